What follows belongs to an exercise in optimizing a design on an open flow for small area; a production flow would make more cautious choices. At most, simulation tests tie the RTL to the original design; equivalence was not proved. Runs are listed by start time; runs that overlapped did not see each other's results, and the first one shown may already differ from the original design. Not every run is shown, and edits may drop behaviour that the tests do not exercise. No functional check of the RTL was part of runs 2 to 6. The flow treats the clock pin as an ideal source, which a real chip does not have.

## flow/design.v

```verilog
`timescale 1ns / 1ps
module fbsbdecoder(
    input pclk, 
    input resetn, 
    input rx, 
    output [7:0] data_o, 
    output dataValid,
    output reg sample,
    output parity_out
    );
    reg [1:0] RxD_sync;
    always @(posedge pclk or negedge resetn) begin 
        if(~resetn)
            RxD_sync <= 2'b0;
        else
            RxD_sync <= {RxD_sync[0], rx}; 
    end
    reg [2:0] tieoff;
    parameter IDLE = 8'h0; 
    parameter SYNCHIGH0 = 8'h1; 
    parameter SYNCHIGH1 = 8'h2; 
    parameter SYNCHIGH2 = 8'h3; 
    parameter SYNCHIGH3 = 8'h17; 
    parameter SYNCHIGH4 = 8'h18; 
    parameter PENDING = 8'h31; 
    parameter SYNCLOW0 = 8'h4; 
    parameter SYNCLOW1 = 8'h5; 
    parameter SYNCLOW2 = 8'h6; 
    parameter SYNCLOW3 = 8'h19; 
    parameter SYNCLOW4 = 8'h1a; 
    parameter DECODE0 = 8'h7; 
    parameter DECODE1 = 8'h8; 
    parameter DECODE2 = 8'h9; 
    parameter DECODE3 = 8'ha; 
    parameter DECODE4 = 8'hb; 
    parameter DECODE5 = 8'hc; 
    parameter DECODE6 = 8'hd; 
    parameter DECODE7 = 8'he; 
    parameter DECODE8 = 8'hf; 
    parameter DECODE9 = 8'h10; 
    parameter DECODEa = 8'h11; 
    parameter DECODEb = 8'h12; 
    parameter VERIFY0 = 8'h22;
    parameter VERIFY1 = 8'h23;
    parameter VERIFY2 = 8'h24;
    parameter VERIFY3 = 8'h25;
    reg [7:0] nxtState, curState, curStateBuf; 
    reg [5:0] bitcounter;
    reg [30:0] sampleCounter; 
    reg [15:0] nextSamplePoint; 
    reg curParity;
    reg [5:0] curSampledValue, nxtSampledValue;
    reg [3:0] curSampledValueIndex, nxtSampledValueIndex; 
    always @(posedge pclk or negedge resetn) begin 
        if(~resetn) begin 
            sample <= 1'b0; 
            sampleCounter <= 31'h0; 
            nextSamplePoint <= 31'd24;  
        end else begin 
            if((curState == IDLE) || (curState == PENDING)) begin 
                sample <= 1'b0; 
                sampleCounter <= 31'h0; 
                nextSamplePoint <= 31'd8;  
            end else begin 
                sampleCounter <= sampleCounter + 1'b1; 
                if(sampleCounter == nextSamplePoint) begin 
                    sample <= 1'b1;
                end else begin
                    if(curState == VERIFY0) begin
                        sample <= 1'b0;
                        nextSamplePoint <= nextSamplePoint + 31'h50;
                    end
                    if((curState > SYNCLOW2) && ((curState < DECODE9) || (curState[7:4] == 4'h2))) begin
                        if(sampleCounter >= (nextSamplePoint + 31'd3))begin
                            sample <= 1'b0;
                            nextSamplePoint <= nextSamplePoint + 31'd25; 
                        end
                    end else begin
                            if(sampleCounter > nextSamplePoint)begin
                            sample <= 1'b0;
                            if((curState == 8'h1a) && (curSampledValueIndex == 3'h3))
                                nextSamplePoint <= nextSamplePoint + 31'd17;
                            else
                                nextSamplePoint <= nextSamplePoint + 31'd10; 
                        end    
                    end
                end
            end 
        end 
    end 
    function [0:0] decodedValueSync;
        input [4:0] sampledValue;
        integer i; 
        reg [3:0] zeroCounter; 
        reg [3:0] oneCounter; 
        begin 
            zeroCounter = 4'h0; 
            oneCounter = 4'h0; 
            for(i=0;i<5;i=i+1) begin 
                if(sampledValue[i] == 1'b1) begin 
                    oneCounter = oneCounter + 1'b1; 
                end else if(sampledValue[i] == 1'b0) begin 
                    zeroCounter = zeroCounter + 1'b1; 
                end
            end 
            if(oneCounter > zeroCounter) begin 
                decodedValueSync = 1'b1; 
            end else if(oneCounter < zeroCounter) begin 
                decodedValueSync = 1'b0; 
            end else begin 
                decodedValueSync = 1'b0; 
            end 
        end 
    endfunction
    function [2:0] decodedValue;
        input [5:0] sampledValue;
        integer i; 
        reg [3:0] zeroCounter;
        reg [3:0] oneCounter; 
        reg [3:0] one;
        begin 
            zeroCounter = 4'h0; 
            oneCounter = 4'h0; 
            one = 4'h1;
            for(i=0;i<6;i=i+1) begin 
                    if(sampledValue[i] == 1'b1) begin 
                        oneCounter = oneCounter + 1'b1; 
                    end if(sampledValue[i] == 1'b0) begin 
                        zeroCounter = zeroCounter + 1'b1; 
                    end
            end 
            if(oneCounter > zeroCounter) begin
                if(zeroCounter > one) begin 
                    decodedValue = 3'b011; 
                end else begin 
                    decodedValue = 3'b001;
                end
            end
            if(zeroCounter == oneCounter) begin
                decodedValue = 3'b101;
            end
            if(zeroCounter > oneCounter) begin  
                if(oneCounter > one) begin
                    decodedValue = 3'b010;
                end else begin 
                    decodedValue = 3'b000; 
                end
            end
        end
endfunction
    reg [11:0] curRawData;
    reg [11:0] nxtRawData;
    reg curDataValid, nxtDataValid; 
    reg nxtParity;
    reg parity_parity;
    always @(posedge pclk or negedge resetn) begin 
        if(~resetn) begin 
            curState <= IDLE; 
            curRawData <= 12'h0; 
            curDataValid <= 1'b0; 
            curSampledValue <= 5'h0; 
            curSampledValueIndex <= 4'h0; 
            curParity <= 1'b0;
            curStateBuf <= IDLE;
            parity_parity <= 1'b0;
        end else begin 
            curStateBuf <= curState;
            curState <= nxtState; 
            curRawData <= nxtRawData; 
            curDataValid <= nxtDataValid; 
            curSampledValue <= nxtSampledValue; 
            curSampledValueIndex <= nxtSampledValueIndex; 
            curParity <= nxtParity;
            parity_parity <= tieoff[0];           
        end 
    end  
    always @(*) begin 
        nxtState = curState; 
        nxtRawData = curRawData; 
        nxtDataValid = 1'b0; 
        nxtSampledValue = curSampledValue; 
        nxtSampledValueIndex = curSampledValueIndex; 
        nxtParity = curParity;
        tieoff = {2'b00, parity_parity};
        case(curState)
            IDLE: begin 
                nxtParity = 1'b0;
                if(&RxD_sync) begin 
                    nxtState = SYNCHIGH0; 
                    nxtRawData = 12'h0; 
                end 
            end 
            SYNCHIGH0: begin 
                if(sample) begin 
                    nxtSampledValue[nxtSampledValueIndex] = RxD_sync[1]; 
                    nxtSampledValueIndex = curSampledValueIndex + 1'b1; 
                end 
                if(curSampledValueIndex == 4'h5) begin 
                    nxtSampledValueIndex = 4'h0; 
                    if(decodedValueSync(curSampledValue)) begin 
                        nxtState = SYNCHIGH1; 
                    end else begin 
                        nxtState = IDLE; 
                    end 
                end 
            end 
            SYNCHIGH1: begin 
                if(sample) begin 
                    nxtSampledValue[nxtSampledValueIndex] = RxD_sync[1]; 
                    nxtSampledValueIndex = curSampledValueIndex + 1'b1; 
                end 
                if(curSampledValueIndex == 4'h5) begin 
                    nxtSampledValueIndex = 4'h0; 
                    if(decodedValueSync(curSampledValue)) begin 
                        nxtState = SYNCHIGH2; 
                    end else begin 
                        nxtState = IDLE; 
                    end 
                end 
            end 
            SYNCHIGH2: begin 
                if(sample) begin 
                    nxtSampledValue[nxtSampledValueIndex] = RxD_sync[1]; 
                    nxtSampledValueIndex = curSampledValueIndex + 1'b1; 
                end 
                if(curSampledValueIndex == 4'h5) begin 
                    nxtSampledValueIndex = 4'h0; 
                    if(decodedValueSync(curSampledValue)) begin 
                        nxtState = SYNCHIGH3; 
                    end else begin 
                        nxtState = IDLE; 
                    end 
                end 
            end 
            SYNCHIGH3: begin 
                if(sample) begin 
                    nxtSampledValue[nxtSampledValueIndex] = RxD_sync[1]; 
                    nxtSampledValueIndex = curSampledValueIndex + 1'b1; 
                end 
                if(curSampledValueIndex == 4'h5) begin 
                    nxtSampledValueIndex = 4'h0; 
                    if(decodedValueSync(curSampledValue)) begin 
                        nxtState = SYNCHIGH4; 
                    end else begin 
                        nxtState = IDLE; 
                    end 
                end 
            end 
            SYNCHIGH4: begin 
                if(sample) begin 
                    nxtSampledValue[nxtSampledValueIndex] = RxD_sync[1]; 
                    nxtSampledValueIndex = curSampledValueIndex + 1'b1; 
                end 
                if(curSampledValueIndex == 4'h4) begin 
                    nxtSampledValueIndex = 4'h0; 
                    if(decodedValueSync({curSampledValue, 1'b1})) begin 
                        nxtState = PENDING; 
                    end else begin 
                        nxtState = IDLE; 
                    end 
                end 
            end 
            PENDING: begin 
                if(~|RxD_sync) begin 
                    nxtState = SYNCLOW0; 
                end 
            end 
            SYNCLOW0: begin 
                if(sample) begin 
                    nxtSampledValue[nxtSampledValueIndex] = RxD_sync[1]; 
                    nxtSampledValueIndex = curSampledValueIndex + 1'b1; 
                end 
                if(curSampledValueIndex == 4'h5) begin 
                    nxtSampledValueIndex = 4'h0; 
                    if(~decodedValueSync(curSampledValue)) begin 
                        nxtState = SYNCLOW1; 
                    end else begin 
                        nxtState = SYNCLOW0; 
                    end 
                end 
            end 
            SYNCLOW1: begin 
                if(sample) begin 
                    nxtSampledValue[nxtSampledValueIndex] = RxD_sync[1]; 
                    nxtSampledValueIndex = curSampledValueIndex + 1'b1; 
                end 
                if(curSampledValueIndex == 4'h5) begin 
                    nxtSampledValueIndex = 4'h0; 
                    if(~decodedValueSync(curSampledValue)) begin 
                        nxtState = SYNCLOW2; 
                    end else begin 
                        nxtState = IDLE; 
                    end 
                end 
            end 
            SYNCLOW2: begin 
                if(sample) begin 
                    nxtSampledValue[nxtSampledValueIndex] = RxD_sync[1]; 
                    nxtSampledValueIndex = curSampledValueIndex + 1'b1; 
                end 
                if(curSampledValueIndex == 4'h5) begin 
                    nxtSampledValueIndex = 4'h0; 
                    if(~decodedValueSync(curSampledValue)) begin 
                        nxtState = SYNCLOW3; 
                    end else begin 
                        nxtState = IDLE; 
                    end 
                end 
            end 
            SYNCLOW3: begin 
                if(sample) begin 
                    nxtSampledValue[nxtSampledValueIndex] = RxD_sync[1]; 
                    nxtSampledValueIndex = curSampledValueIndex + 1'b1; 
                end 
                if(curSampledValueIndex == 4'h5) begin 
                    nxtSampledValueIndex = 4'h0; 
                    if(~decodedValueSync(curSampledValue)) begin 
                        nxtState = SYNCLOW4; 
                    end else begin 
                        nxtState = IDLE; 
                    end 
                end 
            end 
            SYNCLOW4: begin 
                if(sample) begin 
                    nxtSampledValue[nxtSampledValueIndex] = RxD_sync[1]; 
                    nxtSampledValueIndex = curSampledValueIndex + 1'b1; 
                end 
                if(curSampledValueIndex == 4'h4) begin 
                    nxtSampledValueIndex = 4'h0; 
                    if(~decodedValueSync({curSampledValue, 1'b0})) begin 
                        nxtState = DECODE0; 
                    end else begin 
                        nxtState = IDLE; 
                    end 
                end 
            end 
            DECODE0: begin 
                if(sample) begin 
                    nxtSampledValue[nxtSampledValueIndex] = RxD_sync[1]; 
                    nxtSampledValueIndex = curSampledValueIndex + 1'b1; 
                end
                if(curSampledValueIndex == 4'h6) begin 
                    nxtSampledValueIndex = 4'h0; 
                    nxtRawData[7] = decodedValue(curSampledValue ^ 6'b000111) & 3'b001; 
                    nxtParity = nxtRawData[7];
                    nxtState = DECODE1; 
                end 
            end 
            DECODE1: begin 
                if(sample) begin 
                    nxtSampledValue[nxtSampledValueIndex] = RxD_sync[1]; 
                    nxtSampledValueIndex = curSampledValueIndex + 1'b1; 
                end 
                if(curSampledValueIndex == 4'h6) begin 
                    nxtSampledValueIndex = 4'h0; 
                    nxtRawData[6] = decodedValue(curSampledValue ^ 6'b000111) & 3'b001; 
                    nxtParity = curParity ^ nxtRawData[6];
                    nxtState = DECODE2; 
                end 
            end 
            DECODE2: begin 
                if(sample) begin 
                    nxtSampledValue[nxtSampledValueIndex] = RxD_sync[1]; 
                    nxtSampledValueIndex = curSampledValueIndex + 1'b1; 
                end 
                if(curSampledValueIndex == 4'h6) begin 
                    nxtSampledValueIndex = 4'h0; 
                    nxtRawData[5] = decodedValue(curSampledValue ^ 6'b000111) & 3'b001; 
                    nxtParity = curParity ^ nxtRawData[5];
                    nxtState = DECODE3; 
                end 
            end 
            DECODE3: begin 
                if(sample) begin 
                    nxtSampledValue[nxtSampledValueIndex] = RxD_sync[1]; 
                    nxtSampledValueIndex = curSampledValueIndex + 1'b1; 
                end 
                if(curSampledValueIndex == 4'h6) begin 
                    nxtSampledValueIndex = 4'h0; 
                    nxtRawData[4] = decodedValue(curSampledValue ^ 6'b000111) & 3'b001; 
                    nxtParity = curParity ^ nxtRawData[4];
                    nxtState = DECODE4; 
                end 
            end 
            DECODE4: begin 
                if(sample) begin 
                    nxtSampledValue[nxtSampledValueIndex] = RxD_sync[1]; 
                    nxtSampledValueIndex = curSampledValueIndex + 1'b1; 
                end 
                if(curSampledValueIndex == 4'h6) begin 
                    nxtSampledValueIndex = 4'h0; 
                    nxtRawData[3] = decodedValue(curSampledValue ^ 6'b000111) & 3'b001; 
                    nxtParity = curParity ^ nxtRawData[3];
                    nxtState = DECODE5; 
                end 
            end 
            DECODE5: begin 
                if(sample) begin 
                    nxtSampledValue[nxtSampledValueIndex] = RxD_sync[1]; 
                    nxtSampledValueIndex = curSampledValueIndex + 1'b1; 
                end 
                if(curSampledValueIndex == 4'h6) begin 
                    nxtSampledValueIndex = 4'h0; 
                    nxtRawData[2] = decodedValue(curSampledValue ^ 6'b000111) & 3'b001; 
                    nxtParity = curParity ^ nxtRawData[2];
                    nxtState = DECODE6; 
                end 
            end 
            DECODE6: begin 
                if(sample) begin 
                    nxtSampledValue[nxtSampledValueIndex] = RxD_sync[1]; 
                    nxtSampledValueIndex = curSampledValueIndex + 1'b1; 
                end 
                if(curSampledValueIndex == 4'h6) begin 
                    nxtSampledValueIndex = 4'h0; 
                    nxtRawData[1] = decodedValue(curSampledValue ^ 6'b000111) & 3'b001; 
                    nxtParity = curParity ^ nxtRawData[1];
                    nxtState = DECODE7; 
                end 
            end 
            DECODE7: begin 
                if(sample) begin 
                    nxtSampledValue[nxtSampledValueIndex] = RxD_sync[1]; 
                    nxtSampledValueIndex = curSampledValueIndex + 1'b1; 
                end 
                if(curSampledValueIndex == 4'h6) begin 
                    nxtSampledValueIndex = 4'h0; 
                    nxtRawData[0] = decodedValue(curSampledValue ^ 6'b000111) & 3'b001; 
                    nxtParity = curParity ^ nxtRawData[0];
                    nxtState = DECODE8; 
                end 
            end 
            DECODE8: begin 
                if(sample) begin 
                    nxtSampledValue[nxtSampledValueIndex] = RxD_sync[1]; 
                    nxtSampledValueIndex = curSampledValueIndex + 1'b1; 
                end 
                if(curSampledValueIndex == 4'h5) begin 
                    nxtSampledValueIndex = 4'h0; 
                    {tieoff[2], tieoff[1], tieoff[0]} = decodedValue(curSampledValue ^ 6'b000111); 
                    if(bitcounter == 6'd35)
                        nxtState = VERIFY0;
                    else
                        nxtState = DECODE0; 
                end 
            end 
            DECODE9: begin 
                if(sample) begin 
                    nxtSampledValue[nxtSampledValueIndex] = RxD_sync[1]; 
                    nxtSampledValueIndex = curSampledValueIndex + 1'b1; 
                end 
                if(curSampledValueIndex == 4'h5) begin 
                    nxtSampledValueIndex = 4'h0; 
                    nxtRawData[9] = decodedValue(curSampledValue); 
                    nxtState = DECODEa; 
                end 
            end 
            DECODEa: begin 
                if(sample) begin 
                    nxtSampledValue[nxtSampledValueIndex] = RxD_sync[1]; 
                    nxtSampledValueIndex = curSampledValueIndex + 1'b1; 
                end 
                if(curSampledValueIndex == 4'h5) begin 
                    nxtSampledValueIndex = 4'h0; 
                    nxtRawData[10] = decodedValue(curSampledValue); 
                    nxtState = DECODEb; 
                end 
            end 
            DECODEb: begin 
                if(sample) begin 
                    nxtSampledValue[nxtSampledValueIndex] = RxD_sync[1]; 
                    nxtSampledValueIndex = curSampledValueIndex + 1'b1; 
                end 
                if(curSampledValueIndex == 4'h5) begin 
                    nxtSampledValueIndex = 4'h0; 
                    nxtRawData[11] = decodedValue(curSampledValue); 
                    nxtState = VERIFY0; 
                end 
            end 
            VERIFY0: begin 
                nxtState = VERIFY1; 
            end 
            VERIFY1: begin 
                    nxtState = VERIFY2; 
            end 
            VERIFY2: begin 
                    nxtState = VERIFY3; 
            end 
            VERIFY3: begin 
                    nxtState = IDLE; 
            end 
            default: begin 
                nxtState = IDLE; 
            end 
        endcase 
    end 
    always@(posedge pclk or negedge resetn) begin
        if(~resetn)
            bitcounter <= 6'b0;
        else begin
        if(curStateBuf == DECODE8) begin
            if(curState != curStateBuf) begin
                if(bitcounter < 6'd35)
                    bitcounter <= bitcounter + 1;
            end
        end
        if(curState == IDLE)
            bitcounter <= 6'b0;
        end
    end
    reg validFlag;
    reg validReq;
    reg [4:0] dataValid_reg;
    always@(posedge pclk or negedge resetn) begin
        if(~resetn) begin
            dataValid_reg <= 5'b0;
            validFlag <= 1'b0;
        end else begin
        dataValid_reg[4:1] <= dataValid_reg[3:0];
        if(validReq == 1'b1) begin
            if(validFlag == 1'b0) begin
                dataValid_reg[0] <= 1'b1;
                validFlag <= 1'b1;
            end else begin
                dataValid_reg[0] <= 1'b0;
            end
        end else begin
            dataValid_reg[0] <= 1'b0;
            validFlag <= 1'b0;
        end
        end
    end
    always@(posedge pclk or negedge resetn) begin
        if(~resetn)
            validReq <= 1'b0;
        else if((curStateBuf == DECODE8) && (curState != DECODE8))
            validReq <= 1'b1;
        else
            validReq <= 1'b0;
    end
    assign data_o = curRawData[7:0];
    assign dataValid = dataValid_reg[4];
    assign parity_out = curParity ^ parity_parity;
endmodule
```

## flow/run.sh

```bash
#!/bin/bash
# synth_recipe.tcl (not shown) runs the flow's synth.tcl, then flattens the netlist and writes it again
# the make line also repeats each setting of config.mk as NAME=value (left out here)
make -C /OpenROAD-flow-scripts/flow DESIGN_CONFIG=/design/flow/config.mk WORK_HOME=/design/flow/orfs CLKGATE_MAP_FILE= SYNTH_SCRIPT=/design/flow/synth_recipe.tcl finish
```

## flow/config.mk

```make
export PLATFORM = sky130hd
export DESIGN_NAME = fbsbdecoder
export DESIGN_NICKNAME = fbsbdecoder
export VERILOG_FILES = /design/flow/design.v
export SDC_FILE = /design/flow/constraint.sdc
export NUM_CORES = 4
export LEC_CHECK = 0
export CAP_MARGIN = 20
export CORE_MARGIN = 2
export CORE_UTILIZATION = 40
export SLEW_MARGIN = 20
```

## flow/constraint.sdc

```tcl
create_clock -name core_clock -period 10.0 [get_ports {pclk}]
set_input_delay 2.0000 -clock core_clock [delete_from_list [all_inputs] [get_ports {pclk}]]
set_output_delay 2.0000 -clock core_clock [all_outputs]
set_load 0.01 [all_outputs]
```

==> run summary, run 1 <==
| Result | This run | Unit |
| --- | --- | --- |
| Required arrival time at the worst endpoint | 10270 | ps |
| First-pass GRT wire length | 31400 | µm |
| Hold-fix buffers at CTS | 0 | - |
| Post-synthesis instance total | 932 | - |
| Sequential area share after synthesis | 30.8 | % |
| Routability congestion estimate | 0.861 | - |
| Min-Delay Startpoint | dataValid_reg[1] | - |
| Final hold slack | 347 | ps |
| Diodes inserted | 0 | - |
| Relative slew slack | 45.6 | % |
| Min Tclk post-route | 4800 | ps |
| Resized cells post-CTS | 0 | - |
| Root buffer selected by CTS | sky130_fd_sc_hd__clkbuf_16 | - |
| Area of the core region | 18800 | µm² |
| Synthesized flop and latch total | 95 | - |
| Maximum number of pins on one net before global-route repair | 53 | - |
| Number of rows created at floorplan | 50 | - |
| Transition at the pin with the smallest max-transition slack | 810 | ps |
| Total setup violations reported at the end of the flow | 0 | - |
| Clock latency of the later-clocked register in the worst-skew pair | 350 | ps |
| Number of buffers created by CTS | 9 | - |
| TritonCTS clock tree | done | - |
| Die outline area | 20500 | µm² |
| Crit path launch | curSampledValue[2] | - |
| Antenna viol nets, final | 0 | - |
| Detailed Route WL | 18400 | µm |
| Part of the cycle the worst path needs | 48.0 | % |
| Final instance area | 8350 | µm² |
| H-tree level count | 3 | - |
| Violation count after the first detailed-routing iteration | 585 | - |
| Residual overflow from global routing | 0 | - |
| Post-detailed-placement cell area | 8020 | µm² |
| I/O Buffers | 13 | - |
| Final count of pins violating max slew | 0 | - |
| Final Hold Fails | 0 | - |
| Number of maximum-capacitance violations | 0 | - |
| Buffers from clock root to sink, at most | 2 | - |
| Max Freq | 208 | MHz |
| Layout cells sized above 1 | 5.78 | % |
| EDFF count, synth | 0 | - |
| Mapped Avg Cell Area | 8.30 | µm² |
| Die span in x | 143 | µm |
| Vert. Die Dim | 143 | µm |
| Class of the worst hold path | flop to flop | - |
| Worst EP arrival | 5080 | ps |
| Number of global-route vias before repair | 6280 | - |
| Post-CTS setup repair buffer count | 0 | - |
| Crit path launch type | flop | - |
| Kind of critical path | flop to flop | - |
| Number of warnings printed during yosys synthesis | 1 | - |
| Top FF cell, synth | sky130_fd_sc_hd__dfrtp_1 | - |
| Largest reg by FF count | sampleCounter | - |
| Largest driver fanout on the critical path | 15 | - |
| Number of antenna violations at the first check in global routing | 0 | - |
| Distinct cells, synth | 79 | - |
| Register clock-pin slew on the reported worst setup and hold paths | 70 | ps |
| Half-perimeter wire length after detailed placement | 13400 | µm |
| Number of iterations in the first detailed-routing pass | 5 | - |
| Drt via density | 5.57 | - |
| Post-Syn Area | 7740 | µm² |
| Largest registers ranked by flip-flop count | sampleCounter (31), nextSamplePoint (16), curRawData (8) | - |
| Kind of end point of the critical path | flop | - |
| Aggregate global-route resource usage | 18.9 | % |
| Boundary pin count | 14 | - |
| Total number of clock tree sinks | 95 | - |
| Final nets | 986 | - |
| Mapped Nets | 1006 | - |
| Ys async rst share | 100 | % |
| Outcome | timing/DRC/antenna clean | - |
| DR WL/cell | 15.6 | µm |
| Accumulated negative setup slack | 0 | ps |
| Initial core utilization | 41.1 | % |
| Unrepaired setup endpoints after global routing | no | - |
| Clock skew | 5.36 | ps |
| Start of the worst register-to-register path | curSampledValue[2] | - |
| DRC errors left | 0 | - |
| Area Overhead vs Synth | 7.92 | % |
| Routed vias | 6551 | - |
| Largest register FFs | 31 | - |
-- worst max-delay path, stage by stage, from the launching register on --
cell                      delay, ps
sky130_fd_sc_hd__dfrtp_1        460
sky130_fd_sc_hd__inv_1          120
sky130_fd_sc_hd__fa_1           860
sky130_fd_sc_hd__xor2_1         380
sky130_fd_sc_hd__nor2_1         130
sky130_fd_sc_hd__nor2_1         330
sky130_fd_sc_hd__inv_1           90
sky130_fd_sc_hd__ha_1           270
sky130_fd_sc_hd__mux2_2         260
sky130_fd_sc_hd__ha_1           300
sky130_fd_sc_hd__nor2b_1        130
sky130_fd_sc_hd__o21a_1         160
sky130_fd_sc_hd__o21a_1         160
sky130_fd_sc_hd__o21ai_1        530
sky130_fd_sc_hd__nand2_1        180
sky130_fd_sc_hd__nor2_1         180
sky130_fd_sc_hd__a32oi_1        110
sky130_fd_sc_hd__o21ai_0         90
-- routing by layer --
layer / wire, µm / track usage [%]
met1: 8810 / 25.5
met2: 8590 / 31.2
met3: 691 / 3.15
met4: 303 / 5.37
met5: 0 / 0
-- synthesized netlist by cell type (30+ instances only) --
master / count / area [µm²]
sky130_fd_sc_hd__a21oi_1: 61 / 305
sky130_fd_sc_hd__clkbuf_1: 35 / 131
sky130_fd_sc_hd__dfrtp_1: 93 / 2330
sky130_fd_sc_hd__ha_1: 70 / 876
sky130_fd_sc_hd__inv_1: 41 / 154
sky130_fd_sc_hd__nand2_1: 82 / 308
sky130_fd_sc_hd__nand3_1: 36 / 180
sky130_fd_sc_hd__nor2_1: 113 / 424
sky130_fd_sc_hd__nor3_1: 30 / 150
sky130_fd_sc_hd__o21ai_0: 39 / 195
sky130_fd_sc_hd__xnor2_1: 48 / 420
sky130_fd_sc_hd__xor2_1: 33 / 289
-- metrics by stage --
stage	instances	util, %	setup WS (ps)
4_1_cts	1176	44.3	5180
2_1_floorplan	932	-	5420
6_report	1177	44.3	5200
3_5_place_dp	1160	42.6	5190
5_1_grt	1177	44.3	4710
3_3_place_gp	1160	42.6	5310
-- path summary, 6_finish.rpt --
check,slack (ps),cells after the start,end
worst max-delay path,5200,17,curRawData[0]
worst min-delay path,350,0,dataValid_reg[2]
worst max register to register,5200,17,curRawData[0]
worst min register to register,350,0,dataValid_reg[2]
max in group asynchronous,7260,2,curSampledValue[3]
min in group asynchronous,1650,1,sampleCounter[24]
-- logic make-up after synthesis --
group	share of synthesized area (%)
AND/OR/NAND/NOR	23.5
AO/OA/AOI/OAI	17.1
flip-flops	30.8
buffers and inverters	4.48
XOR/XNOR	9.17
adder cells (fa/ha/maj)	11.6
multiplexers	3.36
-- layout make-up --
class / count / area, µm²
timing repair buffer: 17 / 155
inverter: 41 / 154
sequential: 95 / 2380
clock buffer: 13 / 260
multi-input combinational: 748 / 5010
tap: 260 / 325
fill: 1860 / 10500
clock inverter: 3 / 65.1
-- layout by cell type, fill, tap and decap left out, types with 12 or more instances in the layout --
master                            Yosys  final
sky130_fd_sc_hd__or3_1               12     12
sky130_fd_sc_hd__nor2b_1             21     21
sky130_fd_sc_hd__a21oi_1             61     61
sky130_fd_sc_hd__o21ai_0             39     39
sky130_fd_sc_hd__ha_1                70     70
sky130_fd_sc_hd__inv_1               41     41
sky130_fd_sc_hd__mux2_2              12     12
sky130_fd_sc_hd__nand4_1             25     25
sky130_fd_sc_hd__xnor2_1             48     48
sky130_fd_sc_hd__nor3_1              30     30
sky130_fd_sc_hd__nor2_1             113    113
sky130_fd_sc_hd__clkdlybuf4s50_1      0     12
sky130_fd_sc_hd__dfrtp_1             93     93
sky130_fd_sc_hd__nand2_1             82     82
sky130_fd_sc_hd__a31oi_1             12     12
sky130_fd_sc_hd__xor2_1              33     33
sky130_fd_sc_hd__nand3_1             36     36
Power of run 1 is not shown: the default activity estimate is doubtful for this run.
==> run 2, diff against run 1 <==
==> flow/design.v (replaced) <==
`timescale 1ns / 1ps
module fbsbdecoder(
    input pclk,
    input resetn,
    input rx,
    output [7:0] data_o,
    output dataValid,
    output sample,
    output parity_out
    );
    localparam [4:0] SH0 = 5'd0,  SH4 = 5'd4,  IDLE = 5'd7;
    localparam [4:0] SL0 = 5'd8,  SL4 = 5'd12, PEND = 5'd15;
    localparam [4:0] D0  = 5'd16, D7  = 5'd23, D8 = 5'd24, VER = 5'd25;
    reg [1:0] sync;
    reg       s2;
    reg [4:0] st;
    reg [5:0] cnt;
    reg       half;
    reg [1:0] vote;
    reg [4:0] dd;
    reg [13:0] r;
    reg [7:0] data;
    reg       par, pp;
    reg [2:0] tmr;
    wire idle  = (st == IDLE);
    wire pend  = (st == PEND);
    wire scls  = ~st[4] & ~(st[2] & (st[1] | st[0]));    
    wire dcls  = st[4] & ~(st[3] & st[0]);                
    wire ver   = (st == VER);
    wire lastg = st[2];                                   
    wire low   = st[3];                                   
    wire stuck = ~|r[13:3];
    assign sample = (scls & (dd == 5'd0)) | (dcls & (dd[4:2] == 3'd0) & ~(dd[1] & dd[0]));
    wire ev    = sample & (dd == 5'd0);                   
    wire cap   = sample;
    wire rxs   = sync[1];
    wire v3    = (vote == 2'd3);
    wire sdec  = scls & (cnt[2:0] == (lastg ? 3'd4 : 3'd5));
    wire spass = low ? ~v3 : (lastg ? vote[1] : v3);
    wire ddec  = dcls & ~half & (dd == 5'd24);
    wire ppdec = (st == D8) & half & (dd == 5'd0);
    wire last  = (cnt == 6'd35);
    wire vb    = rxs ^ (dcls & ~half);
    wire [1:0] vinc = (vote == 2'd3) ? 2'd3 : vote + {1'b0, vb};
    always @(posedge pclk or negedge resetn) begin
        if (~resetn) begin
            sync <= 2'b0;
            st   <= IDLE;
            data <= 8'h0;
            par  <= 1'b0;
            pp   <= 1'b0;
            tmr  <= 3'd0;
        end else begin
            sync <= {sync[0], rx};
            tmr  <= tmr + {2'b0, |tmr};
            if (idle) begin
                par <= 1'b0;
                if (&sync) begin
                    st   <= SH0;
                    data <= 8'h0;
                end
            end else if (pend) begin
                if (~|sync) st <= SL0;
            end else if (sdec) begin
                if (spass) st <= lastg ? (low ? D0 : PEND) : st + 5'd1;
                else       st <= (st == SL0) ? SL0 : IDLE;
            end else if (ddec) begin
                if (st == D8) begin
                    st  <= last ? VER : D0;
                    tmr <= 3'd2;
                end else begin
                    st <= st + 5'd1;
                    data[~st[2:0]] <= v3;
                    par <= (st == D0) ? v3 : par ^ v3;
                end
            end else if (ver) begin
                if (dd == 5'd21) st <= IDLE;
            end
            if (ppdec) pp <= v3;
        end
    end
    always @(posedge pclk) begin
        s2 <= rxs;
        if (idle | pend)
            dd <= 5'd9;
        else if (ev)
            dd <= dcls ? 5'd24 : ((st == SL4) & (cnt[2:0] == 3'd3)) ? 5'd18 : 5'd9;
        else if (~(stuck & (dd == 5'd3)))
            dd <= dd - 5'd1;
        if (idle | pend)
            r <= 14'd3278;
        else if (ev)
            r <= r + (dcls ? 14'd5 : ((st == SL4) & (cnt[2:0] == 3'd3)) ? 14'd3 : 14'd2);
        if (idle | (scls & sdec))
            cnt <= 6'd0;
        else if ((scls & cap) | ((st == D8) & ddec))
            cnt <= cnt + 6'd1;
        if (~dcls)
            half <= 1'b0;
        else if (ev)
            half <= ~half;
        if (idle | sdec)
            vote <= 2'd0;
        else if (ddec)
            vote <= (st == D7) ? {1'b0, s2} : 2'd0;
        else if (cap)
            vote <= vinc;
    end
    assign data_o     = data;
    assign dataValid  = &tmr;
    assign parity_out = par ^ pp;
endmodule
==> run summary, run 2 <==
| Result | This run | Unit | Delta |
| --- | --- | --- | --- |
| Outcome | timing/DRC/antenna clean | - |  |
| Diodes inserted | 0 | - | unchanged |
| Min-Delay Startpoint | sync[0] | - |  |
| DR WL/cell | 14.9 | µm | -4.9% |
| Clock latency of the later-clocked register in the worst-skew pair | 310 | ps | -40 ps |
| R2R setup slack | 6980 | ps | +1780 ps |
| Routability congestion estimate | 0.861 | - | about the same |
| Synthesized flop and latch total | 49 | - | -48% |
| Detailed Route WL | 6780 | µm | -63% |
| Root buffer selected by CTS | sky130_fd_sc_hd__clkbuf_8 | - |  |
| Sequential area share after synthesis | 35.0 | % | +4.3 points |
| Largest register FFs | 14 | - | -55% |
| Post-Syn Area | 3100 | µm² | -60% |
| Boundary pin count | 14 | - | unchanged |
| Transition at the pin with the smallest max-transition slack | 872 | ps | +61.8 ps |
| Number of buffers created by CTS | 5 | - | -4 |
| Initial core utilization | 40.7 | % | -0.36 points |
| Residual overflow from global routing | 0 | - | unchanged |
| Accumulated negative setup slack | 0 | ps | unchanged |
| Required arrival time at the worst endpoint | 8000 | ps | -2270 ps |
| Largest registers ranked by flip-flop count | r (14), data (8), cnt (6) | - |  |
| Start of the worst register-to-register path | st[0] | - |  |
| Final count of pins violating max slew | 0 | - | unchanged |
| Total number of clock tree sinks | 49 | - | -48% |
| H-tree level count | 2 | - | -1 |
| Worst EP arrival | 2700 | ps | -2380 ps |
| Register clock-pin slew on the reported worst setup and hold paths | 90 | ps | +20 ps |
| Path depth of the worst reg2reg path | 11 | - | -6 |
| Half-perimeter wire length after detailed placement | 5000 | µm | -63% |
| Number of rows created at floorplan | 32 | - | -36% |
| Kind of critical path | flop to output port | - |  |
| Xor/xnor share of the synthesized area | 5.65 | % | -3.5 points |
| Antenna viol nets, final | 0 | - | unchanged |
| Number of warnings printed during yosys synthesis | 1 | - | unchanged |
| Mapped Avg Cell Area | 8.83 | µm² | +6.3% |
| Hold-fix buffers at CTS | 0 | - | unchanged |
| Storage element area | 1080 | µm² | -54% |
| Min Tclk post-route | 4700 | ps | -103 ps |
| Reg2reg end | r[8] | - |  |
| Layout cells sized above 1 | 6.50 | % | +0.72 points |
| Kind of end point of the critical path | output port | - |  |
| Aggregate global-route resource usage | 17.0 | % | -1.9 points |
| Crit path launch | st[0] | - |  |
| Top library cells by usage in the layout, fill and taps aside | sky130_fd_sc_hd__nand2_1, sky130_fd_sc_hd__dfxtp_1, sky130_fd_sc_hd__o21ai_0 | - |  |
| Hold Path Sink | sync[1] | - |  |
| Complex-gate fraction of the synthesized area | 21.3 | % | +4.2 points |
| Class of the worst hold path | flop to flop | - |  |
| Biggest area contributors in the synthesized netlist | sky130_fd_sc_hd__dfxtp_1, sky130_fd_sc_hd__dfrtp_1, sky130_fd_sc_hd__ha_1, sky130_fd_sc_hd__o21ai_0, sky130_fd_sc_hd__nand2_1 | - |  |
| DRC errors left | 0 | - | unchanged |
| Fraction of the mapped netlist area in simple logic gates | 22.4 | % | -1.1 points |
| Total setup violations reported at the end of the flow | 0 | - | unchanged |
| Die outline area | 8460 | µm² | -59% |
| Max Freq | 213 | MHz | +2.2% |
| Buffers from clock root to sink, at most | 2 | - | unchanged |
| Dominant combinational cell family by area after synthesis | simple AND/OR/NAND/NOR gates | - |  |
| Largest reg by FF count | r | - |  |
| Relative slew slack | 41.7 | % | -3.9 points |
| Number of global-route vias before repair | 2391 | - | -62% |
| Area of the core region | 7610 | µm² | -60% |
| Post-CTS setup repair buffer count | 0 | - | unchanged |
| Number of antenna violations at the first check in global routing | 0 | - | unchanged |
| Final core utilization | 44.4 | % | +0.10 points |
| EDFF count, synth | 0 | - | unchanged |
| Routed vias | 2547 | - | -61% |
| I/O Buffers | 13 | - | unchanged |
| Library cell with the largest summed area after synthesis | sky130_fd_sc_hd__dfxtp_1 | - |  |
| Largest driver fanout on the critical path | 12 | - | -3 |
| Post-synthesis adder-cell area fraction | 9.53 | % | -2.0 points |
| Vert. Die Dim | 92.0 | µm | -36% |
| Number of iterations in the first detailed-routing pass | 5 | - | unchanged |
| Smallest setup slack after layout | 5300 | ps | +103 ps |
| Post-synthesis instance total | 351 | - | -62% |
| Number of maximum-capacitance violations | 0 | - | unchanged |
| Mapped Nets | 377 | - | -63% |
| Final standard cell count with taps included and fillers excluded | 456 | - | -61% |
| Final Hold Fails | 0 | - | unchanged |
| Multiplexer share of the synthesized area | 1.29 | % | -2.1 points |
| Violation count after the first detailed-routing iteration | 226 | - | -61% |
| Dpl cells | 448 | - | -61% |
| Part of the cycle the worst path needs | 47.0 | % | -1.0 points |
| Resized cells post-CTS | 0 | - | unchanged |
| Area Overhead vs Synth | 9.13 | % |  |
| Ys async rst share | 40.8 | % | -59 points |
| Clock skew | 6.91 | ps | +1.55 ps |
| Drt via density | 5.59 | - | +0.35% |
| Distinct cells, synth | 65 | - | -18% |
| First-pass GRT wire length | 11800 | µm | -62% |
| Most common library cells after synthesis | sky130_fd_sc_hd__nand2_1, sky130_fd_sc_hd__dfxtp_1, sky130_fd_sc_hd__o21ai_0, sky130_fd_sc_hd__ha_1, sky130_fd_sc_hd__nor2_1 | - |  |
| Top-count cell post-synth | sky130_fd_sc_hd__nand2_1 | - |  |
| Fillers | 744 | - | -60% |
| Most frequent standard cell in the layout excluding fill and tap cells | sky130_fd_sc_hd__nand2_1 | - |  |
| Unrepaired setup endpoints after global routing | no | - |  |
| Maximum number of pins on one net before global-route repair | 21 | - | -60% |
| Area taken by multi-input logic gates | 1860 | µm² | -63% |
| Worst hold path depth | 0 | - | unchanged |
| Post-Place Setup Slack | 5630 | ps | +441 ps |
| Crit path launch type | flop | - |  |
| TritonCTS clock tree | done | - |  |
| Final nets | 379 | - | -62% |
| Top-area cell type share of the netlist area | 18.7 | % | -11 points |
| Top FF cell, synth | sky130_fd_sc_hd__dfxtp_1 | - |  |
| Die span in x | 92.0 | µm | -36% |
[run 2: worst max-delay path by stage]
stage             end  slack [ps]
2_1_floorplan  sample        6200
3_3_place_gp   sample        5670
3_5_place_dp   sample        5630
4_1_cts        sample        5290
5_1_grt        sample        5120
6_report       sample        5300
[run 2: kinds of logic after synthesis]
family          after synthesis
compound gates               96
xor+xnor                     20
fa+ha+maj                    23
buf+inv                      35
flops                        49
mux                           4
simple gates                124
[run 2: layout make-up]
| type | count | area share, % |
|---|---|---|
| Clock inverter | 2 | 0.518 |
| Sequential cell | 49 | 32.1 |
| Multi-Input combinational cell | 267 | 55.1 |
| Timing Repair Buffer | 13 | 3.85 |
| Clock buffer | 6 | 2.78 |
| Inverter | 17 | 1.89 |
| Tap cell | 102 | 3.77 |
[run 2: worst max-delay path: stages, from the launching register on]
cell                              delay (ps)
sky130_fd_sc_hd__dfstp_2                 650
sky130_fd_sc_hd__inv_1                   140
sky130_fd_sc_hd__ha_1                    330
sky130_fd_sc_hd__nor2b_1                 360
sky130_fd_sc_hd__nor3b_1                 110
sky130_fd_sc_hd__o21ai_0                 220
sky130_fd_sc_hd__inv_1                   100
sky130_fd_sc_hd__clkdlybuf4s50_1         480
[run 2: through the flow]
stage                     hold slack (ps)  instance area (µm²)
after global placement                397                 3270
after CTS                             409                 3380
after floorplan                       367                 3100
final                                 403                 3380
after detailed placement              387                 3270
after global routing                  417                 3380
[run 2: layer usage]
layer	share of wire [%]	track usage [%]
met1	50	24.4
met2	44	26.3
met3	3.7	3.04
met4	1.5	4.73
met5	0	0
Power of run 2 is not shown: the default activity estimate is doubtful for this run.
==> run 3, diff against run 2 <==
--- a/flow/config.mk
+++ b/flow/config.mk
@@ -7,5 +7,6 @@
 export LEC_CHECK = 0
 export CAP_MARGIN = 20
 export CORE_MARGIN = 2
-export CORE_UTILIZATION = 40
+export CORE_UTILIZATION = 88
+export PLACE_DENSITY = 0.93
 export SLEW_MARGIN = 20
==> run summary, run 3 <==
| Result | This run | Unit | Delta |
| --- | --- | --- | --- |
| Dominant combinational cell family by area after synthesis | simple AND/OR/NAND/NOR gates | - |  |
| Post-synthesis instance total | 351 | - | unchanged |
| Top-area cell type share of the netlist area | 18.7 | % | unchanged |
| Top FF cell, synth | sky130_fd_sc_hd__dfxtp_1 | - |  |
| Post-Syn Area | 3100 | µm² | unchanged |
| Vert. Die Dim | 63.3 | µm | -31% |
| Biggest area contributors in the synthesized netlist | sky130_fd_sc_hd__dfxtp_1, sky130_fd_sc_hd__dfrtp_1, sky130_fd_sc_hd__ha_1, sky130_fd_sc_hd__o21ai_0, sky130_fd_sc_hd__nand2_1 | - |  |
| Number of rows created at floorplan | 21 | - | -34% |
| Initial core utilization | 92.1 | % | +51 points |
| Xor/xnor share of the synthesized area | 5.65 | % | unchanged |
| Fraction of the mapped netlist area in simple logic gates | 22.4 | % | unchanged |
| Stage at which the flow ended | 3_1_place_gp_skip_io | - |  |
| Most common library cells after synthesis | sky130_fd_sc_hd__nand2_1, sky130_fd_sc_hd__dfxtp_1, sky130_fd_sc_hd__o21ai_0, sky130_fd_sc_hd__ha_1, sky130_fd_sc_hd__nor2_1 | - |  |
| Complex-gate fraction of the synthesized area | 21.3 | % | unchanged |
| Multiplexer share of the synthesized area | 1.29 | % | unchanged |
| Post-synthesis adder-cell area fraction | 9.53 | % | unchanged |
| Number of warnings printed during yosys synthesis | 1 | - | unchanged |
| Outcome | did not finish | - |  |
| Synthesized flop and latch total | 49 | - | unchanged |
| Distinct cells, synth | 65 | - | unchanged |
| Ys async rst share | 40.8 | % | unchanged |
| Mapped Nets | 377 | - | unchanged |
| Library cell with the largest summed area after synthesis | sky130_fd_sc_hd__dfxtp_1 | - |  |
| Top-count cell post-synth | sky130_fd_sc_hd__nand2_1 | - |  |
| Stop err | [ERROR GPL-0301] Utilization 103.085 % exceeds 100%. | - |  |
| Die span in x | 63.3 | µm | -31% |
| Sequential area share after synthesis | 35.0 | % | unchanged |
| Mapped Avg Cell Area | 8.83 | µm² | unchanged |
| EDFF count, synth | 0 | - | unchanged |
==> run 3: cell counts after synthesis <==
No cell type changed its count.
==> run 3: cell families after synthesis <==
logic type	Yosys count
xor+xnor	20
flops	49
mux	4
buf+inv	35
compound gates	96
simple gates	124
fa+ha+maj	23
==> run 4, diff against run 3 <==
--- a/flow/config.mk
+++ b/flow/config.mk
@@ -7,6 +7,6 @@
 export LEC_CHECK = 0
 export CAP_MARGIN = 20
 export CORE_MARGIN = 2
-export CORE_UTILIZATION = 88
-export PLACE_DENSITY = 0.93
+export CORE_UTILIZATION = 70
+export PLACE_DENSITY = 0.75
 export SLEW_MARGIN = 20
==> run summary, run 4 <==
| Result | This run | Unit | Delta |
| --- | --- | --- | --- |
| Outcome | timing/DRC/antenna clean | - |  |
| Detailed Route WL | 7010 | µm |  |
| Buffers from clock root to sink, at most | 2 | - |  |
| Number of rows created at floorplan | 24 | - | +14% |
| Fillers | 317 | - |  |
| Most common library cells after synthesis | sky130_fd_sc_hd__nand2_1, sky130_fd_sc_hd__dfxtp_1, sky130_fd_sc_hd__o21ai_0, sky130_fd_sc_hd__ha_1, sky130_fd_sc_hd__nor2_1 | - |  |
| Resized cells post-CTS | 0 | - |  |
| Required arrival time at the worst endpoint | 8000 | ps |  |
| Post-CTS setup repair buffer count | 0 | - |  |
| Kind of end point of the critical path | output port | - |  |
| Aggregate global-route resource usage | 30.5 | % |  |
| Drt via density | 6.53 | - |  |
| Worst hold path depth | 0 | - |  |
| Violation count after the first detailed-routing iteration | 225 | - |  |
| Biggest area contributors in the synthesized netlist | sky130_fd_sc_hd__dfxtp_1, sky130_fd_sc_hd__dfrtp_1, sky130_fd_sc_hd__ha_1, sky130_fd_sc_hd__o21ai_0, sky130_fd_sc_hd__nand2_1 | - |  |
| Number of maximum-capacitance violations | 0 | - |  |
| Residual overflow from global routing | 0 | - |  |
| Total number of clock tree sinks | 49 | - |  |
| First-pass GRT wire length | 12000 | µm |  |
| Xor/xnor share of the synthesized area | 5.65 | % | unchanged |
| Largest reg by FF count | r | - |  |
| Area Overhead vs Synth | 7.07 | % |  |
| Half-perimeter wire length after detailed placement | 5070 | µm |  |
| Post-synthesis instance total | 351 | - | unchanged |
| Most frequent standard cell in the layout excluding fill and tap cells | sky130_fd_sc_hd__nand2_1 | - |  |
| Final hold slack | 395 | ps |  |
| Mapped Avg Cell Area | 8.83 | µm² | unchanged |
| Storage element area | 1080 | µm² |  |
| Class of the worst hold path | flop to flop | - |  |
| Maximum number of pins on one net before global-route repair | 21 | - |  |
| Routability congestion estimate | 0.923 | - |  |
| Multiplexer share of the synthesized area | 1.29 | % | unchanged |
| Number of global-route vias before repair | 2575 | - |  |
| Initial core utilization | 72.1 | % | -20 points |
| Die outline area | 4970 | µm² |  |
| Register clock-pin slew on the reported worst setup and hold paths | 90 | ps |  |
| Fraction of the mapped netlist area in simple logic gates | 22.4 | % | unchanged |
| Complex-gate fraction of the synthesized area | 21.3 | % | unchanged |
| Final nets | 379 | - |  |
| Final count of pins violating max slew | 0 | - |  |
| Library cell with the largest summed area after synthesis | sky130_fd_sc_hd__dfxtp_1 | - |  |
| Kind of critical path | flop to output port | - |  |
| Max Freq | 211 | MHz |  |
| Diodes inserted | 0 | - |  |
| Path depth of the worst reg2reg path | 11 | - |  |
| Distinct cells, synth | 65 | - | unchanged |
| Relative slew slack | 38.9 | % |  |
| Top-count cell post-synth | sky130_fd_sc_hd__nand2_1 | - |  |
| Number of warnings printed during yosys synthesis | 1 | - | unchanged |
| Number of antenna violations at the first check in global routing | 0 | - |  |
| Post-Syn Area | 3100 | µm² | unchanged |
| Hold-fix buffers at CTS | 0 | - |  |
| Worst EP arrival | 2740 | ps |  |
| DRC errors left | 0 | - |  |
| Boundary pin count | 14 | - |  |
| EDFF count, synth | 0 | - | unchanged |
| Root buffer selected by CTS | sky130_fd_sc_hd__clkbuf_8 | - |  |
| Sequential area share after synthesis | 35.0 | % | unchanged |
| Total setup violations reported at the end of the flow | 0 | - |  |
| Top library cells by usage in the layout, fill and taps aside | sky130_fd_sc_hd__nand2_1, sky130_fd_sc_hd__dfxtp_1, sky130_fd_sc_hd__o21ai_0 | - |  |
| Reg2reg end | r[12] | - |  |
| Largest register FFs | 14 | - |  |
| Vert. Die Dim | 70.5 | µm | +11% |
| Mapped Nets | 377 | - | unchanged |
| Number of buffers created by CTS | 5 | - |  |
| Final Hold Fails | 0 | - |  |
| Crit path launch type | flop | - |  |
| Clock skew | 14.8 | ps |  |
| Die span in x | 70.5 | µm | +11% |
| Largest registers ranked by flip-flop count | r (14), data (8), cnt (6) | - |  |
| Clock latency of the later-clocked register in the worst-skew pair | 320 | ps |  |
| Synthesized flop and latch total | 49 | - | unchanged |
| Min Tclk post-route | 4740 | ps |  |
| DR WL/cell | 17.3 | µm |  |
| Min-Delay Startpoint | sync[0] | - |  |
| H-tree level count | 2 | - |  |
| Antenna viol nets, final | 0 | - |  |
| Routed vias | 2653 | - |  |
| R2R setup slack | 6840 | ps |  |
| Ys async rst share | 40.8 | % | unchanged |
| Hold Path Sink | sync[1] | - |  |
| Top-area cell type share of the netlist area | 18.7 | % | unchanged |
| Number of iterations in the first detailed-routing pass | 4 | - |  |
| Largest driver fanout on the critical path | 12 | - |  |
| TritonCTS clock tree | done | - |  |
| Area taken by multi-input logic gates | 1860 | µm² |  |
| Part of the cycle the worst path needs | 47.4 | % |  |
| Layout cells sized above 1 | 6.50 | % |  |
| Transition at the pin with the smallest max-transition slack | 914 | ps |  |
| Accumulated negative setup slack | 0 | ps |  |
| Top FF cell, synth | sky130_fd_sc_hd__dfxtp_1 | - |  |
| Start of the worst register-to-register path | st[0] | - |  |
| Area of the core region | 4290 | µm² |  |
| I/O Buffers | 13 | - |  |
| Unrepaired setup endpoints after global routing | no | - |  |
| Dominant combinational cell family by area after synthesis | simple AND/OR/NAND/NOR gates | - |  |
| Post-synthesis adder-cell area fraction | 9.53 | % | unchanged |
==> run 4: area by class of cell <==
class	instances	share of cell area, %
clock inverters	2	0.490
well taps	52	1.96
repair buffers	13	3.92
clock buffers	6	2.83
flip-flops and latches	49	32.7
inverters	17	1.92
multi-input cells	267	56.2
==> run 4: cells by family (layout without fill, tap and decap cells) <==
logic type / Yosys count / after routing
xor gates and xnor gates: 20 / 20
and+or+nand+nor: 124 / 124
adders and majority gates: 23 / 23
buffers and inverters: 35 / 38
AOI/OAI and AO/OA: 96 / 96
muxes: 4 / 4
DFF: 49 / 49
==> run 4: critical path: stages (launching register included) <==
cell and delay, ps:
sky130_fd_sc_hd__dfstp_2 660, sky130_fd_sc_hd__inv_1 150, sky130_fd_sc_hd__ha_1 350, sky130_fd_sc_hd__nor2b_1 380, sky130_fd_sc_hd__nor3b_1 110, sky130_fd_sc_hd__o21ai_0 210, sky130_fd_sc_hd__inv_1 90, sky130_fd_sc_hd__clkdlybuf4s50_1 480
==> run 4: per-layer routing <==
| layer | global-route usage [%] | wire [µm] |
|---|---|---|
| met1 | 36.6 | 2910 |
| met2 | 51.4 | 3460 |
| met3 | 6.35 | 398 |
| met4 | 16.0 | 250 |
| met5 | 0 | 0 |
==> run 4: how the worst max path moves through the flow <==
stage,start,end,depth (start not counted)
2_1_floorplan,st[0],sample,8
6_report,st[0],sample,7
3_3_place_gp,st[0],sample,7
3_5_place_dp,st[0],sample,7
4_1_cts,st[0],sample,7
5_1_grt,st[0],sample,7
==> run 4: stage by stage <==
| stage | cells | setup WS, ps | instance area, µm² | util (%) |
|---|---|---|---|---|
| floorplan | 351 | 6200 | 3100 | - |
| global placement | 398 | 5690 | 3210 | 74.7 |
| detailed placement | 398 | 5640 | 3210 | 74.7 |
| CTS | 406 | 5300 | 3320 | 77.2 |
| global route | 406 | 5020 | 3320 | 77.2 |
| finish | 406 | 5260 | 3320 | 77.2 |
Power of run 4 is not shown: the default activity estimate is doubtful for this run.
==> run 5, diff against run 4 <==
--- a/flow/design.v
+++ b/flow/design.v
@@ -12,7 +12,6 @@
     localparam [4:0] SL0 = 5'd8,  SL4 = 5'd12, PEND = 5'd15;
     localparam [4:0] D0  = 5'd16, D7  = 5'd23, D8 = 5'd24, VER = 5'd25;
     reg [1:0] sync;
-    reg       s2;
     reg [4:0] st;
     reg [5:0] cnt;
     reg       half;
@@ -21,7 +20,6 @@
     reg [13:0] r;
     reg [7:0] data;
     reg       par, pp;
-    reg [2:0] tmr;
     wire idle  = (st == IDLE);
     wire pend  = (st == PEND);
     wire scls  = ~st[4] & ~(st[2] & (st[1] | st[0]));    
@@ -40,6 +38,8 @@
     wire ddec  = dcls & ~half & (dd == 5'd24);
     wire ppdec = (st == D8) & half & (dd == 5'd0);
     wire last  = (cnt == 6'd35);
+    wire sixth = dcls & half & (dd == 5'd0) & (st != D8);
+    wire tmode = idle | ((st == SH0) & (cnt[2:0] == 3'd0));
     wire vb    = rxs ^ (dcls & ~half);
     wire [1:0] vinc = (vote == 2'd3) ? 2'd3 : vote + {1'b0, vb};
     always @(posedge pclk or negedge resetn) begin
@@ -49,10 +49,9 @@
             data <= 8'h0;
             par  <= 1'b0;
             pp   <= 1'b0;
-            tmr  <= 3'd0;
+            vote <= 2'd0;
         end else begin
             sync <= {sync[0], rx};
-            tmr  <= tmr + {2'b0, |tmr};
             if (idle) begin
                 par <= 1'b0;
                 if (&sync) begin
@@ -67,20 +66,28 @@
             end else if (ddec) begin
                 if (st == D8) begin
                     st  <= last ? VER : D0;
-                    tmr <= 3'd2;
                 end else begin
                     st <= st + 5'd1;
-                    data[~st[2:0]] <= v3;
-                    par <= (st == D0) ? v3 : par ^ v3;
+                    data[~st[2:0]] <= vote[1];
+                    par <= (st == D0) ? vote[1] : par ^ vote[1];
                 end
             end else if (ver) begin
                 if (dd == 5'd21) st <= IDLE;
             end
             if (ppdec) pp <= v3;
+            if (sdec)
+                vote <= 2'd0;
+            else if (ddec)
+                vote <= (st == D7) ? {1'b0, vote[0]} : 2'd0;
+            else if (ver)
+                vote <= {1'b0, dd == 5'd21};
+            else if (cap)
+                vote <= sixth ? {vinc == 2'd3, rxs} : vinc;
+            else if (tmode)
+                vote <= vote + {1'b0, |vote};
         end
     end
     always @(posedge pclk) begin
-        s2 <= rxs;
         if (idle | pend)
             dd <= 5'd9;
         else if (ev)
@@ -99,14 +106,8 @@
             half <= 1'b0;
         else if (ev)
             half <= ~half;
-        if (idle | sdec)
-            vote <= 2'd0;
-        else if (ddec)
-            vote <= (st == D7) ? {1'b0, s2} : 2'd0;
-        else if (cap)
-            vote <= vinc;
     end
     assign data_o     = data;
-    assign dataValid  = &tmr;
+    assign dataValid  = ((st == D0) & ~half & (dd == 5'd18)) | (tmode & (vote == 2'd3));
     assign parity_out = par ^ pp;
 endmodule
==> flow/flow/run.sh (new file) <==
#!/bin/bash
# Own layout flow: the standard ORFS flow (standard.sh) with two changes to synthesis
# and two to placement/CTS:
#  - the combinational logic is mapped with an area-oriented ABC script (flow/area.abc)
#    instead of ORFS's speed script, and adders are left to ABC (no ha/fa cell mapping);
#    everything else in synthesis, including register mapping and naming, is the standard
#    synthesis (synth_recipe.tcl sourcing ORFS's synth.tcl, patched only at the abc call);
#  - ports are buffered with buf_1 instead of the default clkdlybuf4s50_1;
#  - CTS uses small clock buffers and no dummy loads.
# Each tool's output goes to the ORFS logs under orfs/logs; make's output to flow_make.log.
set -euo pipefail
W=$(pwd)
F=$W/flow
# ORFS synth.tcl with the abc call's script swapped for flow/area.abc
sed 's#^  log_cmd abc {\*}\$abc_args#  set abc_args [lreplace $abc_args 1 1 $::env(OWN_ABC_SCRIPT)]\n  log_cmd abc {*}$abc_args#' \
  "$FLOW_HOME/scripts/synth.tcl" > "$W/own_synth_body.tcl"
grep -q OWN_ABC_SCRIPT "$W/own_synth_body.tcl"
sed "s#\$::env(SCRIPTS_DIR)/synth.tcl#$W/own_synth_body.tcl#" "$W/synth_recipe.tcl" > "$W/own_synth.tcl"
grep -q own_synth_body "$W/own_synth.tcl"
export OWN_ABC_SCRIPT=$F/area.abc
export BUFFER_PORTS_ARGS="-buffer_cell sky130_fd_sc_hd__buf_1"
export CTS_ARGS="-sink_clustering_enable -repair_clock_nets -dont_use_dummy_load -buf_list {sky130_fd_sc_hd__clkbuf_8}"
bash "$W/standard.sh" SYNTH_SCRIPT="$W/own_synth.tcl" ADDER_MAP_FILE= finish > "$W/flow_make.log" 2>&1
==> flow/flow/area.abc (new file) <==
strash
ifraig
scorr
dc2
strash
&get -n
&dch -f
&nf -R 1000
&put
topo
stime -c
==> flow/standard.sh (new file) <==
#!/bin/bash
# synth_recipe.tcl (not shown) runs the flow's synth.tcl, then flattens the netlist and writes it again
# the make line also repeats each setting of config.mk as NAME=value (left out here)
make -C /OpenROAD-flow-scripts/flow DESIGN_CONFIG=/design/flow/config.mk WORK_HOME=/design/flow/orfs CLKGATE_MAP_FILE= SYNTH_SCRIPT=/design/flow/synth_recipe.tcl "${@:-finish}"
removed: flow/run.sh
==> run summary, run 5 <==
| Result | This run | Unit | Delta |
| --- | --- | --- | --- |
| Most frequent standard cell in the layout excluding fill and tap cells | sky130_fd_sc_hd__nand2_1 | - |  |
| Violation count after the first detailed-routing iteration | 145 | - | -36% |
| Met3 GRT Util | 6.51 | % | +0.16 points |
| Maximum number of pins on one net before global-route repair | 23 | - | +9.5% |
| Number of buffers created by CTS | 5 | - | unchanged |
| Mapped Nets | 292 | - | -23% |
| Final count of pins violating max slew | 0 | - | unchanged |
| Clock skew | 18.8 | ps | +4.04 ps |
| Initial core utilization | 74.6 | % | +2.5 points |
| Final nets | 313 | - | -17% |
| Top FF cell, synth | sky130_fd_sc_hd__dfxtp_1 | - |  |
| Relative slew slack | 42.9 | % | +4.0 points |
| Half-perimeter wire length after detailed placement | 3680 | µm | -27% |
| Final hold slack | 456 | ps | +60.6 ps |
| Post-synthesis instance total | 289 | - | -18% |
| Number of iterations in the first detailed-routing pass | 5 | - | +1 |
| Drt via density | 6.29 | - | -3.7% |
| Number of antenna violations at the first check in global routing | 0 | - | unchanged |
| Synthesized flop and latch total | 45 | - | -8.2% |
| Part of the cycle the worst path needs | 43.0 | % | -4.4 points |
| Hold-fix buffers at CTS | 0 | - | unchanged |
| Vert. Die Dim | 61.5 | µm | -13% |
| Start of the worst register-to-register path | st[3] | - |  |
| Kind of end point of the critical path | output port | - |  |
| Min Tclk post-route | 4300 | ps | -442 ps |
| Critical path buffers and inverters | 1 | - | -2 |
| Cell mode on critical path | sky130_fd_sc_hd__nand3_1 | - |  |
| Global routing usage on met1 | 36.2 | % | -0.42 points |
| Aggregate global-route resource usage | 29.5 | % | -1.1 points |
| Routed vias | 2215 | - | -17% |
| Worst hold path depth | 0 | - | unchanged |
| Resized cells post-CTS | 0 | - | unchanged |
| Largest registers ranked by flip-flop count | r (14), data (8), cnt (6) | - |  |
| TritonCTS clock tree | done | - |  |
| Area Overhead vs Synth | 7.95 | % |  |
| DRC errors left | 0 | - | unchanged |
| Most heavily used metal layer in global routing | met2 | - |  |
| R2R setup slack | 5900 | ps | -940 ps |
| Accumulated negative setup slack | 0 | ps | unchanged |
| Total number of clock tree sinks | 45 | - | -8.2% |
| Max Freq | 232 | MHz | +10% |
| Distinct cells, synth | 42 | - | -35% |
| Biggest area contributors in the synthesized netlist | sky130_fd_sc_hd__dfxtp_1, sky130_fd_sc_hd__dfrtp_1, sky130_fd_sc_hd__nand2_1, sky130_fd_sc_hd__nor2_1, sky130_fd_sc_hd__a21oi_1 | - |  |
| Sequential area share after synthesis | 43.2 | % | +8.2 points |
| Buffers from clock root to sink, at most | 2 | - | unchanged |
| Path depth of the worst reg2reg path | 13 | - | +2 |
| Longest individual stage delay on the worst path | 760 | ps | +100 ps |
| Antenna viol nets, final | 0 | - | unchanged |
| I/O Buffers | 13 | - | unchanged |
| Register clock-pin slew on the reported worst setup and hold paths | 80 | ps | about the same |
| Largest reg by FF count | r | - |  |
| Number of rows created at floorplan | 20 | - | -17% |
| Top-count cell post-synth | sky130_fd_sc_hd__nand2_1 | - |  |
| Kind of critical path | flop to output port | - |  |
| Library cell with the largest summed area after synthesis | sky130_fd_sc_hd__dfxtp_1 | - |  |
| H-tree level count | 2 | - | unchanged |
| Post-CTS setup repair buffer count | 0 | - | unchanged |
| Slowest cell on the critical path | sky130_fd_sc_hd__dfstp_2 | - |  |
| Post-Syn Area | 2310 | µm² | -25% |
| First-pass GRT wire length | 8340 | µm | -31% |
| Diodes inserted | 0 | - | unchanged |
| Mapped Avg Cell Area | 8.01 | µm² | -9.3% |
| Min-Delay Startpoint | sync[0] | - |  |
| Number of warnings printed during yosys synthesis | 1 | - | unchanged |
| Class of the worst hold path | flop to flop | - |  |
| Top-area cell type share of the netlist area | 22.5 | % | +3.7 points |
| Largest driver fanout on the critical path | 22 | - | +10 |
| Final Hold Fails | 0 | - | unchanged |
| Reg2reg end | r[13] | - |  |
| Number of maximum-capacitance violations | 0 | - | unchanged |
| Largest register FFs | 14 | - | unchanged |
| Crit path launch type | flop | - |  |
| Top library cells by usage in the layout, fill and taps aside | sky130_fd_sc_hd__nand2_1, sky130_fd_sc_hd__nor2_1, sky130_fd_sc_hd__a21oi_1, sky130_fd_sc_hd__o21ai_0, sky130_fd_sc_hd__dfxtp_1 | - |  |
| Worst EP arrival | 2300 | ps | -440 ps |
| Number of global-route vias before repair | 1918 | - | -26% |
| Layout cells sized above 1 | 2.92 | % | -3.6 points |
| Boundary pin count | 14 | - | unchanged |
| Ys async rst share | 42.2 | % | +1.4 points |
| Die span in x | 61.5 | µm | -13% |
| Die outline area | 3780 | µm² | -24% |
| DR WL/cell | 14.6 | µm | -16% |
| Area of the core region | 3100 | µm² | -28% |
| Root buffer selected by CTS | sky130_fd_sc_hd__clkbuf_8 | - |  |
| Outcome | timing/DRC/antenna clean | - |  |
| Met2 track utilization from global routing | 48.9 | % | -2.5 points |
| Residual overflow from global routing | 0 | - | unchanged |
| Kind of cell adding the most delay to the critical path | simple AND/OR/NAND/NOR gates | - |  |
| Total setup violations reported at the end of the flow | 0 | - | unchanged |
| Hold Path Sink | sync[1] | - |  |
| Clock latency of the later-clocked register in the worst-skew pair | 300 | ps | -20 ps |
| Required arrival time at the worst endpoint | 8000 | ps | about the same |
| Ordered list of cells on the worst path | nand3_1, or3_1, nand2_1, nand3_1, o41ai_1, buf_1 | - |  |
| EDFF count, synth | 0 | - | unchanged |
| Unrepaired setup endpoints after global routing | no | - |  |
| Detailed Route WL | 5130 | µm | -27% |
| Routability congestion estimate | 0.921 | - | -0.28% |
| Most common library cells after synthesis | sky130_fd_sc_hd__nand2_1, sky130_fd_sc_hd__nor2_1, sky130_fd_sc_hd__a21oi_1, sky130_fd_sc_hd__dfxtp_1, sky130_fd_sc_hd__o21ai_0 | - |  |
| Transition at the pin with the smallest max-transition slack | 847 | ps | -66.3 ps |
==> run 5: changes by cell type in the layout (fill, tap and decap cells not counted), sizes merged, moves of 5 or more <==
cell,change
a21oi,+9
nand2,+9
ha,-22
xor2,-6
nor2,+15
clkinv,+7
or3,-6
nor3,+13
clkdlybuf4s50,-13
nand4,-5
a2111oi,-6
buf,+14
inv,-17
==> run 5: logic make-up after synthesis <==
group / share of synthesized area, %
buffers and inverters: 1.30
and+or+nand+nor: 28.0
AOI/OAI and AO/OA: 20.9
muxes: 0.919
xor gates and xnor gates: 5.68
DFF: 43.2
==> run 5: how the worst max path moves through the flow <==
stage	from	end	slack, ps	cells after the start
5_1_grt	st[3]	r[13]	5540	13
4_1_cts	st[2]	dataValid	5730	6
3_3_place_gp	st[2]	dataValid	6160	6
2_1_floorplan	st[2]	dataValid	6440	5
6_report	st[2]	dataValid	5700	6
3_5_place_dp	st[2]	dataValid	6070	6
==> run 5: routing by layer <==
metal  vias up  wire length, µm
li1       1096                -
met1      1014             2250
met2        87             2420
met3        18              288
met4         0              165
met5         -                0
==> run 5: layout make-up <==
class                           count  area (µm²)
Fill cell                         232         604
Sequential cell                    45        1000
Inverter                            8        30.0
Clock buffer                        5        68.8
Tap cell                           44        55.1
Timing Repair Buffer               14        60.1
Multi-Input combinational cell    236        1280
==> run 5: per-stage QoR <==
stage	util [%]	instance area (µm²)	setup WS [ps]	cells
floorplan	-	2310	6440	289
global placement	77.9	2420	6160	346
detailed placement	77.9	2420	6070	346
CTS	80.2	2490	5730	351
global route	80.5	2500	5540	352
finish	80.5	2500	5700	352
==> run 5: worst reg2reg max path, stage by stage, from the launching register on <==
cell,delay (ps)
sky130_fd_sc_hd__dfrtp_1,540
sky130_fd_sc_hd__nand2_1,140
sky130_fd_sc_hd__nand2_1,210
sky130_fd_sc_hd__o21ai_0,760
sky130_fd_sc_hd__and2_0,500
sky130_fd_sc_hd__o211ai_1,230
sky130_fd_sc_hd__nor2_1,180
sky130_fd_sc_hd__and2_0,280
sky130_fd_sc_hd__and3_1,220
sky130_fd_sc_hd__and2_0,240
sky130_fd_sc_hd__and3_1,260
sky130_fd_sc_hd__and3_1,220
sky130_fd_sc_hd__o21ai_0,100
sky130_fd_sc_hd__a21oi_1,140
Power of run 5 is not shown: the default activity estimate is doubtful for this run.
==> run 6, diff against run 5 <==
--- a/flow/flow/run.sh
+++ b/flow/flow/run.sh
@@ -19,5 +19,5 @@
 grep -q own_synth_body "$W/own_synth.tcl"
 export OWN_ABC_SCRIPT=$F/area.abc
 export BUFFER_PORTS_ARGS="-buffer_cell sky130_fd_sc_hd__buf_1"
-export CTS_ARGS="-sink_clustering_enable -repair_clock_nets -dont_use_dummy_load -buf_list {sky130_fd_sc_hd__clkbuf_8}"
+export CTS_ARGS="-sink_clustering_enable -repair_clock_nets -dont_use_dummy_load -sink_clustering_size 50 -sink_clustering_max_diameter 200 -buf_list {sky130_fd_sc_hd__clkbuf_16}"
 bash "$W/standard.sh" SYNTH_SCRIPT="$W/own_synth.tcl" ADDER_MAP_FILE= finish > "$W/flow_make.log" 2>&1
==> run summary, run 6 <==
| Result | This run | Unit | Delta |
| --- | --- | --- | --- |
| Top library cells by usage in the layout, fill and taps aside | sky130_fd_sc_hd__nand2_1, sky130_fd_sc_hd__nor2_1, sky130_fd_sc_hd__a21oi_1, sky130_fd_sc_hd__o21ai_0, sky130_fd_sc_hd__dfxtp_1 | - |  |
| Resized cells post-CTS | 0 | - | unchanged |
| Number of maximum-capacitance violations | 0 | - | unchanged |
| Final count of pins violating max slew | 0 | - | unchanged |
| Vert. Die Dim | 61.5 | µm | unchanged |
| Final hold slack | 462 | ps | +6.18 ps |
| TritonCTS clock tree | done | - |  |
| Accumulated negative setup slack | 0 | ps | unchanged |
| Number of global-route vias before repair | 1967 | - | +2.6% |
| Register clock-pin slew on the reported worst setup and hold paths | 60 | ps | -20 ps |
| Routability congestion estimate | 0.921 | - | unchanged |
| Area of the core region | 3100 | µm² | unchanged |
| Area Overhead vs Synth | 9.95 | % |  |
| Fillers | 211 | - | -9.1% |
| Start of the worst register-to-register path | st[3] | - |  |
| Sequential area share after synthesis | 43.2 | % | unchanged |
| Ys async rst share | 42.2 | % | unchanged |
| Top-area cell type share of the netlist area | 22.5 | % | unchanged |
| Maximum number of pins on one net before global-route repair | 23 | - | unchanged |
| I/O Buffers | 13 | - | unchanged |
| Initial core utilization | 74.6 | % | unchanged |
| Antenna viol nets, final | 0 | - | unchanged |
| Buffers from clock root to sink, at most | 2 | - | unchanged |
| Most common library cells after synthesis | sky130_fd_sc_hd__nand2_1, sky130_fd_sc_hd__nor2_1, sky130_fd_sc_hd__a21oi_1, sky130_fd_sc_hd__dfxtp_1, sky130_fd_sc_hd__o21ai_0 | - |  |
| Largest driver fanout on the critical path | 22 | - | unchanged |
| Largest reg by FF count | r | - |  |
| Biggest area contributors in the synthesized netlist | sky130_fd_sc_hd__dfxtp_1, sky130_fd_sc_hd__dfrtp_1, sky130_fd_sc_hd__nand2_1, sky130_fd_sc_hd__nor2_1, sky130_fd_sc_hd__a21oi_1 | - |  |
| Distinct cells, synth | 42 | - | unchanged |
| Largest register FFs | 14 | - | unchanged |
| Kind of critical path | flop to output port | - |  |
| Die span in x | 61.5 | µm | unchanged |
| Total setup violations reported at the end of the flow | 0 | - | unchanged |
| Path depth of the worst reg2reg path | 13 | - | unchanged |
| Kind of end point of the critical path | output port | - |  |
| Top-count cell post-synth | sky130_fd_sc_hd__nand2_1 | - |  |
| Min Tclk post-route | 4290 | ps | -7.27 ps |
| Outcome | timing/DRC/antenna clean | - |  |
| Post-Syn Area | 2310 | µm² | unchanged |
| Transition at the pin with the smallest max-transition slack | 823 | ps | -24.0 ps |
| R2R setup slack | 5910 | ps | about the same |
| Die outline area | 3780 | µm² | unchanged |
| EDFF count, synth | 0 | - | unchanged |
| Mapped Nets | 292 | - | unchanged |
| Most frequent standard cell in the layout excluding fill and tap cells | sky130_fd_sc_hd__nand2_1 | - |  |
| DR WL/cell | 15.0 | µm | +2.7% |
| Number of buffers created by CTS | 5 | - | unchanged |
| Detailed Route WL | 5250 | µm | +2.4% |
| Post-synthesis instance total | 289 | - | unchanged |
| First-pass GRT wire length | 8570 | µm | +2.8% |
| Boundary pin count | 14 | - | unchanged |
| DRC errors left | 0 | - | unchanged |
| Clock latency of the later-clocked register in the worst-skew pair | 280 | ps | -20 ps |
| Clock skew | 12.6 | ps | -6.24 ps |
| Root buffer selected by CTS | sky130_fd_sc_hd__clkbuf_16 | - |  |
| Mapped Avg Cell Area | 8.01 | µm² | unchanged |
| Relative slew slack | 44.5 | % | +1.6 points |
| Number of antenna violations at the first check in global routing | 0 | - | unchanged |
| Top FF cell, synth | sky130_fd_sc_hd__dfxtp_1 | - |  |
| Aggregate global-route resource usage | 30.4 | % | +0.91 points |
| Synthesized flop and latch total | 45 | - | unchanged |
| Worst EP arrival | 2290 | ps | about the same |
| Part of the cycle the worst path needs | 42.9 | % | -0.073 points |
| Class of the worst hold path | flop to flop | - |  |
| Diodes inserted | 0 | - | unchanged |
| Final nets | 312 | - | -0.32% |
| Crit path launch type | flop | - |  |
| Hold-fix buffers at CTS | 0 | - | unchanged |
| Post-CTS setup repair buffer count | 0 | - | unchanged |
| Largest registers ranked by flip-flop count | r (14), data (8), cnt (6) | - |  |
| Library cell with the largest summed area after synthesis | sky130_fd_sc_hd__dfxtp_1 | - |  |
| Layout cells sized above 1 | 2.93 | % | +0.0095 points |
| Drt via density | 6.25 | - | -0.71% |
| Routed vias | 2193 | - | -0.99% |
| Number of rows created at floorplan | 20 | - | unchanged |
| Hold Path Sink | sync[1] | - |  |
| Max Freq | 233 | MHz | +0.17% |
| Violation count after the first detailed-routing iteration | 155 | - | +6.9% |
| H-tree level count | 2 | - | unchanged |
| Number of warnings printed during yosys synthesis | 1 | - | unchanged |
| Worst hold path depth | 0 | - | unchanged |
| Residual overflow from global routing | 0 | - | unchanged |
| Number of iterations in the first detailed-routing pass | 4 | - | -1 |
| Unrepaired setup endpoints after global routing | no | - |  |
| Min-Delay Startpoint | sync[0] | - |  |
| Reg2reg end | r[13] | - |  |
| Half-perimeter wire length after detailed placement | 3680 | µm | unchanged |
| Required arrival time at the worst endpoint | 8000 | ps | about the same |
| Total number of clock tree sinks | 45 | - | unchanged |
| Final Hold Fails | 0 | - | unchanged |
[run 6: per-stage QoR]
step	cells	worst slack (ps)	utilization, %	area [µm²]
2_1_floorplan	289	6440	-	2310
5_1_grt	351	5570	82.0	2540
6_report	351	5710	82.0	2540
4_1_cts	351	5740	82.0	2540
3_5_place_dp	346	6070	77.9	2420
3_3_place_gp	346	6160	77.9	2420
[run 6: kinds of logic (layout without fill, tap and decap cells)]
group | count (synthesis) | after routing | synth area share (%)
compound gates | 81 | 81 | 20.9
xor+xnor | 15 | 15 | 5.68
buf+inv | 8 | 26 | 1.30
flops | 45 | 45 | 43.2
mux | 2 | 2 | 0.919
simple gates | 138 | 138 | 28.0
[run 6: critical path: stages, from the launching register on]
cell	delay [ps]
sky130_fd_sc_hd__dfstp_2	760
sky130_fd_sc_hd__nand3_1	270
sky130_fd_sc_hd__or3_1	480
sky130_fd_sc_hd__nand2_1	130
sky130_fd_sc_hd__nand3_1	90
sky130_fd_sc_hd__o41ai_1	90
sky130_fd_sc_hd__buf_1	190
[run 6: final cells by class]
| type | instances | area (µm²) | share of cell area, % |
|---|---|---|---|
| timing repair buffer | 13 | 50.0 | 1.97 |
| inverter | 8 | 30.0 | 1.18 |
| sequential | 45 | 1000 | 39.3 |
| tap | 44 | 55.1 | 2.16 |
| clock buffer | 5 | 125 | 4.92 |
| multi-input combinational | 236 | 1280 | 50.5 |
[run 6: how the worst max path moves through the flow]
| stage | cells past startpoint | endpoint | slack (ps) | startpoint |
|---|---|---|---|---|
| floorplan | 5 | dataValid | 6440 | st[2] |
| global placement | 6 | dataValid | 6160 | st[2] |
| detailed placement | 6 | dataValid | 6070 | st[2] |
| CTS | 6 | dataValid | 5740 | st[2] |
| global route | 13 | r[13] | 5570 | st[3] |
| finish | 6 | dataValid | 5710 | st[2] |
[run 6: layer usage]
metal,up-vias,wire length (µm),global-route usage [%],share of wire [%]
met4,0,171,14.3,3.3
met1,997,2320,37.1,44
li1,1087,-,-,-
met3,20,289,7.14,5.5
met2,89,2480,50.4,47
met5,-,0,0,0
Power of run 6 is not shown: the default activity estimate is doubtful for this run.
==> run 7, diff against run 6 <==
--- a/flow/design.v
+++ b/flow/design.v
@@ -8,8 +8,8 @@
     output sample,
     output parity_out
     );
-    localparam [4:0] SH0 = 5'd0,  SH4 = 5'd4,  IDLE = 5'd7;
-    localparam [4:0] SL0 = 5'd8,  SL4 = 5'd12, PEND = 5'd15;
+    localparam [4:0] SH0 = 5'd1,  SH4 = 5'd5,  IDLE = 5'd0;
+    localparam [4:0] SL0 = 5'd9,  SL4 = 5'd13, PEND = 5'd8;
     localparam [4:0] D0  = 5'd16, D7  = 5'd23, D8 = 5'd24, VER = 5'd25;
     reg [1:0] sync;
     reg [4:0] st;
@@ -17,17 +17,17 @@
     reg       half;
     reg [1:0] vote;
     reg [4:0] dd;
-    reg [13:0] r;
+    reg [10:0] h;
     reg [7:0] data;
     reg       par, pp;
     wire idle  = (st == IDLE);
     wire pend  = (st == PEND);
-    wire scls  = ~st[4] & ~(st[2] & (st[1] | st[0]));    
+    wire scls  = ~st[4] & (st[2:0] != 3'd0) & ~(st[2] & st[1]);    
     wire dcls  = st[4] & ~(st[3] & st[0]);                
     wire ver   = (st == VER);
-    wire lastg = st[2];                                   
+    wire lastg = st[2] & st[0];                           
     wire low   = st[3];                                   
-    wire stuck = ~|r[13:3];
+    wire stuck = ~|h[10:9];
     assign sample = (scls & (dd == 5'd0)) | (dcls & (dd[4:2] == 3'd0) & ~(dd[1] & dd[0]));
     wire ev    = sample & (dd == 5'd0);                   
     wire cap   = sample;
@@ -95,9 +95,9 @@
         else if (~(stuck & (dd == 5'd3)))
             dd <= dd - 5'd1;
         if (idle | pend)
-            r <= 14'd3278;
-        else if (ev)
-            r <= r + (dcls ? 14'd5 : ((st == SL4) & (cnt[2:0] == 3'd3)) ? 14'd3 : 14'd2);
+            h <= 11'd737;
+        else if (ev & (dcls ? half : (cnt[2:0] == 3'd2)))
+            h <= h + 11'd1;
         if (idle | (scls & sdec))
             cnt <= 6'd0;
         else if ((scls & cap) | ((st == D8) & ddec))
--- a/flow/flow/run.sh
+++ b/flow/flow/run.sh
@@ -19,5 +19,5 @@
 grep -q own_synth_body "$W/own_synth.tcl"
 export OWN_ABC_SCRIPT=$F/area.abc
 export BUFFER_PORTS_ARGS="-buffer_cell sky130_fd_sc_hd__buf_1"
-export CTS_ARGS="-sink_clustering_enable -repair_clock_nets -dont_use_dummy_load -sink_clustering_size 50 -sink_clustering_max_diameter 200 -buf_list {sky130_fd_sc_hd__clkbuf_16}"
+export CTS_ARGS="-sink_clustering_enable -repair_clock_nets -dont_use_dummy_load -buf_list {sky130_fd_sc_hd__clkbuf_8}"
 bash "$W/standard.sh" SYNTH_SCRIPT="$W/own_synth.tcl" ADDER_MAP_FILE= finish > "$W/flow_make.log" 2>&1
==> flow/flow/area.abc (replaced) <==
strash
ifraig
scorr
dc2
strash
dc2
strash
&get -n
&dch -f
&nf -R 1000
&put
&get -n
&dch -f
&nf -R 1000
&put
topo
stime -c
--- a/flow/config.mk
+++ b/flow/config.mk
@@ -6,7 +6,7 @@
 export NUM_CORES = 4
 export LEC_CHECK = 0
 export CAP_MARGIN = 20
-export CORE_MARGIN = 2
-export CORE_UTILIZATION = 70
-export PLACE_DENSITY = 0.75
+export CORE_AREA = 4 4 68 68
+export DIE_AREA = 0 0 72 72
+export PLACE_DENSITY = 0.6
 export SLEW_MARGIN = 20
==> run summary, run 7 <==
| Result | This run | Unit | Delta |
| --- | --- | --- | --- |
| Outcome | timing/DRC/antenna clean | - |  |
| Clock latency of the later-clocked register in the worst-skew pair | 290 | ps | about the same |
| Buffers from clock root to sink, at most | 2 | - | unchanged |
| Dominant combinational cell family by area after synthesis | simple AND/OR/NAND/NOR gates | - |  |
| Synthesized flop and latch total | 42 | - | -6.7% |
| Ordered list of cells on the worst path | nor3_1, o21bai_1, nor3_1, a31oi_1, clkinv_1, buf_1 | - |  |
| Mapped Avg Cell Area | 8.14 | µm² | +1.6% |
| Most frequent standard cell in the layout excluding fill and tap cells | sky130_fd_sc_hd__nor2_1 | - |  |
| Accumulated negative setup slack | 0 | ps | unchanged |
| Aggregate global-route resource usage | 20.9 | % | -9.5 points |
| First-pass GRT wire length | 8440 | µm | -1.5% |
| Most common library cells after synthesis | sky130_fd_sc_hd__nor2_1, sky130_fd_sc_hd__nand2_1, sky130_fd_sc_hd__o21ai_0, sky130_fd_sc_hd__dfxtp_1, sky130_fd_sc_hd__a21oi_1 | - |  |
| Final nets | 279 | - | -11% |
| Multiplexer share of the synthesized area | 0.484 | % | -0.43 points |
| Number of iterations in the first detailed-routing pass | 4 | - | unchanged |
| Crit path launch type | flop | - |  |
| Top-area cell type share of the netlist area | 23.0 | % | +0.52 points |
| Transition at the pin with the smallest max-transition slack | 919 | ps | +95.9 ps |
| Number of antenna violations at the first check in global routing | 0 | - | unchanged |
| H-tree level count | 2 | - | unchanged |
| Top sig layer | met4 | - |  |
| Top FF cell, synth | sky130_fd_sc_hd__dfxtp_1 | - |  |
| Root buffer selected by CTS | sky130_fd_sc_hd__clkbuf_8 | - |  |
| Maximum number of pins on one net before global-route repair | 20 | - | -13% |
| Kind of critical path | flop to output port | - |  |
| Die outline area | 5180 | µm² | +37% |
| Area Overhead vs Synth | 9.50 | % |  |
| Largest driver fanout on the critical path | 17 | - | -23% |
| Diodes inserted | 0 | - | unchanged |
| Mapped Nets | 257 | - | -12% |
| Number of maximum-capacitance violations | 0 | - | unchanged |
| Number of warnings printed during yosys synthesis | 1 | - | unchanged |
| Min-Delay Startpoint | sync[0] | - |  |
| DRC errors left | 0 | - | unchanged |
| Final count of pins violating max slew | 0 | - | unchanged |
| Worst EP arrival | 2540 | ps | +250 ps |
| Hold-fix buffers at CTS | 0 | - | unchanged |
| Violation count after the first detailed-routing iteration | 196 | - | +26% |
| Complex-gate fraction of the synthesized area | 18.5 | % | -2.5 points |
| Unrepaired setup endpoints after global routing | no | - |  |
| Max Freq | 220 | MHz | -5.3% |
| Fillers | 390 | - | +85% |
| Longest individual stage delay on the worst path | 640 | ps | -120 ps |
| Register clock-pin slew on the reported worst setup and hold paths | 70 | ps | about the same |
| Total setup violations reported at the end of the flow | 0 | - | unchanged |
| Largest registers ranked by flip-flop count | h (11), data (8), cnt (6) | - |  |
| Required arrival time at the worst endpoint | 8000 | ps | about the same |
| Post-CTS setup repair buffer count | 0 | - | unchanged |
| Post-synthesis adder-cell area fraction | 0 | % | unchanged |
| Final Hold Fails | 0 | - | unchanged |
| Part of the cycle the worst path needs | 45.4 | % | +2.4 points |
| TritonCTS clock tree | done | - |  |
| Biggest area contributors in the synthesized netlist | sky130_fd_sc_hd__dfrtp_1, sky130_fd_sc_hd__dfxtp_1, sky130_fd_sc_hd__nor2_1, sky130_fd_sc_hd__o21ai_0, sky130_fd_sc_hd__a21oi_1 | - |  |
| Dpl cells | 319 | - | -7.8% |
| Number of buffers created by CTS | 5 | - | unchanged |
| Met2 wire length | 2110 | µm | -15% |
| Fraction of the mapped netlist area in simple logic gates | 31.2 | % | +3.2 points |
| EDFF count, synth | 0 | - | unchanged |
| Routability congestion estimate | 0.905 | - | -1.7% |
| Layout cells sized above 1 | 2.92 | % | -0.012 points |
| Class of the worst hold path | flop to flop | - |  |
| Min Tclk post-route | 4540 | ps | +242 ps |
| Vert. Die Dim | 72 | µm | +17% |
| Initial core utilization | 52.0 | % | -23 points |
| Half-perimeter wire length after detailed placement | 3530 | µm | -4.0% |
| Clock skew | 13.2 | ps | +0.625 ps |
| Area of the core region | 3970 | µm² | +28% |
| Boundary pin count | 14 | - | unchanged |
| Crit path launch | st[0] | - |  |
| Total number of clock tree sinks | 42 | - | -6.7% |
| Slowest cell on the critical path | sky130_fd_sc_hd__nor3_1 | - |  |
| Final standard cell count with taps included and fillers excluded | 324 | - | -7.7% |
| Detailed Route WL | 4840 | µm | -8.0% |
| Kind of end point of the critical path | output port | - |  |
| Xor/xnor share of the synthesized area | 3.81 | % | -1.9 points |
| Start of the worst register-to-register path | st[0] | - |  |
| Library cell with the largest summed area after synthesis | sky130_fd_sc_hd__dfrtp_1 | - |  |
| Largest register FFs | 11 | - | -3 |
| Routed met1 length | 2330 | µm | +0.35% |
| Drt via density | 5.85 | - | -6.4% |
| Residual overflow from global routing | 0 | - | unchanged |
| Number of global-route vias before repair | 1735 | - | -12% |
| Cell mode on critical path | sky130_fd_sc_hd__nor3_1 | - |  |
| DR WL/cell | 14.9 | µm | -0.29% |
| Resized cells post-CTS | 0 | - | unchanged |
| Distinct cells, synth | 35 | - | -17% |
| Relative slew slack | 38.3 | % | -6.3 points |
| Sequential area share after synthesis | 45.3 | % | +2.1 points |
| Number of rows created at floorplan | 23 | - | +15% |
| Post-synthesis instance total | 254 | - | -12% |
| Largest reg by FF count | h | - |  |
| Antenna viol nets, final | 0 | - | unchanged |
| Total length of routed met3 wires | 325 | µm | +12% |
| Post-Syn Area | 2070 | µm² | -11% |
| Ys async rst share | 45.2 | % | +3.0 points |
| I/O Buffers | 13 | - | unchanged |
| Top library cells by usage in the layout, fill and taps aside | sky130_fd_sc_hd__nor2_1, sky130_fd_sc_hd__nand2_1, sky130_fd_sc_hd__o21ai_0 | - |  |
| Top-count cell post-synth | sky130_fd_sc_hd__nor2_1 | - |  |
| Die span in x | 72 | µm | +17% |
| Routed vias | 1895 | - | -14% |
run 7: cell types whose count changed in the layout (fill, tap and decap cells not counted), sizes merged, moves of 3 or more:
cell,change
nand2,-10
a21oi,-4
a31oi,+4
clkinv,-4
nor2,-4
xnor2,-4
and3,+3
dfrtp,+3
dfstp,-3
dfxtp,-3
nand3,-3
nor4,+3
o211ai,-3
run 7: final cells by class:
cell class / count / area [µm²] / area share (%)
multi-input cells: 208 / 1120 / 49.3
flip-flops and latches: 42 / 936 / 41.3
clock buffers: 5 / 68.8 / 3.04
repair buffers: 15 / 65.1 / 2.87
well taps: 50 / 62.6 / 2.76
inverters: 4 / 15.0 / 0.663
run 7: path summary, 6_finish.rpt:
path	to	slack (ps)	cells after the start
min in group asynchronous	vote[0]	1650	1
hold / removal	sync[1]	400	0
setup / recovery	sample	5460	6
max in group asynchronous	data[1]	8000	1
hold reg to reg	sync[1]	400	0
setup reg to reg	h[10]	5910	15
run 7: layer usage:
metal  track usage [%]  up-vias
met1              30.5      860
li1                  -      977
met2              30.4       50
met4              8.14        0
met5                 0        -
met3              4.16        8
run 7: cells by family (layout without fill, tap and decap cells):
group           after synthesis  after routing
xor+xnor                      9              9
mux                           1              1
simple gates                132            132
flops                        42             42
compound gates               66             66
buf+inv                       4             24
run 7: critical path: cells and delay by family (launching register included):
family                 cells  cell delay (ps)
and+or+nand+nor            2              740
DFF                        1              550
AOI/OAI and AO/OA          2              600
buffers and inverters      2              360
run 7: stage by stage:
| step | instance area (µm²) | worst slack, ps | hold WS (ps) | utilization [%] |
|---|---|---|---|---|
| after floorplan | 2070 | 6290 | 376 | - |
| after global placement | 2190 | 5940 | 391 | 55.2 |
| after detailed placement | 2190 | 5850 | 394 | 55.2 |
| after global routing | 2260 | 5190 | 444 | 57.0 |
| final | 2260 | 5460 | 405 | 57.0 |
| after CTS | 2260 | 5510 | 412 | 57.0 |
Power of run 7 is not shown: the default activity estimate is doubtful for this run.
==> run 8, diff against run 7 <==
--- a/flow/flow/area.abc
+++ b/flow/flow/area.abc
@@ -3,6 +3,9 @@
 scorr
 dc2
 strash
+&get -n
+&deepsyn -T 30
+&put
 dc2
 strash
 &get -n
--- a/flow/config.mk
+++ b/flow/config.mk
@@ -5,8 +5,8 @@
 export SDC_FILE = /design/flow/constraint.sdc
 export NUM_CORES = 4
 export LEC_CHECK = 0
-export CAP_MARGIN = 20
+export CAP_MARGIN = 0
 export CORE_AREA = 4 4 68 68
 export DIE_AREA = 0 0 72 72
 export PLACE_DENSITY = 0.6
-export SLEW_MARGIN = 20
+export SLEW_MARGIN = 0
==> run summary, run 8 <==
| Result | This run | Unit | Delta |
| --- | --- | --- | --- |
| Outcome | timing/DRC/antenna clean | - |  |
| Sequential area share after synthesis | 47.7 | % | +2.5 points |
| Maximum number of pins on one net before global-route repair | 20 | - | unchanged |
| Top-area cell type share of the netlist area | 24.3 | % | +1.2 points |
| Distinct cells, synth | 39 | - | +11% |
| Most common library cells after synthesis | sky130_fd_sc_hd__a21oi_1, sky130_fd_sc_hd__dfxtp_1, sky130_fd_sc_hd__nor2_1, sky130_fd_sc_hd__nand2_1, sky130_fd_sc_hd__dfrtp_1 | - |  |
| Max Freq | 222 | MHz | +0.80% |
| Largest register FFs | 11 | - | unchanged |
| Mapped Nets | 229 | - | -11% |
| Class of the worst hold path | flop to flop | - |  |
| Layout cells sized above 1 | 2.05 | % | -0.87 points |
| Mapped Avg Cell Area | 8.68 | µm² | +6.6% |
| Ordered list of cells on the worst path | or2_0, or3_1, nor2_1, a21o_1, nand3_1, o31ai_1, buf_1 | - |  |
| Aggregate global-route resource usage | 20.4 | % | -0.52 points |
| Biggest area contributors in the synthesized netlist | sky130_fd_sc_hd__dfrtp_1, sky130_fd_sc_hd__dfxtp_1, sky130_fd_sc_hd__a21oi_1, sky130_fd_sc_hd__nor2_1, sky130_fd_sc_hd__nor3_1 | - |  |
| Top FF cell, synth | sky130_fd_sc_hd__dfxtp_1 | - |  |
| H-tree level count | 2 | - | unchanged |
| EDFF count, synth | 0 | - | unchanged |
| Crit path launch type | flop | - |  |
| Relative slew slack | 33.3 | % | -4.9 points |
| Boundary pin count | 14 | - | unchanged |
| Vert. Die Dim | 72 | µm | unchanged |
| Number of warnings printed during yosys synthesis | 1 | - | unchanged |
| Drt via density | 6.22 | - | +6.4% |
| Initial core utilization | 49.4 | % | -2.7 points |
| Accumulated negative setup slack | 0 | ps | unchanged |
| Diodes inserted | 0 | - | unchanged |
| Number of rows created at floorplan | 23 | - | unchanged |
| Number of global-route vias before repair | 1684 | - | -2.9% |
| Resized cells post-CTS | 0 | - | unchanged |
| Number of antenna violations at the first check in global routing | 0 | - | unchanged |
| Largest reg by FF count | h | - |  |
| Residual overflow from global routing | 0 | - | unchanged |
| Hold-fix buffers at CTS | 0 | - | unchanged |
| Synthesized flop and latch total | 42 | - | unchanged |
| Min Tclk post-route | 4500 | ps | -35.9 ps |
| Number of iterations in the first detailed-routing pass | 4 | - | unchanged |
| Part of the cycle the worst path needs | 45.0 | % | -0.36 points |
| Required arrival time at the worst endpoint | 8000 | ps | about the same |
| Top library cells by usage in the layout, fill and taps aside | sky130_fd_sc_hd__a21oi_1, sky130_fd_sc_hd__nor2_1, sky130_fd_sc_hd__dfxtp_1 | - |  |
| Final Hold Fails | 0 | - | unchanged |
| Area of the core region | 3970 | µm² | unchanged |
| Kind of critical path | flop to output port | - |  |
| Post-synthesis instance total | 226 | - | -11% |
| Die outline area | 5180 | µm² | unchanged |
| TritonCTS clock tree | done | - |  |
| Final count of pins violating max slew | 0 | - | unchanged |
| Worst EP arrival | 2500 | ps | -40 ps |
| Transition at the pin with the smallest max-transition slack | 1000 | ps | +80.6 ps |
| First-pass GRT wire length | 8280 | µm | -1.9% |
| Top-count cell post-synth | sky130_fd_sc_hd__a21oi_1 | - |  |
| Final nets | 249 | - | -11% |
| Half-perimeter wire length after detailed placement | 3600 | µm | +1.9% |
| Largest driver fanout on the critical path | 12 | - | -5 |
| DR WL/cell | 16.6 | µm | +11% |
| I/O Buffers | 13 | - | unchanged |
| Violation count after the first detailed-routing iteration | 169 | - | -14% |
| Detailed Route WL | 4870 | µm | +0.66% |
| Die span in x | 72 | µm | unchanged |
| Library cell with the largest summed area after synthesis | sky130_fd_sc_hd__dfrtp_1 | - |  |
| Unrepaired setup endpoints after global routing | no | - |  |
| Register clock-pin slew on the reported worst setup and hold paths | 60 | ps | about the same |
| Number of buffers created by CTS | 5 | - | unchanged |
| Fillers | 384 | - | -1.5% |
| Number of maximum-capacitance violations | 0 | - | unchanged |
| Most frequent standard cell in the layout excluding fill and tap cells | sky130_fd_sc_hd__a21oi_1 | - |  |
| Routed vias | 1830 | - | -3.4% |
| Largest registers ranked by flip-flop count | h (11), data (8), cnt (6) | - |  |
| Clock latency of the later-clocked register in the worst-skew pair | 290 | ps | about the same |
| Total setup violations reported at the end of the flow | 0 | - | unchanged |
| Area Overhead vs Synth | 9.19 | % |  |
| Kind of end point of the critical path | output port | - |  |
| Clock skew | 20.2 | ps | +7.00 ps |
| Post-CTS setup repair buffer count | 0 | - | unchanged |
| Post-Syn Area | 1960 | µm² | -5.1% |
| Routability congestion estimate | 0.915 | - | +1.0% |
| Slowest cell on the critical path | sky130_fd_sc_hd__or3_1 | - |  |
| DRC errors left | 0 | - | unchanged |
| Antenna viol nets, final | 0 | - | unchanged |
| Buffers from clock root to sink, at most | 2 | - | unchanged |
| Ys async rst share | 45.2 | % | unchanged |
| Longest individual stage delay on the worst path | 560 | ps | -80 ps |
| Root buffer selected by CTS | sky130_fd_sc_hd__clkbuf_8 | - |  |
| Total number of clock tree sinks | 42 | - | unchanged |
## run 8: cell types whose count changed in the layout (fill, tap and decap cells not counted), sizes merged, moves of 5 or more
cell | previous run | this run
nor2 | 33 | 23
nor3 | 21 | 16
o21ai | 24 | 14
nand2 | 29 | 21
and3 | 9 | 4
## run 8: worst paths after layout
kind,from,end,slack [ps],cells past startpoint
max in group asynchronous,resetn,st[1],7530,1
max,st[2],dataValid,5500,7
min in group asynchronous,resetn,data[6],1860,1
min reg2reg,sync[0],sync[1],430,0
max reg2reg,dd[2],h[10],6570,11
min,sync[0],sync[1],430,0
## run 8: cell type report
class	instances	area (µm²)	area share, %
Multi-Input combinational cell	181	1010	47.3
Sequential cell	42	936	43.7
Tap cell	50	62.6	2.92
Inverter	3	11.3	0.526
Timing Repair Buffer	13	48.8	2.28
Clock buffer	5	68.8	3.21
## run 8: cells by family after synthesis
group | share of synthesized area (%)
buffers and inverters | 0.574
muxes | 0.574
xor gates and xnor gates | 3.13
AOI/OAI and AO/OA | 21.2
DFF | 47.7
and+or+nand+nor | 26.8
## run 8: worst max-delay path, delay by kind of cell (launching register included)
kind | cells | cell delay, ps
AND/OR/NAND/NOR | 4 | 1310
buffers and inverters | 1 | 190
flip-flops | 1 | 470
AO/OA/AOI/OAI | 2 | 240
## run 8: through the flow
| step | setup slack, ps | util [%] | cells | area (µm²) | hold WS [ps] |
|---|---|---|---|---|---|
| 3_3_place_gp | 5970 | 52.2 | 289 | 2070 | 420 |
| 5_1_grt | 5320 | 53.9 | 294 | 2140 | 464 |
| 4_1_cts | 5530 | 53.9 | 294 | 2140 | 436 |
| 3_5_place_dp | 5840 | 52.2 | 289 | 2070 | 422 |
| 2_1_floorplan | 6300 | - | 226 | 1960 | 376 |
| 6_report | 5500 | 53.9 | 294 | 2140 | 435 |
## run 8: metal layers
| layer | wire length [µm] | global-route usage (%) |
|---|---|---|
| met4 | 102 | 6.26 |
| met1 | 2370 | 29.1 |
| met5 | 0 | 0 |
| met3 | 233 | 4.85 |
| met2 | 2170 | 30.5 |
Power of run 8 is not shown: the default activity estimate is doubtful for this run.
==> run 9, diff against run 8 <==
--- a/flow/design.v
+++ b/flow/design.v
@@ -39,7 +39,7 @@
     wire ppdec = (st == D8) & half & (dd == 5'd0);
     wire last  = (cnt == 6'd35);
     wire sixth = dcls & half & (dd == 5'd0) & (st != D8);
-    wire tmode = idle | ((st == SH0) & (cnt[2:0] == 3'd0));
+    wire tmr   = cnt[5] & ~dcls;                          
     wire vb    = rxs ^ (dcls & ~half);
     wire [1:0] vinc = (vote == 2'd3) ? 2'd3 : vote + {1'b0, vb};
     always @(posedge pclk or negedge resetn) begin
@@ -49,7 +49,7 @@
             data <= 8'h0;
             par  <= 1'b0;
             pp   <= 1'b0;
-            vote <= 2'd0;
+            cnt[5] <= 1'b0;
         end else begin
             sync <= {sync[0], rx};
             if (idle) begin
@@ -75,16 +75,12 @@
                 if (dd == 5'd21) st <= IDLE;
             end
             if (ppdec) pp <= v3;
-            if (sdec)
-                vote <= 2'd0;
-            else if (ddec)
-                vote <= (st == D7) ? {1'b0, vote[0]} : 2'd0;
-            else if (ver)
-                vote <= {1'b0, dd == 5'd21};
-            else if (cap)
-                vote <= sixth ? {vinc == 2'd3, rxs} : vinc;
-            else if (tmode)
-                vote <= vote + {1'b0, |vote};
+            if (tmr)
+                cnt[5] <= ~(cnt[3] & cnt[0]);
+            else if (idle | sdec)
+                cnt[5] <= 1'b0;
+            else if ((scls & cap) | ((st == D8) & ddec))
+                cnt[5] <= cnt[5] ^ (&cnt[4:0]);
         end
     end
     always @(posedge pclk) begin
@@ -98,16 +94,24 @@
             h <= 11'd737;
         else if (ev & (dcls ? half : (cnt[2:0] == 3'd2)))
             h <= h + 11'd1;
-        if (idle | (scls & sdec))
-            cnt <= 6'd0;
+        if (tmr)
+            cnt[4:0] <= (cnt[3] & cnt[0]) ? 5'd0 : cnt[4:0] + 5'd1;
+        else if (idle | sdec)
+            cnt[4:0] <= 5'd0;
         else if ((scls & cap) | ((st == D8) & ddec))
-            cnt <= cnt + 6'd1;
+            cnt[4:0] <= cnt[4:0] + 5'd1;
+        if (idle | sdec)
+            vote <= 2'd0;
+        else if (ddec)
+            vote <= (st == D7) ? {1'b0, vote[0]} : 2'd0;
+        else if (cap)
+            vote <= sixth ? {vinc == 2'd3, rxs} : vinc;
         if (~dcls)
             half <= 1'b0;
         else if (ev)
             half <= ~half;
     end
     assign data_o     = data;
-    assign dataValid  = ((st == D0) & ~half & (dd == 5'd18)) | (tmode & (vote == 2'd3));
+    assign dataValid  = ((st == D0) & ~half & (dd == 5'd18)) | (tmr & cnt[3] & cnt[0]);
     assign parity_out = par ^ pp;
 endmodule
--- a/flow/flow/area.abc
+++ b/flow/flow/area.abc
@@ -4,7 +4,7 @@
 dc2
 strash
 &get -n
-&deepsyn -T 30
+&deepsyn -I 4 -J 200
 &put
 dc2
 strash
==> run summary, run 9 <==
| Result | This run | Unit | Delta |
| --- | --- | --- | --- |
| Longest individual stage delay on the worst path | 480 | ps | -80 ps |
| Total number of clock tree sinks | 42 | - | unchanged |
| DRC errors left | 0 | - | unchanged |
| Die outline area | 5180 | µm² | unchanged |
| Relative slew slack | 26.2 | % | -7.2 points |
| Violation count after the first detailed-routing iteration | 92 | - | -46% |
| Diodes inserted | 0 | - | unchanged |
| Number of maximum-capacitance violations | 0 | - | unchanged |
| Crit path launch type | flop | - |  |
| Met2 track utilization from global routing | 26.9 | % | -3.6 points |
| Largest register FFs | 11 | - | unchanged |
| First-pass GRT wire length | 6940 | µm | -16% |
| Number of antenna violations at the first check in global routing | 0 | - | unchanged |
| Kind of end point of the critical path | output port | - |  |
| Hold-fix buffers at CTS | 0 | - | unchanged |
| Top-area cell type share of the netlist area | 23.7 | % | -0.57 points |
| Post-CTS setup repair buffer count | 0 | - | unchanged |
| Most frequent standard cell in the layout excluding fill and tap cells | sky130_fd_sc_hd__nand2_1 | - |  |
| Kind of cell adding the most delay to the critical path | simple AND/OR/NAND/NOR gates | - |  |
| Vert. Die Dim | 72 | µm | unchanged |
| Number of global-route vias before repair | 1481 | - | -12% |
| Total setup violations reported at the end of the flow | 0 | - | unchanged |
| Most common library cells after synthesis | sky130_fd_sc_hd__nand2_1, sky130_fd_sc_hd__o21ai_0, sky130_fd_sc_hd__nor2_1, sky130_fd_sc_hd__a21oi_1, sky130_fd_sc_hd__dfxtp_1 | - |  |
| Kind of critical path | flop to output port | - |  |
| Final Hold Fails | 0 | - | unchanged |
| Global routing usage on met1 | 23.2 | % | -5.9 points |
| Number of rows created at floorplan | 23 | - | unchanged |
| Top library cells by usage in the layout, fill and taps aside | sky130_fd_sc_hd__nand2_1, sky130_fd_sc_hd__o21ai_0, sky130_fd_sc_hd__nor2_1 | - |  |
| Largest driver fanout on the critical path | 11 | - | -1 |
| Part of the cycle the worst path needs | 40.2 | % | -4.8 points |
| TritonCTS clock tree | done | - |  |
| Drt via density | 5.73 | - | -7.9% |
| Slowest cell on the critical path | sky130_fd_sc_hd__dfrtp_1 | - |  |
| H-tree level count | 2 | - | unchanged |
| Layout cells sized above 1 | 2.16 | % | +0.11 points |
| Post-Syn Area | 1900 | µm² | -3.0% |
| Dpl cells | 277 | - | -4.2% |
| Sequential area share after synthesis | 51.6 | % | +3.8 points |
| Ordered list of cells on the worst path | nor3_1, nand2b_1, or4_1, o21ai_0, buf_1 | - |  |
| Largest registers ranked by flip-flop count | h (11), data (8), cnt (6) | - |  |
| Critical path buffers and inverters | 1 | - | unchanged |
| Final nets | 237 | - | -4.8% |
| Clock skew | 15.5 | ps | -4.72 ps |
| Residual overflow from global routing | 0 | - | unchanged |
| Half-perimeter wire length after detailed placement | 3010 | µm | -16% |
| Synthesized flop and latch total | 42 | - | unchanged |
| Boundary pin count | 14 | - | unchanged |
| Routability congestion estimate | 0.907 | - | -0.81% |
| Detailed Route WL | 4010 | µm | -18% |
| Transition at the pin with the smallest max-transition slack | 1080 | ps | +79.9 ps |
| Routed vias | 1617 | - | -12% |
| Top FF cell, synth | sky130_fd_sc_hd__dfxtp_1 | - |  |
| Biggest area contributors in the synthesized netlist | sky130_fd_sc_hd__dfrtp_1, sky130_fd_sc_hd__dfxtp_1, sky130_fd_sc_hd__edfxtp_1, sky130_fd_sc_hd__o21ai_0, sky130_fd_sc_hd__a21oi_1 | - |  |
| Antenna viol nets, final | 0 | - | unchanged |
| Max Freq | 249 | MHz | +12% |
| Distinct cells, synth | 35 | - | -10% |
| Library cell with the largest summed area after synthesis | sky130_fd_sc_hd__dfrtp_1 | - |  |
| Post-synthesis instance total | 214 | - | -5.3% |
| Area Overhead vs Synth | 9.47 | % |  |
| Register clock-pin slew on the reported worst setup and hold paths | 80 | ps | +20 ps |
| Number of buffers created by CTS | 5 | - | unchanged |
| Mapped Avg Cell Area | 8.89 | µm² | +2.4% |
| Ys async rst share | 42.9 | % | -2.4 points |
| Met3 GRT Util | 3.74 | % | -1.1 points |
| Outcome | timing/DRC/antenna clean | - |  |
| I/O Buffers | 13 | - | unchanged |
| Unrepaired setup endpoints after global routing | no | - |  |
| Most heavily used metal layer in global routing | met2 | - |  |
| Final standard cell count with taps included and fillers excluded | 282 | - | -4.1% |
| Number of iterations in the first detailed-routing pass | 5 | - | +1 |
| Buffers from clock root to sink, at most | 2 | - | unchanged |
| Number of warnings printed during yosys synthesis | 1 | - | unchanged |
| Resized cells post-CTS | 0 | - | unchanged |
| Min Tclk post-route | 4020 | ps | -483 ps |
| Initial core utilization | 47.9 | % | -1.5 points |
| Required arrival time at the worst endpoint | 8000 | ps | about the same |
| Largest reg by FF count | h | - |  |
| Top-count cell post-synth | sky130_fd_sc_hd__nand2_1 | - |  |
| Clock latency of the later-clocked register in the worst-skew pair | 290 | ps | about the same |
| Class of the worst hold path | flop to flop | - |  |
| Final count of pins violating max slew | 0 | - | unchanged |
| Accumulated negative setup slack | 0 | ps | unchanged |
| Worst EP arrival | 2020 | ps | -480 ps |
| Die span in x | 72 | µm | unchanged |
| EDFF count, synth | 5 | - | +5 |
| DR WL/cell | 14.2 | µm | -14% |
| Area of the core region | 3970 | µm² | unchanged |
| Aggregate global-route resource usage | 17.0 | % | -3.4 points |
| Root buffer selected by CTS | sky130_fd_sc_hd__clkbuf_8 | - |  |
| Mapped Nets | 217 | - | -5.2% |
| Maximum number of pins on one net before global-route repair | 19 | - | -5.0% |
## run 9: cell count changes after synthesis, moves of 4 or more
cell                       delta
sky130_fd_sc_hd__o21ai_0      +8
sky130_fd_sc_hd__a21oi_1      -5
sky130_fd_sc_hd__and3_1       +5
sky130_fd_sc_hd__edfxtp_1     +5
sky130_fd_sc_hd__nor2b_1      -5
sky130_fd_sc_hd__dfxtp_1      -4
sky130_fd_sc_hd__nor3_1       -4
sky130_fd_sc_hd__o211ai_1     -4
sky130_fd_sc_hd__o31ai_1      -4
## run 9: path summary, 6_finish.rpt
kind | from | to | slack [ps] | depth (start not counted)
max | st[0] | dataValid | 5980 | 5
min | sync[0] | sync[1] | 410 | 0
max reg2reg | st[0] | h[10] | 6650 | 12
min reg2reg | sync[0] | sync[1] | 410 | 0
max in group asynchronous | resetn | cnt[5] | 7580 | 1
min in group asynchronous | resetn | par | 1830 | 1
## run 9: layout make-up
type | instances | area [µm²]
well taps | 50 | 62.6
multi-input cells | 170 | 913
fillers | 377 | 1890
flip-flops and latches | 42 | 981
clock buffers | 5 | 68.8
repair buffers | 13 | 48.8
inverters | 2 | 7.51
## run 9: layer usage
layer | up-vias | part of all wire (%)
met5 | - | 0
met4 | 0 | 1.3
met3 | 5 | 4.9
met2 | 43 | 45
met1 | 746 | 49
li1 | 823 | -
## run 9: cells by family (layout without fill, tap and decap cells)
| group | after synthesis | in the layout | synth area share, % |
|---|---|---|---|
| AO/OA/AOI/OAI | 57 | 57 | 17.0 |
| XOR/XNOR | 8 | 8 | 3.68 |
| buffers and inverters | 2 | 20 | 0.395 |
| flip-flops | 42 | 42 | 51.6 |
| multiplexers | 1 | 1 | 0.526 |
| AND/OR/NAND/NOR | 104 | 104 | 26.8 |
## run 9: worst register-to-register path, cell delays in order, from the launching register on
cell and delay [ps]:
sky130_fd_sc_hd__dfrtp_1 500, sky130_fd_sc_hd__nor3_1 140, sky130_fd_sc_hd__a211o_1 260, sky130_fd_sc_hd__or2_0 300, sky130_fd_sc_hd__o22ai_1 330, sky130_fd_sc_hd__and3_1 290
sky130_fd_sc_hd__and3_1 220, sky130_fd_sc_hd__and2_0 240, sky130_fd_sc_hd__and3_1 230, sky130_fd_sc_hd__and2_0 300, sky130_fd_sc_hd__and3_1 240, sky130_fd_sc_hd__xnor2_1 120
sky130_fd_sc_hd__nor2_1 50
## run 9: through the flow
step	hold WS, ps	worst slack (ps)	instance area (µm²)	util, %
final	406	5980	2080	52.4
after global routing	418	5860	2080	52.4
after CTS	412	5970	2080	52.4
after detailed placement	395	6300	2010	50.7
after global placement	398	6310	2010	50.7
after floorplan	376	6520	1900	-
Power of run 9 is not shown: the default activity estimate is doubtful for this run.
==> run 10, diff against run 9 <==
==> flow/design.v: back to that of run 7 <==
==> run summary, run 10 <==
| Result | This run | Unit | Delta |
| --- | --- | --- | --- |
| Outcome | timing/DRC/antenna clean | - |  |
| Violation count after the first detailed-routing iteration | 171 | - | +86% |
| Die outline area | 5180 | µm² | unchanged |
| Largest register FFs | 11 | - | unchanged |
| Diodes inserted | 0 | - | unchanged |
| Library cell with the largest summed area after synthesis | sky130_fd_sc_hd__dfrtp_1 | - |  |
| Final Hold Fails | 0 | - | unchanged |
| Number of global-route vias before repair | 1631 | - | +10% |
| Buffers from clock root to sink, at most | 2 | - | unchanged |
| Total setup violations reported at the end of the flow | 0 | - | unchanged |
| Kind of critical path | flop to output port | - |  |
| H-tree level count | 2 | - | unchanged |
| Initial core utilization | 48.8 | % | +0.91 points |
| Most common library cells after synthesis | sky130_fd_sc_hd__nor2_1, sky130_fd_sc_hd__dfxtp_1, sky130_fd_sc_hd__a21oi_1, sky130_fd_sc_hd__dfrtp_1, sky130_fd_sc_hd__o21ai_0 | - |  |
| Maximum number of pins on one net before global-route repair | 20 | - | +1 |
| Mapped Avg Cell Area | 8.65 | µm² | -2.6% |
| Number of buffers created by CTS | 5 | - | unchanged |
| Final core utilization | 53.3 | % | +0.91 points |
| First-pass GRT wire length | 7630 | µm | +9.9% |
| Residual overflow from global routing | 0 | - | unchanged |
| Path depth of the worst reg2reg path | 13 | - | +1 |
| Boundary pin count | 14 | - | unchanged |
| Worst EP arrival | 2490 | ps | +470 ps |
| Clock skew | 10.6 | ps | -4.95 ps |
| EDFF count, synth | 0 | - | -5 |
| Hold Path Sink | sync[1] | - |  |
| Max Freq | 223 | MHz | -11% |
| Area Overhead vs Synth | 9.30 | % |  |
| Kind of end point of the critical path | output port | - |  |
| Min-Delay Startpoint | sync[0] | - |  |
| Number of antenna violations at the first check in global routing | 0 | - | unchanged |
| Start of the worst register-to-register path | st[1] | - |  |
| Number of maximum-capacitance violations | 0 | - | unchanged |
| Number of rows created at floorplan | 23 | - | unchanged |
| Layout cells sized above 1 | 2.07 | % | -0.089 points |
| DR WL/cell | 14.9 | µm | +5.1% |
| Most frequent standard cell in the layout excluding fill and tap cells | sky130_fd_sc_hd__nor2_1 | - |  |
| Final count of pins violating max slew | 0 | - | unchanged |
| Post-CTS setup repair buffer count | 0 | - | unchanged |
| Area of the core region | 3970 | µm² | unchanged |
| Post-Syn Area | 1940 | µm² | +1.9% |
| Vert. Die Dim | 72 | µm | unchanged |
| Largest registers ranked by flip-flop count | h (11), data (8), cnt (6) | - |  |
| DRC errors left | 0 | - | unchanged |
| Number of iterations in the first detailed-routing pass | 4 | - | -1 |
| Half-perimeter wire length after detailed placement | 3260 | µm | +8.2% |
| Biggest area contributors in the synthesized netlist | sky130_fd_sc_hd__dfrtp_1, sky130_fd_sc_hd__dfxtp_1, sky130_fd_sc_hd__nor2_1, sky130_fd_sc_hd__a21oi_1, sky130_fd_sc_hd__o21ai_0 | - |  |
| R2R setup slack | 6520 | ps | -130 ps |
| Hold-fix buffers at CTS | 0 | - | unchanged |
| Top FF cell, synth | sky130_fd_sc_hd__dfxtp_1 | - |  |
| Class of the worst hold path | flop to flop | - |  |
| Detailed Route WL | 4360 | µm | +8.8% |
| Part of the cycle the worst path needs | 44.9 | % | +4.7 points |
| Min Tclk post-route | 4490 | ps | +472 ps |
| Register clock-pin slew on the reported worst setup and hold paths | 70 | ps | about the same |
| Largest driver fanout on the critical path | 13 | - | +2 |
| Required arrival time at the worst endpoint | 8000 | ps | about the same |
| Largest reg by FF count | h | - |  |
| Sequential area share after synthesis | 48.3 | % | -3.3 points |
| Synthesized flop and latch total | 42 | - | unchanged |
| Accumulated negative setup slack | 0 | ps | unchanged |
| Aggregate global-route resource usage | 18.4 | % | +1.4 points |
| Transition at the pin with the smallest max-transition slack | 1030 | ps | -49.3 ps |
| Root buffer selected by CTS | sky130_fd_sc_hd__clkbuf_8 | - |  |
| Resized cells post-CTS | 0 | - | unchanged |
| Ys async rst share | 45.2 | % | +2.4 points |
| Relative slew slack | 31.3 | % | +5.1 points |
| Mapped Nets | 227 | - | +4.6% |
| Routability congestion estimate | 1.00 | - | +10% |
| Clock latency of the later-clocked register in the worst-skew pair | 290 | ps | about the same |
| I/O Buffers | 13 | - | unchanged |
| Top library cells by usage in the layout, fill and taps aside | sky130_fd_sc_hd__nor2_1, sky130_fd_sc_hd__dfxtp_1, sky130_fd_sc_hd__a21oi_1 | - |  |
| Antenna viol nets, final | 0 | - | unchanged |
| TritonCTS clock tree | done | - |  |
| Number of warnings printed during yosys synthesis | 1 | - | unchanged |
| Total number of clock tree sinks | 42 | - | unchanged |
| Worst hold path depth | 0 | - | unchanged |
| Top-area cell type share of the netlist area | 24.5 | % | +0.85 points |
| Drt via density | 5.99 | - | +4.5% |
| Reg2reg end | h[10] | - |  |
| Final nets | 247 | - | +4.2% |
| Die span in x | 72 | µm | unchanged |
| Unrepaired setup endpoints after global routing | no | - |  |
| Post-synthesis instance total | 224 | - | +4.7% |
| Routed vias | 1750 | - | +8.2% |
| Top-count cell post-synth | sky130_fd_sc_hd__nor2_1 | - |  |
| Distinct cells, synth | 36 | - | +2.9% |
| Crit path launch type | flop | - |  |
## run 10: cell count changes after synthesis, moves of 3 or more
cell / change
sky130_fd_sc_hd__xor2_1: +3
sky130_fd_sc_hd__nand2_1: -7
sky130_fd_sc_hd__edfxtp_1: -5
sky130_fd_sc_hd__a31oi_1: +4
sky130_fd_sc_hd__nor2_1: +9
sky130_fd_sc_hd__o21ai_0: -4
sky130_fd_sc_hd__dfxtp_1: +4
sky130_fd_sc_hd__nor2b_1: +3
sky130_fd_sc_hd__nor3b_1: +3
## run 10: logic make-up after synthesis
group	Yosys count	synth area share [%]
buf+inv	4	0.774
compound gates	63	19.6
flops	42	48.3
simple gates	106	27.3
xor+xnor	9	4.07
## run 10: cell type report
class                   count  area [µm²]
clock buffers               5        68.8
repair buffers             13        48.8
flip-flops and latches     42         936
fillers                   372        1850
inverters                   4        15.0
well taps                  50        62.6
multi-input cells         178         987
## run 10: worst max path at each step
stage	start	end	slack (ps)	depth (start not counted)
4_1_cts	st[1]	sample	5510	5
6_report	st[1]	sample	5510	5
5_1_grt	st[1]	sample	5220	5
2_1_floorplan	st[1]	dataValid	6280	5
3_5_place_dp	st[1]	sample	5830	5
3_3_place_gp	st[1]	sample	5890	5
## run 10: worst max-delay path, stage by stage (launching register included)
cell and delay [ps]:
sky130_fd_sc_hd__dfrtp_1 540, sky130_fd_sc_hd__or2_0 390, sky130_fd_sc_hd__nor2_1 90, sky130_fd_sc_hd__a2111oi_0 690, sky130_fd_sc_hd__a41o_1 300, sky130_fd_sc_hd__buf_1 180
## run 10: stage by stage
stage / cell area [µm²] / setup slack, ps / hold slack [ps] / cells
3_3_place_gp: 2050 / 5890 / 405 / 287
4_1_cts: 2120 / 5510 / 423 / 292
5_1_grt: 2120 / 5220 / 448 / 292
2_1_floorplan: 1940 / 6280 / 376 / 224
6_report: 2120 / 5510 / 424 / 292
3_5_place_dp: 2050 / 5830 / 411 / 287
## run 10: per-layer routing
layer | track usage (%) | vias up | wire length [µm]
met5 | 0 | - | 0
met4 | 6.26 | 0 | 80
met3 | 4.99 | 11 | 277
met2 | 30.0 | 52 | 2070
met1 | 23.5 | 820 | 1940
li1 | - | 867 | -
Power of run 10 is not shown: the default activity estimate is doubtful for this run.
==> run 11, diff against run 10 <==
==> flow/flow/run.sh (replaced) <==
#!/bin/bash
set -euo pipefail
W=$(pwd)
F=$W/flow
# ORFS synth.tcl with the abc call's script swapped for flow/area.abc
sed 's#^  log_cmd abc {\*}\$abc_args#  set abc_args [lreplace $abc_args 1 1 $::env(OWN_ABC_SCRIPT)]\n  log_cmd abc {*}$abc_args#' \
  "$FLOW_HOME/scripts/synth.tcl" > "$W/own_synth_body.tcl"
grep -q OWN_ABC_SCRIPT "$W/own_synth_body.tcl"
sed "s#\$::env(SCRIPTS_DIR)/synth.tcl#$W/own_synth_body.tcl#" "$W/synth_recipe.tcl" > "$W/own_synth.tcl"
grep -q own_synth_body "$W/own_synth.tcl"
export OWN_ABC_SCRIPT=$F/area.abc
export BUFFER_PORTS_ARGS="-buffer_cell sky130_fd_sc_hd__buf_1"
export POST_CTS_TCL=$F/post_cts.tcl
export CTS_ARGS="-sink_clustering_enable -repair_clock_nets -dont_use_dummy_load -buf_list {sky130_fd_sc_hd__clkbuf_8}"
bash "$W/standard.sh" SYNTH_SCRIPT="$W/own_synth.tcl" ADDER_MAP_FILE= finish > "$W/flow_make.log" 2>&1
==> flow/flow/post_cts.tcl (new file) <==
estimate_parasitics -placement
proc clk_slew_max {} {
  set m 0.0
  foreach pin [get_pins -of_objects [all_registers] -filter "is_clock==1"] {
    foreach p {slew_max_rise slew_max_fall} {
      set v [get_property $pin $p]
      if {$v > $m} { set m $v }
    }
  }
  return $m
}
set limit 0.112
set sizes {sky130_fd_sc_hd__clkbuf_2 sky130_fd_sc_hd__clkbuf_4 sky130_fd_sc_hd__clkbuf_8 sky130_fd_sc_hd__clkbuf_16}
puts "post_cts: clock pin slew before [clk_slew_max]"
foreach inst [get_cells -filter "ref_name=~sky130_fd_sc_hd__clkbuf_*"] {
  set name [get_full_name $inst]
  if {![string match clkbuf_* $name]} { continue }
  set orig [get_property $inst ref_name]
  foreach s $sizes {
    if {$s eq $orig} { break }
    replace_cell $inst $s
    estimate_parasitics -placement
    if {[clk_slew_max] <= $limit} { puts "post_cts: $name $orig -> $s"; set orig $s; break }
    replace_cell $inst $orig
    estimate_parasitics -placement
  }
}
puts "post_cts: clock pin slew after [clk_slew_max]"
==> run summary, run 11 <==
| Result | This run | Unit | Delta |
| --- | --- | --- | --- |
| Outcome | timing/DRC/antenna clean | - |  |
| Biggest area contributors in the synthesized netlist | sky130_fd_sc_hd__dfrtp_1, sky130_fd_sc_hd__dfxtp_1, sky130_fd_sc_hd__nor2_1, sky130_fd_sc_hd__a21oi_1, sky130_fd_sc_hd__o21ai_0 | - |  |
| Number of iterations in the first detailed-routing pass | 4 | - | unchanged |
| Ordered list of cells on the worst path | or2_0, nor2_1, a2111oi_0, a41o_1, buf_1 | - |  |
| Routed vias | 1734 | - | -0.91% |
| Die outline area | 5180 | µm² | unchanged |
| Final core utilization | 52.6 | % | -0.69 points |
| Clock latency of the later-clocked register in the worst-skew pair | 370 | ps | +80 ps |
| Post-synthesis instance total | 224 | - | unchanged |
| First-pass GRT wire length | 7660 | µm | +0.37% |
| Boundary pin count | 14 | - | unchanged |
| Post-Syn Area | 1940 | µm² | unchanged |
| Kind of end point of the critical path | output port | - |  |
| Synthesized flop and latch total | 42 | - | unchanged |
| Die span in x | 72 | µm | unchanged |
| Most frequent standard cell in the layout excluding fill and tap cells | sky130_fd_sc_hd__nor2_1 | - |  |
| Register clock-pin slew on the reported worst setup and hold paths | 110 | ps | +40 ps |
| Area Overhead vs Synth | 7.88 | % |  |
| I/O Buffers | 13 | - | unchanged |
| TritonCTS clock tree | done | - |  |
| Library cell with the largest summed area after synthesis | sky130_fd_sc_hd__dfrtp_1 | - |  |
| DR WL/cell | 15.0 | µm | +0.62% |
| Aggregate global-route resource usage | 18.4 | % | +0.058 points |
| Top library cells by usage in the layout, fill and taps aside | sky130_fd_sc_hd__nor2_1, sky130_fd_sc_hd__dfxtp_1, sky130_fd_sc_hd__a21oi_1 | - |  |
| Clock skew | 35.7 | ps | +25.1 ps |
| Largest registers ranked by flip-flop count | h (11), data (8), cnt (6) | - |  |
| Violation count after the first detailed-routing iteration | 164 | - | -4.1% |
| Number of antenna violations at the first check in global routing | 0 | - | unchanged |
| Final count of pins violating max slew | 0 | - | unchanged |
| Required arrival time at the worst endpoint | 8000 | ps | about the same |
| Part of the cycle the worst path needs | 46.3 | % | +1.4 points |
| Ys async rst share | 45.2 | % | unchanged |
| Mapped Nets | 227 | - | unchanged |
| Largest reg by FF count | h | - |  |
| Worst EP arrival | 2630 | ps | +140 ps |
| Mapped Avg Cell Area | 8.65 | µm² | unchanged |
| Largest register FFs | 11 | - | unchanged |
| Class of the worst hold path | flop to flop | - |  |
| Unrepaired setup endpoints after global routing | no | - |  |
| Detailed Route WL | 4390 | µm | +0.62% |
| Drt via density | 5.94 | - | -0.91% |
| Area taken by multi-input logic gates | 987 | µm² | unchanged |
| Smallest setup slack after layout | 5370 | ps | -144 ps |
| Number of global-route vias before repair | 1634 | - | +0.18% |
| Top-area cell type share of the netlist area | 24.5 | % | unchanged |
| Fillers | 376 | - | +1.1% |
| Initial core utilization | 48.8 | % | unchanged |
| Relative slew slack | 31.1 | % | -0.19 points |
| Top-count cell post-synth | sky130_fd_sc_hd__nor2_1 | - |  |
| Distinct cells, synth | 36 | - | unchanged |
| Routability congestion estimate | 1.00 | - | unchanged |
| Storage element area | 936 | µm² | unchanged |
| EDFF count, synth | 0 | - | unchanged |
| Longest individual stage delay on the worst path | 710 | ps | +20 ps |
| Transition at the pin with the smallest max-transition slack | 1030 | ps | +2.80 ps |
| DRC errors left | 0 | - | unchanged |
| Accumulated negative setup slack | 0 | ps | unchanged |
| Half-perimeter wire length after detailed placement | 3260 | µm | unchanged |
| Slowest cell on the critical path | sky130_fd_sc_hd__a2111oi_0 | - |  |
| Final Hold Fails | 0 | - | unchanged |
| Min Tclk post-route | 4630 | ps | +144 ps |
| Area of the core region | 3970 | µm² | unchanged |
| Kind of critical path | flop to output port | - |  |
| Maximum number of pins on one net before global-route repair | 20 | - | unchanged |
| Final nets | 247 | - | unchanged |
| Number of rows created at floorplan | 23 | - | unchanged |
| Most common library cells after synthesis | sky130_fd_sc_hd__nor2_1, sky130_fd_sc_hd__dfxtp_1, sky130_fd_sc_hd__a21oi_1, sky130_fd_sc_hd__dfrtp_1, sky130_fd_sc_hd__o21ai_0 | - |  |
| Total setup violations reported at the end of the flow | 0 | - | unchanged |
| Residual overflow from global routing | 0 | - | unchanged |
| Sequential area share after synthesis | 48.3 | % | unchanged |
| Vert. Die Dim | 72 | µm | unchanged |
| Total number of clock tree sinks | 42 | - | unchanged |
| Final hold slack | 442 | ps | +18.7 ps |
| Number of warnings printed during yosys synthesis | 1 | - | unchanged |
| Crit path launch type | flop | - |  |
| Top FF cell, synth | sky130_fd_sc_hd__dfxtp_1 | - |  |
| Post-Place Setup Slack | 5830 | ps | unchanged |
| Diodes inserted | 0 | - | unchanged |
| Number of maximum-capacitance violations | 0 | - | unchanged |
| Max Freq | 216 | MHz | -3.1% |
| Layout cells sized above 1 | 2.07 | % | unchanged |
| Antenna viol nets, final | 0 | - | unchanged |
| Largest driver fanout on the critical path | 13 | - | unchanged |
## run 11: worst paths after layout
check / startpoint / to / slack, ps / cells after the start
worst max-delay path: st[1] / sample / 5370 / 5
worst min-delay path: sync[0] / sync[1] / 440 / 0
worst max register to register: st[1] / h[10] / 6470 / 13
worst min register to register: sync[0] / sync[1] / 440 / 0
max in group asynchronous: resetn / st[0] / 7560 / 1
min in group asynchronous: resetn / data[5] / 1780 / 1
## run 11: area by class of cell
| class | instances | area share, % |
|---|---|---|
| Multi-Input combinational cell | 178 | 47.2 |
| Sequential cell | 42 | 44.8 |
| Tap cell | 50 | 2.99 |
| Timing Repair Buffer | 13 | 2.33 |
| Clock buffer | 5 | 1.97 |
| Inverter | 4 | 0.718 |
## run 11: kinds of logic after synthesis
| group | after synthesis | synth area share, % |
|---|---|---|
| compound gates | 63 | 19.6 |
| xor+xnor | 9 | 4.07 |
| buf+inv | 4 | 0.774 |
| flops | 42 | 48.3 |
| simple gates | 106 | 27.3 |
## run 11: worst max-delay path, delay by kind of cell, from the launching register on
family / cells / cell delay, ps
AOI/OAI and AO/OA: 2 / 1020
buffers and inverters: 1 / 180
DFF: 1 / 570
and+or+nand+nor: 2 / 480
## run 11: per-stage QoR
step	cells	area, µm²
after floorplan	224	1940
after global placement	287	2050
after detailed placement	287	2050
after global routing	292	2090
final	292	2090
## run 11: per-layer routing
layer | up-vias | part of all wire, % | global-route usage [%]
li1 | 869 | - | -
met1 | 795 | 45 | 23.6
met2 | 58 | 47 | 30.1
met3 | 12 | 6.0 | 4.99
met4 | 0 | 2.0 | 6.26
met5 | - | 0 | 0
Power of run 11 is not shown: the default activity estimate is doubtful for this run.
==> run 12, diff against run 11 <==
==> flow/design.v: back to that of run 9 <==
==> run summary, run 12 <==
| Result | This run | Unit | Delta |
| --- | --- | --- | --- |
| Top FF cell, synth | sky130_fd_sc_hd__dfxtp_1 | - |  |
| Clock skew | 19.8 | ps | -15.9 ps |
| Die outline area | 5180 | µm² | unchanged |
| Outcome | timing/DRC/antenna clean | - |  |
| Mapped Nets | 217 | - | -4.4% |
| Routability congestion estimate | 0.907 | - | -9.4% |
| Biggest area contributors in the synthesized netlist | sky130_fd_sc_hd__dfrtp_1, sky130_fd_sc_hd__dfxtp_1, sky130_fd_sc_hd__edfxtp_1, sky130_fd_sc_hd__o21ai_0, sky130_fd_sc_hd__a21oi_1 | - |  |
| Required arrival time at the worst endpoint | 8000 | ps | about the same |
| Boundary pin count | 14 | - | unchanged |
| EDFF count, synth | 5 | - | +5 |
| First-pass GRT wire length | 6940 | µm | -9.4% |
| Largest registers ranked by flip-flop count | h (11), data (8), cnt (6) | - |  |
| Largest register FFs | 11 | - | unchanged |
| Dominant combinational cell family by area after synthesis | simple AND/OR/NAND/NOR gates | - |  |
| Ys async rst share | 42.9 | % | -2.4 points |
| Maximum number of pins on one net before global-route repair | 19 | - | -5.0% |
| Number of rows created at floorplan | 23 | - | unchanged |
| Total number of clock tree sinks | 42 | - | unchanged |
| Number of maximum-capacitance violations | 0 | - | unchanged |
| TritonCTS clock tree | done | - |  |
| Area Overhead vs Synth | 8.68 | % |  |
| Multiplexer share of the synthesized area | 0.526 | % | +0.53 points |
| Antenna viol nets, final | 0 | - | unchanged |
| Layout cells sized above 1 | 2.16 | % | +0.089 points |
| Transition at the pin with the smallest max-transition slack | 1080 | ps | +42.4 ps |
| Largest driver fanout on the critical path | 11 | - | -2 |
| Final nets | 237 | - | -4.0% |
| Min-Delay Startpoint | sync[0] | - |  |
| Largest reg by FF count | h | - |  |
| Top library cells by usage in the layout, fill and taps aside | sky130_fd_sc_hd__nand2_1, sky130_fd_sc_hd__o21ai_0, sky130_fd_sc_hd__nor2_1 | - |  |
| Sequential area share after synthesis | 51.6 | % | +3.3 points |
| Area of the core region | 3970 | µm² | unchanged |
| DR WL/cell | 14.2 | µm | -5.4% |
| Violation count after the first detailed-routing iteration | 102 | - | -38% |
| Final Hold Fails | 0 | - | unchanged |
| DRC errors left | 0 | - | unchanged |
| Vert. Die Dim | 72 | µm | unchanged |
| Half-perimeter wire length after detailed placement | 3010 | µm | -7.6% |
| Slowest cell on the critical path | sky130_fd_sc_hd__dfrtp_1 | - |  |
| Start of the worst register-to-register path | dd[3] | - |  |
| Final hold slack | 406 | ps | -35.9 ps |
| Synthesized flop and latch total | 42 | - | unchanged |
| Ordered list of cells on the worst path | nor3_1, nand2b_1, or4_1, o21ai_0, buf_1 | - |  |
| Class of the worst hold path | flop to flop | - |  |
| Max Freq | 245 | MHz | +13% |
| Complex-gate fraction of the synthesized area | 17.0 | % | -2.5 points |
| Worst EP arrival | 2090 | ps | -540 ps |
| Xor/xnor share of the synthesized area | 3.68 | % | -0.38 points |
| Residual overflow from global routing | 0 | - | unchanged |
| Top-area cell type share of the netlist area | 23.7 | % | -0.85 points |
| Routed vias | 1620 | - | -6.6% |
| Accumulated negative setup slack | 0 | ps | unchanged |
| Initial core utilization | 47.9 | % | -0.91 points |
| Diodes inserted | 0 | - | unchanged |
| Register clock-pin slew on the reported worst setup and hold paths | 80 | ps | -30 ps |
| Crit path launch type | flop | - |  |
| Number of global-route vias before repair | 1480 | - | -9.4% |
| Top-count cell post-synth | sky130_fd_sc_hd__nand2_1 | - |  |
| Part of the cycle the worst path needs | 40.9 | % | -5.5 points |
| Kind of end point of the critical path | output port | - |  |
| Crit path launch | st[0] | - |  |
| Number of iterations in the first detailed-routing pass | 5 | - | +1 |
| Aggregate global-route resource usage | 16.9 | % | -1.5 points |
| I/O Buffers | 13 | - | unchanged |
| Final count of pins violating max slew | 0 | - | unchanged |
| Most frequent standard cell in the layout excluding fill and tap cells | sky130_fd_sc_hd__nand2_1 | - |  |
| Unrepaired setup endpoints after global routing | no | - |  |
| Fraction of the mapped netlist area in simple logic gates | 26.8 | % | -0.53 points |
| Post-synthesis adder-cell area fraction | 0 | % | unchanged |
| Total setup violations reported at the end of the flow | 0 | - | unchanged |
| Detailed Route WL | 4010 | µm | -8.7% |
| Most common library cells after synthesis | sky130_fd_sc_hd__nand2_1, sky130_fd_sc_hd__o21ai_0, sky130_fd_sc_hd__nor2_1, sky130_fd_sc_hd__a21oi_1, sky130_fd_sc_hd__dfxtp_1 | - |  |
| Post-synthesis instance total | 214 | - | -4.5% |
| Distinct cells, synth | 35 | - | -2.8% |
| Relative slew slack | 26.4 | % | -4.7 points |
| Library cell with the largest summed area after synthesis | sky130_fd_sc_hd__dfrtp_1 | - |  |
| Die span in x | 72 | µm | unchanged |
| Min Tclk post-route | 4090 | ps | -547 ps |
| Longest individual stage delay on the worst path | 480 | ps | -230 ps |
| Smallest setup slack after layout | 5910 | ps | +547 ps |
| Post-Place Setup Slack | 6300 | ps | +474 ps |
| Kind of critical path | flop to output port | - |  |
| Clock latency of the later-clocked register in the worst-skew pair | 370 | ps | about the same |
| Mapped Avg Cell Area | 8.89 | µm² | +2.7% |
| Post-Syn Area | 1900 | µm² | -1.9% |
| Number of warnings printed during yosys synthesis | 1 | - | unchanged |
| Number of antenna violations at the first check in global routing | 0 | - | unchanged |
| Drt via density | 5.74 | - | -3.3% |
[run 12: cell count changes after synthesis, moves of 3 or more]
| cell | previous run | this run |
|---|---|---|
| sky130_fd_sc_hd__dfxtp_1 | 23 | 19 |
| sky130_fd_sc_hd__a31oi_1 | 7 | 3 |
| sky130_fd_sc_hd__xor2_1 | 7 | 4 |
| sky130_fd_sc_hd__nor3b_1 | 3 | 0 |
| sky130_fd_sc_hd__nor2b_1 | 4 | 1 |
| sky130_fd_sc_hd__nand2_1 | 17 | 24 |
| sky130_fd_sc_hd__edfxtp_1 | 0 | 5 |
| sky130_fd_sc_hd__o21ai_0 | 18 | 22 |
| sky130_fd_sc_hd__nor2_1 | 30 | 21 |
[run 12: cells by family (layout without fill, tap and decap cells)]
| group | count (synthesis) | in the layout |
|---|---|---|
| and+or+nand+nor | 104 | 104 |
| AOI/OAI and AO/OA | 57 | 57 |
| DFF | 42 | 42 |
| xor gates and xnor gates | 8 | 8 |
| buffers and inverters | 2 | 20 |
| muxes | 1 | 1 |
[run 12: layout make-up]
| class | count | area [µm²] |
|---|---|---|
| well taps | 50 | 62.6 |
| inverters | 2 | 7.51 |
| clock buffers | 5 | 53.8 |
| repair buffers | 13 | 48.8 |
| multi-input cells | 170 | 913 |
| fillers | 382 | 1900 |
| flip-flops and latches | 42 | 981 |
[run 12: per-layer routing]
layer  vias to the layer above  track usage [%]  wire length [µm]
met3                         5             3.74               210
met1                       747             23.1              1930
met2                        45             26.9              1820
li1                        823                -                 -
met4                         0             5.22                53
met5                         -                0                 0
[run 12: metrics by stage]
step	cell area [µm²]	std cells	util [%]
after global routing	2070	282	52.0
after floorplan	1900	214	-
after detailed placement	2010	277	50.7
after global placement	2010	277	50.7
final	2070	282	52.0
[run 12: worst paths after layout]
kind                        endpoint  slack (ps)  cells past startpoint
setup / recovery           dataValid        5910                      5
hold / removal               sync[1]         410                      0
setup reg to reg               h[10]        6650                     12
hold reg to reg              sync[1]         410                      0
max in group asynchronous    sync[0]        7660                      1
min in group asynchronous     cnt[5]        1750                      1
[run 12: critical path: cells and delay by family (launching register included)]
kind,cells,cell delay (ps)
and+or+nand+nor,3,850
buffers and inverters,1,180
AOI/OAI and AO/OA,1,210
DFF,1,480
Power of run 12 is not shown: the default activity estimate is doubtful for this run.
==> run 13, diff against run 12 <==
--- a/flow/design.v
+++ b/flow/design.v
@@ -94,11 +94,9 @@
             h <= 11'd737;
         else if (ev & (dcls ? half : (cnt[2:0] == 3'd2)))
             h <= h + 11'd1;
-        if (tmr)
-            cnt[4:0] <= (cnt[3] & cnt[0]) ? 5'd0 : cnt[4:0] + 5'd1;
-        else if (idle | sdec)
+        if (tmr ? (cnt[3] & cnt[0]) : (idle | sdec))
             cnt[4:0] <= 5'd0;
-        else if ((scls & cap) | ((st == D8) & ddec))
+        else if (tmr | (scls & cap) | ((st == D8) & ddec))
             cnt[4:0] <= cnt[4:0] + 5'd1;
         if (idle | sdec)
             vote <= 2'd0;
==> run summary, run 13 <==
| Result | This run | Unit | Delta |
| --- | --- | --- | --- |
| Outcome | timing/DRC/antenna clean | - |  |
| Longest individual stage delay on the worst path | 510 | ps | +30 ps |
| Number of rows created at floorplan | 23 | - | unchanged |
| Relative slew slack | 36.0 | % | +9.5 points |
| Number of global-route vias before repair | 1616 | - | +9.2% |
| Number of iterations in the first detailed-routing pass | 4 | - | -1 |
| Vert. Die Dim | 72 | µm | unchanged |
| Post-detailed-placement cell area | 2010 | µm² | about the same |
| Number of warnings printed during yosys synthesis | 1 | - | unchanged |
| Boundary pin count | 14 | - | unchanged |
| Initial core utilization | 47.9 | % | about the same |
| Most common library cells after synthesis | sky130_fd_sc_hd__nor2_1, sky130_fd_sc_hd__dfxtp_1, sky130_fd_sc_hd__dfrtp_1, sky130_fd_sc_hd__o21ai_0, sky130_fd_sc_hd__nand3_1 | - |  |
| Post-Syn Area | 1900 | µm² | about the same |
| Routability congestion estimate | 0.865 | - | -4.7% |
| Top FF cell, synth | sky130_fd_sc_hd__dfxtp_1 | - |  |
| Final nets | 242 | - | +2.1% |
| Synthesized flop and latch total | 42 | - | unchanged |
| Biggest area contributors in the synthesized netlist | sky130_fd_sc_hd__dfxtp_1, sky130_fd_sc_hd__dfrtp_1, sky130_fd_sc_hd__nor2_1, sky130_fd_sc_hd__o21ai_0, sky130_fd_sc_hd__nand3_1 | - |  |
| Ordered list of cells on the worst path | nor3_1, a211oi_1, nor2b_1, a31oi_1, clkinv_1, buf_1 | - |  |
| Library cell with the largest summed area after synthesis | sky130_fd_sc_hd__dfxtp_1 | - |  |
| Post-Place Setup Slack | 6220 | ps | -82.4 ps |
| Half-perimeter wire length after detailed placement | 3220 | µm | +6.9% |
| Total number of clock tree sinks | 42 | - | unchanged |
| Top-area cell type share of the netlist area | 25.3 | % | +1.6 points |
| Area of the core region | 3970 | µm² | unchanged |
| Final count of pins violating max slew | 0 | - | unchanged |
| Die span in x | 72 | µm | unchanged |
| Crit path launch type | flop | - |  |
| DRC errors left | 0 | - | unchanged |
| Aggregate global-route resource usage | 18.3 | % | +1.3 points |
| Slowest cell on the critical path | sky130_fd_sc_hd__dfrtp_1 | - |  |
| Sequential area share after synthesis | 49.0 | % | -2.6 points |
| Register clock-pin slew on the reported worst setup and hold paths | 90 | ps | about the same |
| Die outline area | 5180 | µm² | unchanged |
| Final standard cell count with taps included and fillers excluded | 287 | - | +1.8% |
| TritonCTS clock tree | done | - |  |
| Dpl cells | 282 | - | +1.8% |
| Most frequent standard cell in the layout excluding fill and tap cells | sky130_fd_sc_hd__nor2_1 | - |  |
| Largest register FFs | 11 | - | unchanged |
| Min Tclk post-route | 4190 | ps | +106 ps |
| Accumulated negative setup slack | 0 | ps | unchanged |
| Largest driver fanout on the critical path | 12 | - | +1 |
| Kind of critical path | flop to output port | - |  |
| Largest reg by FF count | h | - |  |
| Kind of cell adding the most delay to the critical path | simple AND/OR/NAND/NOR gates | - |  |
| Detailed Route WL | 4240 | µm | +5.6% |
| Critical path buffers and inverters | 2 | - | +1 |
| Final instance area | 2060 | µm² | -0.36% |
| Mapped Avg Cell Area | 8.68 | µm² | -2.3% |
| Smallest setup slack after layout | 5810 | ps | -106 ps |
| Largest registers ranked by flip-flop count | h (11), data (8), cnt (6) | - |  |
| Worst EP arrival | 2190 | ps | +100 ps |
| Max Freq | 239 | MHz | -2.5% |
| Antenna viol nets, final | 0 | - | unchanged |
| Drt via density | 5.72 | - | -0.47% |
| Diodes inserted | 0 | - | unchanged |
| EDFF count, synth | 0 | - | -5 |
| Transition at the pin with the smallest max-transition slack | 960 | ps | -115 ps |
| Layout cells sized above 1 | 2.11 | % | -0.045 points |
| Class of the worst hold path | flop to flop | - |  |
| Required arrival time at the worst endpoint | 8000 | ps | about the same |
| Number of antenna violations at the first check in global routing | 0 | - | unchanged |
| Residual overflow from global routing | 0 | - | unchanged |
| Maximum number of pins on one net before global-route repair | 19 | - | unchanged |
| Number of maximum-capacitance violations | 0 | - | unchanged |
| Kind of end point of the critical path | output port | - |  |
| Mapped Nets | 222 | - | +2.3% |
| Ys async rst share | 42.9 | % | unchanged |
| Total setup violations reported at the end of the flow | 0 | - | unchanged |
| Unrepaired setup endpoints after global routing | no | - |  |
| Routed vias | 1641 | - | +1.3% |
| Top-count cell post-synth | sky130_fd_sc_hd__nor2_1 | - |  |
| Top library cells by usage in the layout, fill and taps aside | sky130_fd_sc_hd__nor2_1, sky130_fd_sc_hd__dfxtp_1, sky130_fd_sc_hd__dfrtp_1 | - |  |
| Part of the cycle the worst path needs | 41.9 | % | +1.1 points |
| I/O Buffers | 13 | - | unchanged |
| Post-synthesis instance total | 219 | - | +2.3% |
| Clock latency of the later-clocked register in the worst-skew pair | 380 | ps | about the same |
| Clock skew | 19.1 | ps | -0.645 ps |
| DR WL/cell | 14.8 | µm | +3.8% |
| Final Hold Fails | 0 | - | unchanged |
| First-pass GRT wire length | 7400 | µm | +6.7% |
| Violation count after the first detailed-routing iteration | 81 | - | -21% |
| Distinct cells, synth | 31 | - | -11% |
| Area Overhead vs Synth | 8.36 | % |  |
-- run 13: final timing paths --
check                           startpoint       to  slack (ps)  cells past startpoint
min in group asynchronous           resetn  data[3]        1740                      1
worst min-delay path               sync[0]  sync[1]         460                      0
worst max register to register       st[0]    h[10]        6730                     13
worst min register to register     sync[0]  sync[1]         460                      0
worst max-delay path                 st[2]   sample        5810                      6
max in group asynchronous           resetn    st[4]        7660                      1
-- run 13: layout make-up --
| class | instances | area (µm²) |
|---|---|---|
| fillers | 394 | 1910 |
| clock buffers | 5 | 47.5 |
| repair buffers | 13 | 48.8 |
| flip-flops and latches | 42 | 931 |
| well taps | 50 | 62.6 |
| inverters | 7 | 26.3 |
| multi-input cells | 170 | 943 |
-- run 13: logic make-up after synthesis --
kind of cell	count (synthesis)	synth area share (%)
AND/OR/NAND/NOR	102	26.1
AO/OA/AOI/OAI	58	19.0
buffers and inverters	7	1.38
flip-flops	42	49.0
XOR/XNOR	10	4.61
-- run 13: layer usage --
| metal | up-vias | routed length (µm) | part of all wire (%) | track usage [%] |
|---|---|---|---|---|
| li1 | 832 | - | - | - |
| met3 | 6 | 244 | 5.8 | 3.19 |
| met4 | 0 | 63 | 1.5 | 8.35 |
| met2 | 42 | 1890 | 45 | 28.6 |
| met5 | - | 0 | 0 | 0 |
| met1 | 761 | 2030 | 48 | 24.7 |
-- run 13: per-stage QoR --
stage / utilization, % / hold slack (ps)
floorplan: - / 376
detailed placement: 50.7 / 419
global placement: 50.7 / 407
global route: 51.9 / 487
finish: 51.9 / 459
Power of run 13 is not shown: the default activity estimate is doubtful for this run.
==> run 14, diff against run 13 <==
--- a/flow/config.mk
+++ b/flow/config.mk
@@ -8,5 +8,5 @@
 export CAP_MARGIN = 0
 export CORE_AREA = 4 4 68 68
 export DIE_AREA = 0 0 72 72
-export PLACE_DENSITY = 0.6
+export PLACE_DENSITY = 0.85
 export SLEW_MARGIN = 0
==> run summary, run 14 <==
| Result | This run | Unit | Delta |
| --- | --- | --- | --- |
| Number of global-route vias before repair | 1549 | - | -4.1% |
| Residual overflow from global routing | 0 | - | unchanged |
| Min Tclk post-route | 4190 | ps | +1.69 ps |
| Post-Place Setup Slack | 6290 | ps | +70.8 ps |
| Longest individual stage delay on the worst path | 500 | ps | about the same |
| Path depth of the worst reg2reg path | 13 | - | unchanged |
| Clock skew | 23.6 | ps | +4.44 ps |
| Required arrival time at the worst endpoint | 8000 | ps | about the same |
| Diodes inserted | 0 | - | unchanged |
| Number of stages on the worst setup path | 6 | - | unchanged |
| Library cell with the largest summed area after synthesis | sky130_fd_sc_hd__dfxtp_1 | - |  |
| Most frequent standard cell in the layout excluding fill and tap cells | sky130_fd_sc_hd__nor2_1 | - |  |
| EDFF count, synth | 0 | - | unchanged |
| Largest reg by FF count | h | - |  |
| Drt via density | 5.92 | - | +3.6% |
| Slowest cell on the critical path | sky130_fd_sc_hd__dfrtp_1 | - |  |
| Mapped Nets | 222 | - | unchanged |
| First-pass GRT wire length | 7250 | µm | -2.1% |
| Part of the cycle the worst path needs | 41.9 | % | about the same |
| Number of warnings printed during yosys synthesis | 1 | - | unchanged |
| Max Freq | 238 | MHz | about the same |
| Relative slew slack | 35.4 | % | -0.60 points |
| Half-perimeter wire length after detailed placement | 3130 | µm | -2.7% |
| Top library cells by usage in the layout, fill and taps aside | sky130_fd_sc_hd__nor2_1, sky130_fd_sc_hd__dfxtp_1, sky130_fd_sc_hd__dfrtp_1 | - |  |
| Number of iterations in the first detailed-routing pass | 4 | - | unchanged |
| Clock latency of the later-clocked register in the worst-skew pair | 390 | ps | about the same |
| Sequential area share after synthesis | 49.0 | % | unchanged |
| Worst hold path depth | 0 | - | unchanged |
| Top-area cell type share of the netlist area | 25.3 | % | unchanged |
| Class of the worst hold path | flop to flop | - |  |
| Top FF cell, synth | sky130_fd_sc_hd__dfxtp_1 | - |  |
| Kind of critical path | flop to output port | - |  |
| Number of maximum-capacitance violations | 0 | - | unchanged |
| Die span in x | 72 | µm | unchanged |
| Routability congestion estimate | 0.935 | - | +8.1% |
| DRC errors left | 0 | - | unchanged |
| Synthesized flop and latch total | 42 | - | unchanged |
| Biggest area contributors in the synthesized netlist | sky130_fd_sc_hd__dfxtp_1, sky130_fd_sc_hd__dfrtp_1, sky130_fd_sc_hd__nor2_1, sky130_fd_sc_hd__o21ai_0, sky130_fd_sc_hd__nand3_1 | - |  |
| Distinct cells, synth | 31 | - | unchanged |
| Largest registers ranked by flip-flop count | h (11), data (8), cnt (6) | - |  |
| Area of the core region | 3970 | µm² | unchanged |
| Register clock-pin slew on the reported worst setup and hold paths | 100 | ps | about the same |
| Largest driver fanout on the critical path | 12 | - | unchanged |
| Total setup violations reported at the end of the flow | 0 | - | unchanged |
| Post-synthesis instance total | 219 | - | unchanged |
| DR WL/cell | 14.6 | µm | -1.3% |
| Accumulated negative setup slack | 0 | ps | unchanged |
| Initial core utilization | 47.9 | % | unchanged |
| Post-Syn Area | 1900 | µm² | unchanged |
| Maximum number of pins on one net before global-route repair | 19 | - | unchanged |
| Kind of cell adding the most delay to the critical path | simple AND/OR/NAND/NOR gates | - |  |
| Final nets | 242 | - | unchanged |
| Top-count cell post-synth | sky130_fd_sc_hd__nor2_1 | - |  |
| Number of antenna violations at the first check in global routing | 0 | - | unchanged |
| Routed vias | 1700 | - | +3.6% |
| Aggregate global-route resource usage | 17.7 | % | -0.58 points |
| Ys async rst share | 42.9 | % | unchanged |
| Final Hold Fails | 0 | - | unchanged |
| Unrepaired setup endpoints after global routing | no | - |  |
| Violation count after the first detailed-routing iteration | 241 | - | +200% |
| Area Overhead vs Synth | 8.03 | % |  |
| Critical path buffers and inverters | 2 | - | unchanged |
| Kind of end point of the critical path | output port | - |  |
| Smallest setup slack after layout | 5810 | ps | -1.69 ps |
| Crit path launch type | flop | - |  |
| Final count of pins violating max slew | 0 | - | unchanged |
| Dpl cells | 282 | - | unchanged |
| Final standard cell count with taps included and fillers excluded | 287 | - | unchanged |
| Ordered list of cells on the worst path | nor3_1, a211oi_1, nor2b_1, a31oi_1, clkinv_1, buf_1 | - |  |
| Fillers | 377 | - | -4.3% |
| Layout cells sized above 1 | 2.11 | % | unchanged |
| Detailed Route WL | 4180 | µm | -1.3% |
| I/O Buffers | 13 | - | unchanged |
| Transition at the pin with the smallest max-transition slack | 969 | ps | +9.04 ps |
| Die outline area | 5180 | µm² | unchanged |
| Antenna viol nets, final | 0 | - | unchanged |
| Largest register FFs | 11 | - | unchanged |
| TritonCTS clock tree | done | - |  |
| Number of rows created at floorplan | 23 | - | unchanged |
| Worst EP arrival | 2190 | ps | about the same |
| Outcome | timing/DRC/antenna clean | - |  |
| Mapped Avg Cell Area | 8.68 | µm² | unchanged |
| Most common library cells after synthesis | sky130_fd_sc_hd__nor2_1, sky130_fd_sc_hd__dfxtp_1, sky130_fd_sc_hd__dfrtp_1, sky130_fd_sc_hd__o21ai_0, sky130_fd_sc_hd__nand3_1 | - |  |
| Vert. Die Dim | 72 | µm | unchanged |
| Total number of clock tree sinks | 42 | - | unchanged |
| Boundary pin count | 14 | - | unchanged |
## run 14: cell counts after synthesis
No cell type changed its count.
## run 14: final cells by class
type | count | area (µm²) | share of cell area (%)
Clock buffer | 5 | 41.3 | 2.01
Inverter | 7 | 26.3 | 1.28
Multi-Input combinational cell | 170 | 943 | 45.9
Sequential cell | 42 | 931 | 45.3
Tap cell | 50 | 62.6 | 3.05
Timing Repair Buffer | 13 | 48.8 | 2.38
## run 14: stage by stage
step	hold slack [ps]	instance area, µm²	utilization (%)
final	400	2050	51.7
after global routing	398	2050	51.7
after detailed placement	419	2010	50.7
after global placement	405	2010	50.7
after floorplan	376	1900	-
## run 14: cells by family after synthesis
kind of cell	count (synthesis)	share of synthesized area, %
AO/OA/AOI/OAI	58	19.0
buffers and inverters	7	1.38
XOR/XNOR	10	4.61
AND/OR/NAND/NOR	102	26.1
flip-flops	42	49.0
## run 14: path summary, 6_finish.rpt
check / startpoint / slack [ps] / end
max: st[2] / 5810 / sample
min: sync[0] / 400 / sync[1]
max reg2reg: st[2] / 6810 / h[10]
min reg2reg: sync[0] / 400 / sync[1]
max in group asynchronous: resetn / 7650 / par
min in group asynchronous: resetn / 1730 / data[3]
## run 14: routing by layer
layer  up-vias  GRT usage, %  wire, µm
met5         -             0         0
met4         0          6.05        74
met3        11          6.37       293
met2        63          26.1      1900
met1       793          24.0      1910
li1        833             -         -
Power of run 14 is not shown: the default activity estimate is doubtful for this run.
==> run 15, diff against run 14 <==
--- a/flow/flow/area.abc
+++ b/flow/flow/area.abc
@@ -4,7 +4,7 @@
 dc2
 strash
 &get -n
-&deepsyn -I 4 -J 200
+&deepsyn -I 8 -J 200
 &put
 dc2
 strash
==> run summary, run 15 <==
| Result | This run | Unit | Delta |
| --- | --- | --- | --- |
| Largest driver fanout on the critical path | 12 | - | unchanged |
| Area Overhead vs Synth | 8.03 | % | unchanged |
| Area taken by multi-input logic gates | 943 | µm² | unchanged |
| Top-count cell post-synth | sky130_fd_sc_hd__nor2_1 | - |  |
| Die outline area | 5180 | µm² | unchanged |
| Drt via density | 5.92 | - | unchanged |
| Crit path launch type | flop | - |  |
| Mapped Nets | 222 | - | unchanged |
| DR WL/cell | 14.6 | µm | unchanged |
| Largest register FFs | 11 | - | unchanged |
| Post-Syn Area | 1900 | µm² | unchanged |
| Kind of cell adding the most delay to the critical path | simple AND/OR/NAND/NOR gates | - |  |
| Number of antenna violations at the first check in global routing | 0 | - | unchanged |
| Class of the worst hold path | flop to flop | - |  |
| DRC errors left | 0 | - | unchanged |
| Initial core utilization | 47.9 | % | unchanged |
| Final count of pins violating max slew | 0 | - | unchanged |
| Final Hold Fails | 0 | - | unchanged |
| First-pass GRT wire length | 7250 | µm | unchanged |
| Part of the cycle the worst path needs | 41.9 | % | unchanged |
| Clock skew | 23.6 | ps | unchanged |
| Antenna viol nets, final | 0 | - | unchanged |
| Routed met1 length | 1910 | µm | unchanged |
| Number of warnings printed during yosys synthesis | 1 | - | unchanged |
| Top-area cell type share of the netlist area | 25.3 | % | unchanged |
| Transition at the pin with the smallest max-transition slack | 969 | ps | unchanged |
| Final nets | 242 | - | unchanged |
| Sequential area share after synthesis | 49.0 | % | unchanged |
| Outcome | timing/DRC/antenna clean | - |  |
| Total length of routed met3 wires | 293 | µm | unchanged |
| Longest individual stage delay on the worst path | 500 | ps | about the same |
| Violation count after the first detailed-routing iteration | 241 | - | unchanged |
| Synthesized flop and latch total | 42 | - | unchanged |
| Biggest area contributors in the synthesized netlist | sky130_fd_sc_hd__dfxtp_1, sky130_fd_sc_hd__dfrtp_1, sky130_fd_sc_hd__nor2_1, sky130_fd_sc_hd__o21ai_0, sky130_fd_sc_hd__nand3_1 | - |  |
| Most common library cells after synthesis | sky130_fd_sc_hd__nor2_1, sky130_fd_sc_hd__dfxtp_1, sky130_fd_sc_hd__dfrtp_1, sky130_fd_sc_hd__o21ai_0, sky130_fd_sc_hd__nand3_1 | - |  |
| Final hold slack | 400 | ps | unchanged |
| Fillers | 377 | - | unchanged |
| Number of global-route vias before repair | 1549 | - | unchanged |
| Distinct cells, synth | 31 | - | unchanged |
| Required arrival time at the worst endpoint | 8000 | ps | about the same |
| Total number of clock tree sinks | 42 | - | unchanged |
| Min Tclk post-route | 4190 | ps | unchanged |
| Largest reg by FF count | h | - |  |
| Register clock-pin slew on the reported worst setup and hold paths | 100 | ps | about the same |
| Top sig layer | met4 | - |  |
| Routability congestion estimate | 0.935 | - | unchanged |
| Half-perimeter wire length after detailed placement | 3130 | µm | unchanged |
| Mapped Avg Cell Area | 8.68 | µm² | unchanged |
| Worst EP arrival | 2190 | ps | about the same |
| Unrepaired setup endpoints after global routing | no | - |  |
| Final core utilization | 51.7 | % | unchanged |
| Most frequent standard cell in the layout excluding fill and tap cells | sky130_fd_sc_hd__nor2_1 | - |  |
| Largest registers ranked by flip-flop count | h (11), data (8), cnt (6) | - |  |
| Routed vias | 1700 | - | unchanged |
| Boundary pin count | 14 | - | unchanged |
| Kind of end point of the critical path | output port | - |  |
| Layout cells sized above 1 | 2.11 | % | unchanged |
| Accumulated negative setup slack | 0 | ps | unchanged |
| I/O Buffers | 13 | - | unchanged |
| Aggregate global-route resource usage | 17.7 | % | unchanged |
| Number of iterations in the first detailed-routing pass | 4 | - | unchanged |
| Die span in x | 72 | µm | unchanged |
| Total setup violations reported at the end of the flow | 0 | - | unchanged |
| Met2 wire length | 1900 | µm | unchanged |
| Relative slew slack | 35.4 | % | unchanged |
| Detailed Route WL | 4180 | µm | unchanged |
| Diodes inserted | 0 | - | unchanged |
| Area of the core region | 3970 | µm² | unchanged |
| Post-synthesis instance total | 219 | - | unchanged |
| Clock latency of the later-clocked register in the worst-skew pair | 390 | ps | about the same |
| Max Freq | 238 | MHz | unchanged |
| EDFF count, synth | 0 | - | unchanged |
| TritonCTS clock tree | done | - |  |
| Vert. Die Dim | 72 | µm | unchanged |
| Number of maximum-capacitance violations | 0 | - | unchanged |
| Storage element area | 931 | µm² | unchanged |
| Ys async rst share | 42.9 | % | unchanged |
| Library cell with the largest summed area after synthesis | sky130_fd_sc_hd__dfxtp_1 | - |  |
| Number of rows created at floorplan | 23 | - | unchanged |
| Slowest cell on the critical path | sky130_fd_sc_hd__dfrtp_1 | - |  |
| Ordered list of cells on the worst path | nor3_1, a211oi_1, nor2b_1, a31oi_1, clkinv_1, buf_1 | - |  |
| Residual overflow from global routing | 0 | - | unchanged |
| Critical path buffers and inverters | 2 | - | unchanged |
| Maximum number of pins on one net before global-route repair | 19 | - | unchanged |
| Post-detailed-placement cell area | 2010 | µm² | unchanged |
| Top library cells by usage in the layout, fill and taps aside | sky130_fd_sc_hd__nor2_1, sky130_fd_sc_hd__dfxtp_1, sky130_fd_sc_hd__dfrtp_1 | - |  |
| Kind of critical path | flop to output port | - |  |
| Top FF cell, synth | sky130_fd_sc_hd__dfxtp_1 | - |  |
| Final instance area | 2050 | µm² | unchanged |
[run 15: cell counts after synthesis]
Identical to the previous run, type by type.
[run 15: cell families after synthesis]
group,share of synthesized area (%)
AND/OR/NAND/NOR,26.1
AO/OA/AOI/OAI,19.0
flip-flops,49.0
XOR/XNOR,4.61
buffers and inverters,1.38
[run 15: worst register-to-register path, delay by kind of cell (launching register included)]
| family | cells | cell delay (ps) |
|---|---|---|
| simple gates | 11 | 2150 |
| compound gates | 1 | 250 |
| xor+xnor | 1 | 120 |
| flops | 1 | 540 |
[run 15: routing by layer]
| metal | global-route usage, % | vias up |
|---|---|---|
| met2 | 26.1 | 63 |
| li1 | - | 833 |
| met4 | 6.05 | 0 |
| met5 | 0 | - |
| met3 | 6.37 | 11 |
| met1 | 24.0 | 793 |
[run 15: final timing paths]
kind                         start      end  slack (ps)  cells past startpoint
max in group asynchronous   resetn      par        7650                      1
hold reg to reg            sync[0]  sync[1]         400                      0
setup reg to reg             st[2]    h[10]        6810                     13
min in group asynchronous   resetn  data[3]        1730                      1
hold / removal             sync[0]  sync[1]         400                      0
setup / recovery             st[2]   sample        5810                      6
[run 15: cell type report]
type,instances,share of cell area [%]
inverter,7,1.28
timing repair buffer,13,2.38
sequential,42,45.3
tap,50,3.05
multi-input combinational,170,45.9
clock buffer,5,2.01
[run 15: through the flow]
step                      setup slack [ps]  cells
final                                 5810    287
after global routing                  5670    287
after detailed placement              6290    282
after floorplan                       6570    219
after global placement                6350    282
Power of run 15 is not shown: the default activity estimate is doubtful for this run.
==> run 16, diff against run 15 <==
--- a/flow/flow/area.abc
+++ b/flow/flow/area.abc
@@ -4,7 +4,7 @@
 dc2
 strash
 &get -n
-&deepsyn -I 8 -J 200
+&deepsyn -I 4 -J 200
 &put
 dc2
 strash
--- a/flow/config.mk
+++ b/flow/config.mk
@@ -8,5 +8,5 @@
 export CAP_MARGIN = 0
 export CORE_AREA = 4 4 68 68
 export DIE_AREA = 0 0 72 72
-export PLACE_DENSITY = 0.85
+export PLACE_DENSITY = 0.95
 export SLEW_MARGIN = 0
==> run summary, run 16 <==
| Result | This run | Unit | Delta |
| --- | --- | --- | --- |
| Outcome | timing/DRC/antenna clean | - |  |
| Relative slew slack | 36.4 | % | +0.99 points |
| Sequential area share after synthesis | 49.0 | % | unchanged |
| Layout cells sized above 1 | 2.11 | % | unchanged |
| I/O Buffers | 13 | - | unchanged |
| Maximum number of pins on one net before global-route repair | 19 | - | unchanged |
| Antenna viol nets, final | 0 | - | unchanged |
| Final nets | 242 | - | unchanged |
| Clock latency of the later-clocked register in the worst-skew pair | 370 | ps | -20 ps |
| Total number of clock tree sinks | 42 | - | unchanged |
| Unrepaired setup endpoints after global routing | no | - |  |
| Start of the worst register-to-register path | st[2] | - |  |
| First-pass GRT wire length | 7220 | µm | -0.37% |
| Min Tclk post-route | 4130 | ps | -63.6 ps |
| Synthesized flop and latch total | 42 | - | unchanged |
| Most frequent standard cell in the layout excluding fill and tap cells | sky130_fd_sc_hd__nor2_1 | - |  |
| Crit path launch type | flop | - |  |
| Required arrival time at the worst endpoint | 8000 | ps | about the same |
| EDFF count, synth | 0 | - | unchanged |
| Largest register FFs | 11 | - | unchanged |
| Number of maximum-capacitance violations | 0 | - | unchanged |
| Initial core utilization | 47.9 | % | unchanged |
| Vert. Die Dim | 72 | µm | unchanged |
| Diodes inserted | 0 | - | unchanged |
| Area Overhead vs Synth | 8.03 | % | unchanged |
| Accumulated negative setup slack | 0 | ps | unchanged |
| Library cell with the largest summed area after synthesis | sky130_fd_sc_hd__dfxtp_1 | - |  |
| Kind of critical path | flop to output port | - |  |
| Mapped Nets | 222 | - | unchanged |
| Distinct cells, synth | 31 | - | unchanged |
| Total setup violations reported at the end of the flow | 0 | - | unchanged |
| Die span in x | 72 | µm | unchanged |
| Violation count after the first detailed-routing iteration | 208 | - | -14% |
| Most common library cells after synthesis | sky130_fd_sc_hd__nor2_1, sky130_fd_sc_hd__dfxtp_1, sky130_fd_sc_hd__dfrtp_1, sky130_fd_sc_hd__o21ai_0, sky130_fd_sc_hd__nand3_1 | - |  |
| DRC errors left | 0 | - | unchanged |
| Routed vias | 1707 | - | +0.41% |
| Residual overflow from global routing | 0 | - | unchanged |
| Class of the worst hold path | flop to flop | - |  |
| Number of iterations in the first detailed-routing pass | 4 | - | unchanged |
| Detailed Route WL | 4140 | µm | -0.98% |
| Largest reg by FF count | h | - |  |
| Final Hold Fails | 0 | - | unchanged |
| Half-perimeter wire length after detailed placement | 3090 | µm | -1.4% |
| Top-area cell type share of the netlist area | 25.3 | % | unchanged |
| Kind of end point of the critical path | output port | - |  |
| Worst EP arrival | 2130 | ps | -60 ps |
| Number of warnings printed during yosys synthesis | 1 | - | unchanged |
| Crit path launch | st[2] | - |  |
| Largest driver fanout on the critical path | 12 | - | unchanged |
| Ys async rst share | 42.9 | % | unchanged |
| Transition at the pin with the smallest max-transition slack | 954 | ps | -14.9 ps |
| Register clock-pin slew on the reported worst setup and hold paths | 100 | ps | about the same |
| Number of rows created at floorplan | 23 | - | unchanged |
| TritonCTS clock tree | done | - |  |
| Part of the cycle the worst path needs | 41.3 | % | -0.64 points |
| Top library cells by usage in the layout, fill and taps aside | sky130_fd_sc_hd__nor2_1, sky130_fd_sc_hd__dfxtp_1, sky130_fd_sc_hd__dfrtp_1 | - |  |
| Min-Delay Startpoint | sync[0] | - |  |
| Post-Syn Area | 1900 | µm² | unchanged |
| Routability congestion estimate | 1.04 | - | +11% |
| Clock skew | 27.2 | ps | +3.66 ps |
| Aggregate global-route resource usage | 17.4 | % | -0.23 points |
| Top-count cell post-synth | sky130_fd_sc_hd__nor2_1 | - |  |
| Max Freq | 242 | MHz | +1.5% |
| Drt via density | 5.95 | - | +0.41% |
| Mapped Avg Cell Area | 8.68 | µm² | unchanged |
| Final core utilization | 51.7 | % | unchanged |
| Largest registers ranked by flip-flop count | h (11), data (8), cnt (6) | - |  |
| Top FF cell, synth | sky130_fd_sc_hd__dfxtp_1 | - |  |
| DR WL/cell | 14.4 | µm | -0.98% |
| Final count of pins violating max slew | 0 | - | unchanged |
| Number of global-route vias before repair | 1635 | - | +5.6% |
| Post-synthesis instance total | 219 | - | unchanged |
| Die outline area | 5180 | µm² | unchanged |
| Number of antenna violations at the first check in global routing | 0 | - | unchanged |
| Boundary pin count | 14 | - | unchanged |
| Area of the core region | 3970 | µm² | unchanged |
| Biggest area contributors in the synthesized netlist | sky130_fd_sc_hd__dfxtp_1, sky130_fd_sc_hd__dfrtp_1, sky130_fd_sc_hd__nor2_1, sky130_fd_sc_hd__o21ai_0, sky130_fd_sc_hd__nand3_1 | - |  |
## run 16: cell type report
cell class | count | area [µm²]
fill | 384 | 1920
inverter | 7 | 26.3
tap | 50 | 62.6
clock buffer | 5 | 41.3
multi-input combinational | 170 | 943
timing repair buffer | 13 | 48.8
sequential | 42 | 931
## run 16: path summary, 6_finish.rpt
kind | endpoint | slack, ps | cells past startpoint
max in group asynchronous | par | 7650 | 1
hold / removal | sync[1] | 420 | 0
setup / recovery | dataValid | 5870 | 6
min in group asynchronous | data[3] | 1750 | 1
hold reg to reg | sync[1] | 420 | 0
setup reg to reg | st[0] | 6800 | 12
## run 16: kinds of logic after synthesis
family	synth area share [%]
xor+xnor	4.61
buf+inv	1.38
simple gates	26.1
compound gates	19.0
flops	49.0
## run 16: stage by stage
step	worst slack (ps)	std cells	hold WS (ps)	instance area (µm²)
floorplan	6570	219	376	1900
global placement	6390	282	398	2010
detailed placement	6320	282	400	2010
global route	5700	287	433	2050
finish	5870	287	423	2050
## run 16: routing by layer
layer	GRT usage, %	vias up	share of wire (%)
met3	4.99	20	8.0
met1	21.0	777	42
li1	-	829	-
met5	0	-	0
met2	28.4	81	47
met4	9.19	0	3.1
## run 16: critical path, stage by stage (launching register included)
cell                      delay (ps)
sky130_fd_sc_hd__dfrtp_1         520
sky130_fd_sc_hd__nor3_1          420
sky130_fd_sc_hd__nand3_1         120
sky130_fd_sc_hd__nor2_1          180
sky130_fd_sc_hd__nand3_1         100
sky130_fd_sc_hd__o21ai_0         220
sky130_fd_sc_hd__buf_1           180
Power of run 16 is not shown: the default activity estimate is doubtful for this run.
==> run 17, diff against run 16 <==
==> flow/flow/area.abc (replaced) <==
strash
ifraig
scorr
dc2
strash
&get -n
&deepsyn -I 4 -J 200
&put
&get -n
&dch -f
&nf -R 1000
&put
&get -n
&dch -f
&nf -R 1000
&put
topo
stime -c
--- a/flow/config.mk
+++ b/flow/config.mk
@@ -8,5 +8,5 @@
 export CAP_MARGIN = 0
 export CORE_AREA = 4 4 68 68
 export DIE_AREA = 0 0 72 72
-export PLACE_DENSITY = 0.95
+export PLACE_DENSITY = 0.85
 export SLEW_MARGIN = 0
==> run summary, run 17 <==
| Result | This run | Unit | Delta |
| --- | --- | --- | --- |
| Maximum number of pins on one net before global-route repair | 19 | - | unchanged |
| Largest driver fanout on the critical path | 6 | - | -6 |
| Clock latency of the later-clocked register in the worst-skew pair | 380 | ps | about the same |
| DRC errors left | 0 | - | unchanged |
| Slowest cell on the critical path | sky130_fd_sc_hd__or3_1 | - |  |
| Unrepaired setup endpoints after global routing | no | - |  |
| Diodes inserted | 0 | - | unchanged |
| Top FF cell, synth | sky130_fd_sc_hd__dfxtp_1 | - |  |
| Transition at the pin with the smallest max-transition slack | 942 | ps | -12.0 ps |
| Routed vias | 1685 | - | -1.3% |
| Reg2reg end | h[10] | - |  |
| Aggregate global-route resource usage | 17.9 | % | +0.48 points |
| Synthesized flop and latch total | 42 | - | unchanged |
| Relative slew slack | 37.2 | % | +0.80 points |
| I/O Buffers | 13 | - | unchanged |
| DR WL/cell | 13.9 | µm | -3.9% |
| Antenna viol nets, final | 0 | - | unchanged |
| First-pass GRT wire length | 7360 | µm | +1.8% |
| Total setup violations reported at the end of the flow | 0 | - | unchanged |
| Initial core utilization | 48.1 | % | +0.25 points |
| Total number of clock tree sinks | 42 | - | unchanged |
| Library cell with the largest summed area after synthesis | sky130_fd_sc_hd__dfxtp_1 | - |  |
| R2R setup slack | 6540 | ps | -260 ps |
| Vert. Die Dim | 72 | µm | unchanged |
| Area of the core region | 3970 | µm² | unchanged |
| Routability congestion estimate | 0.991 | - | -4.9% |
| TritonCTS clock tree | done | - |  |
| Most common library cells after synthesis | sky130_fd_sc_hd__nor2_1, sky130_fd_sc_hd__nand2_1, sky130_fd_sc_hd__dfxtp_1, sky130_fd_sc_hd__dfrtp_1 | - |  |
| Half-perimeter wire length after detailed placement | 3050 | µm | -1.2% |
| Kind of end point of the critical path | output port | - |  |
| Crit path launch | dd[2] | - |  |
| Register clock-pin slew on the reported worst setup and hold paths | 100 | ps | about the same |
| Boundary pin count | 14 | - | unchanged |
| Number of iterations in the first detailed-routing pass | 4 | - | unchanged |
| Class of the worst hold path | flop to flop | - |  |
| Top library cells by usage in the layout, fill and taps aside | sky130_fd_sc_hd__nor2_1, sky130_fd_sc_hd__nand2_1, sky130_fd_sc_hd__dfxtp_1 | - |  |
| Largest register FFs | 11 | - | unchanged |
| Kind of critical path | flop to output port | - |  |
| Final Hold Fails | 0 | - | unchanged |
| Required arrival time at the worst endpoint | 8000 | ps | about the same |
| Detailed Route WL | 4050 | µm | -2.2% |
| Ys async rst share | 42.9 | % | unchanged |
| Final count of pins violating max slew | 0 | - | unchanged |
| Most frequent standard cell in the layout excluding fill and tap cells | sky130_fd_sc_hd__nor2_1 | - |  |
| Post-Syn Area | 1910 | µm² | +0.53% |
| Storage element area | 931 | µm² | unchanged |
| Number of warnings printed during yosys synthesis | 1 | - | unchanged |
| Mapped Avg Cell Area | 8.53 | µm² | -1.7% |
| Part of the cycle the worst path needs | 42.5 | % | +1.2 points |
| Clock skew | 30.5 | ps | +3.31 ps |
| EDFF count, synth | 0 | - | unchanged |
| Largest reg by FF count | h | - |  |
| Die outline area | 5180 | µm² | unchanged |
| Post-Place Setup Slack | 6150 | ps | -165 ps |
| Fillers | 384 | - | unchanged |
| Residual overflow from global routing | 0 | - | unchanged |
| Max Freq | 235 | MHz | -2.9% |
| Top-count cell post-synth | sky130_fd_sc_hd__nor2_1 | - |  |
| Top-area cell type share of the netlist area | 25.1 | % | -0.13 points |
| Number of rows created at floorplan | 23 | - | unchanged |
| Min Tclk post-route | 4250 | ps | +125 ps |
| Sequential area share after synthesis | 48.7 | % | -0.26 points |
| Area Overhead vs Synth | 7.99 | % | about the same |
| Post-synthesis instance total | 224 | - | +2.3% |
| Worst setup path endpoint | sample | - |  |
| Number of global-route vias before repair | 1661 | - | +1.6% |
| Area taken by multi-input logic gates | 972 | µm² | +3.1% |
| Number of antenna violations at the first check in global routing | 0 | - | unchanged |
| Biggest area contributors in the synthesized netlist | sky130_fd_sc_hd__dfxtp_1, sky130_fd_sc_hd__dfrtp_1, sky130_fd_sc_hd__nor2_1, sky130_fd_sc_hd__nand2_1, sky130_fd_sc_hd__a21oi_1 | - |  |
| Distinct cells, synth | 34 | - | +9.7% |
| Accumulated negative setup slack | 0 | ps | unchanged |
| Drt via density | 5.77 | - | -3.0% |
| Worst EP arrival | 2250 | ps | +120 ps |
| Path depth of the worst reg2reg path | 13 | - | +1 |
| Outcome | timing/DRC/antenna clean | - |  |
| Start of the worst register-to-register path | dd[2] | - |  |
| Layout cells sized above 1 | 2.07 | % | -0.044 points |
| Violation count after the first detailed-routing iteration | 154 | - | -26% |
| Mapped Nets | 227 | - | +2.3% |
| Die span in x | 72 | µm | unchanged |
| Final nets | 247 | - | +2.1% |
| Crit path launch type | flop | - |  |
| Largest registers ranked by flip-flop count | h (11), data (8), cnt (6) | - |  |
| Number of maximum-capacitance violations | 0 | - | unchanged |
| Smallest setup slack after layout | 5750 | ps | -125 ps |
| Longest individual stage delay on the worst path | 450 | ps | -70 ps |
| Ordered list of cells on the worst path | or3_1, nor3_1, and2_0, a31oi_1, clkinv_1, buf_1 | - |  |
==> run 17: worst max-delay path: cells and delay by family (launching register included) <==
family                 cells  cell delay, ps
AO/OA/AOI/OAI              1             110
buffers and inverters      2             230
flip-flops                 1             370
AND/OR/NAND/NOR            3            1190
==> run 17: cell families (layout without fill, tap and decap cells) <==
logic type,after synthesis,in the layout,synth area share [%]
XOR/XNOR,9,9,4.13
buffers and inverters,2,20,0.393
flip-flops,42,42,48.7
AND/OR/NAND/NOR,112,112,28.0
AO/OA/AOI/OAI,59,59,18.7
==> run 17: final cells by class <==
class	instances	area share, %
clock buffers	5	2.00
inverters	2	0.364
multi-input cells	180	47.1
flip-flops and latches	42	45.1
well taps	50	3.03
repair buffers	13	2.37
==> run 17: worst min-delay path by stage <==
stage	cells after the start	from	slack (ps)	endpoint
after floorplan	0	sync[0]	380	sync[1]
after global placement	0	sync[0]	390	sync[1]
after detailed placement	0	sync[0]	400	sync[1]
after global routing	0	sync[0]	440	sync[1]
final	0	sync[0]	420	sync[1]
==> run 17: per-stage QoR <==
| step | cells | utilization (%) | hold WS, ps | cell area [µm²] |
|---|---|---|---|---|
| 2_1_floorplan | 224 | - | 376 | 1910 |
| 3_3_place_gp | 287 | 50.9 | 390 | 2020 |
| 3_5_place_dp | 287 | 50.9 | 396 | 2020 |
| 5_1_grt | 292 | 52.0 | 436 | 2060 |
| 6_report | 292 | 52.0 | 420 | 2060 |
==> run 17: per-layer routing <==
layer  wire length [µm]  up-vias  track usage (%)
li1                   -      843                -
met1               1840      789             22.6
met2               1910       43             29.3
met3                227       10             4.29
met4                 78        0             7.93
met5                  0        -                0
Power of run 17 is not shown: the default activity estimate is doubtful for this run.
==> run 18, diff against run 17 <==
==> flow/design.v (replaced) <==
`timescale 1ns / 1ps
module fbsbdecoder(
    input pclk,
    input resetn,
    input rx,
    output [7:0] data_o,
    output dataValid,
    output sample,
    output parity_out
    );
    localparam [4:0] SH0 = 5'd8,  SH4 = 5'd12, IDLE = 5'd0, PEND = 5'd13, VER = 5'd14;
    localparam [4:0] SL0 = 5'd24, SL4 = 5'd28, D8 = 5'd29;
    localparam [4:0] D0  = 5'd16, D7  = 5'd23;
    reg [1:0] sync;
    reg [4:0] st, nst;
    reg [5:0] cnt;
    reg       half;
    reg [1:0] vote;
    reg [4:0] dd;
    reg [10:0] h;
    reg [7:0] data;
    reg       par, pp;
    wire idle  = ~st[4] & ~st[3];
    wire pend  = (st == PEND);
    wire scls  = st[3] & ~(st[2] & (st[1] | st[0]));      
    wire d07   = st[4] & ~st[3];                          
    wire d8    = (st == D8);
    wire dcls  = d07 | d8;                                
    wire ver   = (st == VER);
    wire lastg = st[2];                                   
    wire low   = st[4];                                   
    wire stuck = ~|h[10:9];
    assign sample = (scls & (dd == 5'd0)) | (dcls & (dd[4:2] == 3'd0) & ~(dd[1] & dd[0]));
    wire ev    = sample & (dd == 5'd0);                   
    wire cap   = sample;
    wire rxs   = sync[1];
    wire v3    = (vote == 2'd3);
    wire sdec  = scls & (cnt[2:0] == (lastg ? 3'd4 : 3'd5));
    wire spass = low ? ~v3 : (lastg ? vote[1] : v3);
    wire ddec  = dcls & ~half & (dd == 5'd24);
    wire ppdec = d8 & half & (dd == 5'd0);
    wire last  = (cnt == 6'd35);
    wire sixth = d07 & half & (dd == 5'd0);
    wire tmr   = cnt[5] & ~dcls;                          
    wire vb    = rxs ^ (dcls & ~half);
    wire [1:0] vinc = (vote == 2'd3) ? 2'd3 : vote + {1'b0, vb};
    always @(*) begin
        nst = st;
        if (idle) begin
            if (&sync) nst = SH0;
        end else if (pend) begin
            if (~|sync) nst = SL0;
        end else if (sdec) begin
            if (spass) nst = lastg ? (low ? D0 : PEND) : st + 5'd1;
            else       nst = (st == SL0) ? SL0 : IDLE;
        end else if (ddec) begin
            if (d8)                nst = last ? VER : D0;
            else if (st[2:0] == 3'd7) nst = D8;
            else                   nst = st + 5'd1;
        end else if (ver) begin
            if (dd == 5'd21) nst = IDLE;
        end
    end
    always @(posedge pclk or negedge resetn) begin
        if (~resetn) begin
            sync <= 2'b0;
            st[4:3] <= 2'b00;
            data <= 8'h0;
            par  <= 1'b0;
            pp   <= 1'b0;
            cnt[5] <= 1'b0;
        end else begin
            sync <= {sync[0], rx};
            st[4:3] <= nst[4:3];
            if (idle) begin
                par <= 1'b0;
                if (&sync) data <= 8'h0;
            end else if (ddec & d07) begin
                data[~st[2:0]] <= vote[1];
                par <= (st == D0) ? vote[1] : par ^ vote[1];
            end
            if (ppdec) pp <= v3;
            if (tmr)
                cnt[5] <= ~(cnt[3] & cnt[0]);
            else if (idle | sdec)
                cnt[5] <= 1'b0;
            else if ((scls & cap) | (d8 & ddec))
                cnt[5] <= cnt[5] ^ (&cnt[4:0]);
        end
    end
    always @(posedge pclk) begin
        if (idle)
            st[2:0] <= 3'd0;                    
        else
            st[2:0] <= nst[2:0];
        if (idle | pend)
            dd <= 5'd9;
        else if (ev)
            dd <= dcls ? 5'd24 : ((st == SL4) & (cnt[2:0] == 3'd3)) ? 5'd18 : 5'd9;
        else if (~(stuck & (dd == 5'd3)))
            dd <= dd - 5'd1;
        if (idle | pend)
            h <= 11'd737;
        else if (ev & (dcls ? half : (cnt[2:0] == 3'd2)))
            h <= h + 11'd1;
        if (tmr ? (cnt[3] & cnt[0]) : (idle | sdec))
            cnt[4:0] <= 5'd0;
        else if (tmr | (scls & cap) | (d8 & ddec))
            cnt[4:0] <= cnt[4:0] + 5'd1;
        if (idle | sdec)
            vote <= 2'd0;
        else if (ddec)
            vote <= (st == D7) ? {1'b0, vote[0]} : 2'd0;
        else if (cap)
            vote <= sixth ? {vinc == 2'd3, rxs} : vinc;
        if (~dcls)
            half <= 1'b0;
        else if (ev)
            half <= ~half;
    end
    assign data_o     = data;
    assign dataValid  = ((st == D0) & ~half & (dd == 5'd18)) | (tmr & cnt[3] & cnt[0]);
    assign parity_out = par ^ pp;
endmodule
==> flow/flow/area.abc (replaced) <==
strash
ifraig
scorr
dc2
strash
&get -n
&deepsyn -I 8 -J 200
&put
dc2
strash
&get -n
&dch -f
&nf -R 1000
&put
&get -n
&dch -f
&nf -R 1000
&put
topo
stime -c
==> run summary, run 18 <==
| Result | This run | Unit | Delta |
| --- | --- | --- | --- |
| Outcome | timing/DRC/antenna clean | - |  |
| Clock skew | 30.8 | ps | +0.242 ps |
| Distinct cells, synth | 36 | - | +5.9% |
| Die span in x | 72 | µm | unchanged |
| Final count of pins violating max slew | 0 | - | unchanged |
| Number of warnings printed during yosys synthesis | 1 | - | unchanged |
| TritonCTS clock tree | done | - |  |
| Post-Syn Area | 1860 | µm² | -2.7% |
| Unrepaired setup endpoints after global routing | no | - |  |
| Relative slew slack | 47.5 | % | +10 points |
| Violation count after the first detailed-routing iteration | 210 | - | +36% |
| Layout cells sized above 1 | 2.09 | % | +0.026 points |
| Critical path buffers and inverters | 1 | - | -1 |
| Die outline area | 5180 | µm² | unchanged |
| Kind of critical path | flop to output port | - |  |
| Half-perimeter wire length after detailed placement | 2950 | µm | -3.6% |
| Worst hold path depth | 0 | - | unchanged |
| Most frequent standard cell in the layout excluding fill and tap cells | sky130_fd_sc_hd__nand2_1 | - |  |
| Routability congestion estimate | 0.905 | - | -8.7% |
| Antenna viol nets, final | 0 | - | unchanged |
| Mapped Nets | 224 | - | -1.3% |
| Max Freq | 229 | MHz | -2.5% |
| Kind of cell adding the most delay to the critical path | simple AND/OR/NAND/NOR gates | - |  |
| Transition at the pin with the smallest max-transition slack | 788 | ps | -155 ps |
| Most common library cells after synthesis | sky130_fd_sc_hd__nand2_1, sky130_fd_sc_hd__nor2_1, sky130_fd_sc_hd__dfxtp_1, sky130_fd_sc_hd__a21oi_1, sky130_fd_sc_hd__o21ai_0 | - |  |
| R2R setup slack | 6740 | ps | +200 ps |
| Top library cells by usage in the layout, fill and taps aside | sky130_fd_sc_hd__nand2_1, sky130_fd_sc_hd__nor2_1, sky130_fd_sc_hd__dfxtp_1 | - |  |
| Biggest area contributors in the synthesized netlist | sky130_fd_sc_hd__dfxtp_1, sky130_fd_sc_hd__dfrtp_1, sky130_fd_sc_hd__a21oi_1, sky130_fd_sc_hd__nand2_1, sky130_fd_sc_hd__nor2_1 | - |  |
| DRC errors left | 0 | - | unchanged |
| Top-count cell post-synth | sky130_fd_sc_hd__nand2_1 | - |  |
| Top-area cell type share of the netlist area | 29.1 | % | +3.9 points |
| Residual overflow from global routing | 0 | - | unchanged |
| Largest register FFs | 11 | - | unchanged |
| DR WL/cell | 13.8 | µm | -0.28% |
| Number of global-route vias before repair | 1615 | - | -2.8% |
| Number of antenna violations at the first check in global routing | 0 | - | unchanged |
| Maximum number of pins on one net before global-route repair | 16 | - | -3 |
| Accumulated negative setup slack | 0 | ps | unchanged |
| Min-Delay Startpoint | sync[0] | - |  |
| I/O Buffers | 13 | - | unchanged |
| Worst EP arrival | 2360 | ps | +110 ps |
| Ys async rst share | 35.7 | % | -7.1 points |
| Aggregate global-route resource usage | 17.0 | % | -0.92 points |
| Post-synthesis instance total | 221 | - | -1.3% |
| Cell mode on critical path | sky130_fd_sc_hd__nand2_1 | - |  |
| Library cell with the largest summed area after synthesis | sky130_fd_sc_hd__dfxtp_1 | - |  |
| Area of the core region | 3970 | µm² | unchanged |
| Largest reg by FF count | h | - |  |
| First-pass GRT wire length | 7090 | µm | -3.7% |
| Slowest cell on the critical path | sky130_fd_sc_hd__dfxtp_1 | - |  |
| Largest registers ranked by flip-flop count | h (11), data (8), cnt (6) | - |  |
| Part of the cycle the worst path needs | 43.6 | % | +1.1 points |
| Area Overhead vs Synth | 8.21 | % |  |
| Min Tclk post-route | 4360 | ps | +110 ps |
| Number of rows created at floorplan | 23 | - | unchanged |
| Kind of end point of the critical path | output port | - |  |
| Number of maximum-capacitance violations | 0 | - | unchanged |
| Required arrival time at the worst endpoint | 8000 | ps | about the same |
| Fillers | 369 | - | -3.9% |
| Clock latency of the later-clocked register in the worst-skew pair | 380 | ps | about the same |
| Total setup violations reported at the end of the flow | 0 | - | unchanged |
| Sequential area share after synthesis | 49.3 | % | +0.54 points |
| Drt via density | 5.78 | - | about the same |
| Register clock-pin slew on the reported worst setup and hold paths | 70 | ps | -30 ps |
| Number of iterations in the first detailed-routing pass | 5 | - | +1 |
| Crit path launch type | flop | - |  |
| Final nets | 244 | - | -1.2% |
| Reg2reg end | cnt[5] | - |  |
| Path depth of the worst reg2reg path | 13 | - | unchanged |
| Routed vias | 1669 | - | -0.95% |
| Boundary pin count | 14 | - | unchanged |
| Class of the worst hold path | flop to flop | - |  |
| Detailed Route WL | 4000 | µm | -1.3% |
| EDFF count, synth | 0 | - | unchanged |
| Vert. Die Dim | 72 | µm | unchanged |
| Longest individual stage delay on the worst path | 510 | ps | +60 ps |
| Start of the worst register-to-register path | st[0] | - |  |
| Total number of clock tree sinks | 42 | - | unchanged |
| Diodes inserted | 0 | - | unchanged |
| Mapped Avg Cell Area | 8.41 | µm² | -1.4% |
| Initial core utilization | 46.8 | % | -1.3 points |
| Ordered list of cells on the worst path | nor2b_1, nand2_1, nand2_1, nand2_1, nor2_1, nand3_1, o31ai_1, buf_1 | - |  |
| Hold Path Sink | sync[1] | - |  |
| Synthesized flop and latch total | 42 | - | unchanged |
| Final Hold Fails | 0 | - | unchanged |
| Top FF cell, synth | sky130_fd_sc_hd__dfxtp_1 | - |  |
| Largest driver fanout on the critical path | 11 | - | +5 |
-- run 18: cell count changes in the layout (fill, tap and decap cells not counted), sizes merged, moves of 4 or more --
cell,previous run,this run
a21boi,4,0
a21oi,17,23
o21ai,17,21
xnor2,7,3
-- run 18: per-stage QoR --
step	instance area (µm²)	util [%]	worst slack [ps]	hold slack, ps	cells
after floorplan	1860	-	6350	375	221
after global placement	1970	49.6	6160	384	284
after global routing	2010	50.7	5340	424	289
final	2010	50.7	5640	411	289
after detailed placement	1970	49.6	6090	391	284
-- run 18: logic make-up (layout without fill, tap and decap cells) --
logic type      after synthesis  after routing  share of synthesized area [%]
simple gates                109            109                           27.7
flops                        42             42                           49.3
xor+xnor                      7              7                           3.30
buf+inv                       1             19                          0.202
compound gates               62             62                           19.5
-- run 18: worst register-to-register path, delay by kind of cell, from the launching register on --
family,cells,cell delay (ps)
AO/OA/AOI/OAI,1,240
flip-flops,1,510
AND/OR/NAND/NOR,12,2410
-- run 18: how the worst max path moves through the flow --
stage                     slack [ps]  depth (start not counted)         to  startpoint
after global routing            5340                          8  dataValid       st[0]
after floorplan                 6350                          7  dataValid       st[0]
final                           5640                          8  dataValid       st[0]
after global placement          6160                          8  dataValid       st[0]
after detailed placement        6090                          8  dataValid       st[0]
-- run 18: final cells by class --
class | instances | area, µm² | area share [%]
Inverter | 1 | 3.75 | 0.187
Clock buffer | 5 | 41.3 | 2.05
Multi-Input combinational cell | 178 | 940 | 46.7
Timing Repair Buffer | 13 | 48.8 | 2.43
Sequential cell | 42 | 916 | 45.5
Tap cell | 50 | 62.6 | 3.11
-- run 18: per-layer routing --
layer / global-route usage (%) / up-vias / wire length (µm)
met5: 0 / - / 0
met4: 6.05 / 0 / 62
met3: 4.57 / 9 / 225
met2: 29.2 / 54 / 1900
met1: 20.5 / 765 / 1810
li1: - / 841 / -
Power of run 18 is not shown: the default activity estimate is doubtful for this run.

## re-timing with driven ports
The results above use ideal ports. As a check the final layouts listed here were re-extracted and re-timed, cells and wires unchanged. Step 1: set_driving_cell puts a clkbuf_16 on pclk and a buf_2 on each other input, an assumption about the parent block. Step 2, shift: input delay + t, output delay - t, t = (earliest + latest rising clock arrival at the registers) / 2. This alone moves slack from input paths to output paths. a / b / c = ideal / step 1 / step 2; a / b = the first two.
run	t, ns	setup slack, ns	worst hold slack (ns)	worst setup path after step 2
run 1	0.398	5.197 / 5.197 / 5.197	0.347 / 0.347 / 0.347	register to register
run 2	0.333	5.300 / 5.270 / 5.602	0.403 / 0.403 / 0.403	register to output
run 4	0.335	5.257 / 5.231 / 5.566	0.395 / 0.395 / 0.395	register to output
run 5	0.322	5.699 / 5.671 / 5.903	0.456 / 0.456 / 0.456	register to register
run 6	0.311	5.706 / 5.673 / 5.914	0.462 / 0.462 / 0.462	register to register
run 7	0.313	5.463 / 5.435 / 5.748	0.405 / 0.405 / 0.405	register to output
run 8	0.312	5.499 / 5.470 / 5.782	0.435 / 0.435 / 0.435	register to output
run 9	0.307	5.983 / 5.958 / 6.265	0.406 / 0.406 / 0.406	register to output
run 10	0.306	5.511 / 5.486 / 5.792	0.424 / 0.424 / 0.424	register to output
run 11	0.370	5.367 / 5.345 / 5.715	0.442 / 0.442 / 0.442	register to output
run 12	0.383	5.914 / 5.890 / 6.273	0.406 / 0.406 / 0.406	register to output
run 13	0.392	5.808 / 5.784 / 6.175	0.459 / 0.459 / 0.459	register to output
run 14	0.398	5.806 / 5.784 / 6.182	0.400 / 0.400 / 0.400	register to output
run 15	0.398	5.806 / 5.784 / 6.182	0.400 / 0.400 / 0.400	register to output
run 16	0.383	5.870 / 5.846 / 6.228	0.423 / 0.423 / 0.423	register to output
run 17	0.385	5.745 / 5.721 / 6.106	0.420 / 0.420 / 0.420	register to output
run 18	0.382	5.635 / 5.614 / 5.995	0.411 / 0.411 / 0.411	register to output
After both steps setup and hold are still met in every run listed.
